This is an optimization exercise on Yosys and OpenROAD, whose aim is small area, not a production implementation.
Only simulation tests tie the RTL to the original design; equivalence was not proved.
The runs stand in the order in which they began. Some may have run side by side, so a run need not build on the results above it, and the first need not be the original design.
Not every run is shown, and edits may drop behaviour that the tests do not exercise.

$ cat design.v
module decoder(
	input [3:0] binary_in,
	output reg [6:0] segments,
	output reg enable
);
	always @(*)begin
		enable = 1;
		case(binary_in)
			(4'd1):begin
				segments = 7'b1111101 & 7'b1111011;
				enable = 0;
			end
			(4'd2):begin
				segments = 7'b1111110 & 7'b1111101 & 7'b0111111 & 7'b1101111 & 7'b1110111;
				enable = 0;
			end
			(4'd3):begin	
				segments = 7'b1111110 & 7'b1111101 & 7'b0111111 & 7'b1111011 & 7'b1110111 ;
				enable = 0;
			end
			(4'd4):begin
				segments = 7'b1011111 & 7'b0111111 & 7'b1111101 &  7'b1111011;
				enable = 0;
			end
			(4'd5):begin
				segments = 7'b1111110 & 7'b1011111 & 7'b0111111 & 7'b1111011 & 7'b1110111;
				enable = 0;
			end
			(4'd6):begin
				segments =  7'b1111110 & 7'b1011111 & 7'b0111111 & 7'b1101111 & 7'b1111011 & 7'b1110111;
				enable = 0;
			end
			(4'd7):begin
				segments = 7'b1111110 & 7'b1111101 & 7'b1111011;
				enable = 0;
			end
			(4'd8):begin
				segments =  7'b1111110 & 7'b1011111 & 7'b0111111 & 7'b1101111 & 7'b1111011 & 7'b1110111 & 7'b1111101;
				enable = 0;
			end
			(4'd9):begin
				segments =  7'b1111110 & 7'b1011111 & 7'b0111111  & 7'b1111011 & 7'b1110111 & 7'b1111101;
				enable = 0;
			end
			(4'd0):begin
				segments =  7'b1111110 & 7'b1011111 & 7'b1101111 & 7'b1111011 & 7'b1110111 & 7'b1111101;
				enable = 0;
			end
			(4'd10):begin
				segments =  7'b1111110 & 7'b1011111 & 7'b0111111 & 7'b1101111 & 7'b1111011 & 7'b1111101;
				enable = 0;
			end
			(4'd11):begin
				segments =  7'b1111110 & 7'b1011111 & 7'b0111111 & 7'b1101111 & 7'b1111011 & 7'b1110111 & 7'b1111101;
				enable = 0;
			end
			(4'd12):begin
				segments =  7'b1111110 & 7'b1011111 & 7'b1101111 & 7'b1110111;
				enable = 0;
			end
			(4'd13):begin
				segments =  7'b0111111 & 7'b1101111 & 7'b1111011 & 7'b1110111 & 7'b1111101;
				enable = 0;
			end
			default:begin
				segments = 7'd0;
			end
		endcase
	end
endmodule
module speed_select(
				clk,rst_n,
				bps_start,clk_bps
			);
input clk;	 
input rst_n;	 
input bps_start;	 
output clk_bps;	 
parameter 		bps9600 	= 5207,	 
			 	bps19200 	= 2603,	 
				bps38400 	= 1301,	 
				bps57600 	= 867,	 
				bps115200	= 433;	 
parameter 		bps9600_2 	= 2603,
				bps19200_2	= 1301,
				bps38400_2	= 650,
				bps57600_2	= 433,
				bps115200_2 = 216;  
reg[12:0] cnt;			 
reg clk_bps_r;			 
reg[2:0] uart_ctrl;	 
always @ (posedge clk or negedge rst_n)
	if(!rst_n) cnt <= 13'd0;
	else if((cnt == bps9600) || !bps_start) cnt <= 13'd0;	 
	else cnt <= cnt+1'b1;			 
always @ (posedge clk or negedge rst_n)
	if(!rst_n) clk_bps_r <= 1'b0;
	else if(cnt == bps9600_2 && bps_start) clk_bps_r <= 1'b1;	 
	else clk_bps_r <= 1'b0;
assign clk_bps = clk_bps_r;
endmodule
module my_uart_rx(
				input clk, input rst_n,
				input rs232_rx, output [7:0] rx_data, output reg rx_int,
				input clk_bps,output bps_start
			);
reg rs232_rx0,rs232_rx1,rs232_rx2,rs232_rx3;	 
wire neg_rs232_rx;	 
always @ (posedge clk or negedge rst_n) begin
	if(!rst_n) begin
			rs232_rx0 <= 1'b0;
			rs232_rx1 <= 1'b0;
			rs232_rx2 <= 1'b0;
			rs232_rx3 <= 1'b0;
		end
	else begin
			rs232_rx0 <= rs232_rx;
			rs232_rx1 <= rs232_rx0;
			rs232_rx2 <= rs232_rx1;
			rs232_rx3 <= rs232_rx2;
		end
end
assign neg_rs232_rx = rs232_rx3 & rs232_rx2 & ~rs232_rx1 & ~rs232_rx0;	 
reg bps_start_r;
reg[3:0] num;	 
always @ (posedge clk or negedge rst_n)
	if(!rst_n) begin
			bps_start_r <= 1'b0;
			rx_int <= 1'b0;
		end
	else if(neg_rs232_rx) begin		 
			bps_start_r <= 1'b1;	 
			rx_int <= 1'b1;			 
		end
	else if(num==4'd11) begin		 
			bps_start_r <= 1'b0;	 
			rx_int <= 1'b0;			 
		end
assign bps_start = bps_start_r;
reg[7:0] rx_data_r;		 
reg[7:0] rx_temp_data;	 
always @ (posedge clk or negedge rst_n)
	if(!rst_n) begin
			rx_temp_data <= 8'd0;
			num <= 4'd0;
			rx_data_r <= 8'd0;
		end
	else if(rx_int) begin	 
		if(clk_bps) begin	 
				num <= num+1'b1;
				case (num)
						4'd1: rx_temp_data[0] <= rs232_rx;	 
						4'd2: rx_temp_data[1] <= rs232_rx;	 
						4'd3: rx_temp_data[2] <= rs232_rx;	 
						4'd4: rx_temp_data[3] <= rs232_rx;	 
						4'd5: rx_temp_data[4] <= rs232_rx;	 
						4'd6: rx_temp_data[5] <= rs232_rx;	 
						4'd7: rx_temp_data[6] <= rs232_rx;	 
						4'd8: rx_temp_data[7] <= rs232_rx;	 
						default: ;
					endcase
			end
		else if(num == 4'd11) begin		 
				num <= 4'd0;			 
				rx_data_r <= rx_temp_data;	 
			end
		end
assign rx_data = rx_data_r;	
endmodule
module my_uart_tx(
    input clk, input  rst_n,
    input [7:0] rx_data, input rx_int, output rs232_tx,
    input clk_bps, output bps_start
);
reg rx_int0, rx_int1, rx_int2;
wire neg_rx_int;
always @ (posedge clk or negedge rst_n) begin
    if (!rst_n) begin
        rx_int0 <= 1'b0;
        rx_int1 <= 1'b0;
        rx_int2 <= 1'b0;
    end else begin
        rx_int0 <= rx_int;
        rx_int1 <= rx_int0;
        rx_int2 <= rx_int1;
    end
end
assign neg_rx_int = rx_int1 & ~rx_int0;
reg [7:0] tx_data;
reg bps_start_r;
reg tx_en;
reg [3:0] num;
reg rs232_tx_r;
always @ (posedge clk or negedge rst_n) begin
    if (!rst_n) begin
        bps_start_r <= 1'b0;
        tx_en       <= 1'b0;
        tx_data     <= 8'd0;
    end else begin
        if (neg_rx_int) begin
            bps_start_r <= 1'b1;     
            tx_data     <= rx_data;
            tx_en       <= 1'b1;
        end
        else if (tx_en && (num == 4'd9) && clk_bps) begin
            bps_start_r <= 1'b0;
            tx_en       <= 1'b0;
        end
    end
end
assign bps_start = bps_start_r;
always @ (posedge clk or negedge rst_n) begin
    if (!rst_n) begin
        num         <= 4'd0;
        rs232_tx_r  <= 1'b1;  
    end else begin
        if (tx_en) begin
            if (clk_bps) begin
                case (num)
                    4'd0: rs232_tx_r <= 1'b0;         
                    4'd1: rs232_tx_r <= tx_data[0];
                    4'd2: rs232_tx_r <= tx_data[1];
                    4'd3: rs232_tx_r <= tx_data[2];
                    4'd4: rs232_tx_r <= tx_data[3];
                    4'd5: rs232_tx_r <= tx_data[4];
                    4'd6: rs232_tx_r <= tx_data[5];
                    4'd7: rs232_tx_r <= tx_data[6];
                    4'd8: rs232_tx_r <= tx_data[7];
                    4'd9: rs232_tx_r <= 1'b1;         
                    default: rs232_tx_r <= 1'b1;
                endcase
                if (num == 4'd9)
                    num <= 4'd0;
                else
                    num <= num + 1'b1;
            end
        end else begin
            num <= 4'd0;
            rs232_tx_r <= 1'b1;
        end
    end
end
assign rs232_tx = rs232_tx_r;
endmodule
module my_uart_top(
				input clk, 
				input rst_n,
				input rs232_rx,
				output rs232_tx,
				output reg [3:0]leds,
				output [9:0] segments
				);
	wire bps_start1,bps_start2;
	wire clk_bps1,clk_bps2;
	wire[7:0] rx_data;
	wire rx_int;
	wire rx_int_2;
	reg [7:0] first_deg;
	reg [7:0] second_deg;
	reg [7:0] third_deg;
	reg [9:0] first_operand;
	reg [9:0] second_operand;
	reg [9:0] summ;
	reg [3:0] summ_to_show [0:2];
	reg rx_reg_int;
	speed_select		speed_rx(	
								.clk(clk),	 
								.rst_n(rst_n),
								.bps_start(bps_start1),
								.clk_bps(clk_bps1)
							);
	my_uart_rx			my_uart_rx(		
								.clk(clk),	 
								.rst_n(rst_n),
								.rs232_rx(rs232_rx),
								.rx_data(rx_data),
								.rx_int(rx_int),
								.clk_bps(clk_bps1),
								.bps_start(bps_start1)
							);
	speed_select		speed_tx(	
								.clk(clk),	 
								.rst_n(rst_n),
								.bps_start(bps_start2),
								.clk_bps(clk_bps2)
							);
	my_uart_tx			my_uart_tx(		
								.clk(clk),	 
								.rst_n(rst_n),
								.rx_data(rx_data),
								.rx_int(rx_int),
								.rs232_tx(rs232_tx),
								.clk_bps(clk_bps2),
								.bps_start(bps_start2)
							);
	decoder dec(.binary_in(summ_to_show[0]), .segments(segments[6:0]), .enable(segments[7]));
	assign segments[9:8] = 2'b00;
reg [31:0] state;
reg rx_int_d;
wire [9:0] new_operand = first_deg*100 + second_deg*10 + third_deg;
always @(posedge clk or negedge rst_n) begin
    if (!rst_n) begin
        state <= 0;
        first_operand <= 0;
        second_operand <= 0;
        summ <= 0;
        leds <= 0;
        rx_int_d <= 0;
        summ_to_show[0] <= 0;
        summ_to_show[1] <= 0;
        summ_to_show[2] <= 0;
    end else begin
        rx_int_d <= rx_int;
        if (~rx_int & rx_int_d) begin
            leds <= state[3:0];   
            case (state)
                0: begin first_deg <= rx_data - 8'd48; state <= 1; end
                1: begin second_deg <= rx_data - 8'd48; state <= 2; end
                2: begin third_deg <= rx_data - 8'd48; state <= 3; end
                3: begin
                    if (rx_data == 8'd101) begin
                        first_operand <= first_deg*100 + second_deg*10 + third_deg;
                        state <= 4;
                    end else state <= 0;
                end
                4: begin first_deg <= rx_data - 8'd48; state <= 5; end
                5: begin second_deg <= rx_data - 8'd48; state <= 6; end
                6: begin third_deg <= rx_data - 8'd48; state <= 7; end
                7: begin
                    if (rx_data == 8'd101) begin
                        second_operand <= new_operand;
                        summ <= first_operand + new_operand;
                        summ_to_show[0] <= (first_operand + new_operand) % 10;
                        summ_to_show[1] <= ((first_operand + new_operand)/10) % 10;
                        summ_to_show[2] <= ((first_operand + new_operand)/100) % 10;
                        state <= 0;
                    end else state <= 0;
                end
            endcase
        end
    end
end
endmodule
$ cat config.mk
export PLATFORM = sky130hd
export DESIGN_NAME = my_uart_top
export DESIGN_NICKNAME = my_uart_top
export VERILOG_FILES = /design/flow/design.v
export SDC_FILE = /design/flow/constraint.sdc
export NUM_CORES = 4
export LEC_CHECK = 0
export CAP_MARGIN = 20
export CORE_MARGIN = 2
export CORE_UTILIZATION = 40
export SLEW_MARGIN = 20
$ cat run.sh
#!/bin/bash
# synth_recipe.tcl (not shown) runs the flow's synth.tcl, then flattens the netlist and writes it again
# the make line also repeats each setting of config.mk as NAME=value (left out here)
make -C /OpenROAD-flow-scripts/flow DESIGN_CONFIG=/design/flow/config.mk WORK_HOME=/design/flow/orfs CLKGATE_MAP_FILE= SYNTH_SCRIPT=/design/flow/synth_recipe.tcl finish
$ cat constraint.sdc
create_clock -name core_clock -period 20.0 [get_ports {clk}]
set_input_delay 4.0000 -clock core_clock [delete_from_list [all_inputs] [get_ports {clk}]]
set_output_delay 4.0000 -clock core_clock [all_outputs]
set_load 0.01 [all_outputs]
==> impl_summary.txt, run 1 <==
----------------------------------------------------
[Route]
  Post-route DRC violation count ... 0
  Routed wire length ... around 16000 um
  Number of routed nets with antenna violations ... 0
  Number of DRC markers after the initial detailed-route iteration ... approximately 270
  Via-to-Cell Ratio ... approximately 5.4
  Via count of the routed design ... ~6000
  Routed WL per cell ... ~15 um
  First drt pass iteration count ... 5

[Synthesis]
  Proportion of synthesized chip area in sequential cells ... between 30 and 40%
  EDFF count, synth ... 24
  YS warnings ... 7
  Post-synthesis cell type count ... 103
  Proportion of register bits with asynchronous set or reset after synthesis ... between 70% and 80%
  Synth Area per Inst ... between 9 and 10 um2
  Combined area of all synthesized cells ... about 8200 um2
  Cells after synthesis ... approximately 830
  Total of flip-flops plus latches after synthesis ... around 110
  Most used flip-flop cell after synthesis ... sky130_fd_sc_hd__dfrtp_1

[Global routing]
  Antenna violations before repair ... 0
  Maximum number of pins on one net before global-route repair ... 66
  Global-route usage over all layers ... about 16%
  First-pass GRT wire length ... about 28000 um
  Via count of the first global-routing pass ... roughly 6000
  GR Overflow Total ... 0

[Status]
  Status ... no timing/DRC/antenna violations

[Floorplanning]
  Die Wd ... ~150 um
  Chip Height ... about 150 um
  Placeable core region ... 20200 um2
  Effective utilization at floorplan ... 40.7%
  Rows ... 52
  Die area ... ~22000 um2
  Count of boundary I/O pins ... 18

[Layout]
  Filler instances ... slightly below 2000
  Fraction of final layout cells sized beyond drive strength 1 ... between 10% and 20%
  Ant. Diodes ... 0
  Relative area change from synthesis to final layout ... 11.0%
  Sequential cell area ... 2950 um2
  Combined area of the multi-input logic cells ... between 4000 and 5000 um2
  Number of nets in the finished design ... between 900 and 1000

[Clock network]
  Maximum count of clock buffers along a single path ... 2
  H-tree depth ... 4
  Hold_buf cts ... 0
  Total setup buffers inserted after CTS ... 0
  Clock-pin slew reported for the worst setup and hold paths after clock tree synthesis ... around 0.06 ns
  Insertion delay to the later sink of the worst-skew pair ... around 0.4 ns
  TritonCTS clock tree ... built
  Post-CTS Resized ... 0
  Inserted Clock Buffers ... 17
  Master cell of the clock root buffer ... sky130_fd_sc_hd__clkbuf_16
  Sinks on the clock net ... ~110

[STA]
  Clk_skew ... 0.00584 ns
  Endpoints failing setup ... 0
  Relative slew slack ... a little over a third
  Final count of pins violating max slew ... 0
  Setup TNS ... 0 ns
  Shortest period the worst path allows ... between 9 and 10 ns
  Share of the cycle needed by the critical path after routing ... about half
  Final count of hold timing violations ... 0
  RSZ-0062 raised after global routing ... no
  Fmax ... approximately 0.10 GHz
  Worst Tran Pin Value ... about 0.95 ns

[Critical path]
  Maximum cell stage delay along the critical path ... 0.57 ns
  Kind of cell adding the most delay to the critical path ... adder cells
  Startpoint kind of the worst setup timing path ... register
  FF-to-FF setup slack ... 10.32 ns
  Required time of the critical path ... between 20 and 25 ns
  Most common cell on crit path ... sky130_fd_sc_hd__ha_1
  Maximum fanout encountered on the critical timing path ... 21
  Worst r2r src ... first_deg[1]
  Setup CP Type ... reg -> reg
  Length in cells of the worst reg-to-reg path ... 32
  Cell with the biggest individual delay on the critical path ... sky130_fd_sc_hd__fa_1
  Sort of element at the end of the critical path ... register
  End of the worst register-to-register path ... summ_to_show[0][1]
  Data arrival at the endpoint of the critical path ... about 10 ns
  Buffering stage count on the worst path with inverters included ... 1

[Job]
  Max-capacitance violation count ... 0

[Placement]
  Buffers on Ports ... 14
  HPWL reported at the end of detailed placement ... approximately 12000 um
  Routability congestion estimate from global placement ... roughly 0.86

[Worst hold path]
  End of the worst hold path ... my_uart_rx.rs232_rx2
  Path class of the lowest-slack min-delay path ... reg -> reg
  Hold path depth ... 0
  Critical hold path startpoint ... my_uart_rx.rs232_rx1

----------------------------------------------------
[per-layer routing]
metal,vias to the layer above,GRT usage (%),part of all wire (%)
met5,-,0,0
met3,25,2.87,2.5
li1,3037,-,-
met1,2905,19.7,46
met2,91,27.3,49
met4,0,4.95,1.8
[layout by cell type, fill, tap and decap left out, drive strengths merged, types with 10 or more instances in the layout]
master	count
xor2	29
o211ai	10
dfrtp	88
nor3	17
clkbuf	17
nor2b	10
and3	13
o21ai	37
nand3	34
ha	56
a21o	14
a211oi	12
nor2	62
nand2	58
fa	11
a21oi	40
clkdlybuf4s50	13
and2	16
inv	53
edfxtp	24
mux2	37
xnor2	33
[worst max-delay path by stage]
stage	start	to	cells after the start
after floorplan	first_deg[1]	summ_to_show[0][1]	37
after global placement	first_deg[1]	summ_to_show[0][1]	32
after detailed placement	second_deg[1]	summ_to_show[0][1]	37
after CTS	second_deg[1]	summ_to_show[0][1]	37
after global routing	second_deg[1]	summ_to_show[0][1]	37
final	first_deg[1]	summ_to_show[0][1]	32
[sequential cells by signal, summed over array words and instances, names as in the netlist, 3 cells and up]
name,count
my_uart_rx.rx_temp_data,8
my_uart_tx.tx_data,8
second_deg,8
my_uart_rx.rx_data_r,8
summ_to_show,4
state,3
third_deg,8
my_uart_rx.num,4
first_operand,10
my_uart_tx.num,4
leds,3
speed_tx.cnt,13
speed_rx.cnt,13
first_deg,8
[cells in the mapped netlist (4+ instances only)]
| cell | number | share of area [%] |
|---|---|---|
| sky130_fd_sc_hd__a211o_1 | 7 | 0.74 |
| sky130_fd_sc_hd__a211oi_1 | 4 | 0.36 |
| sky130_fd_sc_hd__a211oi_2 | 5 | 0.76 |
| sky130_fd_sc_hd__a21o_1 | 13 | 1.2 |
| sky130_fd_sc_hd__a21oi_1 | 39 | 2.4 |
| sky130_fd_sc_hd__a22oi_1 | 5 | 0.46 |
| sky130_fd_sc_hd__a31oi_1 | 4 | 0.30 |
| sky130_fd_sc_hd__and2_1 | 13 | 0.99 |
| sky130_fd_sc_hd__and3_1 | 12 | 0.91 |
| sky130_fd_sc_hd__and4_1 | 5 | 0.53 |
| sky130_fd_sc_hd__buf_2 | 4 | 0.24 |
| sky130_fd_sc_hd__buf_4 | 7 | 0.64 |
| sky130_fd_sc_hd__buf_6 | 5 | 0.68 |
| sky130_fd_sc_hd__clkbuf_1 | 14 | 0.64 |
| sky130_fd_sc_hd__dfrtp_1 | 88 | 27 |
| sky130_fd_sc_hd__edfxtp_1 | 24 | 8.8 |
| sky130_fd_sc_hd__fa_1 | 11 | 2.7 |
| sky130_fd_sc_hd__ha_1 | 56 | 8.5 |
| sky130_fd_sc_hd__inv_1 | 46 | 2.1 |
| sky130_fd_sc_hd__maj3_1 | 4 | 0.49 |
| sky130_fd_sc_hd__mux2_2 | 37 | 5.1 |
| sky130_fd_sc_hd__mux2i_1 | 7 | 0.85 |
| sky130_fd_sc_hd__nand2_1 | 57 | 2.6 |
| sky130_fd_sc_hd__nand2b_1 | 8 | 0.61 |
| sky130_fd_sc_hd__nand3_1 | 32 | 1.9 |
| sky130_fd_sc_hd__nand4_1 | 6 | 0.46 |
| sky130_fd_sc_hd__nor2_1 | 61 | 2.8 |
| sky130_fd_sc_hd__nor2b_1 | 10 | 0.76 |
| sky130_fd_sc_hd__nor3_1 | 13 | 0.79 |
| sky130_fd_sc_hd__nor3_2 | 4 | 0.49 |
| sky130_fd_sc_hd__nor4_1 | 8 | 0.61 |
| sky130_fd_sc_hd__o211ai_1 | 8 | 0.73 |
| sky130_fd_sc_hd__o21ai_0 | 30 | 1.8 |
| sky130_fd_sc_hd__o21ai_1 | 7 | 0.43 |
| sky130_fd_sc_hd__o21bai_1 | 5 | 0.46 |
| sky130_fd_sc_hd__o22ai_1 | 5 | 0.38 |
| sky130_fd_sc_hd__o31ai_1 | 8 | 0.73 |
| sky130_fd_sc_hd__xnor2_1 | 32 | 3.4 |
| sky130_fd_sc_hd__xor2_1 | 28 | 3.0 |
[worst reg2reg max path, delay by kind of cell, from the launching register on]
family	cells	cell delay, ns
fa+ha+maj	8	2.94
compound gates	11	2.92
simple gates	9	2.45
flops	1	0.43
xor+xnor	2	0.42
mux	1	0.37
buf+inv	1	0.06
[cells by family (layout without fill, tap and decap cells)]
kind of cell	after synthesis	count (layout)	synth area share, %
adder cells (fa/ha/maj)	71	71	11.7
multiplexers	45	45	6.19
AO/OA/AOI/OAI	192	192	17.8
other	1	3	0.0455
flip-flops	113	113	35.8
buffers and inverters	79	99	4.48
XOR/XNOR	62	62	6.78
AND/OR/NAND/NOR	263	263	17.2
[final cells by class]
cell class / count / share of cell area [%]
Multi-Input combinational cell: 636 / 54.0
Sequential cell: 113 / 32.3
Clock buffer: 17 / 4.66
Tap cell: 270 / 3.70
Timing Repair Buffer: 21 / 2.08
Inverter: 46 / 1.89
Clock inverter: 15 / 1.38
[stage by stage]
stage / cells / setup WS [ns] / area [um2] / hold slack, ns / utilization (%)
6_report: 1118 / 10.32 / 9140 / 0.377 / 45.1
5_1_grt: 1118 / 9.62 / 9140 / 0.395 / 45.1
4_1_cts: 1118 / 10.33 / 9130 / 0.380 / 45.1
3_5_place_dp: 1086 / 10.37 / 8580 / 0.364 / 42.4
3_3_place_gp: 1086 / 10.52 / 8580 / 0.358 / 42.4
2_1_floorplan: 828 / 11.00 / 8240 / 0.352 / -
Power of run 1 is not shown: the default activity estimate is doubtful for this run.
==> run 2: changes to the inputs <==
==> design.v (replaced) <==
module decoder(
	input [3:0] binary_in,
	output reg [6:0] segments
);
	always @(*)
		case (binary_in)
			4'd0: segments = 7'b1000000;
			4'd1: segments = 7'b1111001;
			4'd2: segments = 7'b0100100;
			4'd3: segments = 7'b0110000;
			4'd4: segments = 7'b0011001;
			4'd5: segments = 7'b0010010;
			4'd6: segments = 7'b0000010;
			4'd7: segments = 7'b1111000;
			4'd8: segments = 7'b0000000;
			default: segments = 7'b0010000;
		endcase
endmodule
module speed_select(
	input clk,
	input load,
	output tick
);
	reg [4:0] a;
	reg [6:0] b;
	always @(posedge clk) begin
		if (load) begin
			a <= 5'd0;
			b <= 7'd0;
		end else begin
			a <= {a[3:0], ~(a[4] ^ a[2])};
			b <= {b[5:0], ~(b[6] ^ b[5])};
		end
	end
	assign tick = (a == 5'd14) && (b == 7'd73);
endmodule
module speed_select_tx(
	input clk,
	input load,
	output tick
);
	reg [2:0] a;
	reg [1:0] b;
	reg [2:0] c;
	reg [4:0] d;
	always @(posedge clk) begin
		if (load) begin
			a <= 3'd0;
			b <= 2'd0;
			c <= 3'd0;
			d <= 5'd0;
		end else begin
			a <= a + 3'd1;
			b <= {b[0], ~(b[1] | b[0])};
			c <= {c[1:0], ~(c[2] ^ c[1])};
			d <= {d[3:0], ~(d[4] ^ d[2])};
		end
	end
	assign tick = (a == 3'd5) && (b == 2'd1) && (c == 3'd1) && (d == 5'd1);
endmodule
module my_uart_rx(
	input clk,
	input rst_n,
	input rs232_rx,
	output reg [7:0] rx_data,
	output done
);
	reg [3:0] num;
	wire idle = (num == 4'd0);
	wire start = idle & ~rs232_rx;
	wire tick;
	speed_select timer(.clk(clk), .load(start), .tick(tick));
	wire [3:0] num_next = {num[2:0], ~(num[3] ^ num[2])};
	always @(posedge clk or negedge rst_n)
		if (!rst_n)
			num <= 4'd0;
		else if (start | (tick & ~idle))
			num <= num_next;
	assign done = tick & (num == 4'd8);
	always @(posedge clk)
		if (tick) begin
			case (num)
				4'd3:  rx_data[0] <= rs232_rx;
				4'd7:  rx_data[1] <= rs232_rx;
				4'd13: rx_data[2] <= rs232_rx;
				4'd11: rx_data[3] <= rs232_rx;
				4'd6:  rx_data[4] <= rs232_rx;
				4'd9:  rx_data[5] <= rs232_rx;
				4'd2:  rx_data[6] <= rs232_rx;
				4'd5:  rx_data[7] <= rs232_rx;
				default: ;
			endcase
		end
endmodule
module my_uart_tx(
	input clk,
	input rst_n,
	input [7:0] rx_data,
	input start,
	output reg rs232_tx
);
	reg [3:0] num;
	wire tick;
	speed_select_tx timer(.clk(clk), .load(start), .tick(tick));
	always @(posedge clk or negedge rst_n)
		if (!rst_n)
			num <= 4'd0;
		else if (start)
			num <= 4'd1;
		else if (tick && num != 4'd0)
			num <= {num[2:0], ~(num[3] ^ num[2])};
	always @(posedge clk or negedge rst_n)
		if (!rst_n)
			rs232_tx <= 1'b1;
		else if (tick)
			case (num)
				4'd1:  rs232_tx <= 1'b0;
				4'd3:  rs232_tx <= rx_data[0];
				4'd7:  rs232_tx <= rx_data[1];
				4'd14: rs232_tx <= rx_data[2];
				4'd13: rs232_tx <= rx_data[3];
				4'd11: rs232_tx <= rx_data[4];
				4'd6:  rs232_tx <= rx_data[5];
				4'd12: rs232_tx <= rx_data[6];
				4'd9:  rs232_tx <= rx_data[7];
				default: rs232_tx <= 1'b1;
			endcase
endmodule
module my_uart_top(
	input clk,
	input rst_n,
	input rs232_rx,
	output rs232_tx,
	output [3:0] leds,
	output [9:0] segments
);
	wire [7:0] rx_data;
	wire done;
	my_uart_rx my_uart_rx(.clk(clk), .rst_n(rst_n), .rs232_rx(rs232_rx),
		.rx_data(rx_data), .done(done));
	my_uart_tx my_uart_tx(.clk(clk), .rst_n(rst_n), .rx_data(rx_data),
		.start(done), .rs232_tx(rs232_tx));
	reg [2:0] led;
	reg zero;
	reg [3:0] show;
	reg [9:0] acc;       
	reg [3:0] a_mod;     
	wire [2:0] state = zero ? 3'd0 : led + 3'd1;
	wire [7:0] d = rx_data - 8'd48;
	wire is_e = (rx_data == 8'd101);
	wire [3:0] acc_mod = acc % 10;
	wire [4:0] sum = a_mod + acc_mod;
	wire [3:0] sum_mod = (sum >= 5'd10) ? sum - 5'd10 : sum[3:0];
	always @(posedge clk or negedge rst_n)
		if (!rst_n) begin
			led <= 3'd0;
			zero <= 1'b1;
			show <= 4'd0;
		end else if (done) begin
			led <= state;
			zero <= (state == 3'd3) & ~is_e;
			if (state == 3'd7 && is_e)
				show <= sum_mod;
		end
	always @(posedge clk)
		if (done) begin
			if (state[1:0] == 2'd3)
				a_mod <= acc_mod;
			else if (state[1:0] == 2'd0)
				acc <= {2'b00, d};
			else
				acc <= {acc[6:0], 3'b000} + {acc[8:0], 1'b0} + {2'b00, d};
		end
	assign leds = {1'b0, led};
	decoder dec(.binary_in(show), .segments(segments[6:0]));
	assign segments[9:7] = 3'b000;
endmodule
==> run 2 against run 1 <==
Critical path depth shrank 11. Synthesized cell count fell by 38%. Clock skew down 0.0022 ns. Via count down 40%. Sequential share of layout area fell by 1.6 points. Area after synthesis down 43%. Cell count decreased by 41%. Clock-buffer cell count is 5 lower. Setup slack gained 3.0 ns.
==> impl_summary.txt, run 2 <==
----------------------------------------------------
[Clock network]
  Maximum count of clock buffers along a single path ... 2
  Sinks on the clock net ... 64
  Insertion delay to the later sink of the worst-skew pair ... approximately 0.33 ns
  Master cell of the clock root buffer ... sky130_fd_sc_hd__clkbuf_16
  TritonCTS clock tree ... built
  H-tree depth ... 3
  Inserted Clock Buffers ... 9
  Total setup buffers inserted after CTS ... 0
  Hold_buf cts ... 0
  Post-CTS Resized ... 0
  Clock-pin slew reported for the worst setup and hold paths after clock tree synthesis ... around 0.05 ns

[Critical path]
  Length in cells of the worst reg-to-reg path ... 21
  Source of the critical timing path ... acc[7]
  Maximum cell stage delay along the critical path ... between 0.8 and 0.9 ns
  FF-to-FF setup slack ... 13.34 ns
  Most common cell on crit path ... sky130_fd_sc_hd__ha_1
  Sort of element at the end of the critical path ... register
  Worst r2r src ... acc[7]
  End of the worst register-to-register path ... show[2]
  Buffering stage count on the worst path with inverters included ... 1
  Cells along the critical path ... nor2_4 -> clkinv_2 -> ha_1 -> nor2b_1 -> a21oi_1 -> or3_1 -> o32ai_1 -> o31ai_2 -> a311oi_2 -> nand4_2 -> xnor2_1 -> ha_1 -> mux2i_1 -> ha_1 -> xor2_1 -> ha_1 -> nand2_1 -> a221oi_1 -> mux2i_1 -> nor2_1 -> a21oi_1
  Setup CP Type ... reg -> reg
  Capture point of the worst path ... show[2]
  Critical path depth in cells ... 21
  Startpoint kind of the worst setup timing path ... register
  Cell with the biggest individual delay on the critical path ... sky130_fd_sc_hd__o32ai_1
  Data arrival at the endpoint of the critical path ... roughly 6.9 ns
  Kind of cell adding the most delay to the critical path ... compound AO/OA/AOI/OAI gates
  Required time of the critical path ... 20.25 ns
  Maximum fanout encountered on the critical timing path ... 24

[Floorplanning]
  Die Wd ... between 100 and 150 um
  Placeable core region ... 11500 um2
  Chip Height ... ~110 um
  Count of boundary I/O pins ... 18
  Effective utilization at floorplan ... around two fifths
  Die area ... between 10000 and 15000 um2
  Rows ... 39

[Layout]
  Ant. Diodes ... 0
  Combined area of the multi-input logic cells ... roughly 2900 um2
  Number of nets in the finished design ... 559
  Max reg flops ... 10
  Relative area change from synthesis to final layout ... 9.99%
  Filler instances ... between 1000 and 1500
  Fraction of final layout cells sized beyond drive strength 1 ... a little under 9%
  Largest regs ... acc x10, my_uart_rx.rx_data x8, my_uart_rx.timer.b x7
  Top reg by flops ... acc
  Most common library cell in the layout ignoring fill and taps ... sky130_fd_sc_hd__nor2_1
  Leading cell types in the layout, fill and taps excluded ... sky130_fd_sc_hd__nor2_1, sky130_fd_sc_hd__a21oi_1, sky130_fd_sc_hd__ha_1
  Sequential cell area ... ~1600 um2

[Synthesis]
  Synth Area per Inst ... about 9 um2
  Most repeated cell in the gate-level netlist after synthesis ... sky130_fd_sc_hd__nor2_1
  Most used flip-flop cell after synthesis ... sky130_fd_sc_hd__dfxtp_1
  Proportion of synthesized chip area in sequential cells ... between 30 and 40%
  Post-synthesis cell type with the largest combined area ... sky130_fd_sc_hd__edfxtp_1
  Proportion of register bits with asynchronous set or reset after synthesis ... a little over a quarter
  EDFF count, synth ... 22
  Synth cell count leaders ... sky130_fd_sc_hd__nor2_1, sky130_fd_sc_hd__a21oi_1, sky130_fd_sc_hd__ha_1
  Post-synthesis cell type count ... between 80 and 90
  Total of flip-flops plus latches after synthesis ... 64
  YS warnings ... 6
  Cells after synthesis ... roughly 510
  Combined area of all synthesized cells ... ~4700 um2
  Share of the synthesized area in the top cell type ... 14.0%
  Area contributors post-synth ... sky130_fd_sc_hd__edfxtp_1, sky130_fd_sc_hd__dfxtp_1, sky130_fd_sc_hd__ha_1, sky130_fd_sc_hd__dfrtp_1, sky130_fd_sc_hd__xnor2_1

[Route]
  Routed wire length ... 9230 um
  Number of routed nets with antenna violations ... 0
  Via count of the routed design ... around 3600
  Post-route DRC violation count ... 0
  Via-to-Cell Ratio ... roughly 5.5
  Routed WL per cell ... around 14 um
  Number of DRC markers after the initial detailed-route iteration ... 185
  First drt pass iteration count ... 4

[STA]
  Clk_skew ... approximately 0.0036 ns
  RSZ-0062 raised after global routing ... no
  Shortest period the worst path allows ... roughly 6.7 ns
  Setup ws final ... about 13 ns
  Final count of pins violating max slew ... 0
  Setup TNS ... 0 ns
  Relative slew slack ... about a third
  Fmax ... roughly 0.15 GHz
  Endpoints failing setup ... 0
  Worst Tran Pin Value ... 1.01 ns
  Share of the cycle needed by the critical path after routing ... around a third
  Final count of hold timing violations ... 0

[Worst hold path]
  Path class of the lowest-slack min-delay path ... reg -> reg

[Global routing]
  Via count of the first global-routing pass ... 3468
  First-pass GRT wire length ... 16100 um
  Antenna violations before repair ... 0
  Global-route usage over all layers ... approximately 15%
  Maximum number of pins on one net before global-route repair ... 26
  GR Overflow Total ... 0

[Placement]
  Buffers on Ports ... 13
  Placement Setup Slack ... between 10 and 15 ns
  Routability congestion estimate from global placement ... roughly 0.86
  HPWL reported at the end of detailed placement ... approximately 7000 um

[Job]
  Max-capacitance violation count ... 0

[Status]
  Status ... no timing/DRC/antenna violations

----------------------------------------------------
[run 2: cells by family after synthesis]
| family | Yosys count | synth area share (%) |
|---|---|---|
| DFF | 64 | 33.7 |
| buffers and inverters | 54 | 5.39 |
| AOI/OAI and AO/OA | 127 | 19.2 |
| adders and majority gates | 43 | 12.5 |
| other | 1 | 0.0796 |
| and+or+nand+nor | 177 | 20.6 |
| muxes | 12 | 2.71 |
| xor gates and xnor gates | 31 | 5.77 |
[run 2: final cells by class]
| cell class | count | share of cell area, % |
|---|---|---|
| flip-flops and latches | 64 | 30.7 |
| clock inverters | 4 | 0.507 |
| inverters | 32 | 2.34 |
| repair buffers | 13 | 2.51 |
| multi-input cells | 394 | 55.6 |
| clock buffers | 12 | 4.95 |
| well taps | 143 | 3.45 |
[run 2: metal layers]
layer  vias to the layer above  GRT usage (%)  routed length, um
met4                         0           6.18                210
met3                        22           3.56                340
met5                         -              0                  0
li1                       1839              -                  -
met2                        83           23.9               4250
met1                      1666           20.8               4430
[run 2: worst reg2reg max path: cells and delay by family (launching register included)]
kind / cells / cell delay, ns
muxes: 2 / 0.43
and+or+nand+nor: 6 / 1.40
buffers and inverters: 1 / 0.11
AOI/OAI and AO/OA: 6 / 2.29
adders and majority gates: 4 / 1.14
xor gates and xnor gates: 2 / 0.52
DFF: 1 / 0.69
[run 2: stage by stage]
stage          instance area [um2]  cells  utilization (%)  hold slack [ns]
5_1_grt                       5180    662             45.2            0.443
6_report                      5180    662             45.2            0.406
2_1_floorplan                 4720    512                -            0.393
3_3_place_gp                  4900    646             42.7            0.402
4_1_cts                       5180    662             45.2            0.413
3_5_place_dp                  4900    646             42.7            0.408
[run 2: worst min path at each step]
| stage | from | end | slack (ns) | cells past startpoint |
|---|---|---|---|---|
| final | my_uart_tx.timer.b[1] | my_uart_tx.timer.b[0] | 0.41 | 1 |
| after global routing | my_uart_tx.timer.b[1] | my_uart_tx.timer.b[0] | 0.44 | 1 |
| after CTS | my_uart_tx.timer.b[1] | my_uart_tx.timer.b[0] | 0.41 | 1 |
| after detailed placement | my_uart_tx.timer.b[1] | my_uart_tx.timer.b[0] | 0.41 | 1 |
| after global placement | my_uart_tx.timer.b[1] | my_uart_tx.timer.b[0] | 0.40 | 1 |
| after floorplan | my_uart_tx.timer.b[1] | my_uart_tx.timer.b[0] | 0.39 | 1 |
Power of run 2 is not shown: the default activity estimate is doubtful for this run.
==> run 3: changes to the inputs <==
--- a/design.v
+++ b/design.v
@@ -1,3 +1,3 @@
 module decoder(
-	input [3:0] binary_in,
+	input [3:0] code,
 	output reg [6:0] segments
@@ -5,13 +5,14 @@
 	always @(*)
-		case (binary_in)
-			4'd0: segments = 7'b1000000;
-			4'd1: segments = 7'b1111001;
-			4'd2: segments = 7'b0100100;
-			4'd3: segments = 7'b0110000;
-			4'd4: segments = 7'b0011001;
-			4'd5: segments = 7'b0010010;
-			4'd6: segments = 7'b0000010;
-			4'd7: segments = 7'b1111000;
-			4'd8: segments = 7'b0000000;
-			default: segments = 7'b0010000;
+		case (code)
+			4'h0: segments = 7'b1000000;  
+			4'h1: segments = 7'b0100100;  
+			4'h2: segments = 7'b0011001;  
+			4'h3: segments = 7'b0000010;  
+			4'h4: segments = 7'b0000000;  
+			4'h8: segments = 7'b0010010;  
+			4'h9: segments = 7'b1111000;  
+			4'hA: segments = 7'b0010000;  
+			4'hB: segments = 7'b1111001;  
+			4'hC: segments = 7'b0110000;  
+			default: segments = 7'b0000000;
 		endcase
@@ -52,3 +53,3 @@
 		end else begin
-			a <= a + 3'd1;
+			a <= {a[2] ^ (a[1] & a[0]), a[1] ^ a[0], ~a[0]};
 			b <= {b[0], ~(b[1] | b[0])};
@@ -65,3 +66,4 @@
 	output reg [7:0] rx_data,
-	output done
+	output [3:0] num_o,
+	output tick_o
 );
@@ -72,3 +74,2 @@
 	speed_select timer(.clk(clk), .load(start), .tick(tick));
-	wire [3:0] num_next = {num[2:0], ~(num[3] ^ num[2])};
 	always @(posedge clk or negedge rst_n)
@@ -77,4 +78,3 @@
 		else if (start | (tick & ~idle))
-			num <= num_next;
-	assign done = tick & (num == 4'd8);
+			num <= {num[2:0], ~(num[3] ^ num[2])};
 	always @(posedge clk)
@@ -93,2 +93,4 @@
 		end
+	assign num_o = num;
+	assign tick_o = tick;
 endmodule
@@ -137,5 +139,7 @@
 	wire [7:0] rx_data;
-	wire done;
+	wire [3:0] num;
+	wire tick;
 	my_uart_rx my_uart_rx(.clk(clk), .rst_n(rst_n), .rs232_rx(rs232_rx),
-		.rx_data(rx_data), .done(done));
+		.rx_data(rx_data), .num_o(num), .tick_o(tick));
+	wire done = tick & (num == 4'd8);
 	my_uart_tx my_uart_tx(.clk(clk), .rst_n(rst_n), .rx_data(rx_data),
@@ -144,11 +148,88 @@
 	reg zero;
-	reg [3:0] show;
-	reg [9:0] acc;       
-	reg [3:0] a_mod;     
-	wire [2:0] state = zero ? 3'd0 : led + 3'd1;
-	wire [7:0] d = rx_data - 8'd48;
+	wire [2:0] state = {~zero & (led[2] ^ (led[1] & led[0])),
+	                   ~zero & (led[1] ^ led[0]),
+	                   ~zero & ~led[0]};
 	wire is_e = (rx_data == 8'd101);
-	wire [3:0] acc_mod = acc % 10;
-	wire [4:0] sum = a_mod + acc_mod;
-	wire [3:0] sum_mod = (sum >= 5'd10) ? sum - 5'd10 : sum[3:0];
+	reg [9:0] acc;
+	reg [2:0] dl;        
+	reg [1:0] cy;        
+	reg cb;              
+	reg [2:0] u;
+	reg p;
+	reg [3:0] show;      
+	reg step, first, k, dv;
+	always @(*) begin
+		step = 1'b1; first = 1'b0; k = 1'b0; dv = 1'b1;
+		case (num)
+			4'd3:  first = 1'b1;
+			4'd7, 4'd13, 4'd11, 4'd9: ;
+			4'd6, 4'd2, 4'd5: k = 1'b1;
+			4'd10, 4'd4: dv = 1'b0;
+			default: step = 1'b0;
+		endcase
+	end
+	wire h = state[1:0] != 2'd0;             
+	wire b = rs232_rx;
+	wire d = dv & (b ^ k ^ cb);
+	wire x3 = dl[0] ^ dl[2] ^ d;
+	wire m3 = (dl[0] & dl[2]) | (dl[0] & d) | (dl[2] & d);
+	wire nb = x3 ^ cy[0];
+	wire xc = x3 & cy[0];
+	wire [1:0] cy_next = {m3 & (cy[1] | xc), m3 ^ cy[1] ^ xc};
+	wire ures = (state[1:0] == 2'd2);        
+	wire [2:0] u_in = (first & ~state[2]) ? 3'd0 : u;
+	reg [2:0] u_next;
+	always @(*)
+		case ({~state[2], u_in, nb})
+			5'b00000: u_next = 3'd0;
+			5'b00001: u_next = 3'd1;
+			5'b00010: u_next = 3'd3;
+			5'b00011: u_next = 3'd4;
+			5'b00100: u_next = 3'd1;
+			5'b00101: u_next = 3'd2;
+			5'b00110: u_next = 3'd4;
+			5'b00111: u_next = 3'd0;
+			5'b01000: u_next = 3'd2;
+			5'b01001: u_next = 3'd3;
+			5'b01010: u_next = 3'd0;
+			5'b01011: u_next = 3'd1;
+			5'b01100: u_next = 3'd3;
+			5'b01101: u_next = 3'd4;
+			5'b01110: u_next = 3'd1;
+			5'b01111: u_next = 3'd2;
+			5'b10000: u_next = 3'd0;
+			5'b10001: u_next = 3'd4;
+			5'b10010: u_next = 3'd3;
+			5'b10011: u_next = 3'd2;
+			5'b10100: u_next = 3'd1;
+			5'b10101: u_next = 3'd0;
+			5'b10110: u_next = 3'd4;
+			5'b10111: u_next = 3'd3;
+			5'b11000: u_next = 3'd2;
+			5'b11001: u_next = 3'd1;
+			5'b11010: u_next = 3'd0;
+			5'b11011: u_next = 3'd4;
+			5'b11100: u_next = 3'd3;
+			5'b11101: u_next = 3'd2;
+			5'b11110: u_next = 3'd1;
+			5'b11111: u_next = 3'd0;
+		endcase
+	always @(posedge clk)
+		if (tick) begin
+			if (num == 4'd1) begin
+				dl <= 3'd0;
+				cy <= 2'd0;
+				cb <= 1'b0;
+			end else if (step) begin
+				acc <= {nb, acc[9:1]};
+				dl <= {dl[1:0], h & acc[0]};
+				cy <= cy_next;
+				cb <= (b & k) | (b & cb) | (k & cb);
+				if (ures) begin
+					u <= u_next;
+					if (first)
+						p <= state[2] ? p ^ nb : nb;
+				end
+			end
+		end
 	always @(posedge clk or negedge rst_n)
@@ -162,15 +243,6 @@
 			if (state == 3'd7 && is_e)
-				show <= sum_mod;
-		end
-	always @(posedge clk)
-		if (done) begin
-			if (state[1:0] == 2'd3)
-				a_mod <= acc_mod;
-			else if (state[1:0] == 2'd0)
-				acc <= {2'b00, d};
-			else
-				acc <= {acc[6:0], 3'b000} + {acc[8:0], 1'b0} + {2'b00, d};
+				show <= {p, u};
 		end
 	assign leds = {1'b0, led};
-	decoder dec(.binary_in(show), .segments(segments[6:0]));
+	decoder dec(.code(show), .segments(segments[6:0]));
 	assign segments[9:7] = 3'b000;
==> run 3 against run 2 <==
Clock skew increased by 0.0086 ns. Critical path type is now in -> reg. Sequential share of layout area increased by 14 points. Routed wire length decreased by 33%. Critical path depth decreased by 10. Still clean on timing, DRC and antenna.
==> impl_summary.txt, run 3 <==
----------------------------------------------------
[Layout]
  Ant. Diodes ... 0
  Fraction of final layout cells sized beyond drive strength 1 ... between 10% and 20%
  Filler instances ... between 800 and 900
  Number of nets in the finished design ... 350
  Max reg flops ... 10
  Relative area change from synthesis to final layout ... 12.7%
  Most common library cell in the layout ignoring fill and taps ... sky130_fd_sc_hd__edfxtp_1
  Largest regs ... acc x10, my_uart_rx.rx_data x8, my_uart_rx.timer.b x7
  Top reg by flops ... acc
  Leading cell types in the layout, fill and taps excluded ... sky130_fd_sc_hd__edfxtp_1, sky130_fd_sc_hd__dfxtp_1, sky130_fd_sc_hd__ha_1

[Synthesis]
  Cells after synthesis ... 310
  Fraction of the mapped netlist area in compound gates ... under 10%
  EDFF count, synth ... 28
  Post-synthesis cell type with the largest combined area ... sky130_fd_sc_hd__edfxtp_1
  Share of the synthesized area in the top cell type ... approximately 24%
  Synth cell count leaders ... sky130_fd_sc_hd__edfxtp_1, sky130_fd_sc_hd__dfxtp_1, sky130_fd_sc_hd__ha_1
  Post-synthesis share of cell area spent on xor and xnor gates ... between 2 and 2.5%
  Most repeated cell in the gate-level netlist after synthesis ... sky130_fd_sc_hd__edfxtp_1
  Area contributors post-synth ... sky130_fd_sc_hd__edfxtp_1, sky130_fd_sc_hd__dfxtp_1, sky130_fd_sc_hd__dfrtp_1, sky130_fd_sc_hd__ha_1, sky130_fd_sc_hd__nor2b_1
  Adder and majority gate portion of the synthesized area ... slightly below 9%
  Post-synthesis cell type count ... 66
  Multiplexer area fraction after synthesis ... roughly 3.4%
  Combined area of all synthesized cells ... 3490 um2
  Proportion of register bits with asynchronous set or reset after synthesis ... between 20% and 30%
  Synth Area per Inst ... about 11 um2
  YS warnings ... 6
  Most used flip-flop cell after synthesis ... sky130_fd_sc_hd__edfxtp_1
  Proportion of synthesized chip area in sequential cells ... about half
  Share of synthesized cell area in and, or, nand and nor gates ... a little over a fifth
  Main combinational cell family by area after synthesis ... simple AND/OR/NAND/NOR gates
  Total of flip-flops plus latches after synthesis ... 70

[STA]
  Final count of hold timing violations ... 0
  Shortest period the worst path allows ... roughly 7.0 ns
  Share of the cycle needed by the critical path after routing ... between 30% and 40%
  Final count of pins violating max slew ... 0
  Worst Tran Pin Value ... between 0.9 and 1 ns
  Setup TNS ... 0 ns
  Relative slew slack ... between 30% and 40%
  RSZ-0062 raised after global routing ... no
  Hold Slack ... 0.422 ns
  Clk_skew ... approximately 0.012 ns
  Endpoints failing setup ... 0
  Fmax ... ~0.14 GHz

[Route]
  Post-route DRC violation count ... 0
  Routed wire length ... between 6000 and 7000 um
  Number of routed nets with antenna violations ... 0
  Routed WL per cell ... between 10 and 15 um
  Via count of the routed design ... between 2000 and 2500
  Number of DRC markers after the initial detailed-route iteration ... 87
  First drt pass iteration count ... 4
  Via-to-Cell Ratio ... 5.07

[Clock network]
  Inserted Clock Buffers ... 9
  Clock-pin slew reported for the worst setup and hold paths after clock tree synthesis ... ~0.080 ns
  H-tree depth ... 3
  Maximum count of clock buffers along a single path ... 2
  Insertion delay to the later sink of the worst-skew pair ... 0.34 ns
  TritonCTS clock tree ... built
  Post-CTS Resized ... 0
  Hold_buf cts ... 0
  Total setup buffers inserted after CTS ... 0
  Sinks on the clock net ... 70
  Master cell of the clock root buffer ... sky130_fd_sc_hd__clkbuf_8

[Job]
  Max-capacitance violation count ... 0

[Floorplanning]
  Die area ... approximately 9500 um2
  Die Wd ... 97.4 um
  Chip Height ... slightly below 100 um
  Rows ... 34
  Count of boundary I/O pins ... 18
  Placeable core region ... roughly 8600 um2
  Effective utilization at floorplan ... between 40% and 50%

[Global routing]
  First-pass GRT wire length ... around 11000 um
  Maximum number of pins on one net before global-route repair ... 18
  Via count of the first global-routing pass ... ~2100
  Global-route usage over all layers ... ~14%
  Antenna violations before repair ... 0
  GR Overflow Total ... 0

[Status]
  Status ... no timing/DRC/antenna violations

[Critical path]
  Worst r2r src ... my_uart_rx.num[0]
  Startpoint kind of the worst setup timing path ... input port
  Maximum fanout encountered on the critical timing path ... 10
  Data arrival at the endpoint of the critical path ... ~7 ns
  Source of the critical timing path ... rs232_rx
  Setup CP Type ... in -> reg
  Required time of the critical path ... between 20 and 25 ns
  Sort of element at the end of the critical path ... register

[Worst hold path]
  Critical hold path startpoint ... acc[1]
  Path class of the lowest-slack min-delay path ... reg -> reg

[Placement]
  Routability congestion estimate from global placement ... around 0.8
  HPWL reported at the end of detailed placement ... 4360 um
  Buffers on Ports ... 13

----------------------------------------------------
-- run 3: area by class of cell --
class / instances / area [um2] / area share [%]
multi-input combinational: 215 / 1600 / 40.6
timing repair buffer: 13 / 130 / 3.31
inverter: 15 / 56.3 / 1.43
sequential: 70 / 1770 / 45.0
tap: 108 / 135 / 3.44
clock buffer: 13 / 195 / 4.97
clock inverter: 3 / 45.0 / 1.15
-- run 3: kinds of logic after synthesis --
family	count (synthesis)
DFF	70
muxes	11
AOI/OAI and AO/OA	47
adders and majority gates	23
other	1
and+or+nand+nor	121
xor gates and xnor gates	9
buffers and inverters	28
-- run 3: per-stage QoR --
step           setup slack (ns)  cell area, um2  cells  util, %
2_1_floorplan             13.50            3500    313        -
3_3_place_gp              12.71            3690    421     42.9
3_5_place_dp              12.64            3690    421     42.9
4_1_cts                   13.00            3930    437     45.7
5_1_grt                   12.71            3930    437     45.7
6_report                  13.00            3930    437     45.7
-- run 3: critical path, cell delays in order --
cell	delay, ns
sky130_fd_sc_hd__clkdlybuf4s50_1	0.57
sky130_fd_sc_hd__fa_1	0.59
sky130_fd_sc_hd__o21ai_0	0.12
sky130_fd_sc_hd__fa_1	0.50
sky130_fd_sc_hd__inv_1	0.05
sky130_fd_sc_hd__ha_1	0.33
sky130_fd_sc_hd__inv_1	0.07
sky130_fd_sc_hd__ha_1	0.19
sky130_fd_sc_hd__nor2b_1	0.16
sky130_fd_sc_hd__o311ai_0	0.35
sky130_fd_sc_hd__o31ai_1	0.13
-- run 3: final timing paths --
kind / end / slack (ns) / cells past startpoint
hold reg to reg: acc[0] / 0.42 / 0
max in group asynchronous: show[0] / 15.37 / 1
min in group asynchronous: my_uart_rx.num[0] / 4.13 / 1
setup reg to reg: u[1] / 16.26 / 15
setup / recovery: u[1] / 13.00 / 11
hold / removal: acc[0] / 0.42 / 0
-- run 3: metal layers --
layer | routed length [um] | global-route usage, % | up-vias | part of all wire (%)
met5 | 0 | 0 | - | 0
met4 | 123 | 6.41 | 0 | 2.0
met3 | 151 | 3.02 | 13 | 2.5
met2 | 2830 | 21.7 | 27 | 46
met1 | 3050 | 18.9 | 1053 | 50
li1 | - | - | 1121 | -
Power of run 3 is not shown: the default activity estimate is doubtful for this run.
==> run 4: changes to the inputs <==
--- a/config.mk
+++ b/config.mk
@@ -10,2 +10,5 @@
 export CORE_UTILIZATION = 40
+export CTS_BUF_LIST = sky130_fd_sc_hd__clkbuf_4
+export CTS_CLUSTER_DIAMETER = 100
+export CTS_CLUSTER_SIZE = 40
 export SLEW_MARGIN = 20
==> run 4 against run 3 <==
First-iteration DRC count is 32% higher. Non-clock buffer count stayed put. Still clean. Die area stayed put.
==> impl_summary.txt, run 4 <==
----------------------------------------------------
[Synthesis]
  EDFF count, synth ... 28
  Proportion of synthesized chip area in sequential cells ... 50.8%
  Total of flip-flops plus latches after synthesis ... 70
  YS warnings ... 6
  Area contributors post-synth ... sky130_fd_sc_hd__edfxtp_1, sky130_fd_sc_hd__dfxtp_1, sky130_fd_sc_hd__dfrtp_1, sky130_fd_sc_hd__ha_1, sky130_fd_sc_hd__nor2b_1
  Most repeated cell in the gate-level netlist after synthesis ... sky130_fd_sc_hd__edfxtp_1
  Share of the synthesized area in the top cell type ... 24.1%
  Most used flip-flop cell after synthesis ... sky130_fd_sc_hd__edfxtp_1
  Synth Area per Inst ... 11.2 um2
  Post-synthesis cell type count ... between 60 and 70
  Cells after synthesis ... 310
  Synth cell count leaders ... sky130_fd_sc_hd__edfxtp_1, sky130_fd_sc_hd__dfxtp_1, sky130_fd_sc_hd__ha_1
  Post-synthesis cell type with the largest combined area ... sky130_fd_sc_hd__edfxtp_1
  Combined area of all synthesized cells ... about 3500 um2
  Proportion of register bits with asynchronous set or reset after synthesis ... roughly 24%

[Global routing]
  Antenna violations before repair ... 0
  Via count of the first global-routing pass ... 2099
  GR Overflow Total ... 0
  First-pass GRT wire length ... roughly 10000 um
  Maximum number of pins on one net before global-route repair ... 18
  Global-route usage over all layers ... approximately 14%

[Route]
  Number of DRC markers after the initial detailed-route iteration ... 115
  Post-route DRC violation count ... 0
  Via count of the routed design ... approximately 2200
  Routed WL per cell ... 13.9 um
  Routed wire length ... 6080 um
  Via-to-Cell Ratio ... approximately 5
  Number of routed nets with antenna violations ... 0
  First drt pass iteration count ... 4

[Floorplanning]
  Chip Height ... slightly below 100 um
  Effective utilization at floorplan ... between 40% and 50%
  Count of boundary I/O pins ... 18
  Rows ... 34
  Die area ... 9480 um2
  Die Wd ... between 90 and 100 um
  Placeable core region ... between 8000 and 9000 um2

[Clock network]
  Total setup buffers inserted after CTS ... 0
  Sinks on the clock net ... 70
  H-tree depth ... 3
  Post-CTS Resized ... 0
  Insertion delay to the later sink of the worst-skew pair ... between 0.4 and 0.5 ns
  Inserted Clock Buffers ... 9
  Hold_buf cts ... 0
  Master cell of the clock root buffer ... sky130_fd_sc_hd__clkbuf_4
  TritonCTS clock tree ... built
  Clock-pin slew reported for the worst setup and hold paths after clock tree synthesis ... about 0.12 ns
  Maximum count of clock buffers along a single path ... 2

[Layout]
  Largest regs ... acc x10, my_uart_rx.rx_data x8, my_uart_rx.timer.b x7
  Fraction of final layout cells sized beyond drive strength 1 ... a little under an eighth
  Max reg flops ... 10
  Relative area change from synthesis to final layout ... 11.1%
  Top reg by flops ... acc
  Most common library cell in the layout ignoring fill and taps ... sky130_fd_sc_hd__edfxtp_1
  Leading cell types in the layout, fill and taps excluded ... sky130_fd_sc_hd__edfxtp_1, sky130_fd_sc_hd__dfxtp_1, sky130_fd_sc_hd__ha_1
  Number of nets in the finished design ... 350
  Ant. Diodes ... 0

[STA]
  Worst Tran Pin Value ... just over 0.9 ns
  Setup TNS ... 0 ns
  Share of the cycle needed by the critical path after routing ... between 30% and 40%
  Final count of hold timing violations ... 0
  RSZ-0062 raised after global routing ... no
  Relative slew slack ... a little under two fifths
  Shortest period the worst path allows ... between 6 and 7 ns
  Endpoints failing setup ... 0
  Final count of pins violating max slew ... 0
  Fmax ... 0.144 GHz
  Clk_skew ... 0.0182 ns

[Critical path]
  Maximum fanout encountered on the critical timing path ... 10
  Maximum cell stage delay along the critical path ... slightly below 0.6 ns
  Cell with the biggest individual delay on the critical path ... sky130_fd_sc_hd__fa_1
  Sort of element at the end of the critical path ... register
  Data arrival at the endpoint of the critical path ... about 7 ns
  Buffering stage count on the worst path with inverters included ... 3
  Cells along the critical path ... clkdlybuf4s50_1 -> fa_1 -> o21ai_0 -> fa_1 -> inv_1 -> ha_1 -> inv_1 -> ha_1 -> nor2b_1 -> o311ai_0 -> o31ai_1
  Setup CP Type ... in -> reg
  Kind of cell adding the most delay to the critical path ... adder cells
  Required time of the critical path ... around 20 ns
  Startpoint kind of the worst setup timing path ... input port

[Placement]
  Routability congestion estimate from global placement ... a little over 0.8
  HPWL reported at the end of detailed placement ... between 4000 and 5000 um
  Buffers on Ports ... 13

[Job]
  Max-capacitance violation count ... 0

[Worst hold path]
  Path class of the lowest-slack min-delay path ... reg -> reg

[Status]
  Status ... no timing/DRC/antenna violations

----------------------------------------------------
==> run 4: changes by cell type in the layout (fill, tap and decap cells not counted), sizes merged <==
cell	change
clkinv	+1
clkbuf	-3
bufinv	+2
==> run 4: per-stage QoR <==
stage                     setup WS (ns)  cells  utilization (%)  instance area [um2]  hold slack (ns)
after floorplan                   13.50    313                -                 3500            0.391
after global placement            12.71    421             42.9                 3690            0.404
after detailed placement          12.64    421             42.9                 3690            0.405
after CTS                         13.07    437             45.0                 3870            0.432
after global routing              12.79    437             45.0                 3870            0.438
final                             13.07    437             45.0                 3870            0.432
==> run 4: final timing paths <==
kind	to	cells after the start	slack [ns]	startpoint
worst max register to register	u[1]	15	16.24	my_uart_rx.num[0]
max in group asynchronous	led[2]	1	15.43	rst_n
min in group asynchronous	my_uart_tx.num[2]	1	4.05	rst_n
worst min register to register	my_uart_tx.timer.b[0]	1	0.43	my_uart_tx.timer.b[1]
worst max-delay path	u[1]	11	13.07	rs232_rx
worst min-delay path	my_uart_tx.timer.b[0]	1	0.43	my_uart_tx.timer.b[1]
==> run 4: layout make-up <==
cell class / count / area (um2)
inverter: 15 / 56.3
timing repair buffer: 13 / 130
clock inverter: 6 / 109
multi-input combinational: 215 / 1600
sequential: 70 / 1770
clock buffer: 10 / 75.1
tap: 108 / 135
fill: 814 / 4720
==> run 4: logic make-up after synthesis <==
kind of cell / share of synthesized area (%)
AND/OR/NAND/NOR: 21.8
XOR/XNOR: 2.26
flip-flops: 50.8
other: 0.108
adder cells (fa/ha/maj): 8.69
multiplexers: 3.45
buffers and inverters: 3.77
AO/OA/AOI/OAI: 9.19
==> run 4: per-layer routing <==
layer / up-vias / part of all wire [%] / global-route usage [%]
met5: - / 0 / 0
met4: 0 / 1.7 / 6.41
met3: 11 / 3.0 / 3.02
met2: 37 / 46 / 21.2
met1: 1075 / 49 / 18.6
li1: 1123 / - / -
==> run 4: worst register-to-register path: stages (launching register included) <==
cell and delay, ns:
sky130_fd_sc_hd__dfrtp_1 0.42, sky130_fd_sc_hd__inv_1 0.11, sky130_fd_sc_hd__ha_1 0.23, sky130_fd_sc_hd__nor2b_1 0.15
sky130_fd_sc_hd__a21oi_1 0.13, sky130_fd_sc_hd__nor2_1 0.06, sky130_fd_sc_hd__fa_1 0.48, sky130_fd_sc_hd__o21ai_0 0.12
sky130_fd_sc_hd__fa_1 0.50, sky130_fd_sc_hd__inv_1 0.05, sky130_fd_sc_hd__ha_1 0.33, sky130_fd_sc_hd__inv_1 0.07
sky130_fd_sc_hd__ha_1 0.19, sky130_fd_sc_hd__nor2b_1 0.16, sky130_fd_sc_hd__o311ai_0 0.35, sky130_fd_sc_hd__o31ai_1 0.13
Power of run 4 is not shown: the default activity estimate is doubtful for this run.
==> run 5: changes to the inputs <==
--- a/config.mk
+++ b/config.mk
@@ -10,5 +10,5 @@
 export CORE_UTILIZATION = 40
-export CTS_BUF_LIST = sky130_fd_sc_hd__clkbuf_4
-export CTS_CLUSTER_DIAMETER = 100
-export CTS_CLUSTER_SIZE = 40
+export CTS_BUF_LIST = sky130_fd_sc_hd__clkbuf_8
+export CTS_CLUSTER_DIAMETER = 300
+export CTS_CLUSTER_SIZE = 80
 export SLEW_MARGIN = 20
==> run 5 against run 4 <==
Synthesized cell count did not move. Area after synthesis did not move. Die area did not move. Routed wire length rose by 0.16%. Cell area rose by 1.6%. Utilization rose by 0.73 points. Global-route usage rose by 0.18 points. First-iteration DRC count fell by 7.0%. Worst hold slack got worse by 0.0097 ns. Sequential cell count did not move. Setup slack got worse by 0.067 ns. Clock-buffer cell count did not move. Highest routed layer unchanged.
==> impl_summary.txt, run 5 <==
----------------------------------------------------
[Layout]
  Ant. Diodes ... 0
  Fraction of final layout cells sized beyond drive strength 1 ... 11.9%
  Non-filler instance count after layout ... roughly 440
  Largest regs ... acc x10, my_uart_rx.rx_data x8, my_uart_rx.timer.b x7
  Top reg by flops ... acc
  Relative area change from synthesis to final layout ... 12.8%
  Max reg flops ... 10
  Number of nets in the finished design ... 350
  Leading cell types in the layout, fill and taps excluded ... sky130_fd_sc_hd__edfxtp_1, sky130_fd_sc_hd__dfxtp_1, sky130_fd_sc_hd__ha_1
  Most common library cell in the layout ignoring fill and taps ... sky130_fd_sc_hd__edfxtp_1

[Route]
  Detail Route met3 WL ... 153 um
  Number of DRC markers after the initial detailed-route iteration ... approximately 110
  Routed WL per cell ... roughly 14 um
  Detailed-route wire length on metal 1 ... around 3000 um
  Via-to-Cell Ratio ... between 5 and 6
  First drt pass iteration count ... 4
  Post-route DRC violation count ... 0
  Highest layer used for signal routing ... met4
  Number of routed nets with antenna violations ... 0
  Met2 routed wirelength ... between 2000 and 3000 um
  Routed wire length ... just over 6000 um
  Via count of the routed design ... 2217

[Synthesis]
  Post-synthesis cell type count ... 66
  Proportion of register bits with asynchronous set or reset after synthesis ... around a quarter
  Area contributors post-synth ... sky130_fd_sc_hd__edfxtp_1, sky130_fd_sc_hd__dfxtp_1, sky130_fd_sc_hd__dfrtp_1, sky130_fd_sc_hd__ha_1, sky130_fd_sc_hd__nor2b_1
  Most repeated cell in the gate-level netlist after synthesis ... sky130_fd_sc_hd__edfxtp_1
  Synth cell count leaders ... sky130_fd_sc_hd__edfxtp_1, sky130_fd_sc_hd__dfxtp_1, sky130_fd_sc_hd__ha_1
  Total of flip-flops plus latches after synthesis ... 70
  EDFF count, synth ... 28
  Synth Area per Inst ... roughly 11 um2
  Cells after synthesis ... just over 300
  Combined area of all synthesized cells ... around 3500 um2
  YS warnings ... 6
  Proportion of synthesized chip area in sequential cells ... 50.8%
  Post-synthesis cell type with the largest combined area ... sky130_fd_sc_hd__edfxtp_1
  Most used flip-flop cell after synthesis ... sky130_fd_sc_hd__edfxtp_1
  Share of the synthesized area in the top cell type ... 24.1%

[Clock network]
  Total setup buffers inserted after CTS ... 0
  Sinks on the clock net ... 70
  Insertion delay to the later sink of the worst-skew pair ... 0.34 ns
  Maximum count of clock buffers along a single path ... 2
  H-tree depth ... 3
  TritonCTS clock tree ... built
  Hold_buf cts ... 0
  Inserted Clock Buffers ... 9
  Post-CTS Resized ... 0
  Clock-pin slew reported for the worst setup and hold paths after clock tree synthesis ... around 0.08 ns
  Master cell of the clock root buffer ... sky130_fd_sc_hd__clkbuf_8

[Placement]
  HPWL reported at the end of detailed placement ... ~4400 um
  Placement Setup Slack ... between 10 and 15 ns
  DP Cell Count ... approximately 420
  Buffers on Ports ... 13
  Routability congestion estimate from global placement ... approximately 0.82

[STA]
  Setup TNS ... 0 ns
  Final count of hold timing violations ... 0
  RSZ-0062 raised after global routing ... no
  Relative slew slack ... between 30% and 40%
  Final count of pins violating max slew ... 0
  Setup ws final ... ~13 ns
  Share of the cycle needed by the critical path after routing ... between 30% and 40%
  Worst Tran Pin Value ... roughly 0.91 ns
  Fmax ... between 0.1 and 0.15 GHz
  Shortest period the worst path allows ... ~7 ns
  Clk_skew ... between 0.01 and 0.015 ns
  Endpoints failing setup ... 0

[Job]
  Max-capacitance violation count ... 0

[Critical path]
  Cells along the critical path ... clkdlybuf4s50_1 -> fa_1 -> o21ai_0 -> fa_1 -> inv_1 -> ha_1 -> inv_1 -> ha_1 -> nor2b_1 -> o311ai_0 -> o31ai_1
  Buffering stage count on the worst path with inverters included ... 3
  Setup CP Type ... in -> reg
  Kind of cell adding the most delay to the critical path ... adder cells
  Cell with the biggest individual delay on the critical path ... sky130_fd_sc_hd__fa_1
  Startpoint kind of the worst setup timing path ... input port
  Required time of the critical path ... between 20 and 25 ns
  Sort of element at the end of the critical path ... register
  Maximum cell stage delay along the critical path ... ~0.58 ns
  Maximum fanout encountered on the critical timing path ... 10
  Data arrival at the endpoint of the critical path ... 7.05 ns

[Global routing]
  Global-route usage over all layers ... between 10% and 20%
  Via count of the first global-routing pass ... 2134
  Antenna violations before repair ... 0
  First-pass GRT wire length ... between 10000 and 15000 um
  GR Overflow Total ... 0
  Maximum number of pins on one net before global-route repair ... 18

[Floorplanning]
  Effective utilization at floorplan ... between 40 and 50%
  Count of boundary I/O pins ... 18
  Rows ... 34
  Placeable core region ... 8590 um2
  Chip Height ... 97.4 um
  Die area ... 9480 um2
  Die Wd ... slightly below 100 um

[Worst hold path]
  Path class of the lowest-slack min-delay path ... reg -> reg

[Status]
  Status ... no timing/DRC/antenna violations

----------------------------------------------------
## run 5: cell counts after synthesis
Identical to the previous run, type by type.
## run 5: final timing paths
check,start,to,slack [ns],cells past startpoint
worst max-delay path,rs232_rx,u[1],13.01,11
worst min-delay path,acc[1],acc[0],0.42,0
worst max register to register,my_uart_rx.num[0],u[1],16.25,15
worst min register to register,acc[1],acc[0],0.42,0
max in group asynchronous,rst_n,show[0],15.36,1
min in group asynchronous,rst_n,my_uart_rx.num[0],4.13,1
## run 5: final cells by class
class | instances | area (um2)
clock buffers | 10 | 138
clock inverters | 6 | 109
fillers | 805 | 4660
inverters | 15 | 56.3
multi-input cells | 215 | 1600
flip-flops and latches | 70 | 1770
well taps | 108 | 135
repair buffers | 13 | 130
## run 5: layer usage
metal | track usage (%) | vias to the layer above
met5 | 0 | -
met4 | 6.41 | 0
met3 | 3.02 | 13
met2 | 21.6 | 27
met1 | 18.7 | 1055
li1 | - | 1122
## run 5: worst reg2reg max path, cell delays in order, from the launching register on
cell	delay (ns)
sky130_fd_sc_hd__dfrtp_1	0.41
sky130_fd_sc_hd__inv_1	0.11
sky130_fd_sc_hd__ha_1	0.23
sky130_fd_sc_hd__nor2b_1	0.15
sky130_fd_sc_hd__a21oi_1	0.13
sky130_fd_sc_hd__nor2_1	0.06
sky130_fd_sc_hd__fa_1	0.48
sky130_fd_sc_hd__o21ai_0	0.12
sky130_fd_sc_hd__fa_1	0.50
sky130_fd_sc_hd__inv_1	0.05
sky130_fd_sc_hd__ha_1	0.33
sky130_fd_sc_hd__inv_1	0.07
sky130_fd_sc_hd__ha_1	0.19
sky130_fd_sc_hd__nor2b_1	0.16
sky130_fd_sc_hd__o311ai_0	0.35
sky130_fd_sc_hd__o31ai_1	0.13
## run 5: per-stage QoR
step                util (%)  hold WS [ns]  instance area [um2]
floorplan                  -         0.391                 3500
global placement        42.9         0.404                 3690
detailed placement      42.9         0.405                 3690
CTS                     45.8         0.425                 3930
global route            45.8         0.432                 3930
finish                  45.8         0.422                 3930
## run 5: cell families (layout without fill, tap and decap cells)
group	after synthesis	in the layout	synth area share, %
and+or+nand+nor	121	121	21.8
buffers and inverters	28	44	3.77
adders and majority gates	23	23	8.69
AOI/OAI and AO/OA	47	47	9.19
muxes	11	11	3.45
other	1	4	0.108
DFF	70	70	50.8
xor gates and xnor gates	9	9	2.26
Power of run 5 is not shown: the default activity estimate is doubtful for this run.
==> run 6: changes to the inputs <==
==> flow/run.sh (new file) <==
#!/bin/bash
# Standard ORFS flow with a lighter clock tree and minimum-size port buffers.
set -eo pipefail
bash standard.sh \
  CTS_ARGS="-sink_clustering_enable -repair_clock_nets -dont_use_dummy_load -buf_list sky130_fd_sc_hd__clkbuf_16 -sink_clustering_size 100 -sink_clustering_max_diameter 1000" \
  BUFFER_PORTS_ARGS="-buffer_cell sky130_fd_sc_hd__buf_1" \
  finish > standard.log 2>&1
==> standard.sh (new file) <==
#!/bin/bash
# synth_recipe.tcl (not shown) runs the flow's synth.tcl, then flattens the netlist and writes it again
# the make line also repeats each setting of config.mk as NAME=value (left out here)
make -C /OpenROAD-flow-scripts/flow DESIGN_CONFIG=/design/flow/config.mk WORK_HOME=/design/flow/orfs CLKGATE_MAP_FILE= SYNTH_SCRIPT=/design/flow/synth_recipe.tcl "${@:-finish}"
--- a/config.mk
+++ b/config.mk
@@ -10,5 +10,2 @@
 export CORE_UTILIZATION = 40
-export CTS_BUF_LIST = sky130_fd_sc_hd__clkbuf_8
-export CTS_CLUSTER_DIAMETER = 300
-export CTS_CLUSTER_SIZE = 80
 export SLEW_MARGIN = 20
removed: run.sh
==> run 6 against run 5 <==
Clock-buffer cell count decreased by 1. Critical path depth did not move. Utilization decreased by 1.1 points. First-iteration DRC count is 40% lower. Worst hold slack lost 0.016 ns. Area after synthesis did not move. Synthesized cell count unchanged. Cell area decreased by 2.4%. Die area unchanged. Cell count shrank 1.6%. Critical path type unchanged. Critical endpoint unchanged.
==> impl_summary.txt, run 6 <==
----------------------------------------------------
[Status]
  Status ... no timing/DRC/antenna violations

[Route]
  Via-to-Cell Ratio ... ~5.1
  Post-route DRC violation count ... 0
  Number of routed nets with antenna violations ... 0
  Routed wire length ... 5860 um
  First drt pass iteration count ... 4
  Via count of the routed design ... 2187
  Number of DRC markers after the initial detailed-route iteration ... 64
  Routed WL per cell ... ~14 um

[Synthesis]
  YS warnings ... 6
  Cells after synthesis ... just over 300
  Most used flip-flop cell after synthesis ... sky130_fd_sc_hd__edfxtp_1
  Combined area of all synthesized cells ... 3490 um2
  Most repeated cell in the gate-level netlist after synthesis ... sky130_fd_sc_hd__edfxtp_1
  Area contributors post-synth ... sky130_fd_sc_hd__edfxtp_1, sky130_fd_sc_hd__dfxtp_1, sky130_fd_sc_hd__dfrtp_1, sky130_fd_sc_hd__ha_1, sky130_fd_sc_hd__nor2b_1
  Total of flip-flops plus latches after synthesis ... 70
  Proportion of register bits with asynchronous set or reset after synthesis ... ~24%
  EDFF count, synth ... 28
  Post-synthesis cell type with the largest combined area ... sky130_fd_sc_hd__edfxtp_1
  Post-synthesis cell type count ... 66
  Synth Area per Inst ... between 10 and 15 um2
  Synth cell count leaders ... sky130_fd_sc_hd__edfxtp_1, sky130_fd_sc_hd__dfxtp_1, sky130_fd_sc_hd__ha_1
  Proportion of synthesized chip area in sequential cells ... around half
  Share of the synthesized area in the top cell type ... between 20% and 30%

[Layout]
  Fraction of final layout cells sized beyond drive strength 1 ... between 10% and 20%
  Leading cell types in the layout, fill and taps excluded ... sky130_fd_sc_hd__edfxtp_1, sky130_fd_sc_hd__dfxtp_1, sky130_fd_sc_hd__ha_1
  Ant. Diodes ... 0
  Max reg flops ... 10
  Top reg by flops ... acc
  Number of nets in the finished design ... 350
  Filler instances ... a little over 800
  Largest regs ... acc x10, my_uart_rx.rx_data x8, my_uart_rx.timer.b x7
  Most common library cell in the layout ignoring fill and taps ... sky130_fd_sc_hd__edfxtp_1
  Relative area change from synthesis to final layout ... 10.1%

[Clock network]
  TritonCTS clock tree ... built
  Maximum count of clock buffers along a single path ... 2
  Insertion delay to the later sink of the worst-skew pair ... between 0.3 and 0.4 ns
  H-tree depth ... 3
  Inserted Clock Buffers ... 9
  Post-CTS Resized ... 0
  Clock-pin slew reported for the worst setup and hold paths after clock tree synthesis ... roughly 0.050 ns
  Sinks on the clock net ... 70
  Hold_buf cts ... 0
  Total setup buffers inserted after CTS ... 0
  Master cell of the clock root buffer ... sky130_fd_sc_hd__clkbuf_16

[STA]
  Shortest period the worst path allows ... between 6 and 7 ns
  Share of the cycle needed by the critical path after routing ... 33.0%
  Fmax ... 0.151 GHz
  Setup TNS ... 0 ns
  Relative slew slack ... 39.4%
  Final count of pins violating max slew ... 0
  Worst Tran Pin Value ... 0.901 ns
  Final count of hold timing violations ... 0
  Clk_skew ... roughly 0.010 ns
  RSZ-0062 raised after global routing ... no
  Endpoints failing setup ... 0

[Critical path]
  Source of the critical timing path ... rs232_rx
  Length in cells of the worst reg-to-reg path ... 15
  Cells along the critical path ... buf_1 -> fa_1 -> o21ai_0 -> fa_1 -> inv_1 -> ha_1 -> inv_1 -> ha_1 -> nor2b_1 -> o311ai_0 -> o31ai_1
  Worst r2r src ... my_uart_rx.num[0]
  Required time of the critical path ... approximately 20 ns
  Setup CP Type ... in -> reg
  FF-to-FF setup slack ... 16.28 ns
  Startpoint kind of the worst setup timing path ... input port
  Data arrival at the endpoint of the critical path ... roughly 6.7 ns
  End of the worst register-to-register path ... u[1]
  Maximum cell stage delay along the critical path ... around 0.57 ns
  Sort of element at the end of the critical path ... register
  Cell with the biggest individual delay on the critical path ... sky130_fd_sc_hd__fa_1
  Maximum fanout encountered on the critical timing path ... 10

[Global routing]
  Antenna violations before repair ... 0
  GR Overflow Total ... 0
  Maximum number of pins on one net before global-route repair ... 18
  Via count of the first global-routing pass ... 2192
  Global-route usage over all layers ... a little over an eighth
  First-pass GRT wire length ... 10200 um

[Floorplanning]
  Effective utilization at floorplan ... approximately 41%
  Count of boundary I/O pins ... 18
  Die Wd ... approximately 97 um
  Placeable core region ... roughly 8600 um2
  Chip Height ... between 90 and 100 um
  Die area ... around 9500 um2
  Rows ... 34

[Placement]
  Buffers on Ports ... 13
  Routability congestion estimate from global placement ... slightly above 0.8
  HPWL reported at the end of detailed placement ... ~4200 um

[Worst hold path]
  Path class of the lowest-slack min-delay path ... reg -> reg
  Hold path depth ... 1
  End of the worst hold path ... my_uart_tx.timer.b[0]
  Critical hold path startpoint ... my_uart_tx.timer.b[1]

[Job]
  Max-capacitance violation count ... 0

----------------------------------------------------
==> run 6: cell counts after synthesis <==
No cell type changed its count.
==> run 6: metal layers <==
layer,global-route usage [%],wire (um)
met1,17.3,2810
met2,21.7,2750
met3,3.24,182
met4,6.62,114
met5,0,0
==> run 6: worst max-delay path by stage <==
stage,to,slack [ns]
finish,u[1],13.39
global route,u[1],13.19
CTS,u[1],13.38
detailed placement,u[1],13.06
global placement,u[1],13.12
floorplan,u[1],13.50
==> run 6: through the flow <==
| stage | setup WS, ns | instance area, um2 | instances | utilization, % | hold WS [ns] |
|---|---|---|---|---|---|
| floorplan | 13.50 | 3500 | 313 | - | 0.391 |
| global route | 13.19 | 3840 | 430 | 44.7 | 0.425 |
| global placement | 13.12 | 3610 | 421 | 42.0 | 0.405 |
| detailed placement | 13.06 | 3610 | 421 | 42.0 | 0.403 |
| CTS | 13.38 | 3830 | 430 | 44.6 | 0.410 |
| finish | 13.39 | 3840 | 430 | 44.7 | 0.407 |
==> run 6: cell families (layout without fill, tap and decap cells) <==
kind of cell	Yosys count	after routing	share of synthesized area (%)
compound gates	47	47	9.19
xor+xnor	9	9	2.26
fa+ha+maj	23	23	8.69
buf+inv	28	37	3.77
flops	70	70	50.8
mux	11	11	3.45
other cells	1	4	0.108
simple gates	121	121	21.8
==> run 6: final cells by class <==
cell class                      instances  area (um2)  share of cell area [%]
Multi-Input combinational cell        215        1600                    41.7
Sequential cell                        70        1770                    46.1
Tap cell                              108         135                    3.52
Timing Repair Buffer                   13        50.0                    1.30
Inverter                               15        56.3                    1.47
Clock buffer                            9         225                    5.87
==> run 6: critical path: cells and delay by family <==
kind,cells,cell delay (ns)
AOI/OAI and AO/OA,3,0.58
adders and majority gates,4,1.57
buffers and inverters,3,0.32
and+or+nand+nor,1,0.16
Power of run 6 is not shown: the default activity estimate is doubtful for this run.
==> run 7: changes to the inputs <==
==> flow/run.sh (replaced) <==
#!/bin/bash
# Standard ORFS flow with a lighter clock tree and minimum-size port buffers.
set -eo pipefail
bash standard.sh \
  CTS_ARGS="-sink_clustering_enable -repair_clock_nets -dont_use_dummy_load -buf_list sky130_fd_sc_hd__clkbuf_8 -sink_clustering_size 100 -sink_clustering_max_diameter 1000" \
  BUFFER_PORTS_ARGS="-buffer_cell sky130_fd_sc_hd__buf_1" \
  finish > standard.log 2>&1
==> run 7 against run 6 <==
Still clean. Synthesized cell count unchanged. Cell area decreased by 2.6%. Clock skew increased by 0.0068 ns. Register-to-register slack about the same. Routed wire length decreased by 0.17%. Critical path type unchanged.
==> impl_summary.txt, run 7 <==
----------------------------------------------------
[Synthesis]
  Post-synthesis cell type with the largest combined area ... sky130_fd_sc_hd__edfxtp_1
  Proportion of register bits with asynchronous set or reset after synthesis ... 24.3%
  Share of synthesized cell area in and, or, nand and nor gates ... roughly 22%
  Multiplexer area fraction after synthesis ... between 3 and 4%
  Synth cell count leaders ... sky130_fd_sc_hd__edfxtp_1, sky130_fd_sc_hd__dfxtp_1, sky130_fd_sc_hd__ha_1
  Proportion of synthesized chip area in sequential cells ... around half
  Cells after synthesis ... slightly above 300
  Area contributors post-synth ... sky130_fd_sc_hd__edfxtp_1, sky130_fd_sc_hd__dfxtp_1, sky130_fd_sc_hd__dfrtp_1, sky130_fd_sc_hd__ha_1, sky130_fd_sc_hd__nor2b_1
  Most used flip-flop cell after synthesis ... sky130_fd_sc_hd__edfxtp_1
  Main combinational cell family by area after synthesis ... simple AND/OR/NAND/NOR gates
  Adder and majority gate portion of the synthesized area ... under 10%
  Post-synthesis cell type count ... 66
  Post-synthesis share of cell area spent on xor and xnor gates ... roughly 2.3%
  Combined area of all synthesized cells ... roughly 3500 um2
  YS warnings ... 6
  Total of flip-flops plus latches after synthesis ... 70
  Fraction of the mapped netlist area in compound gates ... a little under a tenth
  Synth Area per Inst ... ~11 um2
  Most repeated cell in the gate-level netlist after synthesis ... sky130_fd_sc_hd__edfxtp_1
  Share of the synthesized area in the top cell type ... about a quarter
  EDFF count, synth ... 28

[Global routing]
  Via count of the first global-routing pass ... about 2200
  Global-route usage over all layers ... between 10% and 20%
  Maximum number of pins on one net before global-route repair ... 18
  Antenna violations before repair ... 0
  First-pass GRT wire length ... slightly above 10000 um
  GR Overflow Total ... 0

[Floorplanning]
  Rows ... 34
  Die area ... ~9500 um2
  Chip Height ... roughly 97 um
  Placeable core region ... ~8600 um2
  Die Wd ... roughly 97 um
  Effective utilization at floorplan ... around two fifths
  Count of boundary I/O pins ... 18

[STA]
  Final count of hold timing violations ... 0
  Share of the cycle needed by the critical path after routing ... around a third
  Fmax ... between 0.15 and 0.2 GHz
  Final count of pins violating max slew ... 0
  RSZ-0062 raised after global routing ... no
  Setup TNS ... 0 ns
  Endpoints failing setup ... 0
  Worst Tran Pin Value ... 0.902 ns
  Relative slew slack ... 39.3%
  Shortest period the worst path allows ... between 6 and 7 ns
  Clk_skew ... about 0.017 ns

[Layout]
  Max reg flops ... 10
  Top reg by flops ... acc
  Fraction of final layout cells sized beyond drive strength 1 ... a little over a tenth
  Most common library cell in the layout ignoring fill and taps ... sky130_fd_sc_hd__edfxtp_1
  Number of nets in the finished design ... 350
  Filler instances ... about 800
  Largest regs ... acc x10, my_uart_rx.rx_data x8, my_uart_rx.timer.b x7
  Leading cell types in the layout, fill and taps excluded ... sky130_fd_sc_hd__edfxtp_1, sky130_fd_sc_hd__dfxtp_1, sky130_fd_sc_hd__ha_1
  Ant. Diodes ... 0
  Relative area change from synthesis to final layout ... 7.18%

[Clock network]
  H-tree depth ... 3
  Hold_buf cts ... 0
  Clock-pin slew reported for the worst setup and hold paths after clock tree synthesis ... around 0.06 ns
  Inserted Clock Buffers ... 9
  Maximum count of clock buffers along a single path ... 2
  Sinks on the clock net ... 70
  Master cell of the clock root buffer ... sky130_fd_sc_hd__clkbuf_8
  Total setup buffers inserted after CTS ... 0
  TritonCTS clock tree ... built
  Post-CTS Resized ... 0
  Insertion delay to the later sink of the worst-skew pair ... 0.34 ns

[Worst hold path]
  Hold path depth ... 1
  Path class of the lowest-slack min-delay path ... reg -> reg
  Critical hold path startpoint ... my_uart_tx.timer.b[1]
  End of the worst hold path ... my_uart_tx.timer.b[0]

[Job]
  Max-capacitance violation count ... 0

[Route]
  Routed WL per cell ... around 14 um
  Post-route DRC violation count ... 0
  Number of routed nets with antenna violations ... 0
  Number of DRC markers after the initial detailed-route iteration ... 48
  Via-to-Cell Ratio ... a little over 5
  Routed wire length ... 5850 um
  First drt pass iteration count ... 6
  Via count of the routed design ... ~2200

[Status]
  Status ... no timing/DRC/antenna violations

[Placement]
  Routability congestion estimate from global placement ... 0.830
  Buffers on Ports ... 13
  HPWL reported at the end of detailed placement ... approximately 4200 um

[Critical path]
  Maximum fanout encountered on the critical timing path ... 10
  FF-to-FF setup slack ... around 16 ns
  Required time of the critical path ... ~20 ns
  Worst r2r src ... my_uart_rx.num[0]
  Startpoint kind of the worst setup timing path ... input port
  Length in cells of the worst reg-to-reg path ... 15
  End of the worst register-to-register path ... u[1]
  Sort of element at the end of the critical path ... register
  Data arrival at the endpoint of the critical path ... 6.65 ns
  Setup CP Type ... in -> reg

----------------------------------------------------
[run 7: cell counts after synthesis]
No cell type changed its count.
[run 7: logic make-up after synthesis]
logic type	Yosys count
AO/OA/AOI/OAI	47
XOR/XNOR	9
adder cells (fa/ha/maj)	23
buffers and inverters	28
flip-flops	70
multiplexers	11
other	1
AND/OR/NAND/NOR	121
[run 7: metal layers]
metal	routed length (um)	part of all wire (%)	GRT usage [%]
met1	2830	48	17.3
met2	2690	46	21.4
met3	196	3.4	3.24
met4	129	2.2	6.62
met5	0	0	0
[run 7: worst max-delay path, cell delays in order]
cell	delay (ns)
sky130_fd_sc_hd__buf_1	0.20
sky130_fd_sc_hd__fa_1	0.57
sky130_fd_sc_hd__o21ai_0	0.11
sky130_fd_sc_hd__fa_1	0.49
sky130_fd_sc_hd__inv_1	0.05
sky130_fd_sc_hd__ha_1	0.33
sky130_fd_sc_hd__inv_1	0.07
sky130_fd_sc_hd__ha_1	0.19
sky130_fd_sc_hd__nor2b_1	0.16
sky130_fd_sc_hd__o311ai_0	0.34
sky130_fd_sc_hd__o31ai_1	0.13
[run 7: area by class of cell]
cell class,count,area (um2),area share [%]
Multi-Input combinational cell,215,1600,42.9
Timing Repair Buffer,13,50.0,1.34
Tap cell,108,135,3.62
Sequential cell,70,1770,47.4
Clock buffer,9,124,3.32
Inverter,15,56.3,1.51
[run 7: metrics by stage]
step | setup slack (ns) | cells | hold WS (ns) | utilization [%] | area [um2]
floorplan | 13.50 | 313 | 0.391 | - | 3500
global placement | 13.12 | 421 | 0.405 | 42.0 | 3610
detailed placement | 13.06 | 421 | 0.403 | 42.0 | 3610
CTS | 13.40 | 430 | 0.412 | 43.4 | 3730
global route | 13.21 | 430 | 0.427 | 43.5 | 3740
finish | 13.40 | 430 | 0.408 | 43.5 | 3740
[run 7: worst max-delay path by stage]
stage	start	to	slack, ns	cells past startpoint
floorplan	rs232_rx	u[1]	13.50	10
global placement	rs232_rx	u[1]	13.12	11
detailed placement	rs232_rx	u[1]	13.06	11
CTS	rs232_rx	u[1]	13.40	11
global route	rs232_rx	u[1]	13.21	11
finish	rs232_rx	u[1]	13.40	11
Power of run 7 is not shown: the default activity estimate is doubtful for this run.
==> run 8: changes to the inputs <==
==> flow/run.sh (replaced) <==
#!/bin/bash
# Standard ORFS flow; after the standard synthesis the combinational logic is
# re-mapped for area (registers untouched), then the standard layout steps run
# with minimum-size port buffers and a clkbuf_8 clock tree without dummy loads.
set -eo pipefail
ARGS=(
  "CTS_ARGS=-sink_clustering_enable -repair_clock_nets -dont_use_dummy_load -buf_list sky130_fd_sc_hd__clkbuf_8"
  "BUFFER_PORTS_ARGS=-buffer_cell sky130_fd_sc_hd__buf_1"
)
bash standard.sh "${ARGS[@]}" synth > std_synth.log 2>&1
export RES=$PWD/orfs/results/sky130hd/my_uart_top/base
export DSYN_T=${DSYN_T:-30}
cp $RES/1_2_yosys.v $RES/1_2_yosys_std.v
YOSYS=$FLOW_HOME/../tools/install/yosys/bin/yosys
LIB=$FLOW_HOME/platforms/sky130hd/lib/sky130_fd_sc_hd__tt_025C_1v80.lib
if $YOSYS -c flow/reopt.tcl > yosys_reopt.log 2>&1 &&
   sed -e "s#LIBFILE#$LIB#" -e "s#RESDIR#$RES#" flow/eq.ys > eq_run.ys &&
   $YOSYS -s eq_run.ys > yosys_equiv.log 2>&1; then
  echo "re-mapped netlist used"
else
  echo "re-map failed or not equivalent; standard netlist used"
  cp $RES/1_2_yosys_std.v $RES/1_2_yosys.v
fi
touch $RES/1_2_yosys.v
bash standard.sh "${ARGS[@]}" finish > std_finish.log 2>&1
==> flow/eq.ys (new file) <==
# Check the re-mapped netlist against the standard one (flops matched by name).
read_liberty -ignore_miss_func LIBFILE
read_verilog RESDIR/1_2_yosys_std.v
rename my_uart_top gold
read_verilog RESDIR/1_2_yosys.v
rename my_uart_top gate
flatten gold gate
opt_clean
async2sync
equiv_make gold gate eq
hierarchy -top eq
equiv_simple -seq 2
equiv_induct
equiv_status -assert
==> flow/reopt.tcl (new file) <==
# Re-map the combinational logic of the standard synthesis netlist for area.
# Flip-flop instances are kept as they are (names and cell types).
set lib $::env(FLOW_HOME)/platforms/sky130hd/lib/sky130_fd_sc_hd__tt_025C_1v80.lib
set r $::env(RES)
yosys read_liberty -ignore_miss_func $lib
yosys setattr -mod -set blackbox 1 sky130_fd_sc_hd__df* sky130_fd_sc_hd__edf* sky130_fd_sc_hd__sdf* sky130_fd_sc_hd__dl* sky130_fd_sc_hd__conb_1
yosys read_verilog $r/1_2_yosys_std.v
yosys hierarchy -top my_uart_top
yosys flatten
yosys opt -purge
yosys abc -liberty $lib -dont_use *probe* -dont_use *lpflow* -script "+strash;&get,-n;&deepsyn,-T,$::env(DSYN_T);&put;dch,-f;amap;topo"
yosys opt_clean -purge
yosys hilomap -singleton -hicell sky130_fd_sc_hd__conb_1 HI -locell sky130_fd_sc_hd__conb_1 LO
yosys splitnets
yosys opt_clean -purge
yosys stat -liberty $lib
yosys select my_uart_top
yosys write_verilog -noattr -nohex -nodec -selected $r/1_2_yosys.v
==> run 8 against run 7 <==
Utilization up 2.1 points. Critical path depth up 3. Die area fell by 16%. Non-clock buffer count up 3. Clock skew up 0.00051 ns. Maximum frequency grew 1.1%. Global-route usage rose by 0.92 points. Synthesized cell count is 0.65% higher. Sequential share of layout area up 7.1 points. Still clean on timing, DRC and antenna. Routed wire length down 11%. Cell count is 2.1% higher.
==> impl_summary.txt, run 8 <==
----------------------------------------------------
[Layout]
  Fraction of final layout cells sized beyond drive strength 1 ... 4.12%
  Number of nets in the finished design ... approximately 350
  Relative area change from synthesis to final layout ... 11.6%
  Combined area of the multi-input logic cells ... roughly 960 um2
  Non-filler instance count after layout ... 439
  Leading cell types in the layout, fill and taps excluded ... sky130_fd_sc_hd__nor2_1, sky130_fd_sc_hd__clkinv_1, sky130_fd_sc_hd__nand2_1
  Sequential cell area ... ~1800 um2
  Top reg by flops ... acc
  Filler instances ... between 700 and 800
  Max reg flops ... 10
  Final core occ ... a little under half
  Most common library cell in the layout ignoring fill and taps ... sky130_fd_sc_hd__nor2_1
  Ant. Diodes ... 0
  Largest regs ... acc x10, my_uart_rx.rx_data x8, my_uart_rx.timer.b x7

[Clock network]
  Inserted Clock Buffers ... 9
  Post-CTS Resized ... 0
  Total setup buffers inserted after CTS ... 0
  Maximum count of clock buffers along a single path ... 2
  Hold_buf cts ... 0
  H-tree depth ... 3
  Clock-pin slew reported for the worst setup and hold paths after clock tree synthesis ... approximately 0.07 ns
  Insertion delay to the later sink of the worst-skew pair ... between 0.3 and 0.4 ns
  TritonCTS clock tree ... built
  Sinks on the clock net ... 70
  Master cell of the clock root buffer ... sky130_fd_sc_hd__clkbuf_8

[Critical path]
  Sort of element at the end of the critical path ... register
  Setup CP Type ... in -> reg
  Startpoint kind of the worst setup timing path ... input port
  Cells along the critical path ... buf_1 -> nor2_1 -> a21oi_1 -> clkinv_1 -> o22ai_1 -> o21ai_0 -> o21ai_0 -> clkinv_1 -> nor2_1 -> nand2_1 -> clkinv_1 -> nor3_1 -> a222oi_1 -> clkinv_1
  Kind of cell adding the most delay to the critical path ... compound AO/OA/AOI/OAI gates
  Data arrival at the endpoint of the critical path ... approximately 6.6 ns
  Most common cell on crit path ... sky130_fd_sc_hd__clkinv_1
  Maximum cell stage delay along the critical path ... 0.43 ns
  Cell with the biggest individual delay on the critical path ... sky130_fd_sc_hd__o21ai_0
  Required time of the critical path ... around 20 ns
  Buffering stage count on the worst path with inverters included ... 5
  Maximum fanout encountered on the critical timing path ... 13

[Worst hold path]
  Path class of the lowest-slack min-delay path ... reg -> reg

[Route]
  Via count of the routed design ... around 2200
  Routed WL per cell ... 11.8 um
  Routed wire length ... around 5200 um
  First drt pass iteration count ... 4
  Via-to-Cell Ratio ... around 4.9
  Number of routed nets with antenna violations ... 0
  Post-route DRC violation count ... 0
  Number of DRC markers after the initial detailed-route iteration ... ~120

[Global routing]
  Via count of the first global-routing pass ... between 1500 and 2000
  GR Overflow Total ... 0
  Antenna violations before repair ... 0
  Maximum number of pins on one net before global-route repair ... 21
  First-pass GRT wire length ... between 8000 and 9000 um
  Global-route usage over all layers ... between 10% and 20%

[Status]
  Status ... no timing/DRC/antenna violations

[Placement]
  Routability congestion estimate from global placement ... 0.749
  DP Cell Count ... 429
  Buffers on Ports ... 13
  HPWL reported at the end of detailed placement ... between 3000 and 4000 um

[Floorplanning]
  Count of boundary I/O pins ... 18
  Die area ... approximately 8000 um2
  Chip Height ... between 80 and 90 um
  Effective utilization at floorplan ... between 40% and 50%
  Die Wd ... 89.3 um
  Placeable core region ... 7140 um2
  Rows ... 31

[Synthesis]
  Combined area of all synthesized cells ... approximately 2900 um2
  YS warnings ... 6
  Cells after synthesis ... 312
  Synth Area per Inst ... between 9 and 10 um2

[STA]
  Relative slew slack ... 51.8%
  Clk_skew ... ~0.018 ns
  Setup TNS ... 0 ns
  Worst Tran Pin Value ... ~0.7 ns
  Fmax ... 0.153 GHz
  Shortest period the worst path allows ... roughly 6.5 ns
  RSZ-0062 raised after global routing ... no
  Endpoints failing setup ... 0
  Hold Slack ... 0.418 ns
  Final count of pins violating max slew ... 0
  Final count of hold timing violations ... 0
  Share of the cycle needed by the critical path after routing ... between 30% and 40%

[Job]
  Max-capacitance violation count ... 0

----------------------------------------------------
## run 8: changes by cell type in the layout (fill, tap and decap cells not counted), sizes merged, moves of 9 or more
cell | previous run | this run
clkinv | 0 | 52
nor2 | 20 | 59
ha | 21 | 0
inv | 15 | 0
o22ai | 1 | 14
and2 | 12 | 0
nor2b | 19 | 8
nor3 | 6 | 17
nand2 | 19 | 29
and3 | 10 | 1
## run 8: final timing paths
path | start | endpoint | slack, ns | depth (start not counted)
setup / recovery | rs232_rx | u[1] | 13.47 | 14
hold / removal | acc[3] | acc[2] | 0.42 | 0
setup reg to reg | my_uart_rx.timer.a[4] | show[2] | 16.04 | 15
hold reg to reg | acc[3] | acc[2] | 0.42 | 0
max in group asynchronous | rst_n | zero | 15.95 | 2
min in group asynchronous | rst_n | show[2] | 3.55 | 1
## run 8: metal layers
layer,up-vias,part of all wire [%],track usage (%)
met5,-,0,0
met4,0,1.1,3.66
met3,5,4.1,4.99
met2,42,44,21.7
met1,972,51,19.9
li1,1134,-,-
## run 8: worst register-to-register path: cells and delay by family (launching register included)
family / cells / cell delay, ns
simple gates: 8 / 2.22
flops: 1 / 0.32
buf+inv: 5 / 1.10
compound gates: 2 / 0.21
## run 8: metrics by stage
step / cell area [um2] / setup WS (ns)
after floorplan: 2920 / 13.92
after global placement: 3110 / 13.26
after detailed placement: 3110 / 13.10
after CTS: 3240 / 13.47
after global routing: 3250 / 13.07
final: 3250 / 13.47
## run 8: cell type report
cell class / instances / share of cell area, %
Timing Repair Buffer: 16 / 2.42
Tap cell: 99 / 3.81
Multi-Input combinational cell: 193 / 29.5
Sequential cell: 70 / 54.4
Clock buffer: 9 / 3.81
Inverter: 52 / 6.00
Power of run 8 is not shown: the default activity estimate is doubtful for this run.
==> run 9: changes to the inputs <==
--- a/design.v
+++ b/design.v
@@ -21,3 +21,3 @@
 	input clk,
-	input load,
+	input run,
 	output tick
@@ -27,9 +27,4 @@
 	always @(posedge clk) begin
-		if (load) begin
-			a <= 5'd0;
-			b <= 7'd0;
-		end else begin
-			a <= {a[3:0], ~(a[4] ^ a[2])};
-			b <= {b[5:0], ~(b[6] ^ b[5])};
-		end
+		a <= {a[3:0], run & ~(a[4] ^ a[2])};
+		b <= {b[5:0], run & ~(b[6] ^ b[5])};
 	end
@@ -39,6 +34,6 @@
 	input clk,
-	input load,
+	input run,
 	output tick
 );
-	reg [2:0] a;
+	reg [2:0] a;    
 	reg [1:0] b;
@@ -47,15 +42,8 @@
 	always @(posedge clk) begin
-		if (load) begin
-			a <= 3'd0;
-			b <= 2'd0;
-			c <= 3'd0;
-			d <= 5'd0;
-		end else begin
-			a <= {a[2] ^ (a[1] & a[0]), a[1] ^ a[0], ~a[0]};
-			b <= {b[0], ~(b[1] | b[0])};
-			c <= {c[1:0], ~(c[2] ^ c[1])};
-			d <= {d[3:0], ~(d[4] ^ d[2])};
-		end
+		a <= {a[1:0], run & (a[2] ^ (a[1] | ~a[0]))};
+		b <= {b[0], run & ~(b[1] | b[0])};
+		c <= {c[1:0], run & ~(c[2] ^ c[1])};
+		d <= {d[3:0], run & ~(d[4] ^ d[2])};
 	end
-	assign tick = (a == 3'd5) && (b == 2'd1) && (c == 3'd1) && (d == 5'd1);
+	assign tick = (a == 3'd7) && (b == 2'd1) && (c == 3'd1) && (d == 5'd1);
 endmodule
@@ -73,3 +61,3 @@
 	wire tick;
-	speed_select timer(.clk(clk), .load(start), .tick(tick));
+	speed_select timer(.clk(clk), .run(~idle), .tick(tick));
 	always @(posedge clk or negedge rst_n)
@@ -104,4 +92,5 @@
 	reg [3:0] num;
+	wire idle = (num == 4'd0);
 	wire tick;
-	speed_select_tx timer(.clk(clk), .load(start), .tick(tick));
+	speed_select_tx timer(.clk(clk), .run(~idle), .tick(tick));
 	always @(posedge clk or negedge rst_n)
@@ -110,4 +99,4 @@
 		else if (start)
-			num <= 4'd1;
-		else if (tick && num != 4'd0)
+			num <= 4'd13;
+		else if (tick && !idle)
 			num <= {num[2:0], ~(num[3] ^ num[2])};
@@ -118,11 +107,11 @@
 			case (num)
-				4'd1:  rs232_tx <= 1'b0;
-				4'd3:  rs232_tx <= rx_data[0];
-				4'd7:  rs232_tx <= rx_data[1];
-				4'd14: rs232_tx <= rx_data[2];
-				4'd13: rs232_tx <= rx_data[3];
-				4'd11: rs232_tx <= rx_data[4];
-				4'd6:  rs232_tx <= rx_data[5];
-				4'd12: rs232_tx <= rx_data[6];
-				4'd9:  rs232_tx <= rx_data[7];
+				4'd13: rs232_tx <= 1'b0;
+				4'd11: rs232_tx <= rx_data[0];
+				4'd6:  rs232_tx <= rx_data[1];
+				4'd12: rs232_tx <= rx_data[2];
+				4'd9:  rs232_tx <= rx_data[3];
+				4'd2:  rs232_tx <= rx_data[4];
+				4'd5:  rs232_tx <= rx_data[5];
+				4'd10: rs232_tx <= rx_data[6];
+				4'd4:  rs232_tx <= rx_data[7];
 				default: rs232_tx <= 1'b1;
@@ -155,3 +144,2 @@
 	reg [1:0] cy;        
-	reg cb;              
 	reg [2:0] u;
@@ -172,2 +160,5 @@
 	wire b = rs232_rx;
+	wire cb = (num == 4'd9) ? rx_data[4] :
+	          (num == 4'd2) ? rx_data[4] & rx_data[5] :
+	          (num == 4'd5) ? rx_data[6] | (rx_data[4] & rx_data[5]) : 1'b0;
 	wire d = dv & (b ^ k ^ cb);
@@ -221,3 +212,2 @@
 				cy <= 2'd0;
-				cb <= 1'b0;
 			end else if (step) begin
@@ -226,3 +216,2 @@
 				cy <= cy_next;
-				cb <= (b & k) | (b & cb) | (k & cb);
 				if (ures) begin
==> run 9 against run 8 <==
Still clean on timing, DRC and antenna. Worst hold slack worse by 0.070 ns. Clock-buffer cell count stayed put. Critical path depth is 4 lower. Setup slack better by 0.49 ns. Via count is 8.7% lower. Die area is 5.7% lower. Register-to-register slack better by 0.46 ns. Maximum frequency is 8.1% higher. Routed wire length is 3.6% lower. Largest cell class unchanged.
==> impl_summary.txt, run 9 <==
----------------------------------------------------
[STA]
  Worst Tran Pin Value ... around 0.99 ns
  Setup TNS ... 0 ns
  Relative slew slack ... roughly a third
  Clk_skew ... between 0.02 and 0.025 ns
  Final count of hold timing violations ... 0
  Hold Slack ... 0.348 ns
  Share of the cycle needed by the critical path after routing ... between 30% and 40%
  Final count of pins violating max slew ... 0
  Endpoints failing setup ... 0
  Fmax ... 0.166 GHz
  RSZ-0062 raised after global routing ... no
  Shortest period the worst path allows ... slightly above 6 ns

[Synthesis]
  Combined area of all synthesized cells ... 2740 um2
  Synth Area per Inst ... roughly 10 um2
  YS warnings ... 6
  Cells after synthesis ... roughly 270

[Clock network]
  Total setup buffers inserted after CTS ... 0
  TritonCTS clock tree ... built
  Clock-pin slew reported for the worst setup and hold paths after clock tree synthesis ... around 0.06 ns
  H-tree depth ... 3
  Post-CTS Resized ... 0
  Sinks on the clock net ... slightly below 70
  Hold_buf cts ... 0
  Maximum count of clock buffers along a single path ... 2
  Master cell of the clock root buffer ... sky130_fd_sc_hd__clkbuf_8
  Inserted Clock Buffers ... 9
  Insertion delay to the later sink of the worst-skew pair ... around 0.34 ns

[Floorplanning]
  Rows ... 30
  Die area ... approximately 7500 um2
  Effective utilization at floorplan ... 40.7%
  Placeable core region ... 6720 um2
  Die Wd ... ~87 um
  Chip Height ... 86.7 um
  Count of boundary I/O pins ... 18

[Global routing]
  Global-route usage over all layers ... between 10% and 20%
  GR Overflow Total ... 0
  Antenna violations before repair ... 0
  First-pass GRT wire length ... ~8600 um
  Maximum number of pins on one net before global-route repair ... 18
  Via count of the first global-routing pass ... 1834

[Layout]
  Leading cell types in the layout, fill and taps excluded ... sky130_fd_sc_hd__clkinv_1, sky130_fd_sc_hd__nor2_1, sky130_fd_sc_hd__edfxtp_1
  Final core occ ... 45.0%
  Ant. Diodes ... 0
  Filler instances ... 647
  Top reg by flops ... acc
  Number of nets in the finished design ... slightly below 300
  Max reg flops ... 10
  Fraction of final layout cells sized beyond drive strength 1 ... under 10%
  Relative area change from synthesis to final layout ... 10.4%
  Most common library cell in the layout ignoring fill and taps ... sky130_fd_sc_hd__clkinv_1
  Largest regs ... acc x10, my_uart_rx.rx_data x8, my_uart_rx.timer.b x7
  Final design instance area without fill ... 3020 um2

[Route]
  First drt pass iteration count ... 4
  Routed WL per cell ... roughly 13 um
  Number of routed nets with antenna violations ... 0
  Via-to-Cell Ratio ... 5.30
  Via count of the routed design ... slightly below 2000
  Post-route DRC violation count ... 0
  Routed wire length ... ~5000 um
  Number of DRC markers after the initial detailed-route iteration ... between 100 and 150

[Placement]
  Area after detailed placement ... just under 3000 um2
  HPWL reported at the end of detailed placement ... between 3000 and 4000 um
  Routability congestion estimate from global placement ... 0.843
  Buffers on Ports ... 13

[Critical path]
  Startpoint kind of the worst setup timing path ... input port
  FF-to-FF setup slack ... between 15 and 20 ns
  End of the worst register-to-register path ... u[2]
  Length in cells of the worst reg-to-reg path ... 6
  Worst r2r src ... my_uart_rx.timer.b[1]
  Setup CP Type ... in -> reg
  Maximum fanout encountered on the critical timing path ... 11
  Required time of the critical path ... ~20 ns
  Sort of element at the end of the critical path ... register
  Data arrival at the endpoint of the critical path ... slightly above 6 ns

[Worst hold path]
  Path class of the lowest-slack min-delay path ... reg -> reg
  Critical hold path startpoint ... my_uart_tx.timer.d[1]
  End of the worst hold path ... my_uart_tx.timer.d[2]
  Hold path depth ... 0

[Job]
  Max-capacitance violation count ... 0

[Status]
  Status ... no timing/DRC/antenna violations

----------------------------------------------------
run 9: per-layer routing:
layer | up-vias | wire length [um] | GRT usage, %
met3 | 7 | 244 | 5.71
met4 | 0 | 64 | 5.11
met5 | - | 0 | 0
li1 | 995 | - | -
met2 | 57 | 2220 | 22.8
met1 | 907 | 2470 | 19.3
run 9: worst max-delay path: stages:
cell and delay, ns:
sky130_fd_sc_hd__buf_1 0.32, sky130_fd_sc_hd__nor2_1 0.09, sky130_fd_sc_hd__a221oi_1 0.36, sky130_fd_sc_hd__nor2_1 0.11, sky130_fd_sc_hd__nor2_1 0.15, sky130_fd_sc_hd__nor2_1 0.06
sky130_fd_sc_hd__a21oi_1 0.40, sky130_fd_sc_hd__clkinv_1 0.20, sky130_fd_sc_hd__or2_0 0.28, sky130_fd_sc_hd__o311a_1 0.13
run 9: worst max path at each step:
stage	start	end	slack, ns	cells after the start
floorplan	rs232_rx	u[1]	14.29	8
global placement	rs232_rx	u[1]	13.70	10
detailed placement	rs232_rx	u[1]	13.60	10
CTS	rs232_rx	u[1]	13.95	10
global route	rs232_rx	u[1]	13.71	10
finish	rs232_rx	u[1]	13.96	10
run 9: final cells by class:
type | count | area (um2) | area share [%]
multi-input cells | 159 | 856 | 28.3
well taps | 80 | 100 | 3.31
repair buffers | 13 | 50.0 | 1.66
flip-flops and latches | 69 | 1740 | 57.5
clock buffers | 9 | 124 | 4.10
inverters | 41 | 154 | 5.09
run 9: metrics by stage:
step                      worst slack [ns]  std cells
after floorplan                      14.29        269
after global placement               13.70        362
after detailed placement             13.60        362
after CTS                            13.95        371
after global routing                 13.71        371
final                                13.96        371
Power of run 9 is not shown: the default activity estimate is doubtful for this run.
==> run 10: changes to the inputs <==
--- a/design.v
+++ b/design.v
@@ -6,13 +6,18 @@
 		case (code)
-			4'h0: segments = 7'b1000000;  
-			4'h1: segments = 7'b0100100;  
-			4'h2: segments = 7'b0011001;  
-			4'h3: segments = 7'b0000010;  
-			4'h4: segments = 7'b0000000;  
-			4'h8: segments = 7'b0010010;  
-			4'h9: segments = 7'b1111000;  
-			4'hA: segments = 7'b0010000;  
-			4'hB: segments = 7'b1111001;  
-			4'hC: segments = 7'b0110000;  
-			default: segments = 7'b0000000;
+			4'b0000: segments = 7'b1000000;  
+			4'b0001: segments = 7'b0000000;
+			4'b0010: segments = 7'b0000000;
+			4'b0011: segments = 7'b0000000;
+			4'b0100: segments = 7'b0100100;  
+			4'b0101: segments = 7'b0000000;  
+			4'b0110: segments = 7'b0000010;  
+			4'b0111: segments = 7'b0011001;  
+			4'b1000: segments = 7'b0010010;  
+			4'b1001: segments = 7'b0000000;
+			4'b1010: segments = 7'b0000000;
+			4'b1011: segments = 7'b0000000;
+			4'b1100: segments = 7'b1111000;  
+			4'b1101: segments = 7'b0110000;  
+			4'b1110: segments = 7'b1111001;  
+			4'b1111: segments = 7'b0010000;  
 		endcase
@@ -92,3 +97,3 @@
 	reg [3:0] num;
-	wire idle = (num == 4'd0);
+	wire idle = (num == 4'd1);
 	wire tick;
@@ -97,7 +102,7 @@
 		if (!rst_n)
-			num <= 4'd0;
+			num <= 4'd1;
 		else if (start)
-			num <= 4'd13;
-		else if (tick && !idle)
-			num <= {num[2:0], ~(num[3] ^ num[2])};
+			num <= 4'd7;
+		else if (tick)
+			num <= num + 4'd1;
 	always @(posedge clk or negedge rst_n)
@@ -106,14 +111,3 @@
 		else if (tick)
-			case (num)
-				4'd13: rs232_tx <= 1'b0;
-				4'd11: rs232_tx <= rx_data[0];
-				4'd6:  rs232_tx <= rx_data[1];
-				4'd12: rs232_tx <= rx_data[2];
-				4'd9:  rs232_tx <= rx_data[3];
-				4'd2:  rs232_tx <= rx_data[4];
-				4'd5:  rs232_tx <= rx_data[5];
-				4'd10: rs232_tx <= rx_data[6];
-				4'd4:  rs232_tx <= rx_data[7];
-				default: rs232_tx <= 1'b1;
-			endcase
+			rs232_tx <= num[3] ? rx_data[num[2:0]] : (num != 4'd7);
 endmodule
@@ -144,3 +138,3 @@
 	reg [1:0] cy;        
-	reg [2:0] u;
+	reg [2:0] u;         
 	reg p;
@@ -175,32 +169,32 @@
 			5'b00000: u_next = 3'd0;
-			5'b00001: u_next = 3'd1;
-			5'b00010: u_next = 3'd3;
-			5'b00011: u_next = 3'd4;
-			5'b00100: u_next = 3'd1;
-			5'b00101: u_next = 3'd2;
-			5'b00110: u_next = 3'd4;
+			5'b00001: u_next = 3'd4;
+			5'b00010: u_next = 3'd0;
+			5'b00011: u_next = 3'd0;
+			5'b00100: u_next = 3'd0;
+			5'b00101: u_next = 3'd0;
+			5'b00110: u_next = 3'd0;
 			5'b00111: u_next = 3'd0;
-			5'b01000: u_next = 3'd2;
-			5'b01001: u_next = 3'd3;
-			5'b01010: u_next = 3'd0;
-			5'b01011: u_next = 3'd1;
-			5'b01100: u_next = 3'd3;
-			5'b01101: u_next = 3'd4;
-			5'b01110: u_next = 3'd1;
-			5'b01111: u_next = 3'd2;
+			5'b01000: u_next = 3'd6;
+			5'b01001: u_next = 3'd5;
+			5'b01010: u_next = 3'd7;
+			5'b01011: u_next = 3'd6;
+			5'b01100: u_next = 3'd5;
+			5'b01101: u_next = 3'd0;
+			5'b01110: u_next = 3'd4;
+			5'b01111: u_next = 3'd7;
 			5'b10000: u_next = 3'd0;
-			5'b10001: u_next = 3'd4;
-			5'b10010: u_next = 3'd3;
-			5'b10011: u_next = 3'd2;
-			5'b10100: u_next = 3'd1;
+			5'b10001: u_next = 3'd5;
+			5'b10010: u_next = 3'd0;
+			5'b10011: u_next = 3'd0;
+			5'b10100: u_next = 3'd0;
 			5'b10101: u_next = 3'd0;
-			5'b10110: u_next = 3'd4;
-			5'b10111: u_next = 3'd3;
-			5'b11000: u_next = 3'd2;
-			5'b11001: u_next = 3'd1;
-			5'b11010: u_next = 3'd0;
+			5'b10110: u_next = 3'd0;
+			5'b10111: u_next = 3'd0;
+			5'b11000: u_next = 3'd6;
+			5'b11001: u_next = 3'd7;
+			5'b11010: u_next = 3'd7;
 			5'b11011: u_next = 3'd4;
-			5'b11100: u_next = 3'd3;
-			5'b11101: u_next = 3'd2;
-			5'b11110: u_next = 3'd1;
+			5'b11100: u_next = 3'd5;
+			5'b11101: u_next = 3'd6;
+			5'b11110: u_next = 3'd4;
 			5'b11111: u_next = 3'd0;
--- a/flow/run.sh
+++ b/flow/run.sh
@@ -11,3 +11,3 @@
 export RES=$PWD/orfs/results/sky130hd/my_uart_top/base
-export DSYN_T=${DSYN_T:-30}
+export DSYN_T=${DSYN_T:-20}
 cp $RES/1_2_yosys.v $RES/1_2_yosys_std.v
--- a/flow/reopt.tcl
+++ b/flow/reopt.tcl
@@ -10,3 +10,3 @@
 yosys opt -purge
-yosys abc -liberty $lib -dont_use *probe* -dont_use *lpflow* -script "+strash;&get,-n;&deepsyn,-T,$::env(DSYN_T);&put;dch,-f;amap;topo"
+yosys abc -liberty $lib -dont_use *probe* -dont_use *lpflow* -script "+strash;&get,-n;&deepsyn,-T,$::env(DSYN_T);&put;dch,-f;amap;topo;amap;topo"
 yosys opt_clean -purge
==> run 10 against run 9 <==
First-iteration DRC count is 39% lower. Area after synthesis is 1.1% lower. Maximum frequency is 1.8% higher. Via count is 2.2% lower. Routed wire length is 4.1% lower. Clock skew is 0.0015 ns higher. Cell count is 0.27% lower. Non-clock buffer count stayed put. Critical path type unchanged. Critical endpoint is now cy[0].
==> impl_summary.txt, run 10 <==
----------------------------------------------------
[Clock network]
  Sinks on the clock net ... between 60 and 70
  Post-CTS Resized ... 0
  Total setup buffers inserted after CTS ... 0
  Insertion delay to the later sink of the worst-skew pair ... roughly 0.34 ns
  TritonCTS clock tree ... built
  Inserted Clock Buffers ... 9
  Master cell of the clock root buffer ... sky130_fd_sc_hd__clkbuf_8
  H-tree depth ... 3
  Clock-pin slew reported for the worst setup and hold paths after clock tree synthesis ... roughly 0.06 ns
  Maximum count of clock buffers along a single path ... 2
  Hold_buf cts ... 0

[Worst hold path]
  Path class of the lowest-slack min-delay path ... reg -> reg
  Hold path depth ... 0
  End of the worst hold path ... my_uart_rx.timer.b[3]
  Critical hold path startpoint ... my_uart_rx.timer.b[2]

[Critical path]
  FF-to-FF setup slack ... 16.44 ns
  Setup CP Type ... in -> reg
  Worst r2r src ... my_uart_rx.timer.a[0]
  Maximum fanout encountered on the critical timing path ... 11
  End of the worst register-to-register path ... show[3]
  Sort of element at the end of the critical path ... register
  Startpoint kind of the worst setup timing path ... input port
  Required time of the critical path ... between 20 and 25 ns
  Length in cells of the worst reg-to-reg path ... 9
  Data arrival at the endpoint of the critical path ... slightly above 6 ns

[STA]
  Final count of pins violating max slew ... 0
  Share of the cycle needed by the critical path after routing ... 29.7%
  Endpoints failing setup ... 0
  Relative slew slack ... a little under 40%
  Shortest period the worst path allows ... about 6 ns
  Clk_skew ... between 0.02 and 0.025 ns
  Final count of hold timing violations ... 0
  Setup TNS ... 0 ns
  RSZ-0062 raised after global routing ... no
  Worst Tran Pin Value ... just over 0.9 ns
  Fmax ... 0.169 GHz

[Floorplanning]
  Rows ... 29
  Placeable core region ... 6460 um2
  Die area ... about 7400 um2
  Effective utilization at floorplan ... between 40% and 50%
  Chip Height ... between 80 and 90 um
  Count of boundary I/O pins ... 18
  Die Wd ... between 80 and 90 um

[Job]
  Max-capacitance violation count ... 0

[Global routing]
  Global-route usage over all layers ... around 15%
  GR Overflow Total ... 0
  Via count of the first global-routing pass ... roughly 1900
  First-pass GRT wire length ... approximately 8400 um
  Antenna violations before repair ... 0
  Maximum number of pins on one net before global-route repair ... 18

[Synthesis]
  Synth Area per Inst ... 10.1 um2
  Combined area of all synthesized cells ... between 2000 and 3000 um2
  YS warnings ... 6
  Cells after synthesis ... ~270

[Layout]
  Largest regs ... acc x10, my_uart_rx.rx_data x8, my_uart_rx.timer.b x7
  Most common library cell in the layout ignoring fill and taps ... sky130_fd_sc_hd__nor2_1
  Max reg flops ... 10
  Top reg by flops ... acc
  Number of nets in the finished design ... about 300
  Combined area of the multi-input logic cells ... 810 um2
  Relative area change from synthesis to final layout ... 10.4%
  Ant. Diodes ... 0
  Fraction of final layout cells sized beyond drive strength 1 ... just over 4%
  Filler instances ... 618
  Sequential cell area ... about 1700 um2
  Leading cell types in the layout, fill and taps excluded ... sky130_fd_sc_hd__nor2_1, sky130_fd_sc_hd__clkinv_1, sky130_fd_sc_hd__edfxtp_1

[Route]
  Number of DRC markers after the initial detailed-route iteration ... 63
  First drt pass iteration count ... 4
  Via-to-Cell Ratio ... between 5 and 6
  Routed WL per cell ... between 10 and 15 um
  Post-route DRC violation count ... 0
  Via count of the routed design ... between 1500 and 2000
  Routed wire length ... between 4000 and 5000 um
  Number of routed nets with antenna violations ... 0

[Placement]
  Buffers on Ports ... 13
  HPWL reported at the end of detailed placement ... around 3600 um
  Routability congestion estimate from global placement ... between 0.7 and 0.8

[Status]
  Status ... no timing/DRC/antenna violations

----------------------------------------------------
==> run 10: cell types whose count changed in the layout (fill, tap and decap cells not counted), moves of 3 or more <==
cell | before | now
sky130_fd_sc_hd__o221a_1 | 4 | 0
sky130_fd_sc_hd__nand4_1 | 4 | 0
sky130_fd_sc_hd__nand2_1 | 17 | 13
sky130_fd_sc_hd__clkinv_1 | 41 | 45
sky130_fd_sc_hd__nor3_1 | 13 | 10
sky130_fd_sc_hd__nor4_1 | 3 | 6
sky130_fd_sc_hd__nor2b_1 | 4 | 1
sky130_fd_sc_hd__nor2_1 | 40 | 53
==> run 10: worst max-delay path: stages <==
cell                       delay (ns)
sky130_fd_sc_hd__buf_1           0.31
sky130_fd_sc_hd__nand2_1         0.10
sky130_fd_sc_hd__o22ai_1         0.22
sky130_fd_sc_hd__nor2_1          0.07
sky130_fd_sc_hd__a21oi_1         0.44
sky130_fd_sc_hd__clkinv_1        0.23
sky130_fd_sc_hd__nor2_1          0.18
sky130_fd_sc_hd__clkinv_1        0.10
sky130_fd_sc_hd__o22ai_1         0.16
sky130_fd_sc_hd__nor2_1          0.06
sky130_fd_sc_hd__a211oi_1        0.20
==> run 10: layer usage <==
metal	share of wire (%)	up-vias	track usage (%)	wire [um]
met4	2.6	0	7.67	125
met1	49	883	19.0	2370
li1	-	990	-	-
met3	3.8	12	4.86	181
met5	0	-	0	0
met2	44	37	22.4	2120
==> run 10: worst max path at each step <==
| stage | start | end | slack (ns) | depth (start not counted) |
|---|---|---|---|---|
| 2_1_floorplan | rs232_rx | cy[0] | 14.48 | 9 |
| 3_3_place_gp | rs232_rx | cy[0] | 13.89 | 11 |
| 3_5_place_dp | rs232_rx | cy[0] | 13.69 | 11 |
| 4_1_cts | rs232_rx | cy[0] | 14.04 | 11 |
| 5_1_grt | rs232_rx | cy[0] | 13.72 | 11 |
| 6_report | rs232_rx | cy[0] | 14.07 | 11 |
==> run 10: layout make-up <==
| type | count | area share, % |
|---|---|---|
| multi-input cells | 157 | 27.1 |
| well taps | 77 | 3.22 |
| inverters | 45 | 5.65 |
| repair buffers | 13 | 1.63 |
| clock buffers | 9 | 4.15 |
| flip-flops and latches | 69 | 58.2 |
==> run 10: metrics by stage <==
step | worst slack (ns) | area, um2 | util (%) | hold WS [ns] | std cells
floorplan | 14.48 | 2720 | - | 0.322 | 271
global placement | 13.89 | 2860 | 44.3 | 0.330 | 361
detailed placement | 13.69 | 2860 | 44.3 | 0.332 | 361
CTS | 14.04 | 2990 | 46.3 | 0.346 | 370
global route | 13.72 | 2990 | 46.3 | 0.359 | 370
finish | 14.07 | 2990 | 46.3 | 0.343 | 370
Power of run 10 is not shown: the default activity estimate is doubtful for this run.
==> run 11: changes to the inputs <==
--- a/design.v
+++ b/design.v
@@ -135,4 +135,3 @@
 	wire is_e = (rx_data == 8'd101);
-	reg [9:0] acc;
-	reg [2:0] dl;        
+	reg [11:0] r;
 	reg [1:0] cy;        
@@ -141,5 +140,5 @@
 	reg [3:0] show;      
-	reg step, first, k, dv;
+	reg step, first, k;
 	always @(*) begin
-		step = 1'b1; first = 1'b0; k = 1'b0; dv = 1'b1;
+		step = 1'b1; first = 1'b0; k = 1'b0;
 		case (num)
@@ -147,4 +146,3 @@
 			4'd7, 4'd13, 4'd11, 4'd9: ;
-			4'd6, 4'd2, 4'd5: k = 1'b1;
-			4'd10, 4'd4: dv = 1'b0;
+			4'd6, 4'd2, 4'd5, 4'd4, 4'd8: k = 1'b1;
 			default: step = 1'b0;
@@ -157,5 +155,7 @@
 	          (num == 4'd5) ? rx_data[6] | (rx_data[4] & rx_data[5]) : 1'b0;
-	wire d = dv & (b ^ k ^ cb);
-	wire x3 = dl[0] ^ dl[2] ^ d;
-	wire m3 = (dl[0] & dl[2]) | (dl[0] & d) | (dl[2] & d);
+	wire d = b ^ k ^ cb;
+	wire xa = h & r[2];
+	wire xb = h & r[0];
+	wire x3 = xa ^ xb ^ d;
+	wire m3 = (xa & xb) | (xa & d) | (xb & d);
 	wire nb = x3 ^ cy[0];
@@ -204,7 +204,7 @@
 			if (num == 4'd1) begin
-				dl <= 3'd0;
+				r[2:0] <= 3'd0;
 				cy <= 2'd0;
 			end else if (step) begin
-				acc <= {nb, acc[9:1]};
-				dl <= {dl[1:0], h & acc[0]};
+				if (num != 4'd8)
+					r <= {nb, r[11:1]};
 				cy <= cy_next;
==> run 11 against run 10 <==
Clock skew down 0.0027 ns. Global-route usage fell by 0.60 points. Cell count decreased by 2.7%. Area after synthesis down 1.6%. Routed wire length shrank 1.8%. Largest cell class unchanged. Sequential share of layout area fell by 0.20 points. Sequential cell count decreased by 1. Register-to-register slack worse by 0.29 ns.
==> impl_summary.txt, run 11 <==
----------------------------------------------------
[Critical path]
  Data arrival at the endpoint of the critical path ... 5.74 ns
  Sort of element at the end of the critical path ... register
  Required time of the critical path ... roughly 20 ns
  Worst r2r src ... my_uart_rx.timer.a[2]
  Cell with the biggest individual delay on the critical path ... sky130_fd_sc_hd__buf_1
  End of the worst register-to-register path ... show[3]
  Maximum fanout encountered on the critical timing path ... 11
  Source of the critical timing path ... rs232_rx
  Critical path depth in cells ... 9
  Length in cells of the worst reg-to-reg path ... 10
  Maximum cell stage delay along the critical path ... roughly 0.33 ns
  FF-to-FF setup slack ... about 16 ns
  Buffering stage count on the worst path with inverters included ... 2
  Kind of cell adding the most delay to the critical path ... compound AO/OA/AOI/OAI gates
  Startpoint kind of the worst setup timing path ... input port
  Most common cell on crit path ... sky130_fd_sc_hd__o21ai_0
  Cells along the critical path ... buf_1 -> nand2_1 -> o21ai_0 -> nor2_1 -> a21o_1 -> o21ai_0 -> clkinv_1 -> o21ai_0 -> o311ai_0
  Setup CP Type ... in -> reg

[Status]
  Status ... no timing/DRC/antenna violations

[Clock network]
  Master cell of the clock root buffer ... sky130_fd_sc_hd__clkbuf_8
  Sinks on the clock net ... 68
  Post-CTS Resized ... 0
  Insertion delay to the later sink of the worst-skew pair ... 0.33 ns
  Total setup buffers inserted after CTS ... 0
  TritonCTS clock tree ... built
  Clock-pin slew reported for the worst setup and hold paths after clock tree synthesis ... ~0.05 ns
  Inserted Clock Buffers ... 9
  H-tree depth ... 3
  Maximum count of clock buffers along a single path ... 2
  Hold_buf cts ... 0

[Floorplanning]
  Rows ... 29
  Count of boundary I/O pins ... 18
  Effective utilization at floorplan ... a little over two fifths
  Die Wd ... about 86 um
  Die area ... ~7300 um2
  Placeable core region ... about 6400 um2
  Chip Height ... 85.6 um

[Worst hold path]
  End of the worst hold path ... my_uart_rx.timer.b[3]
  Path class of the lowest-slack min-delay path ... reg -> reg
  Critical hold path startpoint ... my_uart_rx.timer.b[2]
  Hold path depth ... 0

[STA]
  Clk_skew ... a little over 0.02 ns
  Final count of pins violating max slew ... 0
  Setup TNS ... 0 ns
  Relative slew slack ... between 40% and 50%
  Shortest period the worst path allows ... around 5.7 ns
  Endpoints failing setup ... 0
  RSZ-0062 raised after global routing ... no
  Share of the cycle needed by the critical path after routing ... 28.5%
  Fmax ... ~0.18 GHz
  Final count of hold timing violations ... 0
  Worst Tran Pin Value ... approximately 0.86 ns

[Global routing]
  Global-route usage over all layers ... between 10 and 15%
  Antenna violations before repair ... 0
  GR Overflow Total ... 0
  Maximum number of pins on one net before global-route repair ... 18
  First-pass GRT wire length ... about 8000 um
  Via count of the first global-routing pass ... about 1800

[Route]
  Via-to-Cell Ratio ... 5.20
  Number of DRC markers after the initial detailed-route iteration ... 42
  Via count of the routed design ... 1872
  First drt pass iteration count ... 5
  Number of routed nets with antenna violations ... 0
  Routed WL per cell ... ~13 um
  Post-route DRC violation count ... 0
  Routed wire length ... ~4700 um

[Placement]
  Buffers on Ports ... 13
  HPWL reported at the end of detailed placement ... 3390 um
  Routability congestion estimate from global placement ... 0.889

[Synthesis]
  Cells after synthesis ... ~260
  Synth Area per Inst ... between 10 and 15 um2
  YS warnings ... 6
  Combined area of all synthesized cells ... ~2700 um2

[Layout]
  Fraction of final layout cells sized beyond drive strength 1 ... around 4.6%
  Top reg by flops ... r
  Ant. Diodes ... 0
  Final core occ ... between 40% and 50%
  Max reg flops ... 12
  Number of nets in the finished design ... around 290
  Largest regs ... r x12, my_uart_rx.rx_data x8, my_uart_rx.timer.b x7
  Leading cell types in the layout, fill and taps excluded ... sky130_fd_sc_hd__nor2_1, sky130_fd_sc_hd__clkinv_1, sky130_fd_sc_hd__edfxtp_1
  Most common library cell in the layout ignoring fill and taps ... sky130_fd_sc_hd__nor2_1
  Relative area change from synthesis to final layout ... 10.6%

[Job]
  Max-capacitance violation count ... 0

----------------------------------------------------
run 11: metrics by stage:
step	cells	hold slack [ns]	cell area, um2	setup slack, ns
global route	360	0.352	2950	13.94
CTS	360	0.345	2950	14.30
global placement	351	0.331	2820	14.04
finish	360	0.344	2950	14.31
floorplan	261	0.322	2680	14.47
detailed placement	351	0.333	2820	13.98
run 11: worst max-delay path by stage:
stage | to | slack [ns]
after CTS | u[0] | 14.30
after floorplan | u[2] | 14.47
after global routing | u[0] | 13.94
after global placement | u[2] | 14.04
after detailed placement | u[0] | 13.98
final | u[0] | 14.31
run 11: area by class of cell:
type / count / area, um2
timing repair buffer: 13 / 50.0
clock buffer: 9 / 124
tap: 77 / 96.3
sequential: 68 / 1710
fill: 610 / 3440
inverter: 38 / 143
multi-input combinational: 155 / 823
run 11: routing by layer:
| layer | vias up | share of wire, % | GRT usage [%] |
|---|---|---|---|
| met2 | 28 | 43 | 20.7 |
| met4 | 0 | 1.9 | 6.64 |
| met5 | - | 0 | 0 |
| met3 | 9 | 3.3 | 4.62 |
| met1 | 863 | 52 | 19.3 |
| li1 | 972 | - | - |
Power of run 11 is not shown: the default activity estimate is doubtful for this run.
==> run 12: changes to the inputs <==
==> flow/run.sh (replaced) <==
#!/bin/bash
# Standard ORFS flow, with two changes:
#  - after the standard synthesis, the combinational logic is re-mapped for
#    area with ABC (deepsyn, a few seeds; registers untouched); the smallest
#    result that Yosys proves equivalent to the standard netlist is used;
#  - ports get minimum-size buffers and the clock tree uses clkbuf_8 without
#    dummy loads.
set -eo pipefail
ARGS=(
  "CTS_ARGS=-sink_clustering_enable -repair_clock_nets -dont_use_dummy_load -buf_list sky130_fd_sc_hd__clkbuf_8"
  "BUFFER_PORTS_ARGS=-buffer_cell sky130_fd_sc_hd__buf_1"
)
bash standard.sh "${ARGS[@]}" synth > std_synth.log 2>&1
export RES=$PWD/orfs/results/sky130hd/my_uart_top/base
YOSYS=$FLOW_HOME/../tools/install/yosys/bin/yosys
LIB=$FLOW_HOME/platforms/sky130hd/lib/sky130_fd_sc_hd__tt_025C_1v80.lib
cp $RES/1_2_yosys.v $RES/1_2_yosys_std.v
mkdir -p reopt
SEEDS="1 2 3 4 5 6 7 8"
for s in $SEEDS; do
  ( DSYN_T=20 DSYN_S=$s OUT=$PWD/reopt/s$s.v $YOSYS -c flow/reopt.tcl > reopt/yosys_s$s.log 2>&1 || true ) &
  while [ $(jobs -r | wc -l) -ge 4 ]; do sleep 1; done
done
wait
best=""; best_area=""
for s in $SEEDS; do
  f=reopt/s$s.v
  [ -f $f.stat ] || continue
  a=$(grep "Chip area" $f.stat | awk '{print $NF}')
  sed -e "s#LIBFILE#$LIB#" -e "s#RESDIR#$RES#" -e "s#CANDFILE#$PWD/$f#" flow/eq.ys > reopt/eq_s$s.ys
  if $YOSYS -s reopt/eq_s$s.ys > reopt/yosys_equiv_s$s.log 2>&1; then
    echo "seed $s: area $a, equivalent"
    if [ -z "$best" ] || awk "BEGIN{exit !($a < $best_area)}"; then best=$f; best_area=$a; fi
  else
    echo "seed $s: area $a, NOT proven equivalent"
  fi
done
if [ -n "$best" ]; then
  echo "using $best ($best_area)"
  cp $best $RES/1_2_yosys.v
else
  echo "no re-mapped netlist proven; standard netlist used"
fi
touch $RES/1_2_yosys.v
bash standard.sh "${ARGS[@]}" finish > std_finish.log 2>&1
--- a/flow/eq.ys
+++ b/flow/eq.ys
@@ -4,3 +4,3 @@
 rename my_uart_top gold
-read_verilog RESDIR/1_2_yosys.v
+read_verilog CANDFILE
 rename my_uart_top gate
--- a/flow/reopt.tcl
+++ b/flow/reopt.tcl
@@ -2,2 +2,3 @@
 # Flip-flop instances are kept as they are (names and cell types).
+# Inputs: RES (results folder), DSYN_T (seconds), DSYN_S (seed), OUT (netlist).
 set lib $::env(FLOW_HOME)/platforms/sky130hd/lib/sky130_fd_sc_hd__tt_025C_1v80.lib
@@ -10,3 +11,3 @@
 yosys opt -purge
-yosys abc -liberty $lib -dont_use *probe* -dont_use *lpflow* -script "+strash;&get,-n;&deepsyn,-T,$::env(DSYN_T);&put;dch,-f;amap;topo;amap;topo"
+yosys abc -liberty $lib -dont_use *probe* -dont_use *lpflow* -script "+strash;&get,-n;&deepsyn,-T,$::env(DSYN_T),-S,$::env(DSYN_S);&put;dch,-f;amap;topo;amap;topo"
 yosys opt_clean -purge
@@ -15,4 +16,4 @@
 yosys opt_clean -purge
-yosys stat -liberty $lib
+yosys tee -o $::env(OUT).stat stat -liberty $lib
 yosys select my_uart_top
-yosys write_verilog -noattr -nohex -nodec -selected $r/1_2_yosys.v
+yosys write_verilog -noattr -nohex -nodec -selected $::env(OUT)
==> run 12 against run 11 <==
Critical endpoint unchanged. Global-route usage shrank 0.13 points. Maximum frequency shrank 2.9%. Utilization shrank 0.29 points.
==> impl_summary.txt, run 12 <==
----------------------------------------------------
[Status]
  Status ... no timing/DRC/antenna violations

[Route]
  Via-to-Cell Ratio ... between 5 and 6
  Post-route DRC violation count ... 0
  Routed WL per cell ... 13.0 um
  Routed wire length ... roughly 4600 um
  Number of routed nets with antenna violations ... 0
  First drt pass iteration count ... 4
  Number of DRC markers after the initial detailed-route iteration ... between 100 and 150
  Via count of the routed design ... between 1500 and 2000

[Placement]
  Routability congestion estimate from global placement ... just under 0.8
  Buffers on Ports ... 13
  HPWL reported at the end of detailed placement ... 3230 um

[Clock network]
  Inserted Clock Buffers ... 9
  Post-CTS Resized ... 0
  H-tree depth ... 3
  Sinks on the clock net ... 68
  Clock-pin slew reported for the worst setup and hold paths after clock tree synthesis ... about 0.060 ns
  Master cell of the clock root buffer ... sky130_fd_sc_hd__clkbuf_8
  TritonCTS clock tree ... built
  Insertion delay to the later sink of the worst-skew pair ... between 0.3 and 0.4 ns
  Maximum count of clock buffers along a single path ... 2
  Total setup buffers inserted after CTS ... 0
  Hold_buf cts ... 0

[Critical path]
  Maximum fanout encountered on the critical timing path ... 10
  Most common cell on crit path ... sky130_fd_sc_hd__o21ai_0
  Required time of the critical path ... around 20 ns
  Cells along the critical path ... buf_1 -> xnor2_1 -> nor2_1 -> a21o_1 -> o21ai_0 -> clkinv_1 -> or4_1 -> o21ai_0
  Cell with the biggest individual delay on the critical path ... sky130_fd_sc_hd__o21ai_0
  Setup CP Type ... in -> reg
  Kind of cell adding the most delay to the critical path ... compound AO/OA/AOI/OAI gates
  Sort of element at the end of the critical path ... register
  Maximum cell stage delay along the critical path ... around 0.50 ns
  Buffering stage count on the worst path with inverters included ... 2
  Data arrival at the endpoint of the critical path ... a little over 6 ns
  Startpoint kind of the worst setup timing path ... input port

[Floorplanning]
  Die Wd ... approximately 85 um
  Placeable core region ... around 6300 um2
  Count of boundary I/O pins ... 18
  Chip Height ... approximately 85 um
  Die area ... 7240 um2
  Rows ... 29
  Effective utilization at floorplan ... 41.4%

[Global routing]
  Antenna violations before repair ... 0
  Global-route usage over all layers ... about 14%
  Maximum number of pins on one net before global-route repair ... 18
  GR Overflow Total ... 0
  Via count of the first global-routing pass ... roughly 1700
  First-pass GRT wire length ... ~7900 um

[STA]
  Final count of hold timing violations ... 0
  Relative slew slack ... 46.8%
  Final count of pins violating max slew ... 0
  Worst Tran Pin Value ... a little under 0.8 ns
  Setup TNS ... 0 ns
  Endpoints failing setup ... 0
  Fmax ... around 0.17 GHz
  Clk_skew ... 0.0182 ns
  Share of the cycle needed by the critical path after routing ... ~29%
  Shortest period the worst path allows ... between 5 and 6 ns
  RSZ-0062 raised after global routing ... no

[Layout]
  Max reg flops ... 12
  Filler instances ... roughly 580
  Combined area of the multi-input logic cells ... approximately 810 um2
  Sequential cell area ... roughly 1700 um2
  Ant. Diodes ... 0
  Top reg by flops ... r
  Fraction of final layout cells sized beyond drive strength 1 ... 4.76%
  Most common library cell in the layout ignoring fill and taps ... sky130_fd_sc_hd__nor2_1
  Leading cell types in the layout, fill and taps excluded ... sky130_fd_sc_hd__nor2_1, sky130_fd_sc_hd__clkinv_1, sky130_fd_sc_hd__edfxtp_1
  Relative area change from synthesis to final layout ... 10.7%
  Largest regs ... r x12, my_uart_rx.rx_data x8, my_uart_rx.timer.b x7
  Number of nets in the finished design ... roughly 280

[Job]
  Max-capacitance violation count ... 0

[Worst hold path]
  Path class of the lowest-slack min-delay path ... reg -> reg

[Synthesis]
  YS warnings ... 6
  Synth Area per Inst ... 10.6 um2
  Combined area of all synthesized cells ... approximately 2600 um2
  Cells after synthesis ... approximately 250

----------------------------------------------------
[run 12: changes by cell type in the layout (fill, tap and decap cells not counted), sizes merged, moves of 3 or more]
cell / previous run / this run
clkinv: 38 / 32
o221ai: 4 / 1
nor3: 13 / 9
nand2: 13 / 10
[run 12: path summary, 6_finish.rpt]
kind | slack, ns | endpoint | startpoint | cells past startpoint
min in group asynchronous | 3.59 | my_uart_tx.num[2] | rst_n | 1
worst max register to register | 16.36 | r[5] | my_uart_rx.timer.a[2] | 6
worst min register to register | 0.35 | my_uart_rx.timer.b[3] | my_uart_rx.timer.b[2] | 0
worst min-delay path | 0.35 | my_uart_rx.timer.b[3] | my_uart_rx.timer.b[2] | 0
max in group asynchronous | 16.05 | zero | rst_n | 1
worst max-delay path | 14.13 | u[0] | rs232_rx | 8
[run 12: per-stage QoR]
stage                     cells  setup WS [ns]  util, %  hold slack [ns]  area, um2
final                       350          14.13     45.9            0.348       2910
after global routing        350          13.93     45.9            0.353       2910
after CTS                   350          14.18     45.8            0.351       2910
after detailed placement    341          13.83     43.9            0.336       2790
after global placement      341          13.86     43.9            0.329       2790
after floorplan             251          14.40        -            0.322       2640
[run 12: final cells by class]
cell class	count	area share [%]
sequential	68	58.7
clock buffer	9	4.25
multi-input combinational	151	27.8
tap	77	3.31
inverter	32	4.13
timing repair buffer	13	1.72
[run 12: routing by layer]
layer  share of wire, %  vias up  GRT usage (%)
met5                  0        -              0
met2                 44       28           20.5
li1                   -      941              -
met3                3.7        9           4.67
met4                2.0        0           6.06
met1                 50      842           19.2
Power of run 12 is not shown: the default activity estimate is doubtful for this run.
==> run 13: changes to the inputs <==
--- a/config.mk
+++ b/config.mk
@@ -9,3 +9,4 @@
 export CORE_MARGIN = 2
-export CORE_UTILIZATION = 40
+export CORE_UTILIZATION = 65
+export PLACE_DENSITY = 0.75
 export SLEW_MARGIN = 20
==> run 13 against run 12 <==
Via count up 2.3%. Utilization increased by 27 points. Maximum frequency up 6.8%. Cell area down 1.5%. Synthesized cell count up 1.2%. First-iteration DRC count is 17% lower. Worst hold slack lost 0.00061 ns. Critical path depth down 1. Sequential cell count unchanged. Sequential share of layout area up 0.87 points.
==> impl_summary.txt, run 13 <==
----------------------------------------------------
[Status]
  Status ... no timing/DRC/antenna violations

[Synthesis]
  YS warnings ... 6
  Combined area of all synthesized cells ... around 2600 um2
  Synth Area per Inst ... around 10 um2
  Cells after synthesis ... 251

[Global routing]
  Antenna violations before repair ... 0
  GR Overflow Total ... 0
  Via count of the first global-routing pass ... ~1700
  First-pass GRT wire length ... between 7000 and 8000 um
  Global-route usage over all layers ... between 20 and 25%
  Maximum number of pins on one net before global-route repair ... 18

[Critical path]
  Maximum cell stage delay along the critical path ... ~0.34 ns
  Startpoint kind of the worst setup timing path ... register
  Most common cell on crit path ... sky130_fd_sc_hd__nor2_1
  Cell with the biggest individual delay on the critical path ... sky130_fd_sc_hd__dfrtp_1
  Required time of the critical path ... ~16 ns
  Maximum fanout encountered on the critical timing path ... 6
  Cells along the critical path ... clkinv_1 -> nor2_1 -> o22ai_1 -> clkinv_1 -> nor2_1 -> nor2_1 -> buf_1
  Data arrival at the endpoint of the critical path ... ~1.5 ns
  Setup CP Type ... reg -> out
  Sort of element at the end of the critical path ... output port

[Clock network]
  Insertion delay to the later sink of the worst-skew pair ... roughly 0.34 ns
  Post-CTS Resized ... 0
  Total setup buffers inserted after CTS ... 0
  H-tree depth ... 3
  Master cell of the clock root buffer ... sky130_fd_sc_hd__clkbuf_8
  Hold_buf cts ... 0
  Inserted Clock Buffers ... 9
  Sinks on the clock net ... 68
  Maximum count of clock buffers along a single path ... 2
  Clock-pin slew reported for the worst setup and hold paths after clock tree synthesis ... approximately 0.06 ns
  TritonCTS clock tree ... built

[Route]
  Routed wire length ... about 4600 um
  Number of DRC markers after the initial detailed-route iteration ... 85
  First drt pass iteration count ... 7
  Via count of the routed design ... 1861
  Via-to-Cell Ratio ... 5.71
  Routed WL per cell ... 14.3 um
  Number of routed nets with antenna violations ... 0
  Post-route DRC violation count ... 0

[Layout]
  Filler instances ... between 200 and 300
  Largest regs ... r x12, my_uart_rx.rx_data x8, my_uart_rx.timer.b x7
  Ant. Diodes ... 0
  Relative area change from synthesis to final layout ... 9.40%
  Leading cell types in the layout, fill and taps excluded ... sky130_fd_sc_hd__nor2_1, sky130_fd_sc_hd__clkinv_1, sky130_fd_sc_hd__edfxtp_1
  Most common library cell in the layout ignoring fill and taps ... sky130_fd_sc_hd__nor2_1
  Top reg by flops ... r
  Fraction of final layout cells sized beyond drive strength 1 ... around 4.3%
  Number of nets in the finished design ... approximately 280
  Sequential cell area ... between 1500 and 2000 um2
  Max reg flops ... 12
  Combined area of the multi-input logic cells ... around 800 um2

[STA]
  Relative slew slack ... 37.5%
  Clk_skew ... between 0.01 and 0.015 ns
  Shortest period the worst path allows ... between 5 and 6 ns
  Final count of hold timing violations ... 0
  Setup TNS ... 0 ns
  Final count of pins violating max slew ... 0
  Worst Tran Pin Value ... 0.938 ns
  RSZ-0062 raised after global routing ... no
  Fmax ... around 0.18 GHz
  Endpoints failing setup ... 0
  Share of the cycle needed by the critical path after routing ... 27.5%

[Placement]
  HPWL reported at the end of detailed placement ... between 3000 and 4000 um
  Routability congestion estimate from global placement ... ~0.82
  Buffers on Ports ... 13

[Job]
  Max-capacitance violation count ... 0

[Floorplanning]
  Rows ... 23
  Placeable core region ... slightly below 4000 um2
  Die Wd ... about 68 um
  Die area ... about 4600 um2
  Effective utilization at floorplan ... 66.5%
  Chip Height ... a little under 70 um
  Count of boundary I/O pins ... 18

[Worst hold path]
  Path class of the lowest-slack min-delay path ... reg -> reg

----------------------------------------------------
-- run 13: layout make-up --
type / instances / share of cell area, %
inverters: 32 / 4.19
flip-flops and latches: 68 / 59.6
multi-input cells: 154 / 28.0
well taps: 50 / 2.18
clock buffers: 9 / 4.32
repair buffers: 13 / 1.70
-- run 13: stage by stage --
| step | instance area (um2) | std cells | utilization, % | hold slack, ns | setup WS, ns |
|---|---|---|---|---|---|
| finish | 2870 | 326 | 72.8 | 0.347 | 14.51 |
| global route | 2870 | 326 | 72.8 | 0.355 | 14.33 |
| CTS | 2870 | 326 | 72.8 | 0.350 | 14.50 |
| detailed placement | 2750 | 317 | 69.6 | 0.336 | 14.18 |
| global placement | 2750 | 317 | 69.6 | 0.331 | 14.23 |
| floorplan | 2630 | 254 | - | 0.322 | 14.78 |
-- run 13: path summary, 6_finish.rpt --
| check | start | endpoint | slack [ns] | cells after the start |
|---|---|---|---|---|
| hold / removal | my_uart_tx.timer.d[3] | my_uart_tx.timer.d[4] | 0.35 | 0 |
| hold reg to reg | my_uart_tx.timer.d[3] | my_uart_tx.timer.d[4] | 0.35 | 0 |
| max in group asynchronous | rst_n | show[1] | 15.64 | 1 |
| setup / recovery | show[2] | segments[6] | 14.51 | 7 |
| setup reg to reg | my_uart_rx.timer.b[6] | show[3] | 16.32 | 9 |
| min in group asynchronous | rst_n | my_uart_rx.num[1] | 3.79 | 1 |
-- run 13: critical path, delay by kind of cell, from the launching register on --
kind	cells	cell delay (ns)
AO/OA/AOI/OAI	1	0.12
buffers and inverters	3	0.38
flip-flops	1	0.34
AND/OR/NAND/NOR	3	0.31
-- run 13: layer usage --
metal,track usage [%],up-vias,routed length [um]
met4,9.95,0,88
met5,0,-,0
met1,28.4,859,2160
li1,-,949,-
met2,36.6,44,2200
met3,8.50,9,200
Power of run 13 is not shown: the default activity estimate is doubtful for this run.
==> run 14: changes to the inputs <==
--- a/flow/run.sh
+++ b/flow/run.sh
@@ -9,3 +9,3 @@
 ARGS=(
-  "CTS_ARGS=-sink_clustering_enable -repair_clock_nets -dont_use_dummy_load -buf_list sky130_fd_sc_hd__clkbuf_8"
+  "CTS_ARGS=-sink_clustering_enable -repair_clock_nets -dont_use_dummy_load -buf_list sky130_fd_sc_hd__clkbuf_4"
   "BUFFER_PORTS_ARGS=-buffer_cell sky130_fd_sc_hd__buf_1"
--- a/config.mk
+++ b/config.mk
@@ -9,4 +9,4 @@
 export CORE_MARGIN = 2
-export CORE_UTILIZATION = 65
-export PLACE_DENSITY = 0.75
+export CORE_UTILIZATION = 80
+export PLACE_DENSITY = 0.9
 export SLEW_MARGIN = 20
==> run 14 against run 13 <==
Cell area decreased by 2.2%. Clock skew increased by 0.016 ns. Critical path depth unchanged. Highest routed layer unchanged. Still clean on timing, DRC and antenna. Die area decreased by 18%. Synthesized cell count unchanged. Routed wire length increased by 14%. Worst hold slack got worse by 0.019 ns. Setup slack got worse by 0.059 ns. Non-clock buffer count unchanged. Global-route usage increased by 8.3 points.
==> impl_summary.txt, run 14 <==
----------------------------------------------------
[STA]
  Fmax ... ~0.18 GHz
  Final count of hold timing violations ... 0
  Shortest period the worst path allows ... around 5.6 ns
  Share of the cycle needed by the critical path after routing ... between 20 and 30%
  Final count of pins violating max slew ... 0
  RSZ-0062 raised after global routing ... no
  Worst Tran Pin Value ... around 0.97 ns
  Relative slew slack ... between 30% and 40%
  Setup TNS ... 0 ns
  Endpoints failing setup ... 0
  Clk_skew ... 0.0291 ns

[Clock network]
  Post-CTS Resized ... 0
  Sinks on the clock net ... 68
  Insertion delay to the later sink of the worst-skew pair ... between 0.4 and 0.5 ns
  Maximum count of clock buffers along a single path ... 2
  Master cell of the clock root buffer ... sky130_fd_sc_hd__clkbuf_4
  Clock-pin slew reported for the worst setup and hold paths after clock tree synthesis ... 0.11 ns
  Inserted Clock Buffers ... 9
  Hold_buf cts ... 0
  Total setup buffers inserted after CTS ... 0
  H-tree depth ... 3
  TritonCTS clock tree ... built

[Critical path]
  Kind of cell adding the most delay to the critical path ... flip-flops
  Capture point of the worst path ... segments[6]
  Cells along the critical path ... clkinv_1 -> nor2_1 -> o22ai_1 -> clkinv_1 -> nor2_1 -> nor2_1 -> buf_1
  Cell with the biggest individual delay on the critical path ... sky130_fd_sc_hd__dfrtp_1
  Source of the critical timing path ... show[0]
  Sort of element at the end of the critical path ... output port
  Length in cells of the worst reg-to-reg path ... 9
  Worst r2r src ... my_uart_rx.timer.b[6]
  Maximum fanout encountered on the critical timing path ... 4
  End of the worst register-to-register path ... show[3]
  Critical path depth in cells ... 7
  Startpoint kind of the worst setup timing path ... register
  Required time of the critical path ... around 16 ns
  Buffering stage count on the worst path with inverters included ... 3
  FF-to-FF setup slack ... about 16 ns
  Most common cell on crit path ... sky130_fd_sc_hd__nor2_1
  Data arrival at the endpoint of the critical path ... approximately 1.6 ns
  Setup CP Type ... reg -> out
  Maximum cell stage delay along the critical path ... 0.41 ns

[Synthesis]
  YS warnings ... 6
  Synth Area per Inst ... 10.4 um2
  Combined area of all synthesized cells ... ~2600 um2
  Cells after synthesis ... roughly 250

[Layout]
  Leading cell types in the layout, fill and taps excluded ... sky130_fd_sc_hd__nor2_1, sky130_fd_sc_hd__clkinv_1, sky130_fd_sc_hd__edfxtp_1
  Relative area change from synthesis to final layout ... 6.97%
  Filler instances ... 130
  Ant. Diodes ... 0
  Number of nets in the finished design ... 281
  Most common library cell in the layout ignoring fill and taps ... sky130_fd_sc_hd__nor2_1
  Largest regs ... r x12, my_uart_rx.rx_data x8, my_uart_rx.timer.b x7
  Max reg flops ... 12
  Non-filler instance count after layout ... 320
  Top reg by flops ... r
  Fraction of final layout cells sized beyond drive strength 1 ... between 4 and 5%

[Route]
  Number of DRC markers after the initial detailed-route iteration ... 198
  Post-route DRC violation count ... 0
  Via-to-Cell Ratio ... 6.26
  Routed wire length ... 5280 um
  Number of routed nets with antenna violations ... 0
  Via count of the routed design ... roughly 2000
  First drt pass iteration count ... 5
  Routed WL per cell ... ~16 um

[Placement]
  Routability congestion estimate from global placement ... between 0.8 and 0.9
  HPWL reported at the end of detailed placement ... 3690 um
  DP Cell Count ... 311
  Buffers on Ports ... 13

[Global routing]
  Antenna violations before repair ... 0
  Maximum number of pins on one net before global-route repair ... 18
  First-pass GRT wire length ... 8080 um
  Via count of the first global-routing pass ... 1807
  GR Overflow Total ... 0
  Global-route usage over all layers ... between 30% and 40%

[Floorplanning]
  Die Wd ... roughly 61 um
  Count of boundary I/O pins ... 18
  Placeable core region ... between 3000 and 4000 um2
  Effective utilization at floorplan ... 85.2%
  Die area ... around 3800 um2
  Rows ... 20
  Chip Height ... around 61 um

[Status]
  Status ... no timing/DRC/antenna violations

[Worst hold path]
  Path class of the lowest-slack min-delay path ... reg -> reg

[Job]
  Max-capacitance violation count ... 0

----------------------------------------------------
run 14: cell type report:
cell class | instances | area (um2) | area share, %
Sequential cell | 68 | 1710 | 61.0
Clock buffer | 9 | 67.6 | 2.41
Tap cell | 44 | 55.1 | 1.96
Timing Repair Buffer | 13 | 48.8 | 1.74
Inverter | 32 | 120 | 4.28
Multi-Input combinational cell | 154 | 803 | 28.6
run 14: metrics by stage:
step / instance area [um2] / util [%] / setup WS [ns] / hold slack [ns]
final: 2810 / 91.1 / 14.45 / 0.329
after global routing: 2810 / 91.1 / 14.29 / 0.347
after CTS: 2810 / 91.1 / 14.44 / 0.337
after detailed placement: 2740 / 88.9 / 14.13 / 0.332
after global placement: 2740 / 88.9 / 14.28 / 0.326
after floorplan: 2630 / - / 14.78 / 0.322
run 14: worst min-delay path by stage:
stage / start / to / slack, ns / depth (start not counted)
floorplan: my_uart_rx.timer.b[2] / my_uart_rx.timer.b[3] / 0.32 / 0
global placement: my_uart_tx.timer.d[1] / my_uart_tx.timer.d[2] / 0.33 / 0
detailed placement: my_uart_tx.timer.d[3] / my_uart_tx.timer.d[4] / 0.33 / 0
CTS: my_uart_rx.timer.b[2] / my_uart_rx.timer.b[3] / 0.34 / 0
global route: my_uart_rx.timer.b[2] / my_uart_rx.timer.b[3] / 0.35 / 0
finish: my_uart_rx.timer.b[2] / my_uart_rx.timer.b[3] / 0.33 / 0
run 14: layer usage:
metal	vias up	global-route usage [%]	wire, um
met5	-	0	0
met4	0	11.5	129
met3	17	12.2	407
met2	101	50.2	2500
met1	948	39.4	2240
li1	936	-	-
Power of run 14 is not shown: the default activity estimate is doubtful for this run.
==> run 15: changes to the inputs <==
--- a/config.mk
+++ b/config.mk
@@ -9,4 +9,4 @@
 export CORE_MARGIN = 2
-export CORE_UTILIZATION = 80
-export PLACE_DENSITY = 0.9
+export CORE_UTILIZATION = 65
+export PLACE_DENSITY = 0.75
 export SLEW_MARGIN = 20
==> run 15 against run 14 <==
Maximum frequency shrank 2.6%. Critical path depth up 1. Cell area rose by 0.54%. Sequential cell count unchanged. Routed wire length decreased by 16%. Worst hold slack lost 0.00051 ns. Die area is 22% higher. Clock skew increased by 0.0083 ns. Utilization is 20 points lower. Largest cell class unchanged. Highest routed layer unchanged.
==> impl_summary.txt, run 15 <==
----------------------------------------------------
[Status]
  Status ... no timing/DRC/antenna violations

[STA]
  RSZ-0062 raised after global routing ... no
  Shortest period the worst path allows ... 5.70 ns
  Final count of hold timing violations ... 0
  Setup TNS ... 0 ns
  Final count of pins violating max slew ... 0
  Worst Tran Pin Value ... 0.920 ns
  Endpoints failing setup ... 0
  Fmax ... approximately 0.18 GHz
  Share of the cycle needed by the critical path after routing ... ~29%
  Clk_skew ... roughly 0.037 ns
  Relative slew slack ... 38.7%

[Layout]
  Fraction of final layout cells sized beyond drive strength 1 ... 4.40%
  Relative area change from synthesis to final layout ... 7.23%
  Most common library cell in the layout ignoring fill and taps ... sky130_fd_sc_hd__nor2_1
  Combined area of the multi-input logic cells ... approximately 800 um2
  Sequential cell area ... 1710 um2
  Leading cell types in the layout, fill and taps excluded ... sky130_fd_sc_hd__nor2_1, sky130_fd_sc_hd__clkinv_1, sky130_fd_sc_hd__edfxtp_1
  Largest regs ... r x12, my_uart_rx.rx_data x8, my_uart_rx.timer.b x7
  Ant. Diodes ... 0
  Number of nets in the finished design ... 278
  Top reg by flops ... r
  Filler instances ... 299
  Max reg flops ... 12

[Critical path]
  Source of the critical timing path ... rs232_rx
  Maximum cell stage delay along the critical path ... ~0.45 ns
  Startpoint kind of the worst setup timing path ... input port
  Required time of the critical path ... 20.26 ns
  Sort of element at the end of the critical path ... register
  Worst r2r src ... my_uart_rx.timer.a[2]
  End of the worst register-to-register path ... r[8]
  Setup CP Type ... in -> reg
  Cells along the critical path ... buf_1 -> xnor2_1 -> nor2_1 -> a21o_1 -> o21ai_0 -> clkinv_1 -> or4_1 -> o21ai_0
  Cell with the biggest individual delay on the critical path ... sky130_fd_sc_hd__o21ai_0
  Data arrival at the endpoint of the critical path ... 5.96 ns
  Most common cell on crit path ... sky130_fd_sc_hd__o21ai_0
  Maximum fanout encountered on the critical timing path ... 10
  Length in cells of the worst reg-to-reg path ... 6
  FF-to-FF setup slack ... 16.36 ns

[Synthesis]
  Cells after synthesis ... between 200 and 250
  Synth Area per Inst ... ~11 um2
  YS warnings ... 6
  Combined area of all synthesized cells ... approximately 2600 um2

[Global routing]
  First-pass GRT wire length ... between 7000 and 8000 um
  Global-route usage over all layers ... between 20% and 30%
  Antenna violations before repair ... 0
  GR Overflow Total ... 0
  Via count of the first global-routing pass ... 1678
  Maximum number of pins on one net before global-route repair ... 18

[Floorplanning]
  Die area ... 4570 um2
  Count of boundary I/O pins ... 18
  Rows ... 23
  Die Wd ... slightly below 70 um
  Placeable core region ... ~3900 um2
  Effective utilization at floorplan ... between 60 and 70%
  Chip Height ... roughly 68 um

[Clock network]
  Master cell of the clock root buffer ... sky130_fd_sc_hd__clkbuf_4
  Total setup buffers inserted after CTS ... 0
  Insertion delay to the later sink of the worst-skew pair ... around 0.4 ns
  Maximum count of clock buffers along a single path ... 2
  Sinks on the clock net ... between 60 and 70
  H-tree depth ... 3
  Clock-pin slew reported for the worst setup and hold paths after clock tree synthesis ... approximately 0.11 ns
  Post-CTS Resized ... 0
  TritonCTS clock tree ... built
  Hold_buf cts ... 0
  Inserted Clock Buffers ... 9

[Route]
  Number of DRC markers after the initial detailed-route iteration ... between 100 and 150
  Number of routed nets with antenna violations ... 0
  Via count of the routed design ... around 1800
  First drt pass iteration count ... 4
  Routed wire length ... ~4500 um
  Post-route DRC violation count ... 0
  Routed WL per cell ... 13.8 um
  Via-to-Cell Ratio ... ~5.7

[Worst hold path]
  Critical hold path startpoint ... my_uart_rx.timer.b[1]
  Hold path depth ... 0
  End of the worst hold path ... my_uart_rx.timer.b[2]
  Path class of the lowest-slack min-delay path ... reg -> reg

[Job]
  Max-capacitance violation count ... 0

[Placement]
  HPWL reported at the end of detailed placement ... 3120 um
  Buffers on Ports ... 13
  Routability congestion estimate from global placement ... approximately 0.84

----------------------------------------------------
[run 15: cell count changes in the layout (fill, tap and decap cells not counted), moves of 2 or more]
cell / change
sky130_fd_sc_hd__o221ai_1: -3
sky130_fd_sc_hd__a21o_1: +3
sky130_fd_sc_hd__nor2_1: -5
sky130_fd_sc_hd__nand2_1: -6
sky130_fd_sc_hd__a21oi_1: +2
[run 15: routing by layer]
metal  global-route usage, %  vias to the layer above  wire length [um]
met4                    8.42                        0                35
met2                    33.9                       52              1980
met1                    28.9                      835              2160
met5                       0                        -                 0
li1                        -                      938                 -
met3                    10.8                        4               277
[run 15: how the worst max path moves through the flow]
stage,slack [ns],depth (start not counted),to
after floorplan,14.40,7,u[0]
after global placement,13.92,8,u[0]
after detailed placement,13.90,8,u[0]
after CTS,14.35,8,u[0]
after global routing,14.10,8,u[0]
final,14.30,8,u[0]
[run 15: worst max-delay path, delay by kind of cell]
family | cells | cell delay, ns
buffers and inverters | 2 | 0.54
XOR/XNOR | 1 | 0.19
AO/OA/AOI/OAI | 3 | 0.70
AND/OR/NAND/NOR | 2 | 0.52
[run 15: area by class of cell]
class | instances | area share [%]
repair buffers | 13 | 1.73
multi-input cells | 151 | 28.7
flip-flops and latches | 68 | 60.6
well taps | 50 | 2.22
clock buffers | 9 | 2.40
inverters | 32 | 4.26
[run 15: per-stage QoR]
stage                     worst slack, ns  instance area, um2  utilization, %  hold slack (ns)  instances
after floorplan                     14.40                2640               -            0.322        251
after global placement              13.92                2750            69.8            0.326        314
after detailed placement            13.90                2750            69.8            0.329        314
after CTS                           14.35                2820            71.5            0.323        323
after global routing                14.10                2820            71.5            0.326        323
final                               14.30                2820            71.5            0.328        323
Power of run 15 is not shown: the default activity estimate is doubtful for this run.
==> run 16: changes to the inputs <==
--- a/flow/run.sh
+++ b/flow/run.sh
@@ -5,3 +5,3 @@
 #    result that Yosys proves equivalent to the standard netlist is used;
-#  - ports get minimum-size buffers and the clock tree uses clkbuf_8 without
+#  - ports get minimum-size buffers and the clock tree uses clkbuf_4 without
 #    dummy loads.
@@ -18,3 +18,3 @@
 mkdir -p reopt
-SEEDS="1 2 3 4 5 6 7 8"
+SEEDS="1 2 3 4 5 6 7 8 9 10 11 12"
 for s in $SEEDS; do
==> run 16 against run 15 <==
Maximum frequency increased by 2.5%. Register-to-register slack got worse by 0.21 ns. Sequential cell count stayed put. Worst hold slack better by 0.020 ns. Non-clock buffer count did not move. Global-route usage fell by 0.24 points. Routed wire length down 1.5%. Cell area fell by 0.22%. Area after synthesis decreased by 0.24%. Utilization fell by 0.16 points.
==> impl_summary.txt, run 16 <==
----------------------------------------------------
[Status]
  Status ... no timing/DRC/antenna violations

[Layout]
  Max reg flops ... 12
  Fraction of final layout cells sized beyond drive strength 1 ... under 10%
  Non-filler instance count after layout ... 323
  Top reg by flops ... r
  Ant. Diodes ... 0
  Sequential cell area ... 1710 um2
  Relative area change from synthesis to final layout ... 7.25%
  Combined area of the multi-input logic cells ... a little over 800 um2
  Largest regs ... r x12, my_uart_rx.rx_data x8, my_uart_rx.timer.b x7
  Filler instances ... just under 300
  Number of nets in the finished design ... between 200 and 300
  Most common library cell in the layout ignoring fill and taps ... sky130_fd_sc_hd__nor2_1
  Leading cell types in the layout, fill and taps excluded ... sky130_fd_sc_hd__nor2_1, sky130_fd_sc_hd__clkinv_1, sky130_fd_sc_hd__edfxtp_1

[Job]
  Max-capacitance violation count ... 0

[Clock network]
  TritonCTS clock tree ... built
  Sinks on the clock net ... 68
  Master cell of the clock root buffer ... sky130_fd_sc_hd__clkbuf_4
  Total setup buffers inserted after CTS ... 0
  Post-CTS Resized ... 0
  Insertion delay to the later sink of the worst-skew pair ... 0.39 ns
  Maximum count of clock buffers along a single path ... 2
  Clock-pin slew reported for the worst setup and hold paths after clock tree synthesis ... approximately 0.10 ns
  Hold_buf cts ... 0
  H-tree depth ... 3
  Inserted Clock Buffers ... 9

[Synthesis]
  Combined area of all synthesized cells ... roughly 2600 um2
  Cells after synthesis ... approximately 250
  Synth Area per Inst ... 10.6 um2
  YS warnings ... 6

[Critical path]
  Required time of the critical path ... between 15 and 20 ns
  Data arrival at the endpoint of the critical path ... ~1.6 ns
  Sort of element at the end of the critical path ... output port
  Startpoint kind of the worst setup timing path ... register
  Maximum fanout encountered on the critical timing path ... 6
  Setup CP Type ... reg -> out

[Global routing]
  First-pass GRT wire length ... roughly 7400 um
  Maximum number of pins on one net before global-route repair ... 18
  Global-route usage over all layers ... a little under a quarter
  Antenna violations before repair ... 0
  GR Overflow Total ... 0
  Via count of the first global-routing pass ... around 1700

[Route]
  Routed wire length ... between 4000 and 5000 um
  Detailed-route wire length on metal 1 ... approximately 2200 um
  Number of routed nets with antenna violations ... 0
  Via-to-Cell Ratio ... 5.64
  Via count of the routed design ... between 1500 and 2000
  Highest layer used for signal routing ... met4
  Post-route DRC violation count ... 0
  Met2 routed wirelength ... 1940 um
  Detail Route met3 WL ... ~220 um
  Routed WL per cell ... between 10 and 15 um
  First drt pass iteration count ... 4
  Number of DRC markers after the initial detailed-route iteration ... between 90 and 100

[Floorplanning]
  Effective utilization at floorplan ... approximately two thirds
  Die Wd ... 67.5 um
  Placeable core region ... between 3000 and 4000 um2
  Die area ... about 4600 um2
  Chip Height ... around 68 um
  Count of boundary I/O pins ... 18
  Rows ... 23

[STA]
  Setup TNS ... 0 ns
  Fmax ... approximately 0.18 GHz
  Final count of hold timing violations ... 0
  Clk_skew ... 0.0162 ns
  Endpoints failing setup ... 0
  Worst Tran Pin Value ... 0.906 ns
  Shortest period the worst path allows ... ~5.6 ns
  Final count of pins violating max slew ... 0
  Share of the cycle needed by the critical path after routing ... 27.8%
  Relative slew slack ... about two fifths
  RSZ-0062 raised after global routing ... no

[Placement]
  Buffers on Ports ... 13
  HPWL reported at the end of detailed placement ... around 3200 um
  Routability congestion estimate from global placement ... between 0.8 and 0.9
  DP Cell Count ... around 310

[Worst hold path]
  Path class of the lowest-slack min-delay path ... reg -> reg

----------------------------------------------------
==> run 16: cell count changes in the layout (fill, tap and decap cells not counted), sizes merged, moves of 2 or more <==
| cell | delta |
|---|---|
| a31oi | -2 |
| or2 | +2 |
| nand2 | +5 |
| a21o | -2 |
| nor4 | -2 |
| a211oi | +2 |
| o211ai | -2 |
| o21ai | -2 |
| a21oi | +5 |
| o22ai | -2 |
==> run 16: final timing paths <==
kind / startpoint / endpoint / slack (ns) / depth (start not counted)
worst min-delay path: my_uart_tx.timer.c[0] / my_uart_tx.timer.c[1] / 0.35 / 0
min in group asynchronous: rst_n / my_uart_tx.num[3] / 3.71 / 1
max in group asynchronous: rst_n / show[3] / 15.72 / 1
worst min register to register: my_uart_tx.timer.c[0] / my_uart_tx.timer.c[1] / 0.35 / 0
worst max register to register: my_uart_rx.timer.b[6] / show[1] / 16.15 / 11
worst max-delay path: show[0] / segments[1] / 14.44 / 7
==> run 16: layout make-up <==
| type | count | share of cell area (%) |
|---|---|---|
| Clock buffer | 9 | 2.40 |
| Tap cell | 50 | 2.22 |
| Inverter | 31 | 4.14 |
| Multi-Input combinational cell | 152 | 28.7 |
| Timing Repair Buffer | 13 | 1.73 |
| Sequential cell | 68 | 60.8 |
==> run 16: worst max-delay path: stages, from the launching register on <==
cell	delay (ns)
sky130_fd_sc_hd__dfrtp_1	0.40
sky130_fd_sc_hd__clkinv_1	0.12
sky130_fd_sc_hd__nand2_1	0.10
sky130_fd_sc_hd__nor2_1	0.16
sky130_fd_sc_hd__nor2_1	0.06
sky130_fd_sc_hd__a21oi_1	0.16
sky130_fd_sc_hd__nor2b_1	0.06
sky130_fd_sc_hd__buf_1	0.12
==> run 16: metrics by stage <==
stage | area, um2 | hold slack (ns) | utilization, % | setup slack [ns]
final | 2810 | 0.348 | 71.4 | 14.44
after floorplan | 2640 | 0.322 | - | 14.70
after detailed placement | 2750 | 0.333 | 69.7 | 14.10
after global placement | 2750 | 0.328 | 69.7 | 14.13
after global routing | 2810 | 0.359 | 71.4 | 14.26
after CTS | 2810 | 0.352 | 71.4 | 14.41
==> run 16: metal layers <==
layer | vias to the layer above | track usage (%)
li1 | 927 | -
met1 | 852 | 29.3
met2 | 38 | 35.2
met3 | 6 | 8.50
met4 | 0 | 6.89
met5 | - | 0
Power of run 16 is not shown: the default activity estimate is doubtful for this run.

[port drivers added, routing unchanged]
Ports are ideal in the flow. The routed layouts listed here were re-timed in OpenROAD.
Step 1 (the two cells are an assumption about what drives the block):
set clk [get_ports {clk}]
set_driving_cell -lib_cell sky130_fd_sc_hd__clkbuf_16 $clk
set_driving_cell -lib_cell sky130_fd_sc_hd__buf_2 [delete_from_list [all_inputs] $clk]
Step 2 moves the port delays by t, midway between the first and last clock arrival at a register: inputs arrive t later, outputs are due t later. That takes back most of the time a late clock gives input paths.
Slacks: ideal / step 1 / step 2; pairs: ideal / step 1.
run | t, ns | setup slack, ns | hold WS [ns] | clock arrival spread, ns | pins driven straight from the clock port
run 1 | 0.446 | 10.317 / 10.317 / 10.317 | 0.377 / 0.377 / 0.377 | 0.006 / 0.006 | 1
run 2 | 0.360 | 13.335 / 13.335 / 13.335 | 0.406 / 0.406 / 0.406 | 0.004 / 0.003 | 1
run 3 | 0.369 | 13.002 / 13.005 / 12.636 | 0.422 / 0.422 / 0.422 | 0.012 / 0.012 | 1
run 4 | 0.429 | 13.075 / 13.075 / 12.646 | 0.432 / 0.432 / 0.432 | 0.018 / 0.018 | 1
run 5 | 0.368 | 13.008 / 13.010 / 12.642 | 0.422 / 0.422 / 0.422 | 0.012 / 0.013 | 1
run 6 | 0.356 | 13.392 / 13.402 / 13.046 | 0.407 / 0.407 / 0.407 | 0.011 / 0.012 | 1
run 7 | 0.362 | 13.398 / 13.404 / 13.042 | 0.408 / 0.408 / 0.408 | 0.018 / 0.018 | 1
run 8 | 0.354 | 13.471 / 13.471 / 13.117 | 0.418 / 0.418 / 0.418 | 0.018 / 0.018 | 1
run 9 | 0.358 | 13.962 / 13.967 / 13.609 | 0.348 / 0.348 / 0.348 | 0.022 / 0.022 | 1
run 10 | 0.363 | 14.069 / 14.072 / 13.708 | 0.343 / 0.343 / 0.343 | 0.024 / 0.023 | 1
run 11 | 0.352 | 14.306 / 14.313 / 13.961 | 0.344 / 0.344 / 0.344 | 0.022 / 0.021 | 1
run 12 | 0.354 | 14.134 / 14.141 / 13.787 | 0.348 / 0.348 / 0.348 | 0.024 / 0.024 | 1
run 13 | 0.358 | 14.506 / 14.483 / 14.193 | 0.347 / 0.347 / 0.347 | 0.013 / 0.012 | 1
run 14 | 0.433 | 14.447 / 14.420 / 14.092 | 0.329 / 0.329 / 0.329 | 0.029 / 0.029 | 1
run 15 | 0.405 | 14.299 / 14.302 / 13.897 | 0.328 / 0.328 / 0.328 | 0.038 / 0.037 | 1
run 16 | 0.406 | 14.438 / 14.412 / 14.088 | 0.348 / 0.348 / 0.348 | 0.016 / 0.016 | 1
After both steps every run listed still meets setup and hold. The setup slack of run 4, which loses most, moves by 0.000 ns with the drivers and by -0.429 ns with both steps.
